From an optimization exercise on the open Yosys and OpenROAD flow, aimed at small area and a short achievable clock period; shortcuts taken in it are not production practice. Where RTL was checked, it was by simulation tests only, not by an equivalence proof against the original. Order is by start time. A run may have started before the one above it ended, and the first run may already hold edits. Not every run is shown, and edits may drop behaviour that the tests do not exercise. Function not checked in runs 6, 7 and 15: the RTL went through the layout flow alone. Power is estimated from default activity; no workload was simulated.

--- design/flow/config.mk ---
export PLATFORM = sky130hd
export DESIGN_NAME = PRBS31_Seed_Checker
export DESIGN_NICKNAME = PRBS31_Seed_Checker
export VERILOG_FILES = /design/flow/design.v
export SDC_FILE = /design/flow/constraint.sdc
export NUM_CORES = 4
export LEC_CHECK = 0
export CAP_MARGIN = 20
export CORE_MARGIN = 2
export CORE_UTILIZATION = 40
export PLACE_DENSITY = 0.6
export SETUP_SLACK_MARGIN = 1.0
export SLEW_MARGIN = 20
--- design/flow/constraint.sdc ---
create_clock -name core_clock -period 25.0 [get_ports {clock}]
set_input_delay 5.0000 -clock core_clock [delete_from_list [all_inputs] [get_ports {clock}]]
set_output_delay 5.0000 -clock core_clock [all_outputs]
set_load 0.01 [all_outputs]
--- design/flow/design.v ---
`timescale 1ns / 1ps
module CRC32_8gen(
    input [7:0] data,
    input [31:0] crc32_init,
    output [31:0] crc32
    );
    wire [7:0]d;
    assign d=data;
    wire [31:0]c;
    assign c=crc32_init;
    reg [31:0] ct;
    always @(*)
    begin 
        ct[00]=c[30]^d[06]^c[24]^d[00];
        ct[01]=c[30]^d[06]^c[24]^d[00]^c[31]^d[07]^c[25]^d[01];
        ct[02]=c[30]^d[06]^c[24]^d[00]^c[31]^d[07]^c[25]^d[01]^c[26]^d[02];
        ct[03]=c[31]^d[07]^c[25]^d[01]^c[26]^d[02]^c[27]^d[03];
        ct[04]=c[30]^d[06]^c[24]^d[00]^c[26]^d[02]^c[27]^d[03]^c[28]^d[04];
        ct[05]=c[30]^d[06]^c[24]^d[00]^c[31]^d[07]^c[25]^d[01]^c[27]^d[03]^c[28]^d[04]^c[29]^d[05];
        ct[06]=c[31]^d[07]^c[25]^d[01]^c[26]^d[02]^c[28]^d[04]^c[29]^d[05]^c[30]^d[06];
        ct[07]=c[24]^d[00]^c[26]^d[02]^c[27]^d[03]^c[29]^d[05]^c[31]^d[07];
        ct[08]=c[24]^d[00]^c[25]^d[01]^c[27]^d[03]^c[28]^d[04]^c[00];
        ct[09]=c[25]^d[01]^c[26]^d[02]^c[28]^d[04]^c[29]^d[05]^c[01];
        ct[10]=c[30]^d[06]^c[24]^d[00]^c[26]^d[02]^c[27]^d[03]^c[29]^d[05]^c[30]^d[06]^c[02];
        ct[11]=c[30]^d[06]^c[24]^d[00]^c[31]^d[07]^c[25]^d[01]^c[27]^d[03]^c[28]^d[04]^c[30]^d[06]^c[31]^d[07]^c[03];
        ct[12]=c[30]^d[06]^c[24]^d[00]^c[31]^d[07]^c[25]^d[01]^c[26]^d[02]^c[28]^d[04]^c[29]^d[05]^c[31]^d[07]^c[04];
        ct[13]=c[31]^d[07]^c[25]^d[01]^c[26]^d[02]^c[27]^d[03]^c[29]^d[05]^c[30]^d[06]^c[05];
        ct[14]=c[26]^d[02]^c[27]^d[03]^c[28]^d[04]^c[30]^d[06]^c[31]^d[07]^c[06];	
        ct[15]=c[27]^d[03]^c[28]^d[04]^c[29]^d[05]^c[31]^d[07]^c[07];	
        ct[16]=c[30]^d[06]^c[24]^d[00]^c[28]^d[04]^c[29]^d[05]^c[30]^d[06]^c[08];
        ct[17]=c[31]^d[07]^c[25]^d[01]^c[29]^d[05]^c[30]^d[06]^c[31]^d[07]^c[09];	
        ct[18]=c[26]^d[02]^c[30]^d[06]^c[31]^d[07]^c[10];	
        ct[19]=c[27]^d[03]^c[31]^d[07]^c[11];	
        ct[20]=c[28]^d[04]^c[12];	
        ct[21]=c[29]^d[05]^c[13];	
        ct[22]=c[30]^d[06]^c[24]^d[00]^c[30]^d[06]^c[14];	
        ct[23]=c[30]^d[06]^c[24]^d[00]^c[31]^d[07]^c[25]^d[01]^c[31]^d[07]^c[15];	
        ct[24]=c[31]^d[07]^c[25]^d[01]^c[26]^d[02]^c[16];	
        ct[25]=c[26]^d[02]^c[27]^d[03]^c[17];	
        ct[26]=c[30]^d[06]^c[24]^d[00]^c[27]^d[03]^c[28]^d[04]^c[18];	
        ct[27]=c[31]^d[07]^c[25]^d[01]^c[28]^d[04]^c[29]^d[05]^c[19];	
        ct[28]=c[26]^d[02]^c[29]^d[05]^c[30]^d[06]^c[20];	
        ct[29]=c[27]^d[03]^c[30]^d[06]^c[31]^d[07]^c[21];	
        ct[30]=c[28]^d[04]^c[31]^d[07]^c[22];
        ct[31]=c[29]^d[05]^c[23];       
    end
    assign crc32=ct;
endmodule
`timescale 1ns / 1ps
module CRC32gen(
    input [223:0] data,
    output [31:0] crc32
  );
 wire [7:0]data8[27:0];
 wire [31:0] crc32_8[27:0];
 assign data8[0]=data[223:216];
 CRC32_8gen CRC32_8gen_inst(
 .data(data8[0]),
 .crc32_init(32'hffff_ffff),
 .crc32(crc32_8[0])
 );
 genvar i;
 generate
    for (i=1;i<28; i=i+1)
        begin
            assign data8[i]=data[224-8*i-1:216-8*i];
           CRC32_8gen CRC32_8gen_inst(
             .data(data8[i]), 
             .crc32_init(crc32_8[i-1]),
             .crc32(crc32_8[i])
            );   
        end
 endgenerate
 assign  crc32=crc32_8[27];
endmodule
`timescale 1ns / 1ps
module PRBS31_Seed_Checker(
    input clock,
    input reset,
    input pulse,
    input [3:0] channel,
    input [15:0] injectErrorCount,
    input [31:0] DataIn,
    output [17:0] shortErrorCount,
    output [127+128:0] dataOut
    );
reg [31:0] DataExpected;
 reg [31:0] DataOrigin;
 reg [47:0] TimeStamp;
 wire [63:0] Error_bit_Count;
reg [63:0] Data_reg;
always @(posedge clock)
begin
    if(reset)
        Data_reg<=64'b0;
    else
        Data_reg <= {DataIn[31:0], Data_reg[63:32]};
end
always @(posedge clock)
begin
    if(reset)
        TimeStamp <= 48'd0;
    else
        TimeStamp <= TimeStamp + 1;
end
reg [31:0] Bit_Error;
localparam idle=3'b001;
localparam check=3'b010;
localparam sync=3'b100;
localparam ifs1=3'b011;
localparam ifs2=3'b101;
reg [2:0] state;
reg [3:0] cnt;
reg [31:0] seeds;
reg [31:0] prbs7dataerr;
reg [15:0] INJECT_CNT_OLD;
reg RELINK;
always @(posedge clock)
begin
    if (reset) begin
        state<=idle;
        prbs7dataerr<=32'h0000;
        cnt<=4'b0;
        Bit_Error<=32'b0;
        seeds<=32'b0;
        INJECT_CNT_OLD<=16'h0000;
        RELINK<=1'b0;
    end
    else
    case(state)
    idle:begin
        prbs7dataerr<=32'h0000;
        cnt<=4'b0;
        Bit_Error<=32'b0;
        state<=check;
    end
    check:begin
        if(Data_reg[35:4]^Data_reg[32:1] == Data_reg[63:32])begin
            cnt<=cnt+1'b1;
            if (cnt==14)begin
                 state<=ifs2;
            end
            else state<=check;
        end
        else begin
            state<=check;
        end
    end
    ifs2:begin
       if (Data_reg[63:32]==32'h7009a0b2)begin   
           seeds[31:0]<=32'h1f044a52; 
           if (~RELINK) INJECT_CNT_OLD<=injectErrorCount+1; 
           else RELINK<=1'b0;
           state<=sync;
       end 
       else begin
            if(Data_reg[35:4]^Data_reg[32:1] == Data_reg[63:32])begin
                state<=ifs2;
            end
            else begin
                state<=check;
            end
       end
    end
    sync:begin
        state<=sync;
        seeds[31:0]<={ seeds[7]^seeds[1],
                      seeds[31:29]^seeds[6:4]^seeds[3:1],
                     seeds[31:4]^seeds[28:1]
                      };
       if (seeds[31]^Data_reg[63]) begin 
            prbs7dataerr<=prbs7dataerr+1'b1;
            Bit_Error[31]<=1'b1;
            end
            else Bit_Error[31]<=1'b0;
       if (seeds[30]^Data_reg[62]) begin
            prbs7dataerr<=prbs7dataerr+1'b1;
            Bit_Error[30]<=1'b1;
            end
            else Bit_Error[30]<=1'b0;
       if (seeds[29]^Data_reg[61]) begin
            prbs7dataerr<=prbs7dataerr+1'b1;
            Bit_Error[29]<=1'b1;
            end
            else Bit_Error[29]<=1'b0;
       if (seeds[28]^Data_reg[60]) begin
            prbs7dataerr<=prbs7dataerr+1'b1;
            Bit_Error[28]<=1'b1;
            end
            else Bit_Error[28]<=1'b0;
       if (seeds[27]^Data_reg[59]) begin 
            prbs7dataerr<=prbs7dataerr+1'b1;
            Bit_Error[27]<=1'b1;
            end
            else Bit_Error[27]<=1'b0;
       if (seeds[26]^Data_reg[58]) begin
            prbs7dataerr<=prbs7dataerr+1'b1;
            Bit_Error[26]<=1'b1;
            end
            else Bit_Error[26]<=1'b0;
       if (seeds[25]^Data_reg[57]) begin
            prbs7dataerr<=prbs7dataerr+1'b1;
            Bit_Error[25]<=1'b1;
            end
            else Bit_Error[25]<=1'b0;
       if (seeds[24]^Data_reg[56]) begin
            prbs7dataerr<=prbs7dataerr+1'b1;
            Bit_Error[24]<=1'b1;
            end
            else Bit_Error[24]<=1'b0;   
       if (seeds[23]^Data_reg[55]) begin 
            prbs7dataerr<=prbs7dataerr+1'b1;
            Bit_Error[23]<=1'b1;
            end
            else Bit_Error[23]<=1'b0;
       if (seeds[22]^Data_reg[54]) begin
            prbs7dataerr<=prbs7dataerr+1'b1;
            Bit_Error[22]<=1'b1;
            end
            else Bit_Error[22]<=1'b0;
       if (seeds[21]^Data_reg[53]) begin
            prbs7dataerr<=prbs7dataerr+1'b1;
            Bit_Error[21]<=1'b1;
            end
            else Bit_Error[21]<=1'b0;
       if (seeds[20]^Data_reg[52]) begin
            prbs7dataerr<=prbs7dataerr+1'b1;
            Bit_Error[20]<=1'b1;
            end
            else Bit_Error[20]<=1'b0;
       if (seeds[19]^Data_reg[51]) begin 
            prbs7dataerr<=prbs7dataerr+1'b1;
            Bit_Error[19]<=1'b1;
            end
            else Bit_Error[19]<=1'b0;
       if (seeds[18]^Data_reg[50]) begin
            prbs7dataerr<=prbs7dataerr+1'b1;
            Bit_Error[18]<=1'b1;
            end
            else Bit_Error[18]<=1'b0;
       if (seeds[17]^Data_reg[49]) begin
            prbs7dataerr<=prbs7dataerr+1'b1;
            Bit_Error[17]<=1'b1;
            end
            else Bit_Error[17]<=1'b0;
       if (seeds[16]^Data_reg[48]) begin
            prbs7dataerr<=prbs7dataerr+1'b1;
            Bit_Error[16]<=1'b1;
            end
            else Bit_Error[16]<=1'b0;       
      if (seeds[31-16]^Data_reg[63-16]) begin 
            prbs7dataerr<=prbs7dataerr+1'b1;
            Bit_Error[31-16]<=1'b1;
            end
            else Bit_Error[31-16]<=1'b0;
       if (seeds[30-16]^Data_reg[62-16]) begin
            prbs7dataerr<=prbs7dataerr+1'b1;
            Bit_Error[30-16]<=1'b1;
            end
            else Bit_Error[30-16]<=1'b0;
       if (seeds[29-16]^Data_reg[61-16]) begin
            prbs7dataerr<=prbs7dataerr+1'b1;
            Bit_Error[29-16]<=1'b1;
            end
            else Bit_Error[29-16]<=1'b0;
       if (seeds[28-16]^Data_reg[60-16]) begin
            prbs7dataerr<=prbs7dataerr+1'b1;
            Bit_Error[28-16]<=1'b1;
            end
            else Bit_Error[28-16]<=1'b0;
       if (seeds[27-16]^Data_reg[59-16]) begin 
            prbs7dataerr<=prbs7dataerr+1'b1;
            Bit_Error[27-16]<=1'b1;
            end
            else Bit_Error[27-16]<=1'b0;
       if (seeds[26-16]^Data_reg[58-16]) begin
            prbs7dataerr<=prbs7dataerr+1'b1;
            Bit_Error[26-16]<=1'b1;
            end
            else Bit_Error[26-16]<=1'b0;
       if (seeds[25-16]^Data_reg[57-16]) begin
            prbs7dataerr<=prbs7dataerr+1'b1;
            Bit_Error[25-16]<=1'b1;
            end
            else Bit_Error[25-16]<=1'b0;
       if (seeds[24-16]^Data_reg[56-16]) begin
            prbs7dataerr<=prbs7dataerr+1'b1;
            Bit_Error[24-16]<=1'b1;
            end
            else Bit_Error[24-16]<=1'b0;   
       if (seeds[23-16]^Data_reg[55-16]) begin 
            prbs7dataerr<=prbs7dataerr+1'b1;
            Bit_Error[23-16]<=1'b1;
            end
            else Bit_Error[23-16]<=1'b0;
       if (seeds[22-16]^Data_reg[54-16]) begin
            prbs7dataerr<=prbs7dataerr+1'b1;
            Bit_Error[22-16]<=1'b1;
            end
            else Bit_Error[22-16]<=1'b0;
       if (seeds[21-16]^Data_reg[53-16]) begin
            prbs7dataerr<=prbs7dataerr+1'b1;
            Bit_Error[21-16]<=1'b1;
            end
            else Bit_Error[21-16]<=1'b0;
       if (seeds[20-16]^Data_reg[52-16]) begin
            prbs7dataerr<=prbs7dataerr+1'b1;
            Bit_Error[20-16]<=1'b1;
            end
            else Bit_Error[20-16]<=1'b0;
       if (seeds[19-16]^Data_reg[51-16]) begin 
            prbs7dataerr<=prbs7dataerr+1'b1;
            Bit_Error[19-16]<=1'b1;
            end
            else Bit_Error[19-16]<=1'b0;
       if (seeds[18-16]^Data_reg[50-16]) begin
            prbs7dataerr<=prbs7dataerr+1'b1;
            Bit_Error[18-16]<=1'b1;
            end
            else Bit_Error[18-16]<=1'b0;
       if (seeds[17-16]^Data_reg[49-16]) begin
            prbs7dataerr<=prbs7dataerr+1'b1;
            Bit_Error[17-16]<=1'b1;
            end
            else Bit_Error[17-16]<=1'b0;
       if (seeds[16-16]^Data_reg[48-16]) begin
            prbs7dataerr<=prbs7dataerr+1'b1;
            Bit_Error[16-16]<=1'b1;
            end
            else Bit_Error[16-16]<=1'b0;         
       if ( reset )begin state<=idle; prbs7dataerr<=0;end
       if (prbs7dataerr-injectErrorCount==16'h3000) begin
            state<=idle;
            RELINK<=1'b1;
       end
    end
    default: state<=idle;
    endcase
end
wire [5:0] count;
assign count = Bit_Error[0] + Bit_Error[1] + Bit_Error[2] + Bit_Error[3] + 
               Bit_Error[4] + Bit_Error[5] + Bit_Error[6] + Bit_Error[7] +
               Bit_Error[8] + Bit_Error[9] + Bit_Error[10] + Bit_Error[11] +
               Bit_Error[12] + Bit_Error[13] + Bit_Error[14] + Bit_Error[15] +
               Bit_Error[16] + Bit_Error[17] + Bit_Error[18] + Bit_Error[19] +
               Bit_Error[20] + Bit_Error[21] + Bit_Error[22] + Bit_Error[23] +
               Bit_Error[24] + Bit_Error[25] + Bit_Error[26] + Bit_Error[27] +
               Bit_Error[28] + Bit_Error[29] + Bit_Error[30] + Bit_Error[31];
reg [63:0] Error_bit_Count_reg;
assign Error_bit_Count = Error_bit_Count_reg;
always @(posedge clock)
begin
    if(pulse)
        Error_bit_Count_reg <= 64'b0;
    else if(reset)
        Error_bit_Count_reg <= 64'b0;
    else
        Error_bit_Count_reg <= Error_bit_Count_reg + count;
end
assign shortErrorCount = Error_bit_Count[17:0];
wire errorFlag = |Bit_Error; 
always @(posedge clock)
begin
     DataOrigin<=Data_reg[63:32];
     DataExpected<=seeds;
end
wire [15:0] match_injectErrorCount;
assign match_injectErrorCount=injectErrorCount-INJECT_CNT_OLD;
wire [223:0]checked_data={errorFlag,channel,TimeStamp,match_injectErrorCount,DataExpected,DataOrigin,Bit_Error,Error_bit_Count[58:0]};
wire [31:0] CRC32;
CRC32gen CRC32gen_inst(
.data(checked_data),
.crc32(CRC32)
);
reg [127+128:0] dataOutReg;
always @(posedge clock)
begin
   dataOutReg <= {errorFlag,channel,TimeStamp,match_injectErrorCount,DataExpected,DataOrigin,Bit_Error,Error_bit_Count[58:0],CRC32}; 
end
assign dataOut = dataOutReg;
endmodule
--- design/flow/run.sh ---
#!/bin/bash
# synth_recipe.tcl (not shown) runs the flow's synth.tcl, then flattens the netlist and writes it again
# the make line also repeats each setting of config.mk as NAME=value (left out here)
make -C /OpenROAD-flow-scripts/flow DESIGN_CONFIG=/design/flow/config.mk WORK_HOME=/design/flow/orfs CLKGATE_MAP_FILE= SYNTH_SCRIPT=/design/flow/synth_recipe.tcl finish
==> metrics.md, run 1 <==
| Metric | Value |
|---|---|
| RR Startpoint | Bit_Error[0] |
| Most frequent cell after synthesis | xnor2_1 |
| Hold depth | 0 |
| DR WL/cell | 25.1 microns |
| CTS max path bufs | 3 |
| Die Wd | 361 microns |
| Row count | 130 |
| Endpoints failing hold | 0 |
| Number of CTS-inserted buffers | 73 |
| Synth warnings | 3 |
| Core footprint | 126,000 sq um |
| Slowest-stage cell, CP | clkdlybuf4s50_1 |
| Post-CTS resize count | 0 |
| Hold path endpoint | dataOutReg[140] |
| Max-cap violations | 0 |
| Die Y | 361 microns |
| FF+latch count, synth | 610 |
| Ports | 329 |
| Crit path capture type | flip-flop |
| Period Utilization, post-route | 93.9% |
| Largest net degree at the start of global routing | 93 |
| H-tree levels | 3 |
| Top-area cell type share of the netlist area | 26.2% |
| GRT Util Overall | between 20% and 30% |
| Critical R2R Capture | dataOutReg[28] |
| Area grow syn2layout | 17.4% |
| Postcts setup bufs | 0 |
| Slowest stage delay, CP | 830 ps |
| Startpoint types | input pin |
| Final ANT Viol Nets | 0 |
| Final setup viols | 0 |
| Final wirelength | around 150,000 microns |
| Slew HR | 33.9% |
| Drt pass-1 iters | 5 |
| Least-Margin Pin Slew | slightly below 1000 ps |
| Post-synthesis sequential area ratio | between 20% and 30% |
| Layout cells sized above 1 | 13.1% |
| First-pass GRT wire length | 223,000 microns |
| Initial Util | 40.4% |
| IO Port Bufs | 328 |
| Required @ worst endpoint | 25,570 ps |
| Synth Area per Inst | 12.8 sq um |
| Tmin final | around 23,000 ps |
| Status | finished clean |
| Worst-path maximum fanout | 9 |
| Largest register FFs | 256 |
| Arrival time at the worst endpoint | about 24,000 ps |
| Vias per cell | 5.01 |
| Distinct cells, synth | between 60 and 70 |
| Critical path type | in2reg |
| Number of DRC markers in iteration 0 | 2,531 |
| R2R depth | 43 |
| Clk slew on worst S/H paths | 60 ps |
| CTS tree | done |
| Gate Count Post-Synth | 3,971 |
| GPL Wtd Cong | 0.965 |
| Top cells by area, synth | xnor3_1 26%, dfxtp_1 24%, xnor2_1 14% |
| FILL cells | 11,200 |
| Slew Limit Fails | 0 |
| Skew final | 31.2 ps |
| Die footprint | 130,000 sq um |
| R2r setup slk | 5600 ps |
| Final core occ | between 40% and 50% |
| Synth Flop Type | dfxtp_1 |
| DRC violations left | 0 |
| Detailed placement HPWL | approximately 130,000 microns |
| Commonest cells in the netlist | 843 x xnor2_1, 610 x dfxtp_1, 592 x xnor3_1, 453 x xor2_1, 221 x nor2_1 |
| CTS Hold Bufs | 0 |
| Total grt overflow | 0 |
| Clk latency of the worst-skew pair | 700 ps |
| RSZ-0062 raised after global routing | no |
| Hold_sp | DataOrigin[17] |
| Clock net sink count | 610 |
| EDFF count, synth | 0 |
| Async SR Flop Fraction | 0% |
| Vias | 30,900 |
| Fin nets | 4,599 |
| HP Class | reg2reg |
| Root buf cell | clkbuf_16 |
| Setup TNS | 0 ps |
| Most frequent CP cell | xnor3_1 |
| Number of global-route vias before repair | around 32,000 |
| Post-Synthesis Cell Area | 51,000 sq um |
| Fmax | 0.0426 GHz |
| Antenna violations before repair | 5 |
| Area leader, netlist | xnor3_1 |
==> layout by cell type (no fill, tap or decap), types with 14 or more instances in the layout <==
master,count
a211oi_1,15
a21o_1,18
a21oi_1,59
a22oi_1,33
and3_1,37
buf_4,199
clkbuf_16,73
clkdlybuf4s50_1,326
dfxtp_1,610
fa_1,27
ha_1,53
inv_1,85
nand2_1,106
nand3_1,68
nand4_1,36
nor2_1,220
nor2b_1,74
nor3_1,14
nor4_1,30
o21ai_0,41
or3_1,24
xnor2_1,841
xnor2_2,87
xnor2_4,20
xnor3_1,585
xnor3_2,81
xor2_1,451
xor2_2,38
xor2_4,16
xor3_1,97
xor3_2,15
==> metal layers <==
metal / track usage [%] / share of wire, %
met5: 0 / 0
met4: 6.93 / 3.0
met1: 31.4 / 43
met3: 4.81 / 7.0
met2: 38.5 / 47
==> area by class of cell <==
class	count	area [sq um]	area share [%]
Clock buffer	94	2000	3.34
Inverter	86	323	0.540
Multi-Input combinational cell	3163	37900	63.3
Clock inverter	40	499	0.834
Tap cell	1650	2060	3.45
Timing Repair Buffer	530	4830	8.08
Sequential cell	610	12200	20.4
Antenna cell	4	10.0	0.0167
==> worst max-delay path by stage <==
stage / from / endpoint / slack (ps)
after detailed placement: channel[1] / dataOutReg[12] / 350
after global placement: channel[1] / dataOutReg[13] / 270
after CTS: channel[1] / dataOutReg[6] / 1020
after floorplan: channel[3] / dataOutReg[12] / 3420
after global routing: channel[2] / dataOutReg[13] / 1020
final: channel[0] / dataOutReg[28] / 1520
==> critical path, delay by kind of cell <==
kind / cells / cell delay, ps
xor gates and xnor gates: 39 / 17890
buffers and inverters: 2 / 1070
==> cell families after synthesis <==
kind of cell / Yosys count / share of synthesized area, %
AOI/OAI and AO/OA: 199 / 2.48
adders and majority gates: 80 / 2.36
muxes: 3 / 0.0589
xor gates and xnor gates: 2235 / 63.2
buffers and inverters: 198 / 1.78
DFF: 610 / 24.0
and+or+nand+nor: 646 / 6.19
==> metrics by stage <==
step	cells	instance area [sq um]	hold slack (ps)	worst slack, ps
finish	6177	59800	357	1520
global route	6174	59800	367	1020
CTS	6172	59800	363	1020
detailed placement	6038	57300	355	348
global placement	6038	57300	353	273
floorplan	3971	51000	326	3420
Power of run 1 is not shown: default switching activity piles up to over one toggle a cycle in this logic, so the estimate is an artifact.
==> inputs of run 2 (changes only) <==
==> design/flow/design.v (replaced) <==
`timescale 1ns / 1ps
module CRC32_8gen(
    input [7:0] data,
    input [31:0] crc32_init,
    output [31:0] crc32
    );
    wire [7:0]d;
    assign d=data;
    wire [31:0]c;
    assign c=crc32_init;
    reg [31:0] ct;
    always @(*)
    begin 
        ct[00]=c[30]^d[06]^c[24]^d[00];
        ct[01]=c[30]^d[06]^c[24]^d[00]^c[31]^d[07]^c[25]^d[01];
        ct[02]=c[30]^d[06]^c[24]^d[00]^c[31]^d[07]^c[25]^d[01]^c[26]^d[02];
        ct[03]=c[31]^d[07]^c[25]^d[01]^c[26]^d[02]^c[27]^d[03];
        ct[04]=c[30]^d[06]^c[24]^d[00]^c[26]^d[02]^c[27]^d[03]^c[28]^d[04];
        ct[05]=c[30]^d[06]^c[24]^d[00]^c[31]^d[07]^c[25]^d[01]^c[27]^d[03]^c[28]^d[04]^c[29]^d[05];
        ct[06]=c[31]^d[07]^c[25]^d[01]^c[26]^d[02]^c[28]^d[04]^c[29]^d[05]^c[30]^d[06];
        ct[07]=c[24]^d[00]^c[26]^d[02]^c[27]^d[03]^c[29]^d[05]^c[31]^d[07];
        ct[08]=c[24]^d[00]^c[25]^d[01]^c[27]^d[03]^c[28]^d[04]^c[00];
        ct[09]=c[25]^d[01]^c[26]^d[02]^c[28]^d[04]^c[29]^d[05]^c[01];
        ct[10]=c[30]^d[06]^c[24]^d[00]^c[26]^d[02]^c[27]^d[03]^c[29]^d[05]^c[30]^d[06]^c[02];
        ct[11]=c[30]^d[06]^c[24]^d[00]^c[31]^d[07]^c[25]^d[01]^c[27]^d[03]^c[28]^d[04]^c[30]^d[06]^c[31]^d[07]^c[03];
        ct[12]=c[30]^d[06]^c[24]^d[00]^c[31]^d[07]^c[25]^d[01]^c[26]^d[02]^c[28]^d[04]^c[29]^d[05]^c[31]^d[07]^c[04];
        ct[13]=c[31]^d[07]^c[25]^d[01]^c[26]^d[02]^c[27]^d[03]^c[29]^d[05]^c[30]^d[06]^c[05];
        ct[14]=c[26]^d[02]^c[27]^d[03]^c[28]^d[04]^c[30]^d[06]^c[31]^d[07]^c[06];	
        ct[15]=c[27]^d[03]^c[28]^d[04]^c[29]^d[05]^c[31]^d[07]^c[07];	
        ct[16]=c[30]^d[06]^c[24]^d[00]^c[28]^d[04]^c[29]^d[05]^c[30]^d[06]^c[08];
        ct[17]=c[31]^d[07]^c[25]^d[01]^c[29]^d[05]^c[30]^d[06]^c[31]^d[07]^c[09];	
        ct[18]=c[26]^d[02]^c[30]^d[06]^c[31]^d[07]^c[10];	
        ct[19]=c[27]^d[03]^c[31]^d[07]^c[11];	
        ct[20]=c[28]^d[04]^c[12];	
        ct[21]=c[29]^d[05]^c[13];	
        ct[22]=c[30]^d[06]^c[24]^d[00]^c[30]^d[06]^c[14];	
        ct[23]=c[30]^d[06]^c[24]^d[00]^c[31]^d[07]^c[25]^d[01]^c[31]^d[07]^c[15];	
        ct[24]=c[31]^d[07]^c[25]^d[01]^c[26]^d[02]^c[16];	
        ct[25]=c[26]^d[02]^c[27]^d[03]^c[17];	
        ct[26]=c[30]^d[06]^c[24]^d[00]^c[27]^d[03]^c[28]^d[04]^c[18];	
        ct[27]=c[31]^d[07]^c[25]^d[01]^c[28]^d[04]^c[29]^d[05]^c[19];	
        ct[28]=c[26]^d[02]^c[29]^d[05]^c[30]^d[06]^c[20];	
        ct[29]=c[27]^d[03]^c[30]^d[06]^c[31]^d[07]^c[21];	
        ct[30]=c[28]^d[04]^c[31]^d[07]^c[22];
        ct[31]=c[29]^d[05]^c[23];       
    end
    assign crc32=ct;
endmodule
module crc_rest(input [223:0] d, output [31:0] y);
  wire t0 = d[113] ^ d[187];
  wire t1 = d[121] ^ d[186];
  wire t2 = d[193] ^ d[197];
  wire t3 = d[98] ^ d[122];
  wire t4 = d[24] ^ d[94];
  wire t5 = d[119] ^ d[182];
  wire t6 = d[50] ^ d[120];
  wire t7 = d[52] ^ d[95];
  wire t8 = d[104] ^ d[183];
  wire t9 = d[105] ^ d[184];
  wire t10 = d[51] ^ d[83];
  wire t11 = d[60] ^ d[80];
  wire t12 = d[79] ^ t0;
  wire t13 = d[82] ^ d[207];
  wire t14 = d[123] ^ d[188];
  wire t15 = d[124] ^ d[189];
  wire t16 = d[143] ^ t1;
  wire t17 = d[29] ^ d[115];
  wire t18 = d[31] ^ d[117];
  wire t19 = d[47] ^ d[103];
  wire t20 = d[54] ^ d[97];
  wire t21 = d[111] ^ d[129];
  wire t22 = d[112] ^ d[130];
  wire t23 = d[116] ^ d[190];
  wire t24 = d[128] ^ t2;
  wire t25 = d[185] ^ d[202];
  wire t26 = d[55] ^ d[218];
  wire t27 = d[57] ^ t5;
  wire t28 = d[58] ^ d[171];
  wire t29 = d[59] ^ d[192];
  wire t30 = d[73] ^ d[216];
  wire t31 = d[74] ^ d[217];
  wire t32 = d[78] ^ d[223];
  wire t33 = d[81] ^ d[131];
  wire t34 = d[85] ^ d[210];
  wire t35 = d[86] ^ d[211];
  wire t36 = d[93] ^ t3;
  wire t37 = d[114] ^ t14;
  wire t38 = d[9] ^ d[27];
  wire t39 = d[25] ^ d[208];
  wire t40 = d[26] ^ d[132];
  wire t41 = d[28] ^ d[106];
  wire t42 = d[44] ^ d[100];
  wire t43 = d[53] ^ d[99];
  wire t44 = d[56] ^ d[71];
  wire t45 = d[84] ^ d[136];
  wire t46 = d[87] ^ d[88];
  wire t47 = d[89] ^ d[90];
  wire t48 = d[91] ^ d[92];
  wire t49 = d[101] ^ t6;
  wire t50 = d[110] ^ d[194];
  wire t51 = d[196] ^ t4;
  wire t52 = d[203] ^ t12;
  wire t53 = d[205] ^ t10;
  wire t54 = d[2] ^ d[75];
  wire t55 = d[3] ^ d[76];
  wire t56 = d[4] ^ d[77];
  wire t57 = d[7] ^ d[32];
  wire t58 = d[8] ^ d[33];
  wire t59 = d[19] ^ t21;
  wire t60 = d[20] ^ t22;
  wire t61 = d[21] ^ d[204];
  wire t62 = d[22] ^ t7;
  wire t63 = d[23] ^ d[206];
  wire t64 = d[48] ^ t8;
  wire t65 = d[49] ^ d[201];
  wire t66 = d[62] ^ d[195];
  wire t67 = d[68] ^ d[153];
  wire t68 = d[69] ^ d[154];
  wire t69 = d[70] ^ d[107];
  wire t70 = d[102] ^ d[133];
  wire t71 = d[108] ^ d[140];
  wire t72 = d[109] ^ d[135];
  wire t73 = d[125] ^ d[134];
  wire t74 = d[0] ^ d[149];
  wire t75 = d[1] ^ d[150];
  wire t76 = d[6] ^ d[137];
  wire t77 = d[18] ^ t24;
  wire t78 = d[30] ^ t23;
  wire t79 = d[34] ^ d[213];
  wire t80 = d[37] ^ d[214];
  wire t81 = d[38] ^ d[215];
  wire t82 = d[39] ^ d[138];
  wire t83 = d[40] ^ d[139];
  wire t84 = d[42] ^ d[126];
  wire t85 = d[43] ^ d[142];
  wire t86 = d[45] ^ d[65];
  wire t87 = d[96] ^ d[198];
  wire t88 = d[118] ^ d[127];
  wire t89 = d[141] ^ t9;
  wire t90 = d[148] ^ t11;
  wire t91 = d[191] ^ t18;
  wire t92 = t15 ^ t17;
  wire t93 = d[5] ^ d[13];
  wire t94 = d[14] ^ t26;
  wire t95 = d[16] ^ t19;
  wire t96 = d[17] ^ t46;
  wire t97 = d[35] ^ d[212];
  wire t98 = d[41] ^ d[61];
  wire t99 = d[46] ^ d[145];
  wire t100 = d[63] ^ d[151];
  wire t101 = d[64] ^ d[152];
  wire t102 = d[66] ^ d[209];
  wire t103 = d[176] ^ t16;
  wire t104 = d[181] ^ t13;
  wire t105 = d[199] ^ t20;
  wire t106 = d[10] ^ t43;
  wire t107 = d[11] ^ d[67];
  wire t108 = d[12] ^ t31;
  wire t109 = d[15] ^ t29;
  wire t110 = d[36] ^ d[174];
  wire t111 = d[144] ^ t39;
  wire t112 = d[146] ^ t25;
  wire t113 = d[147] ^ t33;
  wire t114 = d[172] ^ t28;
  wire t115 = d[173] ^ t47;
  wire t116 = d[175] ^ t44;
  wire t117 = d[178] ^ t37;
  wire t118 = d[180] ^ t38;
  wire t119 = d[200] ^ t32;
  wire t120 = t27 ^ t53;
  wire t121 = t30 ^ t86;
  wire t122 = t36 ^ t52;
  wire t123 = t42 ^ t66;
  wire t124 = t48 ^ t61;
  wire t125 = t50 ^ t54;
  wire t126 = d[177] ^ t56;
  wire t127 = d[179] ^ t71;
  wire t128 = t34 ^ t51;
  wire t129 = t35 ^ t41;
  wire t130 = t45 ^ t76;
  wire t131 = t49 ^ t69;
  wire t132 = t55 ^ t62;
  wire t133 = t59 ^ t82;
  wire t134 = t60 ^ t83;
  wire t135 = t65 ^ t70;
  wire t136 = t72 ^ t85;
  wire t137 = d[17] ^ t67;
  wire t138 = d[111] ^ t78;
  wire t139 = d[137] ^ t58;
  wire t140 = d[209] ^ t40;
  wire t141 = t57 ^ t75;
  wire t142 = t63 ^ t79;
  wire t143 = t68 ^ t89;
  wire t144 = t73 ^ t80;
  wire t145 = t81 ^ t103;
  wire t146 = t87 ^ t91;
  wire t147 = t92 ^ t97;
  wire t148 = t94 ^ t125;
  wire t149 = t111 ^ t121;
  wire t150 = d[5] ^ t2;
  wire t151 = d[6] ^ d[65];
  wire t152 = d[7] ^ d[72];
  wire t153 = d[28] ^ t73;
  wire t154 = d[32] ^ t102;
  wire t155 = d[36] ^ d[150];
  wire t156 = d[37] ^ t120;
  wire t157 = d[38] ^ d[120];
  wire t158 = d[47] ^ t98;
  wire t159 = d[50] ^ t105;
  wire t160 = d[52] ^ t114;
  wire t161 = d[56] ^ t88;
  wire t162 = d[57] ^ t119;
  wire t163 = d[59] ^ t101;
  wire t164 = d[66] ^ t25;
  wire t165 = d[75] ^ t84;
  wire t166 = d[80] ^ t106;
  wire t167 = d[82] ^ t96;
  wire t168 = d[89] ^ t16;
  wire t169 = d[99] ^ t64;
  wire t170 = d[100] ^ t113;
  wire t171 = d[107] ^ t123;
  wire t172 = d[108] ^ t128;
  wire t173 = d[114] ^ t107;
  wire t174 = d[119] ^ t7;
  wire t175 = d[127] ^ t93;
  wire t176 = d[135] ^ d[212];
  wire t177 = d[136] ^ t30;
  wire t178 = d[140] ^ t99;
  wire t179 = d[143] ^ t95;
  wire t180 = d[146] ^ d[185];
  wire t181 = d[147] ^ t57;
  wire t182 = d[151] ^ t116;
  wire t183 = d[152] ^ t27;
  wire t184 = d[198] ^ t77;
  wire t185 = d[200] ^ t11;
  wire t186 = d[201] ^ t40;
  wire t187 = d[204] ^ t74;
  wire t188 = d[211] ^ t13;
  wire t189 = t0 ^ t90;
  wire t190 = t36 ^ t132;
  wire t191 = t108 ^ t118;
  wire t192 = t109 ^ t135;
  wire t193 = t112 ^ t134;
  wire t194 = t127 ^ t142;
  wire t195 = d[0] ^ t75;
  wire t196 = d[1] ^ d[76];
  wire t197 = d[2] ^ d[195];
  wire t198 = d[3] ^ d[210];
  wire t199 = d[8] ^ d[79];
  wire t200 = d[9] ^ d[16];
  wire t201 = d[10] ^ t90;
  wire t202 = d[11] ^ d[138];
  wire t203 = d[12] ^ d[186];
  wire t204 = d[13] ^ d[69];
  wire t205 = d[14] ^ d[58];
  wire t206 = d[15] ^ d[40];
  wire t207 = d[18] ^ d[125];
  wire t208 = d[19] ^ t115;
  wire t209 = d[20] ^ t110;
  wire t210 = d[23] ^ t67;
  wire t211 = d[24] ^ d[88];
  wire t212 = d[25] ^ d[51];
  wire t213 = d[26] ^ d[179];
  wire t214 = d[27] ^ d[49];
  wire t215 = d[29] ^ d[41];
  wire t216 = d[31] ^ d[84];
  wire t217 = d[33] ^ d[197];
  wire t218 = d[35] ^ d[39];
  wire t219 = d[42] ^ t104;
  wire t220 = d[43] ^ t100;
  wire t221 = d[44] ^ d[67];
  wire t222 = d[45] ^ d[131];
  wire t223 = d[46] ^ t35;
  wire t224 = d[48] ^ d[70];
  wire t225 = d[53] ^ d[110];
  wire t226 = d[55] ^ t87;
  wire t227 = d[60] ^ d[72];
  wire t228 = d[61] ^ d[81];
  wire t229 = d[63] ^ d[97];
  wire t230 = d[64] ^ d[182];
  wire t231 = d[68] ^ d[95];
  wire t232 = d[73] ^ t26;
  wire t233 = d[77] ^ t129;
  wire t234 = d[79] ^ t100;
  wire t235 = d[83] ^ t19;
  wire t236 = d[87] ^ d[134];
  wire t237 = d[90] ^ d[91];
  wire t238 = d[92] ^ d[141];
  wire t239 = d[93] ^ d[122];
  wire t240 = d[94] ^ d[196];
  wire t241 = d[96] ^ t172;
  wire t242 = d[98] ^ t34;
  wire t243 = d[101] ^ t186;
  wire t244 = d[102] ^ d[216];
  wire t245 = d[106] ^ d[205];
  wire t246 = d[109] ^ d[183];
  wire t247 = d[112] ^ t93;
  wire t248 = d[113] ^ d[203];
  wire t249 = d[115] ^ t15;
  wire t250 = d[116] ^ d[132];
  wire t251 = d[118] ^ t112;
  wire t252 = d[121] ^ t177;
  wire t253 = d[123] ^ d[130];
  wire t254 = d[124] ^ t55;
  wire t255 = d[126] ^ t146;
  wire t256 = d[128] ^ t119;
  wire t257 = d[129] ^ d[149];
  wire t258 = d[133] ^ t182;
  wire t259 = d[139] ^ d[217];
  wire t260 = d[142] ^ d[175];
  wire t261 = d[144] ^ d[194];
  wire t262 = d[145] ^ t48;
  wire t263 = d[153] ^ d[208];
  wire t264 = d[154] ^ t104;
  wire t265 = d[174] ^ t51;
  wire t266 = d[176] ^ t136;
  wire t267 = d[177] ^ d[223];
  wire t268 = d[178] ^ t8;
  wire t269 = d[180] ^ t29;
  wire t270 = d[190] ^ t3;
  wire t271 = d[192] ^ t41;
  wire t272 = d[195] ^ t44;
  wire t273 = d[202] ^ t74;
  wire t274 = d[206] ^ t31;
  wire t275 = d[207] ^ t9;
  wire t276 = d[214] ^ t18;
  wire t277 = d[215] ^ t230;
  wire t278 = d[218] ^ t137;
  wire t279 = t1 ^ t117;
  wire t280 = t4 ^ t163;
  wire t281 = t17 ^ t175;
  wire t282 = t20 ^ t39;
  wire t283 = t32 ^ t214;
  wire t284 = t33 ^ t92;
  wire t285 = t42 ^ t45;
  wire t286 = t49 ^ t124;
  wire t287 = t52 ^ t68;
  wire t288 = t53 ^ t62;
  wire t289 = t56 ^ t138;
  wire t290 = t58 ^ t78;
  wire t291 = t63 ^ t65;
  wire t292 = t64 ^ t130;
  wire t293 = t71 ^ t174;
  wire t294 = t79 ^ t275;
  wire t295 = t84 ^ t288;
  wire t296 = t85 ^ t164;
  wire t297 = t114 ^ t273;
  wire t298 = t115 ^ t139;
  wire t299 = t122 ^ t126;
  wire t300 = t124 ^ t178;
  wire t301 = t133 ^ t197;
  wire t302 = t141 ^ t148;
  wire t303 = t144 ^ t179;
  wire t304 = t150 ^ t222;
  wire t305 = t153 ^ t264;
  wire t306 = t160 ^ t168;
  wire t307 = t165 ^ t232;
  wire t308 = d[0] ^ t147;
  wire t309 = d[1] ^ t192;
  wire t310 = d[4] ^ d[54];
  wire t311 = d[4] ^ d[103];
  wire t312 = d[5] ^ d[30];
  wire t313 = d[8] ^ d[21];
  wire t314 = d[9] ^ t242;
  wire t315 = d[12] ^ d[22];
  wire t316 = d[15] ^ d[191];
  wire t317 = d[16] ^ t102;
  wire t318 = d[26] ^ t103;
  wire t319 = d[27] ^ t228;
  wire t320 = d[28] ^ t132;
  wire t321 = d[30] ^ t77;
  wire t322 = d[31] ^ t180;
  wire t323 = d[33] ^ t268;
  wire t324 = d[34] ^ t4;
  wire t325 = d[41] ^ t131;
  wire t326 = d[44] ^ t296;
  wire t327 = d[46] ^ d[197];
  wire t328 = d[48] ^ d[108];
  wire t329 = d[51] ^ d[81];
  wire t330 = d[55] ^ t24;
  wire t331 = d[56] ^ t171;
  wire t332 = d[58] ^ t12;
  wire t333 = d[59] ^ d[103];
  wire t334 = d[60] ^ t158;
  wire t335 = d[61] ^ t43;
  wire t336 = d[62] ^ d[74];
  wire t337 = d[62] ^ t155;
  wire t338 = d[64] ^ d[149];
  wire t339 = d[67] ^ t91;
  wire t340 = d[68] ^ t94;
  wire t341 = d[69] ^ d[187];
  wire t342 = d[70] ^ t110;
  wire t343 = d[71] ^ d[78];
  wire t344 = d[71] ^ t88;
  wire t345 = d[72] ^ d[213];
  wire t346 = d[76] ^ d[105];
  wire t347 = d[77] ^ t159;
  wire t348 = d[80] ^ t70;
  wire t349 = d[83] ^ t154;
  wire t350 = d[84] ^ t59;
  wire t351 = d[85] ^ d[181];
  wire t352 = d[86] ^ t143;
  wire t353 = d[87] ^ t271;
  wire t354 = d[88] ^ t43;
  wire t355 = d[91] ^ d[193];
  wire t356 = d[92] ^ t95;
  wire t357 = d[94] ^ t72;
  wire t358 = d[97] ^ d[199];
  wire t359 = d[104] ^ d[150];
  wire t360 = d[105] ^ t136;
  wire t361 = d[106] ^ t157;
  wire t362 = d[107] ^ t147;
  wire t363 = d[109] ^ d[206];
  wire t364 = d[110] ^ t89;
  wire t365 = d[112] ^ t38;
  wire t366 = d[117] ^ t101;
  wire t367 = d[119] ^ t126;
  wire t368 = d[120] ^ t156;
  wire t369 = d[122] ^ t105;
  wire t370 = d[123] ^ t10;
  wire t371 = d[124] ^ t122;
  wire t372 = d[132] ^ t217;
  wire t373 = d[133] ^ d[205];
  wire t374 = d[134] ^ t28;
  wire t375 = d[135] ^ t98;
  wire t376 = d[136] ^ t188;
  wire t377 = d[138] ^ t244;
  wire t378 = d[139] ^ d[171];
  wire t379 = d[142] ^ t140;
  wire t380 = d[144] ^ t289;
  wire t381 = d[148] ^ t117;
  wire t382 = d[152] ^ t83;
  wire t383 = d[172] ^ d[187];
  wire t384 = d[172] ^ t294;
  wire t385 = d[173] ^ d[184];
  wire t386 = d[173] ^ t81;
  wire t387 = d[177] ^ t193;
  wire t388 = d[185] ^ d[215];
  wire t389 = d[186] ^ t185;
  wire t390 = d[188] ^ t76;
  wire t391 = d[189] ^ t6;
  wire t392 = d[190] ^ t58;
  wire t393 = d[191] ^ d[199];
  wire t394 = d[194] ^ t184;
  wire t395 = d[196] ^ t187;
  wire t396 = d[201] ^ t173;
  wire t397 = d[204] ^ t38;
  wire t398 = d[207] ^ t15;
  wire t399 = d[209] ^ t181;
  wire t400 = d[210] ^ t40;
  wire t401 = d[214] ^ t37;
  wire t402 = d[216] ^ t129;
  wire t403 = d[217] ^ t116;
  wire t404 = d[218] ^ t22;
  wire t405 = d[223] ^ t80;
  wire t406 = t5 ^ t109;
  wire t407 = t6 ^ t151;
  wire t408 = t8 ^ t61;
  wire t409 = t9 ^ t47;
  wire t410 = t13 ^ t50;
  wire t411 = t14 ^ t152;
  wire t412 = t16 ^ t265;
  wire t413 = t20 ^ t170;
  wire t414 = t21 ^ t23;
  wire t415 = t23 ^ t96;
  wire t416 = t24 ^ t312;
  wire t417 = t25 ^ t285;
  wire t418 = t28 ^ t32;
  wire t419 = t29 ^ t69;
  wire t420 = t31 ^ t190;
  wire t421 = t33 ^ t133;
  wire t422 = t34 ^ t143;
  wire t423 = t35 ^ t149;
  wire t424 = t37 ^ t255;
  wire t425 = t41 ^ t300;
  wire t426 = t46 ^ t247;
  wire t427 = t47 ^ t161;
  wire t428 = t50 ^ t118;
  wire t429 = t51 ^ t107;
  wire t430 = t54 ^ t145;
  wire t431 = t60 ^ t96;
  wire t432 = t63 ^ t305;
  wire t433 = t64 ^ t237;
  wire t434 = t66 ^ t89;
  wire t435 = t67 ^ t82;
  wire t436 = t68 ^ t106;
  wire t437 = t69 ^ t176;
  wire t438 = t70 ^ t338;
  wire t439 = t72 ^ t161;
  wire t440 = t74 ^ t241;
  wire t441 = t77 ^ t99;
  wire t442 = t80 ^ t194;
  wire t443 = t81 ^ t218;
  wire t444 = t86 ^ t393;
  wire t445 = t88 ^ t130;
  wire t446 = t90 ^ t204;
  wire t447 = t95 ^ t209;
  wire t448 = t97 ^ t201;
  wire t449 = t98 ^ t113;
  wire t450 = t100 ^ t187;
  wire t451 = t101 ^ t140;
  wire t452 = t104 ^ t169;
  wire t453 = t108 ^ t225;
  wire t454 = t110 ^ t200;
  wire t455 = t120 ^ t280;
  wire t456 = t123 ^ t128;
  wire t457 = t125 ^ t363;
  wire t458 = t131 ^ t167;
  wire t459 = t131 ^ t233;
  wire t460 = t134 ^ t231;
  wire t461 = t135 ^ t415;
  wire t462 = t141 ^ t246;
  wire t463 = t145 ^ t173;
  wire t464 = t146 ^ t403;
  wire t465 = t148 ^ t213;
  wire t466 = t149 ^ t248;
  wire t467 = t151 ^ t202;
  wire t468 = t152 ^ t369;
  wire t469 = t154 ^ t256;
  wire t470 = t155 ^ t169;
  wire t471 = t158 ^ t367;
  wire t472 = t162 ^ t189;
  wire t473 = t166 ^ t205;
  wire t474 = t167 ^ t274;
  wire t475 = t171 ^ t409;
  wire t476 = t176 ^ t292;
  wire t477 = t180 ^ t428;
  wire t478 = t181 ^ t199;
  wire t479 = t183 ^ t215;
  wire t480 = t183 ^ t262;
  wire t481 = t184 ^ t374;
  wire t482 = t185 ^ t196;
  wire t483 = t190 ^ t284;
  wire t484 = t191 ^ t254;
  wire t485 = t193 ^ t336;
  wire t486 = t194 ^ t226;
  wire t487 = t195 ^ t234;
  wire t488 = t198 ^ t263;
  wire t489 = t203 ^ t227;
  wire t490 = t206 ^ t270;
  wire t491 = t208 ^ t253;
  wire t492 = t210 ^ t251;
  wire t493 = t211 ^ t318;
  wire t494 = t212 ^ t267;
  wire t495 = t216 ^ t333;
  wire t496 = t219 ^ t279;
  wire t497 = t220 ^ t283;
  wire t498 = t221 ^ t419;
  wire t499 = t224 ^ t229;
  wire t500 = t235 ^ t290;
  wire t501 = t236 ^ t278;
  wire t502 = t238 ^ t243;
  wire t503 = t240 ^ t431;
  wire t504 = t249 ^ t331;
  wire t505 = t252 ^ t286;
  wire t506 = t257 ^ t342;
  wire t507 = t259 ^ t291;
  wire t508 = t266 ^ t420;
  wire t509 = t276 ^ t441;
  wire t510 = t277 ^ t282;
  wire t511 = t281 ^ t323;
  wire t512 = t287 ^ t460;
  wire t513 = t293 ^ t298;
  wire t514 = t297 ^ t353;
  wire t515 = t299 ^ t328;
  wire t516 = t301 ^ t423;
  wire t517 = t302 ^ t321;
  wire t518 = t304 ^ t316;
  wire t519 = t307 ^ t395;
  wire t520 = t317 ^ t456;
  wire t521 = t324 ^ t410;
  wire t522 = t330 ^ t489;
  wire t523 = t339 ^ t480;
  wire t524 = t346 ^ t427;
  wire t525 = t350 ^ t474;
  wire t526 = t355 ^ t439;
  wire t527 = t366 ^ t482;
  wire t528 = t383 ^ t397;
  wire t529 = t404 ^ t492;
  wire t530 = t408 ^ t518;
  assign y[0] = (((t521 ^ (((t5 ^ t88) ^ t106) ^ t138)) ^ t424) ^ ((((t159 ^ t243) ^ (t234 ^ ((d[29] ^ t221) ^ (t228 ^ t231)))) ^ ((t314 ^ t349) ^ t303)) ^ ((t466 ^ t476) ^ (t514 ^ t522))));
  assign y[1] = ~((((t450 ^ t453) ^ (t49 ^ (((d[129] ^ d[182]) ^ t204) ^ (t329 ^ t75)))) ^ (t303 ^ t461)) ^ (t504 ^ (((((t97 ^ t99) ^ t365) ^ (t372 ^ t386)) ^ ((t411 ^ t467) ^ t280)) ^ ((t294 ^ t332) ^ (t389 ^ t402)))));
  assign y[2] = ~(((t306 ^ (((t358 ^ ((d[13] ^ d[187]) ^ (d[203] ^ d[98]))) ^ (t398 ^ t443)) ^ (t445 ^ t451))) ^ t440) ^ (t517 ^ (((t454 ^ ((t199 ^ t253) ^ (t259 ^ t345))) ^ t156) ^ (t498 ^ ((t137 ^ t322) ^ (t348 ^ t354))))));
  assign y[3] = ~((t394 ^ t516) ^ (((((t34 ^ (d[36] ^ (d[188] ^ d[206]))) ^ t278) ^ (t389 ^ t436)) ^ ((t462 ^ t490) ^ t258)) ^ ((t413 ^ t513) ^ (t528 ^ (((t157 ^ t205) ^ t144) ^ (t254 ^ t495))))));
  assign y[4] = ~((((t479 ^ t500) ^ t463) ^ (t509 ^ t512)) ^ (t516 ^ ((((t108 ^ t109) ^ (t391 ^ t499)) ^ (t265 ^ t297)) ^ (t445 ^ ((((d[141] ^ d[148]) ^ t198) ^ (t237 ^ t245)) ^ ((t246 ^ t385) ^ (t42 ^ t56)))))));
  assign y[5] = ~(((t425 ^ t468) ^ t387) ^ (((((t144 ^ t274) ^ (t277 ^ t370)) ^ ((t375 ^ t407) ^ (t65 ^ (t250 ^ t260)))) ^ ((t166 ^ t281) ^ (t307 ^ t376))) ^ (((t487 ^ t498) ^ (t488 ^ ((t311 ^ t341) ^ (t343 ^ t385)))) ^ (t412 ^ t421))));
  assign y[6] = ~(((((t437 ^ ((d[50] ^ (d[11] ^ d[127])) ^ (t102 ^ t215))) ^ t258) ^ (t295 ^ t527)) ^ (t371 ^ t430)) ^ (t485 ^ (((((t238 ^ t250) ^ (t310 ^ t313)) ^ (t130 ^ t188)) ^ ((t268 ^ t411) ^ (t71 ^ ((d[154] ^ d[174]) ^ (d[43] ^ d[47]))))) ^ ((t149 ^ t170) ^ (t340 ^ t416)))));
  assign y[7] = ~(((((t364 ^ t478) ^ (t494 ^ ((t54 ^ t84) ^ t398))) ^ (t258 ^ t347)) ^ ((t442 ^ t479) ^ t530)) ^ ((t514 ^ (((t414 ^ t435) ^ (t99 ^ (d[24] ^ t341))) ^ (t179 ^ t201))) ^ t508));
  assign y[8] = ~((((t448 ^ t458) ^ (t487 ^ ((t121 ^ t126) ^ (t139 ^ t165)))) ^ (t469 ^ (((t327 ^ ((d[113] ^ d[116]) ^ (d[171] ^ d[178]))) ^ (t382 ^ t386)) ^ (t266 ^ t396)))) ^ (t529 ^ (((t495 ^ (((d[180] ^ d[34]) ^ t203) ^ t105)) ^ t156) ^ (t320 ^ t422))));
  assign y[9] = ((t527 ^ (((((d[151] ^ d[181]) ^ (d[18] ^ d[2])) ^ ((d[32] ^ d[35]) ^ t10)) ^ ((t211 ^ t244) ^ (t343 ^ t45))) ^ ((t113 ^ t223) ^ (t361 ^ t435)))) ^ ((((t314 ^ t396) ^ (t453 ^ t506)) ^ (t287 ^ t306)) ^ ((t326 ^ t471) ^ (t486 ^ t511))));
  assign y[10] = ((t511 ^ (((t382 ^ t418) ^ (t84 ^ (t2 ^ t200))) ^ (t143 ^ t189))) ^ ((((t252 ^ t349) ^ (t488 ^ ((t218 ^ t73) ^ t174))) ^ (t450 ^ ((t269 ^ t270) ^ (t337 ^ t357)))) ^ ((t459 ^ t464) ^ (t465 ^ t491))));
  assign y[11] = ((t484 ^ (((t137 ^ t186) ^ (t195 ^ t272)) ^ ((t276 ^ t418) ^ (t9 ^ ((d[102] ^ d[131]) ^ (d[211] ^ d[85])))))) ^ ((((t103 ^ t433) ^ (t447 ^ t490)) ^ ((t94 ^ ((t217 ^ t310) ^ t127)) ^ t305)) ^ ((t325 ^ t326) ^ (t455 ^ t466))));
  assign y[12] = ~(((((t219 ^ t457) ^ (t390 ^ (((d[52] ^ d[53]) ^ (d[57] ^ d[63])) ^ (t0 ^ t3)))) ^ (t309 ^ t352)) ^ ((t471 ^ t501) ^ t509)) ^ ((t505 ^ ((((t329 ^ t388) ^ t105) ^ (t116 ^ t175)) ^ (t138 ^ t191))) ^ t440));
  assign y[13] = ~(((((t436 ^ t510) ^ t302) ^ t481) ^ t508) ^ (t496 ^ (((((t224 ^ t227) ^ (t66 ^ t76)) ^ (t129 ^ t377)) ^ ((t391 ^ t53) ^ (t59 ^ t91))) ^ ((t162 ^ t251) ^ (t356 ^ t426)))));
  assign y[14] = ~((((t406 ^ t507) ^ t306) ^ (t465 ^ t503)) ^ (t299 ^ ((((((d[199] ^ d[208]) ^ t30) ^ (d[54] ^ (d[103] ^ d[118]))) ^ ((t55 ^ t87) ^ t220)) ^ ((t272 ^ t285) ^ (t335 ^ t370))) ^ (((t392 ^ t437) ^ (t467 ^ t59)) ^ ((t64 ^ t92) ^ t399)))));
  assign y[15] = ~((((t468 ^ t472) ^ (t484 ^ t513)) ^ (t380 ^ t520)) ^ (t530 ^ (((t60 ^ (((d[202] ^ d[49]) ^ t207) ^ (t26 ^ t378))) ^ t384) ^ (t117 ^ (((t44 ^ t45) ^ t163) ^ (t354 ^ t49))))));
  assign y[16] = ~((((t417 ^ (((t313 ^ t315) ^ (t35 ^ t358)) ^ (t178 ^ t247))) ^ (t452 ^ t469)) ^ ((t501 ^ t526) ^ t368)) ^ (t380 ^ (((t208 ^ t364) ^ (t377 ^ ((d[75] ^ (d[131] ^ d[151])) ^ (t19 ^ t213)))) ^ (t308 ^ t412))));
  assign y[17] = ((((t507 ^ t52) ^ t422) ^ (t476 ^ t477)) ^ (t523 ^ ((((((d[100] ^ d[101]) ^ (d[14] ^ d[213])) ^ ((d[45] ^ d[90]) ^ t1)) ^ ((t196 ^ t207) ^ (t21 ^ t260))) ^ (((t28 ^ t3) ^ t111) ^ (t209 ^ t235))) ^ (((t361 ^ t372) ^ (t62 ^ t78)) ^ (t256 ^ t426)))));
  assign y[18] = (((t424 ^ t493) ^ (t473 ^ ((((d[89] ^ t239) ^ (t260 ^ t351)) ^ (t12 ^ t405)) ^ (t192 ^ t292)))) ^ (t529 ^ (((t300 ^ t399) ^ t301) ^ (t384 ^ t459))));
  assign y[19] = (((t406 ^ (((t236 ^ t239) ^ (t245 ^ t57)) ^ (t111 ^ t283))) ^ t387) ^ ((((t159 ^ t170) ^ (t189 ^ t298)) ^ ((t344 ^ (((d[102] ^ d[193]) ^ (d[203] ^ d[22])) ^ ((d[3] ^ d[51]) ^ t202))) ^ (t356 ^ t401))) ^ ((t145 ^ t172) ^ (t352 ^ t362))));
  assign y[20] = ~(((t122 ^ t381) ^ (t449 ^ (((t378 ^ t388) ^ (t61 ^ t82)) ^ (t142 ^ t249)))) ^ ((t458 ^ t522) ^ ((((t357 ^ t454) ^ t290) ^ (t293 ^ t379)) ^ ((t402 ^ t433) ^ (t494 ^ (((d[125] ^ d[145]) ^ (d[149] ^ d[200])) ^ (t261 ^ t311)))))));
  assign y[21] = ((((t521 ^ t528) ^ t295) ^ (t362 ^ t381)) ^ ((t461 ^ t464) ^ ((((t127 ^ t177) ^ (t262 ^ t400)) ^ ((t93 ^ ((d[109] ^ d[120]) ^ (d[146] ^ d[61]))) ^ t166)) ^ ((t168 ^ t434) ^ (t405 ^ ((t207 ^ t257) ^ (t359 ^ t83)))))));
  assign y[22] = ((t520 ^ (((t340 ^ t360) ^ t122) ^ (t308 ^ t442))) ^ ((t502 ^ ((t191 ^ t334) ^ (t322 ^ (t121 ^ t27)))) ^ (((t376 ^ ((t46 ^ (d[147] ^ t373)) ^ t160)) ^ (t470 ^ t491)) ^ (t394 ^ t463))));
  assign y[23] = ((((t447 ^ (((t17 ^ t267) ^ (t351 ^ t5)) ^ (t115 ^ t118))) ^ t371) ^ (t526 ^ (((t223 ^ t407) ^ (t443 ^ t91)) ^ ((t79 ^ ((d[104] ^ d[128]) ^ (d[72] ^ d[96]))) ^ t379)))) ^ (t525 ^ (((t434 ^ t446) ^ t309) ^ (t413 ^ t519))));
  assign y[24] = (((t506 ^ ((((d[74] ^ d[86]) ^ t229) ^ t242) ^ (t250 ^ ((d[133] ^ d[175]) ^ (d[39] ^ d[40]))))) ^ t517) ^ (((((t271 ^ t319) ^ t117) ^ (t120 ^ t296)) ^ (t303 ^ t448)) ^ ((t452 ^ t503) ^ (t505 ^ t524))));
  assign y[25] = (((((t182 ^ t233) ^ t470) ^ t368) ^ (t430 ^ t481)) ^ ((t475 ^ (((((d[179] ^ d[208]) ^ (d[213] ^ d[21])) ^ (d[49] ^ (d[126] ^ d[130]))) ^ ((t107 ^ t18) ^ (t206 ^ t248))) ^ (((t261 ^ t48) ^ t139) ^ (t375 ^ t438)))) ^ (t483 ^ t525)));
  assign y[26] = (((((t334 ^ t77) ^ t320) ^ (t421 ^ t475)) ^ (t493 ^ t523)) ^ ((t519 ^ (((((d[10] ^ d[110]) ^ (d[210] ^ d[78])) ^ (t157 ^ t359)) ^ (t164 ^ t269)) ^ ((t282 ^ t291) ^ (t390 ^ t60)))) ^ t515));
  assign y[27] = ~(((((t462 ^ t497) ^ t524) ^ t485) ^ t515) ^ (t496 ^ (((((t245 ^ t261) ^ t140) ^ (t210 ^ t226)) ^ (t133 ^ t286)) ^ ((t304 ^ t429) ^ (t335 ^ (((d[189] ^ d[192]) ^ (d[211] ^ d[25])) ^ ((d[29] ^ d[58]) ^ t11)))))));
  assign y[28] = ((t504 ^ t512) ^ (((((t348 ^ t392) ^ (t39 ^ ((d[198] ^ d[212]) ^ (d[6] ^ d[90])))) ^ (t400 ^ ((d[99] ^ (d[179] ^ d[184])) ^ (t239 ^ t315)))) ^ ((t416 ^ t449) ^ (t457 ^ t497))) ^ ((t279 ^ t347) ^ (t425 ^ t455))));
  assign y[29] = ~((((t446 ^ t451) ^ t325) ^ (t477 ^ t486)) ^ (t483 ^ (((((d[7] ^ (d[141] ^ d[153])) ^ (t19 ^ t212)) ^ ((t216 ^ t240) ^ t123)) ^ ((t124 ^ t153) ^ (t188 ^ t37))) ^ (((t373 ^ ((d[183] ^ d[42]) ^ (d[63] ^ d[6]))) ^ (t414 ^ t444)) ^ (t162 ^ t332)))));
  assign y[30] = ~((((t478 ^ ((t136 ^ t269) ^ (t272 ^ t319))) ^ t241) ^ (t502 ^ (((t327 ^ ((d[104] ^ d[117]) ^ (d[184] ^ d[200]))) ^ (t438 ^ t444)) ^ (t147 ^ t401)))) ^ (t432 ^ (((t499 ^ (((d[66] ^ d[93]) ^ t1) ^ (t22 ^ t263))) ^ t289) ^ (t295 ^ t473))));
  assign y[31] = ((t500 ^ (((t344 ^ t36) ^ t192) ^ (t284 ^ t360))) ^ ((((t365 ^ ((d[65] ^ (d[143] ^ d[171])) ^ (t102 ^ t225))) ^ (t417 ^ t429)) ^ (t255 ^ t472)) ^ ((t510 ^ (((t345 ^ t7) ^ t150) ^ (t223 ^ t337))) ^ t432)));
endmodule
module crc_ch(input [3:0] ch, output [31:0] y);
  wire t0 = ch[0] ^ ch[2];
  wire t1 = ch[1] ^ ch[3];
  wire t2 = ch[3] ^ t0;
  wire t3 = t0 ^ t1;
  wire t4 = ch[0] ^ ch[1];
  wire t5 = ch[0] ^ t1;
  wire t6 = ch[1] ^ ch[2];
  wire t7 = ch[1] ^ t0;
  wire t8 = ch[2] ^ t1;
  assign y[0] = 1'b0;
  assign y[1] = 1'b0;
  assign y[2] = 1'b0;
  assign y[3] = ch[0];
  assign y[4] = t4;
  assign y[5] = t6;
  assign y[6] = t2;
  assign y[7] = t5;
  assign y[8] = t6;
  assign y[9] = t2;
  assign y[10] = t1;
  assign y[11] = t0;
  assign y[12] = t5;
  assign y[13] = t7;
  assign y[14] = t3;
  assign y[15] = t3;
  assign y[16] = t3;
  assign y[17] = t3;
  assign y[18] = t8;
  assign y[19] = t2;
  assign y[20] = t1;
  assign y[21] = ch[2];
  assign y[22] = ch[3];
  assign y[23] = ch[0];
  assign y[24] = t4;
  assign y[25] = t7;
  assign y[26] = t8;
  assign y[27] = t2;
  assign y[28] = t1;
  assign y[29] = ch[2];
  assign y[30] = ch[3];
  assign y[31] = 1'b0;
endmodule
module crc_match(input [15:0] m, output [31:0] y);
  wire t0 = m[1] ^ m[12];
  wire t1 = m[2] ^ m[13];
  wire t2 = m[3] ^ m[14];
  wire t3 = m[4] ^ m[9];
  wire t4 = m[5] ^ m[6];
  wire t5 = m[0] ^ m[11];
  wire t6 = m[15] ^ t0;
  wire t7 = m[7] ^ m[10];
  wire t8 = m[8] ^ t1;
  wire t9 = t2 ^ t6;
  wire t10 = t4 ^ t5;
  wire t11 = m[0] ^ m[2];
  wire t12 = m[7] ^ t3;
  wire t13 = t2 ^ t5;
  wire t14 = t7 ^ t8;
  wire t15 = m[1] ^ m[3];
  wire t16 = m[4] ^ m[15];
  wire t17 = m[5] ^ t6;
  wire t18 = m[6] ^ m[11];
  wire t19 = m[8] ^ m[13];
  wire t20 = t4 ^ t7;
  wire t21 = m[1] ^ m[10];
  wire t22 = m[3] ^ t14;
  wire t23 = m[4] ^ t11;
  wire t24 = m[6] ^ t13;
  wire t25 = m[9] ^ t10;
  wire t26 = m[10] ^ m[14];
  wire t27 = m[14] ^ t12;
  wire t28 = t0 ^ t12;
  wire t29 = t1 ^ t10;
  wire t30 = t3 ^ t4;
  assign y[0] = (((m[6] ^ m[7]) ^ t5) ^ t9);
  assign y[1] = ((m[4] ^ t8) ^ t24);
  assign y[2] = (t3 ^ t10);
  assign y[3] = (t0 ^ t20);
  assign y[4] = (t8 ^ t9);
  assign y[5] = ((t1 ^ t18) ^ t28);
  assign y[6] = (((m[12] ^ m[5]) ^ t2) ^ t14);
  assign y[7] = (t19 ^ t28);
  assign y[8] = ((t6 ^ t25) ^ t22);
  assign y[9] = (t24 ^ ((t0 ^ t3) ^ t14));
  assign y[10] = (t8 ^ (m[10] ^ t30));
  assign y[11] = ((m[10] ^ m[9]) ^ t17);
  assign y[12] = ((t1 ^ t7) ^ t9);
  assign y[13] = (t8 ^ (t16 ^ t13));
  assign y[14] = (((m[0] ^ m[5]) ^ t3) ^ t9);
  assign y[15] = ((t1 ^ t16) ^ (t21 ^ t4));
  assign y[16] = (t11 ^ t17);
  assign y[17] = (t15 ^ (m[6] ^ t1));
  assign y[18] = ((m[7] ^ t2) ^ t23);
  assign y[19] = (t16 ^ ((m[5] ^ m[8]) ^ t15));
  assign y[20] = (t11 ^ t30);
  assign y[21] = (t15 ^ t20);
  assign y[22] = ((m[8] ^ t23) ^ t9);
  assign y[23] = (t29 ^ (m[12] ^ t27));
  assign y[24] = ((t19 ^ t20) ^ t9);
  assign y[25] = (((m[15] ^ t18) ^ t8) ^ t27);
  assign y[26] = ((m[8] ^ t21) ^ t25);
  assign y[27] = (((m[2] ^ m[9]) ^ t0) ^ (t18 ^ t7));
  assign y[28] = ((m[11] ^ m[12]) ^ t22);
  assign y[29] = (t13 ^ (t3 ^ (m[12] ^ t19)));
  assign y[30] = ((t3 ^ (m[13] ^ t26)) ^ t17);
  assign y[31] = ((m[15] ^ t26) ^ t29);
endmodule
`timescale 1ns / 1ps
module PRBS31_Seed_Checker(
    input clock,
    input reset,
    input pulse,
    input [3:0] channel,
    input [15:0] injectErrorCount,
    input [31:0] DataIn,
    output [17:0] shortErrorCount,
    output [127+128:0] dataOut
    );
localparam [31:0] MAGIC = 32'h7009a0b2;
localparam [31:0] SEED  = 32'h1f044a52;
localparam [31:0] QINIT = 32'hffffd000;    
localparam [1:0] IDLE = 2'd0, CHECK = 2'd1, IFS2 = 2'd2, SYNC = 2'd3;
reg [31:0] Dh;           
reg [31:0] DO;           
reg [31:0] DE;           
reg        rd;           
reg        ld;           
reg        sv;           
reg [1:0]  state;
reg [3:0]  cnt;
reg [31:0] Q;            
reg [15:0] NOLD;         
reg        RELINK;
reg [17:0] ECL;          
reg        cy;           
reg        clr_d;        
reg [31:0] R;            
reg        oEF;
reg [3:0]  och;
reg [47:0] oTS;
reg [15:0] omatch;
reg [31:0] oDE, oDO, oBE;
reg [58:0] oEC;
wire [31:0] nxt = {DE[7]^DE[1], DE[31:29]^DE[6:4]^DE[3:1], DE[31:4]^DE[28:1]};
wire [31:0] seeds = rd ? 32'd0 : ld ? SEED : sv ? nxt : DE;
wire [31:0] BE = sv ? (DE ^ DO) : 32'd0;
wire        EF = |BE;
wire [47:0] TS = rd ? 48'd0 : oTS + 48'd1;
wire [40:0] ECH = clr_d ? 41'd0 : oEC[58:18] + {40'd0, cy};
wire [58:0] EC = {ECH, ECL};
wire [63:0] Data_reg = {Dh, DO};
wire        T = |(Data_reg[35:4]^Data_reg[32:1] == Data_reg[63:32]);
wire        magic = (Dh == MAGIC);
wire        anyerr = |(seeds ^ Dh);
wire        relink = (Q == {16'd0, injectErrorCount});
wire [5:0]  count = BE[0] + BE[1] + BE[2] + BE[3] + BE[4] + BE[5] + BE[6] + BE[7] + BE[8] + BE[9] + BE[10] + BE[11] + BE[12] + BE[13] + BE[14] + BE[15] + BE[16] + BE[17] + BE[18] + BE[19] + BE[20] + BE[21] + BE[22] + BE[23] + BE[24] + BE[25] + BE[26] + BE[27] + BE[28] + BE[29] + BE[30] + BE[31];
wire [18:0] ecsum = {1'b0, ECL} + {13'd0, count};
wire        clr = pulse | reset;
always @(posedge clock) begin
    Dh <= reset ? 32'd0 : DataIn;
    DO <= Dh;
    DE <= seeds;
    rd <= reset;
    ECL <= clr ? 18'd0 : ecsum[17:0];
    cy <= ~clr & ecsum[18];
    clr_d <= clr;
end
always @(posedge clock) begin
    ld <= 1'b0;
    sv <= 1'b0;
    if (reset) begin
        state <= IDLE;
        cnt <= 4'd0;
        Q <= QINIT;
        NOLD <= 16'd0;
        RELINK <= 1'b0;
    end else
    case (state)
    IDLE: begin
        cnt <= 4'd0;
        Q <= QINIT;
        state <= CHECK;
    end
    CHECK: begin
        if (T) begin
            cnt <= cnt + 4'd1;
            if (cnt == 4'd14) state <= IFS2;
        end
    end
    IFS2: begin
        if (magic) begin
            ld <= 1'b1;
            if (~RELINK) NOLD <= ~injectErrorCount;
            else RELINK <= 1'b0;
            state <= SYNC;
        end else if (!T)
            state <= CHECK;
    end
    SYNC: begin
        sv <= 1'b1;
        if (anyerr) Q <= Q + 32'd1;
        if (relink) begin
            state <= IDLE;
            RELINK <= 1'b1;
        end
    end
    endcase
end
wire [223:0] rec = {EF, channel, TS, 16'd0, DE, DO, BE, EC};
wire [31:0] crc_r;
crc_rest crc_rest_inst(.d(rec), .y(crc_r));
wire [31:0] crc_c;
crc_ch crc_ch_inst(.ch(channel), .y(crc_c));
always @(posedge clock) begin
    R <= crc_r ^ crc_c;
    oEF <= EF;
    och <= channel;
    oTS <= TS;
    omatch <= injectErrorCount + NOLD;
    oDE <= DE;
    oDO <= DO;
    oBE <= BE;
    oEC <= EC;
end
wire [31:0] crc_m;
crc_match crc_match_inst(.m(omatch), .y(crc_m));
assign dataOut = {oEF, och, oTS, omatch, oDE, oDO, oBE, oEC, R ^ crc_m};
assign shortErrorCount = ECL;
endmodule
==> metrics.md, run 2 <==
| Metric | Value |
|---|---|
| CTS max path bufs | 3 |
| Final core occ | 48.5% |
| Antenna violations before repair | 4 |
| Max VDD drop | 0.0455 mV |
| RR Startpoint | sv |
| Total grt overflow | 0 |
| Inst Count DP | 4,452 |
| Area of the multi-input gates | between 20,000 and 25,000 sq um |
| Cell Area, Placed | 34,500 sq um |
| Final ANT Viol Nets | 0 |
| CTS tree | done |
| GRT Util Overall | 34.0% |
| Tmin final | 8490 ps |
| Least-Margin Pin Slew | approximately 1300 ps |
| EDFF count, synth | 0 |
| Most frequent CP cell | xnor2_1 |
| Gate Count Post-Synth | 3,244 |
| Initial Util | 40.4% |
| Hold depth | 0 |
| R2r setup slk | 17,130 ps |
| HP Class | reg2reg |
| Most frequent cell after synthesis | xnor2_1 |
| Area leader, netlist | xnor2_1 |
| Required @ worst endpoint | around 20,000 ps |
| Largest net degree at the start of global routing | between 50 and 60 |
| Post-CTS resize count | 0 |
| IO Port Bufs | 328 |
| DR WL/cell | 30.0 microns |
| Max-cap violations | 0 |
| Detailed placement HPWL | 111,000 microns |
| Fmax | 0.118 GHz |
| Slew Limit Fails | 0 |
| Clk latency of the worst-skew pair | about 610 ps |
| Synth Area per Inst | 9.29 sq um |
| Drt pass-1 iters | 6 |
| Root buf cell | clkbuf_16 |
| Top-area cell type share of the netlist area | between 30% and 40% |
| Core footprint | 74,600 sq um |
| Die Wd | 278 microns |
| Arrival time at the worst endpoint | 3490 ps |
| Number of global-route vias before repair | 23,100 |
| Hold path endpoint | oEC[10] |
| WP buf/inv | 1 |
| Startpoint types | flip-flop |
| Crit path cell chain | xor2_1, xnor2_1, xnor2_1, xnor2_1, xnor2_1, clkdlybuf4s50_1 |
| Number of DRC markers in iteration 0 | 2,960 |
| CP top delay family | XOR/XNOR gates |
| Endpoints failing hold | 0 |
| First-pass GRT wire length | 184,000 microns |
| Synth warnings | 1 |
| CTS Hold Bufs | 0 |
| Leak | 13.4 nW |
| Top cells by area, synth | xnor2_1 33%, dfxtp_1 29%, xor2_1 12% |
| FF+latch count, synth | 430 |
| Hold_sp | ECL[10] |
| Post-synthesis sequential area ratio | approximately 29% |
| Postcts setup bufs | 0 |
| Slowest stage delay, CP | 580 ps |
| Non-filler cells, final | 4,540 |
| Clock net sink count | 430 |
| RSZ-0062 raised after global routing | no |
| Vias | 24,500 |
| Vias per cell | 5.40 |
| Distinct cells, synth | a little over 70 |
| Skew final | between 20 and 25 ps |
| Status | finished clean |
| Design Area, Final | around 36,000 sq um |
| Final wirelength | about 140,000 microns |
| Die Y | 278 microns |
| R2R depth | 22 |
| Largest register FFs | 59 |
| H-tree levels | 2 |
| FF/Latch Area | 8610 sq um |
| DRC violations left | 0 |
| Worst-path maximum fanout | 5 |
| Area grow syn2layout | 19.9% |
| Crit path capture type | primary output |
| Post-Synthesis Cell Area | 30,100 sq um |
| Slew HR | 15.6% |
| Number of CTS-inserted buffers | a little under 50 |
| FILL cells | ~7,100 |
| Critical path type | reg2out |
| Fin nets | 3,654 |
| Row count | 100 |
| Synth Flop Type | dfxtp_1 |
| Async SR Flop Fraction | 0% |
| Setup TNS | 0 ps |
| Ports | around 330 |
| Commonest cells after routing, fill and taps aside | 1,132 x xnor2_1, 428 x dfxtp_1, 414 x xor2_1, 327 x clkdlybuf4s50_1, 181 x nor2_1 |
| Commonest cells in the netlist | 1,132 x xnor2_1, 430 x dfxtp_1, 414 x xor2_1, 182 x nor2_1, 121 x clkbuf_1 |
| Die footprint | 77,500 sq um |
| Slowest-stage cell, CP | xnor2_1 |
| Most common cell after layout, fill and taps aside | xnor2_1 |
| Final setup viols | 0 |
| Clk slew on worst S/H paths | roughly 60 ps |
| PD cells | 62.4 nW/um^2 |
| GPL Wtd Cong | 1.09 |
| Largest register by flop count | oEC |
| Critical R2R Capture | ECL[16] |
| Period Utilization, post-route | roughly a third |
| Layout cells sized above 1 | 6.11% |
-- run 2: area by class of cell --
| class | count | share of cell area (%) |
|---|---|---|
| inverters | 106 | 1.10 |
| clock inverters | 20 | 0.696 |
| flip-flops and latches | 430 | 23.8 |
| clock buffers | 67 | 3.89 |
| multi-input cells | 2544 | 56.5 |
| well taps | 969 | 3.35 |
| diodes | 1 | 0.00692 |
| repair buffers | 403 | 10.6 |
-- run 2: logic make-up after synthesis --
family,after synthesis,share of synthesized area (%)
AO/OA/AOI/OAI,212,4.51
XOR/XNOR,1590,48.0
adder cells (fa/ha/maj),65,3.37
buffers and inverters,270,3.68
flip-flops,430,28.6
multiplexers,11,0.378
AND/OR/NAND/NOR,666,11.5
-- run 2: power breakdown --
group	internal, mW	switching, mW
sequential	0.728	0.0398
combinational	0.375	0.361
clock	0.444	0.306
total	1.55	0.706
-- run 2: worst reg2reg max path, delay by kind of cell (launching register included) --
family	cells	cell delay (ps)
adder cells (fa/ha/maj)	8	3800
AO/OA/AOI/OAI	5	1220
buffers and inverters	4	1180
flip-flops	1	910
AND/OR/NAND/NOR	4	490
XOR/XNOR	1	160
-- run 2: worst max-delay path by stage --
stage | startpoint | endpoint | cells past startpoint
2_1_floorplan | channel[2] | R[9] | 12
3_3_place_gp | channel[2] | R[9] | 13
3_5_place_dp | channel[2] | R[9] | 13
4_1_cts | omatch[1] | dataOut[14] | 6
5_1_grt | omatch[1] | dataOut[14] | 6
6_report | omatch[1] | dataOut[14] | 6
-- run 2: routing by layer --
| metal | share of wire [%] | wire length, microns | GRT usage [%] | up-vias |
|---|---|---|---|---|
| met5 | 0 | 0 | 0 | - |
| met3 | 10 | 14100 | 7.94 | 367 |
| met1 | 40 | 54700 | 44.4 | 11700 |
| met4 | 6.7 | 9120 | 19.6 | 0 |
| li1 | - | - | - | 10900 |
| met2 | 43 | 58100 | 51.5 | 1511 |
-- run 2: metrics by stage --
step                hold WS [ps]  worst slack [ps]  power, mW
floorplan                    329             17440       1.25
global placement             387             16370       1.51
detailed placement           388             16300       1.51
CTS                          397             16420       2.26
global route                 401             16300       2.33
finish                       400             16510       2.25
--- run 3: outline of the changes from run 2 ---
design/flow/design.v: 843 -> 1748 lines; modules unchanged: 1
  x2: new, 3 lines
  xn2: new, 3 lines
  crc_rest: edited, 565 -> 1362 lines, shown in part
  crc_late: new, 208 lines
  PRBS31_Seed_Checker: edited, 121 -> 123 lines
  removed: crc_ch, crc_match
==> module x2 as of run 3 <==
module x2(input a, input b, output y);
  assign y = a ^ b;
endmodule
==> module xn2 as of run 3 <==
module xn2(input a, input b, output y);
  assign y = ~(a ^ b);
endmodule
==> module crc_rest as of run 3, first 19 of 1362 lines <==
module crc_rest(input [223:0] d, output [31:0] y);
  wire t0, t1, t2, t3, t4, t5, t6, t7, t8, t9, t10, t11, t12, t13, t14, t15;
  wire t16, t17, t18, t19, t20, t21, t22, t23, t24, t25, t26, t27, t28, t29, t30, t31;
  wire t32, t33, t34, t35, t36, t37, t38, t39, t40, t41, t42, t43, t44, t45, t46, t47;
  wire t48, t49, t50, t51, t52, t53, t54, t55, t56, t57, t58, t59, t60, t61, t62, t63;
  wire t64, t65, t66, t67, t68, t69, t70, t71, t72, t73, t74, t75, t76, t77, t78, t79;
  wire t80, t81, t82, t83, t84, t85, t86, t87, t88, t89, t90, t91, t92, t93, t94, t95;
  wire t96, t97, t98, t99, t100, t101, t102, t103, t104, t105, t106, t107, t108, t109, t110, t111;
  wire t112, t113, t114, t115, t116, t117, t118, t119, t120, t121, t122, t123, t124, t125, t126, t127;
  wire t128, t129, t130, t131, t132, t133, t134, t135, t136, t137, t138, t139, t140, t141, t142, t143;
  wire t144, t145, t146, t147, t148, t149, t150, t151, t152, t153, t154, t155, t156, t157, t158, t159;
  wire t160, t161, t162, t163, t164, t165, t166, t167, t168, t169, t170, t171, t172, t173, t174, t175;
  wire t176, t177, t178, t179, t180, t181, t182, t183, t184, t185, t186, t187, t188, t189, t190, t191;
  wire t192, t193, t194, t195, t196, t197, t198, t199, t200, t201, t202, t203, t204, t205, t206, t207;
  wire t208, t209, t210, t211, t212, t213, t214, t215, t216, t217, t218, t219, t220, t221, t222, t223;
  wire t224, t225, t226, t227, t228, t229, t230, t231, t232, t233, t234, t235, t236, t237, t238, t239;
  wire t240, t241, t242, t243, t244, t245, t246, t247, t248, t249, t250, t251, t252, t253, t254, t255;
  wire t256, t257, t258, t259, t260, t261, t262, t263, t264, t265, t266, t267, t268, t269, t270, t271;
  wire t272, t273, t274, t275, t276, t277, t278, t279, t280, t281, t282, t283, t284, t285, t286, t287;
==> module crc_late as of run 3 <==
module crc_late(input [31:0] r, input [3:0] ch, input [15:0] m, output [31:0] y);
  wire t0, t1, t2, t3, t4, t5, t6, t7, t8, t9, t10, t11, t12, t13, t14, t15;
  wire t16, t17, t18, t19, t20, t21, t22, t23, t24, t25, t26, t27, t28, t29, t30, t31;
  wire t32, t33, t34, t35, t36, t37, t38, t39, t40, t41, t42, t43, t44, t45, t46, t47;
  wire t48, t49, t50, t51, t52, t53, t54, t55, t56, t57, t58, t59, t60, t61, t62, t63;
  wire t64, t65, t66, t67, t68, t69, t70, t71, t72, t73, t74, t75, t76, t77, t78, t79;
  wire t80, t81, t82, t83, t84, t85, t86, t87, t88, t89, t90, t91, t92, t93, t94, t95;
  wire t96, t97, t98, t99, t100, t101, t102, t103, t104, t105, t106, t107, t108, t109, t110, t111;
  wire t112, t113, t114, t115, t116, t117, t118, t119, t120, t121, t122, t123, t124, t125, t126, t127;
  wire t128, t129, t130, t131, t132, t133, t134, t135, t136, t137, t138, t139, t140, t141, t142, t143;
  wire t144, t145, t146, t147, t148, t149, t150, t151, t152, t153, t154, t155, t156, t157, t158, t159;
  wire t160, t161, t162;
  x2 u1(.a(m[1]), .b(m[12]), .y(t0));
  x2 u2(.a(m[2]), .b(m[13]), .y(t1));
  x2 u3(.a(m[3]), .b(m[14]), .y(t2));
  x2 u4(.a(ch[0]), .b(ch[2]), .y(t3));
  x2 u5(.a(ch[1]), .b(ch[3]), .y(t4));
  x2 u6(.a(m[4]), .b(m[9]), .y(t5));
  x2 u7(.a(m[5]), .b(m[6]), .y(t6));
  x2 u8(.a(m[0]), .b(m[11]), .y(t7));
  x2 u9(.a(m[15]), .b(t0), .y(t8));
  x2 u10(.a(m[7]), .b(m[10]), .y(t9));
  x2 u11(.a(m[8]), .b(t1), .y(t10));
  x2 u12(.a(t2), .b(t8), .y(t11));
  x2 u13(.a(m[5]), .b(t3), .y(t12));
  x2 u14(.a(t6), .b(t7), .y(t13));
  x2 u15(.a(ch[1]), .b(t10), .y(t14));
  x2 u16(.a(m[0]), .b(m[2]), .y(t15));
  x2 u17(.a(m[6]), .b(t3), .y(t16));
  x2 u18(.a(m[7]), .b(t5), .y(t17));
  x2 u19(.a(t2), .b(t7), .y(t18));
  x2 u20(.a(ch[0]), .b(t9), .y(t19));
  x2 u21(.a(ch[3]), .b(t9), .y(t20));
  x2 u22(.a(m[1]), .b(m[3]), .y(t21));
  x2 u23(.a(m[4]), .b(m[15]), .y(t22));
  x2 u24(.a(m[8]), .b(m[13]), .y(t23));
  x2 u25(.a(m[10]), .b(t4), .y(t24));
  x2 u26(.a(t4), .b(t15), .y(t25));
  x2 u27(.a(ch[0]), .b(t17), .y(t26));
  x2 u28(.a(ch[2]), .b(m[9]), .y(t27));
  x2 u29(.a(ch[3]), .b(m[8]), .y(t28));
  x2 u30(.a(m[1]), .b(t24), .y(t29));
  x2 u31(.a(m[3]), .b(t9), .y(t30));
  x2 u32(.a(m[10]), .b(m[14]), .y(t31));
  x2 u33(.a(m[11]), .b(t0), .y(t32));
  x2 u34(.a(m[12]), .b(t10), .y(t33));
  x2 u35(.a(t1), .b(t4), .y(t34));
  x2 u36(.a(t1), .b(t13), .y(t35));
  x2 u37(.a(t3), .b(t22), .y(t36));
  x2 u38(.a(t5), .b(t6), .y(t37));
  x2 u39(.a(t5), .b(t18), .y(t38));
  x2 u40(.a(t6), .b(t19), .y(t39));
  x2 u41(.a(t8), .b(t12), .y(t40));
  x2 u42(.a(t13), .b(t27), .y(t41));
  x2 u43(.a(t16), .b(t20), .y(t42));
  x2 u44(.a(r[0]), .b(m[6]), .y(t43));
  x2 u45(.a(m[7]), .b(t43), .y(t44));
  x2 u46(.a(t7), .b(t44), .y(t45));
  x2 u47(.a(t11), .b(t45), .y(t46));
  x2 u48(.a(r[1]), .b(m[4]), .y(t47));
  x2 u49(.a(m[6]), .b(t47), .y(t48));
  x2 u50(.a(t10), .b(t18), .y(t49));
  x2 u51(.a(t48), .b(t49), .y(t50));
  x2 u52(.a(r[2]), .b(t5), .y(t51));
  x2 u53(.a(t13), .b(t51), .y(t52));
  x2 u54(.a(r[3]), .b(t0), .y(t53));
  x2 u55(.a(t53), .b(t39), .y(t54));
  x2 u56(.a(r[4]), .b(ch[0]), .y(t55));
  x2 u57(.a(t55), .b(t11), .y(t56));
  x2 u58(.a(t14), .b(t56), .y(t57));
  x2 u59(.a(r[5]), .b(ch[1]), .y(t58));
  x2 u60(.a(ch[2]), .b(t58), .y(t59));
  x2 u61(.a(t59), .b(m[6]), .y(t60));
  x2 u62(.a(t1), .b(t60), .y(t61));
  x2 u63(.a(t17), .b(t32), .y(t62));
  x2 u64(.a(t61), .b(t62), .y(t63));
  x2 u65(.a(r[6]), .b(t12), .y(t64));
  x2 u66(.a(t2), .b(t20), .y(t65));
  x2 u67(.a(t64), .b(t33), .y(t66));
  x2 u68(.a(t65), .b(t66), .y(t67));
  x2 u69(.a(r[7]), .b(t4), .y(t68));
  x2 u70(.a(t68), .b(t0), .y(t69));
  x2 u71(.a(t23), .b(t69), .y(t70));
  x2 u72(.a(t26), .b(t70), .y(t71));
  x2 u73(.a(r[8]), .b(t30), .y(t72));
  x2 u74(.a(t8), .b(t14), .y(t73));
  x2 u75(.a(t41), .b(t72), .y(t74));
  x2 u76(.a(t73), .b(t74), .y(t75));
  x2 u77(.a(r[9]), .b(t0), .y(t76));
  x2 u78(.a(t10), .b(t76), .y(t77));
  x2 u79(.a(t38), .b(t42), .y(t78));
  x2 u80(.a(t77), .b(t78), .y(t79));
  x2 u81(.a(r[10]), .b(t24), .y(t80));
  x2 u82(.a(t10), .b(t37), .y(t81));
  x2 u83(.a(t80), .b(t81), .y(t82));
  x2 u84(.a(r[11]), .b(m[10]), .y(t83));
  x2 u85(.a(m[9]), .b(t83), .y(t84));
  x2 u86(.a(t84), .b(t40), .y(t85));
  x2 u87(.a(r[12]), .b(t19), .y(t86));
  x2 u88(.a(t34), .b(t11), .y(t87));
  x2 u89(.a(t86), .b(t87), .y(t88));
  x2 u90(.a(r[13]), .b(t18), .y(t89));
  x2 u91(.a(t36), .b(t14), .y(t90));
  x2 u92(.a(t89), .b(t90), .y(t91));
  x2 u93(.a(r[14]), .b(t4), .y(t92));
  x2 u94(.a(t92), .b(m[0]), .y(t93));
  x2 u95(.a(t12), .b(t5), .y(t94));
  x2 u96(.a(t93), .b(t94), .y(t95));
  x2 u97(.a(t11), .b(t95), .y(t96));
  x2 u98(.a(r[15]), .b(t1), .y(t97));
  x2 u99(.a(t6), .b(t29), .y(t98));
  x2 u100(.a(t36), .b(t97), .y(t99));
  x2 u101(.a(t98), .b(t99), .y(t100));
  x2 u102(.a(r[16]), .b(t25), .y(t101));
  x2 u103(.a(t101), .b(t40), .y(t102));
  x2 u104(.a(r[17]), .b(t16), .y(t103));
  x2 u105(.a(t21), .b(t103), .y(t104));
  x2 u106(.a(t34), .b(t104), .y(t105));
  x2 u107(.a(r[18]), .b(ch[2]), .y(t106));
  x2 u108(.a(t106), .b(m[4]), .y(t107));
  x2 u109(.a(m[7]), .b(t107), .y(t108));
  x2 u110(.a(t2), .b(t108), .y(t109));
  x2 u111(.a(t25), .b(t109), .y(t110));
  x2 u112(.a(r[19]), .b(t12), .y(t111));
  x2 u113(.a(t21), .b(t22), .y(t112));
  x2 u114(.a(t28), .b(t111), .y(t113));
  x2 u115(.a(t112), .b(t113), .y(t114));
  x2 u116(.a(r[20]), .b(t25), .y(t115));
  x2 u117(.a(t37), .b(t115), .y(t116));
  x2 u118(.a(r[21]), .b(ch[2]), .y(t117));
  x2 u119(.a(t117), .b(t21), .y(t118));
  x2 u120(.a(t6), .b(t9), .y(t119));
  x2 u121(.a(t118), .b(t119), .y(t120));
  x2 u122(.a(r[22]), .b(m[4]), .y(t121));
  x2 u123(.a(t121), .b(t15), .y(t122));
  x2 u124(.a(t28), .b(t122), .y(t123));
  x2 u125(.a(t11), .b(t123), .y(t124));
  x2 u126(.a(r[23]), .b(m[12]), .y(t125));
  x2 u127(.a(m[14]), .b(t125), .y(t126));
  x2 u128(.a(t126), .b(t26), .y(t127));
  x2 u129(.a(t35), .b(t127), .y(t128));
  x2 u130(.a(r[24]), .b(ch[1]), .y(t129));
  x2 u131(.a(t129), .b(t23), .y(t130));
  x2 u132(.a(t130), .b(t11), .y(t131));
  x2 u133(.a(t39), .b(t131), .y(t132));
  x2 u134(.a(r[25]), .b(m[11]), .y(t133));
  x2 u135(.a(m[14]), .b(m[15]), .y(t134));
  x2 u136(.a(t133), .b(t134), .y(t135));
  x2 u137(.a(t16), .b(t135), .y(t136));
  x2 u138(.a(t17), .b(t136), .y(t137));
  x2 u139(.a(t14), .b(t137), .y(t138));
  x2 u140(.a(r[26]), .b(m[8]), .y(t139));
  x2 u141(.a(t139), .b(t29), .y(t140));
  x2 u142(.a(t140), .b(t41), .y(t141));
  x2 u143(.a(r[27]), .b(m[2]), .y(t142));
  x2 u144(.a(m[9]), .b(t142), .y(t143));
  x2 u145(.a(t143), .b(t32), .y(t144));
  x2 u146(.a(t144), .b(t42), .y(t145));
  x2 u147(.a(r[28]), .b(t4), .y(t146));
  x2 u148(.a(t146), .b(m[11]), .y(t147));
  x2 u149(.a(t147), .b(t30), .y(t148));
  x2 u150(.a(t148), .b(t33), .y(t149));
  x2 u151(.a(r[29]), .b(ch[2]), .y(t150));
  x2 u152(.a(t150), .b(m[12]), .y(t151));
  x2 u153(.a(t151), .b(t23), .y(t152));
  x2 u154(.a(t152), .b(t38), .y(t153));
  x2 u155(.a(r[30]), .b(ch[3]), .y(t154));
  x2 u156(.a(t154), .b(m[13]), .y(t155));
  x2 u157(.a(m[5]), .b(t155), .y(t156));
  x2 u158(.a(t31), .b(t5), .y(t157));
  x2 u159(.a(t156), .b(t157), .y(t158));
  x2 u160(.a(t8), .b(t158), .y(t159));
  x2 u161(.a(r[31]), .b(m[15]), .y(t160));
  x2 u162(.a(t160), .b(t31), .y(t161));
  x2 u163(.a(t161), .b(t35), .y(t162));
  assign y[0] = t46;
  assign y[1] = t50;
  assign y[2] = t52;
  assign y[3] = t54;
  assign y[4] = t57;
  assign y[5] = t63;
  assign y[6] = t67;
  assign y[7] = t71;
  assign y[8] = t75;
  assign y[9] = t79;
  assign y[10] = t82;
  assign y[11] = t85;
  assign y[12] = t88;
  assign y[13] = t91;
  assign y[14] = t96;
  assign y[15] = t100;
  assign y[16] = t102;
  assign y[17] = t105;
  assign y[18] = t110;
  assign y[19] = t114;
  assign y[20] = t116;
  assign y[21] = t120;
  assign y[22] = t124;
  assign y[23] = t128;
  assign y[24] = t132;
  assign y[25] = t138;
  assign y[26] = t141;
  assign y[27] = t145;
  assign y[28] = t149;
  assign y[29] = t153;
  assign y[30] = t159;
  assign y[31] = t162;
endmodule
==> module PRBS31_Seed_Checker as of run 3 <==
module PRBS31_Seed_Checker(
    input clock,
    input reset,
    input pulse,
    input [3:0] channel,
    input [15:0] injectErrorCount,
    input [31:0] DataIn,
    output [17:0] shortErrorCount,
    output [127+128:0] dataOut
    );
localparam [31:0] MAGIC = 32'h7009a0b2;
localparam [31:0] SEED  = 32'h1f044a52;
localparam [31:0] QINIT = 32'hffffd000;    
localparam [1:0] IDLE = 2'd0, CHECK = 2'd1, IFS2 = 2'd2, SYNC = 2'd3;
reg [31:0] Dh;           
reg [31:0] DO;           
reg [31:0] DE;           
reg        rd;           
reg        ld;           
reg        sv;           
reg [1:0]  state;
reg [3:0]  cnt;
reg [31:0] Q;            
reg [15:0] NOLD;         
reg        RELINK;
reg [17:0] ECL;          
reg        cy;           
reg        clr_d;        
reg [31:0] R;            
reg [5:0]  popR;         
reg        errR;         
reg        oEF;
reg [3:0]  och;
reg [47:0] oTS;
reg [15:0] omatch;
reg [31:0] oDE, oDO, oBE;
reg [58:0] oEC;
wire [31:0] nxt = {DE[7]^DE[1], DE[31:29]^DE[6:4]^DE[3:1], DE[31:4]^DE[28:1]};
wire [31:0] seeds = rd ? 32'd0 : ld ? SEED : sv ? nxt : DE;
wire [31:0] BE = sv ? (DE ^ DO) : 32'd0;
wire        EF = sv & errR;
wire [47:0] TS = rd ? 48'd0 : oTS + 48'd1;
wire [40:0] ECH = clr_d ? 41'd0 : oEC[58:18] + {40'd0, cy};
wire [58:0] EC = {ECH, ECL};
wire [63:0] Data_reg = {Dh, DO};    
wire        T = |(Data_reg[35:4]^Data_reg[32:1] == Data_reg[63:32]);
wire        magic = (Dh == MAGIC);
wire        anyerr = |diff;
wire        relink = (Q == {16'd0, injectErrorCount});
wire [31:0] diff = seeds ^ Dh;
wire [5:0]  pop = diff[0] + diff[1] + diff[2] + diff[3] + diff[4] + diff[5] + diff[6] + diff[7] + diff[8] + diff[9] + diff[10] + diff[11] + diff[12] + diff[13] + diff[14] + diff[15] + diff[16] + diff[17] + diff[18] + diff[19] + diff[20] + diff[21] + diff[22] + diff[23] + diff[24] + diff[25] + diff[26] + diff[27] + diff[28] + diff[29] + diff[30] + diff[31];
wire [5:0]  count = sv ? popR : 6'd0;
wire [18:0] ecsum = {1'b0, ECL} + {13'd0, count};
wire        clr = pulse | reset;
always @(posedge clock) begin
    Dh <= DataIn;
    DO <= rd ? 32'd0 : Dh;
    popR <= pop;
    errR <= anyerr;
    DE <= seeds;
    rd <= reset;
    ECL <= clr ? 18'd0 : ecsum[17:0];
    cy <= ~clr & ecsum[18];
    clr_d <= clr;
end
always @(posedge clock) begin
    ld <= 1'b0;
    sv <= 1'b0;
    if (reset) begin
        state <= IDLE;
        NOLD <= 16'd0;
        RELINK <= 1'b0;
    end else
    case (state)
    IDLE: begin
        cnt <= 4'd0;
        Q <= QINIT;
        state <= CHECK;
    end
    CHECK: begin
        if (T) begin
            cnt <= cnt + 4'd1;
            if (cnt == 4'd14) state <= IFS2;
        end
    end
    IFS2: begin
        if (magic) begin
            ld <= 1'b1;
            if (~RELINK) NOLD <= ~injectErrorCount;
            else RELINK <= 1'b0;
            state <= SYNC;
        end else if (!T)
            state <= CHECK;
    end
    SYNC: begin
        sv <= 1'b1;
        if (anyerr) Q <= Q + 32'd1;
        if (relink) begin
            state <= IDLE;
            RELINK <= 1'b1;
        end
    end
    endcase
end
wire [223:0] rec = {EF, 4'd0, TS, 16'd0, DE, DO, BE, EC};
wire [15:0] match = injectErrorCount + NOLD;
wire [31:0] crc_r, crc;
crc_rest crc_rest_inst(.d(rec), .y(crc_r));
crc_late crc_late_inst(.r(crc_r), .ch(channel), .m(match), .y(crc));
always @(posedge clock) begin
    R <= crc;
    oEF <= EF;
    och <= channel;
    oTS <= TS;
    omatch <= match;
    oDE <= DE;
    oDO <= DO;
    oBE <= BE;
    oEC <= EC;
end
assign dataOut = {oEF, och, oTS, omatch, oDE, oDO, oBE, oEC, R};
assign shortErrorCount = ECL;
endmodule
--- a/design/flow/config.mk
+++ b/design/flow/config.mk
@@ -11,3 +11,5 @@
 export PLACE_DENSITY = 0.6
 export SETUP_SLACK_MARGIN = 1.0
 export SLEW_MARGIN = 20
+export SYNTH_HIERARCHICAL = 1
+export SYNTH_MINIMUM_KEEP_SIZE = 0
==> metrics.md, run 3 <==
| Metric | Value |
|---|---|
| Critical R2R Capture | R[25] |
| Core footprint | 74,100 sq um |
| Clk latency of the worst-skew pair | approximately 600 ps |
| GRT Util Overall | a little over a third |
| Die footprint | 76,800 sq um |
| DR WL/cell | 32.1 microns |
| R2R depth | 22 |
| Commonest cells after routing, fill and taps aside | 1,567 x xor2_1, 399 x dfxtp_1, 328 x clkdlybuf4s50_1, 169 x nor2_1, 119 x buf_4 |
| Vias per cell | 5.28 |
| Largest register FFs | 59 |
| CP Capture Point | R[4] |
| Synth Area per Inst | 9.58 sq um |
| Antenna violations before repair | 5 |
| RSZ-0062 raised after global routing | no |
| Endpoints failing hold | 0 |
| CTS Hold Bufs | 0 |
| Post-Synthesis Cell Area | between 20,000 and 30,000 sq um |
| Area grow syn2layout | 20.8% |
| Leak | 18.8 nW |
| Postcts setup bufs | 0 |
| Synth warnings | 7 |
| Fin nets | about 3,600 |
| Ports | 329 |
| Most common cell after layout, fill and taps aside | xor2_1 |
| Row count | 100 |
| H-tree levels | 2 |
| Startpoint types | input pin |
| Drt pass-1 iters | 5 |
| IO Port Bufs | 328 |
| Largest register by flop count | oEC |
| Tmin final | between 9000 and 10,000 ps |
| Number of CTS-inserted buffers | 47 |
| Arrival time at the worst endpoint | 9940 ps |
| Required @ worst endpoint | 25,470 ps |
| Worst-path maximum fanout | 6 |
| PD cells | approximately 66 nW/um^2 |
| CTS tree | done |
| Skew final | 23.9 ps |
| WHS | 359 ps |
| RR Startpoint | cy |
| Clock net sink count | 437 |
| Total grt overflow | 0 |
| Max-cap violations | 0 |
| Largest net degree at the start of global routing | slightly below 90 |
| Vias | 23,700 |
| Max VDD drop | 0.0675 mV |
| Crit path capture type | flip-flop |
| Slew Limit Fails | 0 |
| Setup TNS | 0 ps |
| Die Wd | roughly 280 microns |
| Number of global-route vias before repair | 22,900 |
| CTS max path bufs | 3 |
| HP Class | reg2reg |
| Final wirelength | 144,000 microns |
| Post-CTS resize count | 0 |
| R2r setup slk | 17,630 ps |
| Final setup viols | 0 |
| Critical path type | in2reg |
| Layout cells sized above 1 | just under 6% |
| Final ANT Viol Nets | 0 |
| Fmax | 0.106 GHz |
| Status | finished clean |
| Number of DRC markers in iteration 0 | 2,834 |
| First-pass GRT wire length | 193,000 microns |
| Initial Util | 40.3% |
| Slew HR | 18.4% |
| Root buf cell | clkbuf_16 |
| Total Power | 2.40 mW |
| Least-Margin Pin Slew | 1220 ps |
| Detailed placement HPWL | 120,000 microns |
| DRC violations left | 0 |
| Die Y | between 200 and 300 microns |
| GPL Wtd Cong | 1.11 |
| Period Utilization, post-route | 37.9% |
| Gate Count Post-Synth | roughly 3,100 |
| Clk slew on worst S/H paths | 60 ps |
| Critical path origin | injectErrorCount[0] |
## run 3: worst min path at each step
stage / to / slack, ps / cells after the start / start
finish: oDO[22] / 360 / 0 / DO[22]
global route: oDO[22] / 370 / 0 / DO[22]
CTS: oDO[22] / 360 / 0 / DO[22]
detailed placement: oDO[22] / 350 / 0 / DO[22]
global placement: oDO[22] / 360 / 0 / DO[22]
floorplan: oDE[5] / 410 / 0 / DE[5]
## run 3: layer usage
metal	share of wire (%)	GRT usage (%)
met5	0.012	0
met4	6.1	18.9
met3	8.8	7.70
met2	43	55.5
met1	42	48.9
## run 3: metrics by stage
stage / cell area [sq um] / util, % / worst slack [ps] / instances
global placement: 34400 / 46.5 / 14900 / 4400
finish: 36000 / 48.7 / 15530 / 4489
floorplan: 29800 / - / 16320 / 3113
CTS: 36000 / 48.6 / 15480 / 4487
global route: 36000 / 48.7 / 15130 / 4487
detailed placement: 34400 / 46.5 / 14860 / 4400
## run 3: worst max-delay path: stages
cell and delay (ps):
clkdlybuf4s50_1 530, ha_1 210, inv_1 60, fa_1 410, nor2b_1 120, o21ai_0 90, a21boi_0 250, o21ai_0 160
a31oi_1 420, or4_1 180, nand3_1 260, xor2_1 650, xor2_1 550, xor2_1 690, xor2_1 170, xor2_1 190
## run 3: final cells by class
type / count / area (sq um)
multi-input cells: 2487 / 19700
inverters: 60 / 225
clock inverters: 18 / 196
repair buffers: 447 / 4180
fillers: 7058 / 38000
flip-flops and latches: 437 / 9110
well taps: 969 / 1210
diodes: 2 / 5.00
clock buffers: 69 / 1400
## run 3: where the power goes
group          internal, mW  total, mW  switching [mW]  leakage [nW]
combinational         0.361      0.878           0.517          14.5
sequential            0.762      0.796          0.0341          3.57
clock                 0.413      0.721           0.308         0.772
==> inputs of run 4 (changes only) <==
==> design/flow/flow/run.sh (new file) <==
#!/bin/bash
# Layout flow: the standard synthesis unchanged, then the standard layout
# with timing repair aimed at a tighter setup margin (the SDC is unchanged).
set -euo pipefail
bash standard.sh synth > synth.log 2>&1
bash standard.sh SETUP_SLACK_MARGIN=19 finish > layout.log 2>&1
==> design/flow/standard.sh (new file) <==
#!/bin/bash
# synth_recipe.tcl (not shown) runs the flow's synth.tcl, then flattens the netlist and writes it again
# the make line also repeats each setting of config.mk as NAME=value (left out here)
make -C /OpenROAD-flow-scripts/flow DESIGN_CONFIG=/design/flow/config.mk WORK_HOME=/design/flow/orfs CLKGATE_MAP_FILE= SYNTH_SCRIPT=/design/flow/synth_recipe.tcl "${@:-finish}"
removed: design/flow/run.sh
==> metrics.md, run 4 <==
| Metric | Value |
|---|---|
| Layout cells sized above 1 | around 29% |
| Row count | 100 |
| Number of DRC markers in iteration 0 | 2,471 |
| Hold path endpoint | oDO[15] |
| H-tree levels | 2 |
| Tmin final | 7450 ps |
| GPL Wtd Cong | 1.11 |
| Clock net sink count | roughly 440 |
| GRT Util Overall | 37.8% |
| Period Utilization, post-route | 29.8% |
| FILL cells | roughly 6,700 |
| Endpoints failing hold | 0 |
| R2r setup slk | 17,880 ps |
| Met1 usage | about half |
| RSZ-0062 raised after global routing | yes |
| Met3 Use GR | 8.18% |
| Commonest cells after routing, fill and taps aside | 1,511 x xor2_1, 271 x buf_6, 246 x buf_4, 179 x dfxtp_2, 167 x nor2_1 |
| Slowest-stage cell, CP | fa_2 |
| Final ANT Viol Nets | 0 |
| Core footprint | 74,100 sq um |
| Root buf cell | clkbuf_16 |
| Vias per cell | 5.32 |
| Fin nets | approximately 3,800 |
| Most frequent CP cell | xor2_1 |
| Slew Limit Fails | 0 |
| Initial Util | 40.3% |
| Clk latency of the worst-skew pair | 630 ps |
| Number of CTS-inserted buffers | 48 |
| Least-Margin Pin Slew | 1350 ps |
| RR Startpoint | cy |
| Die Wd | 277 microns |
| Startpoint types | input pin |
| Leak | between 20 and 25 nW |
| DR WL/cell | 32.1 microns |
| IO Port Bufs | 328 |
| GRT Max-Usage Layer | met2 |
| PD cells | ~63 nW/um^2 |
| Critical R2R Capture | R[25] |
| Largest register by flop count | oEC |
| Max VDD drop | around 0.14 mV |
| Die footprint | about 77,000 sq um |
| Max-cap violations | 0 |
| Largest register FFs | around 60 |
| Fmax | 0.134 GHz |
| WP buf/inv | 3 |
| Area grow syn2layout | 33.1% |
| R2R depth | 22 |
| HP Class | reg2reg |
| Hold depth | 0 |
| Met2 usage | between 50 and 60% |
| Slew HR | 9.86% |
| Required @ worst endpoint | 25,530 ps |
| Total grt overflow | 0 |
| Synth warnings | 7 |
| Post-Synthesis Cell Area | 29,800 sq um |
| Setup TNS | 0 ps |
| Worst-path maximum fanout | 5 |
| Clk slew on worst S/H paths | approximately 70 ps |
| Arrival time at the worst endpoint | 7970 ps |
| Gate Count Post-Synth | 3,113 |
| CTS max path bufs | 3 |
| Skew final | 34.7 ps |
| Final setup viols | 0 |
| First-pass GRT wire length | 199,000 microns |
| Critical path type | in2reg |
| Largest net degree at the start of global routing | 53 |
| Crit path capture type | flip-flop |
| Vias | 24,800 |
| Ports | 329 |
| CP top delay family | XOR/XNOR gates |
| Most common cell after layout, fill and taps aside | xor2_1 |
| Drt pass-1 iters | 7 |
| Cell Area, Placed | 34,700 sq um |
| Hold_sp | DO[15] |
| Design Area, Final | a little under 40,000 sq um |
| CTS tree | done |
| Detailed placement HPWL | 119,000 microns |
| Slowest stage delay, CP | 390 ps |
| Die Y | 277 microns |
| Status | finished clean |
| Synth Area per Inst | ~9.6 sq um |
| Number of global-route vias before repair | approximately 24,000 |
| DRC violations left | 0 |
| Final wirelength | between 150,000 and 200,000 microns |
| Antenna violations before repair | 2 |
| Crit path cell chain | buf_8, ha_4, inv_4, fa_2, nor2b_2, o21ai_2, a21boi_2, o21ai_2, a31oi_4, nor4_1, or3_4, buf_6, xor2_2, xor2_1, xor2_1, xor2_1, xor2_1 |
==> run 4: cell type report <==
cell class / instances / area, sq um / share of cell area [%]
well taps: 969 / 1210 / 3.05
clock inverters: 17 / 236 / 0.596
repair buffers: 625 / 5900 / 14.9
multi-input cells: 2492 / 21000 / 53.0
diodes: 1 / 2.50 / 0.00630
flip-flops and latches: 437 / 9620 / 24.2
inverters: 60 / 230 / 0.580
clock buffers: 73 / 1480 / 3.72
==> run 4: worst max-delay path by stage <==
| stage | startpoint | cells after the start | end | slack [ps] |
|---|---|---|---|---|
| 4_1_cts | injectErrorCount[0] | 16 | R[12] | 17560 |
| 6_report | injectErrorCount[0] | 17 | R[25] | 17550 |
| 5_1_grt | injectErrorCount[0] | 17 | R[25] | 17400 |
| 3_3_place_gp | injectErrorCount[1] | 14 | R[13] | 16040 |
| 3_5_place_dp | injectErrorCount[0] | 15 | R[13] | 16050 |
| 2_1_floorplan | injectErrorCount[0] | 16 | R[4] | 17000 |
==> run 4: where the power goes <==
group | switching (mW) | total [mW] | internal (mW)
clock network | 0.315 | 0.760 | 0.445
registers | 0.0361 | 0.795 | 0.759
logic | 0.553 | 0.947 | 0.394
total | 0.905 | 2.50 | 1.60
==> run 4: repair_timing <==
item | CTS | global route
setup endpoints to repair | 382 | 370
buffers inserted | 137 | 49
hold buffers | 0 | 0
gates resized for setup | 1745 | 173
pin swaps | 65 | 42
cloned | 5 | 2
==> run 4: through the flow <==
| stage | hold WS [ps] | power (mW) | worst slack [ps] | instances | util (%) |
|---|---|---|---|---|---|
| finish | 386 | 2.50 | 17550 | 4674 | 53.6 |
| global route | 381 | 2.61 | 17400 | 4673 | 53.6 |
| CTS | 378 | 2.47 | 17560 | 4622 | 52.1 |
| detailed placement | 371 | 1.69 | 16050 | 4390 | 46.9 |
| global placement | 366 | 1.69 | 16040 | 4390 | 46.9 |
| floorplan | 405 | 1.59 | 17000 | 3113 | - |
==> run 4: metal layers <==
layer	vias up	routed length (microns)	part of all wire, %
met5	-	99	0.066
met4	2	9680	6.4
met3	363	13400	8.9
met2	1367	65400	44
met1	12100	61700	41
li1	11000	-	-
==> inputs of run 5 (changes only) <==
==> design/flow/flow/run.sh (replaced) <==
#!/bin/bash
# Layout flow: the standard synthesis unchanged, then the standard layout
# with timing repair aimed at a tighter setup margin (the SDC is unchanged).
set -euo pipefail
bash standard.sh synth > synth.log 2>&1
bash standard.sh SETUP_SLACK_MARGIN=17 finish > layout.log 2>&1
==> metrics.md, run 5 <==
| Metric | Value |
|---|---|
| Inst Count DP | 4,394 |
| Die footprint | 76,800 sq um |
| Antenna cells | 0 |
| R2R depth | 23 |
| Fmax | about 0.13 GHz |
| Synth warnings | 7 |
| Startpoint types | input pin |
| Largest net degree at the start of global routing | 93 |
| Ports | roughly 330 |
| Least-Margin Pin Slew | 1300 ps |
| Crit path capture type | flip-flop |
| Worst-path maximum fanout | 4 |
| Initial Util | 40.3% |
| Number of DRC markers in iteration 0 | 2,720 |
| Number of CTS-inserted buffers | 48 |
| Leak | around 19 nW |
| Number of global-route vias before repair | 23,100 |
| Period Utilization, post-route | 31.5% |
| Gate Count Post-Synth | 3,113 |
| First-pass GRT wire length | 198,000 microns |
| FILL cells | between 7,000 and 8,000 |
| Fin nets | 3,617 |
| Post-Synthesis Cell Area | 29,800 sq um |
| R2r setup slk | 17,580 ps |
| Largest register FFs | between 50 and 60 |
| Hold_sp | DO[18] |
| Status | finished clean |
| Endpoints failing hold | 0 |
| CTS max path bufs | 3 |
| Tmin final | about 8000 ps |
| Slew HR | around an eighth |
| Synth Area per Inst | between 9 and 10 sq um |
| Skew final | 29.8 ps |
| Detailed placement HPWL | between 100,000 and 150,000 microns |
| Max VDD drop | 0.112 mV |
| Area of the multi-input gates | 20,200 sq um |
| Layout cells sized above 1 | 7.69% |
| Clk latency of the worst-skew pair | 630 ps |
| H-tree levels | 2 |
| Slew Limit Fails | 0 |
| Final wirelength | 149,000 microns |
| Vias per cell | between 5 and 6 |
| IO Port Bufs | ~330 |
| Hold depth | 0 |
| CTS tree | done |
| Critical path origin | injectErrorCount[4] |
| Drt pass-1 iters | 5 |
| Setup TNS | 0 ps |
| DRC violations left | 0 |
| Required @ worst endpoint | 25,530 ps |
| Antenna violations before repair | 4 |
| Critical R2R Capture | R[18] |
| Most common cell after layout, fill and taps aside | xor2_1 |
| Max-cap violations | 0 |
| Root buf cell | clkbuf_16 |
| GPL Wtd Cong | 1.09 |
| RSZ-0062 raised after global routing | no |
| Arrival time at the worst endpoint | 8400 ps |
| Area grow syn2layout | 23.2% |
| Largest register by flop count | oEC |
| FF/Latch Area | approximately 9100 sq um |
| Non-filler cells, final | 4,506 |
| HP Class | reg2reg |
| PD cells | between 60 and 70 nW/um^2 |
| Row count | 100 |
| Clock net sink count | 437 |
| Commonest cells after routing, fill and taps aside | 1,546 x xor2_1, 399 x dfxtp_1, 324 x clkdlybuf4s50_1, 167 x nor2_1, 138 x buf_4 |
| Core footprint | 74,100 sq um |
| Final ANT Viol Nets | 0 |
| Vias | roughly 24,000 |
| Clk slew on worst S/H paths | 60 ps |
| Die Y | 277 microns |
| Final setup viols | 0 |
| Die Wd | 277 microns |
| DR WL/cell | 33.0 microns |
| Hold path endpoint | oDO[18] |
| GRT Util Overall | 37.8% |
| Critical path type | in2reg |
| RR Startpoint | cy |
| Total grt overflow | 0 |
run 5: worst max-delay path: stages:
cell and delay [ps]:
clkdlybuf4s50_1 470, ha_1 280, nor3_1 190, o211ai_1 160
a31oi_2 280, o21ai_0 110, and2_2 250, o21ai_1 230
xnor2_2 230, xor2_4 280, xor2_4 310, xor2_4 240
xor2_1 200, xor2_1 160
run 5: metal layers:
layer  share of wire [%]  wire [microns]  global-route usage, %  up-vias
li1                    -               -                      -    10700
met1                  44           65400                   51.2    11700
met2                  42           63000                   56.7     1177
met3                 7.8           11600                   8.61      325
met4                 5.8            8640                   18.4        2
met5              0.0087              13                      0        -
run 5: metrics by stage:
stage	setup WS, ps	util [%]	instance area, sq um	power [mW]	hold WS [ps]
5_1_grt	17020	49.6	36700	2.58	393
2_1_floorplan	17000	-	30000	1.59	405
4_1_cts	16950	49.3	36500	2.46	378
6_report	17130	49.6	36700	2.46	368
3_3_place_gp	16000	46.6	34600	1.70	366
3_5_place_dp	15950	46.7	34600	1.70	370
run 5: worst max path at each step:
stage	end	slack, ps	cells after the start
after global routing	R[25]	17020	14
after CTS	R[8]	16950	14
after detailed placement	R[8]	15950	14
after global placement	R[8]	16000	14
after floorplan	R[9]	17000	16
final	R[8]	17130	14
run 5: area by class of cell:
cell class                 instances  share of cell area (%)
multi-input combinational       2487                    54.9
inverter                          60                   0.613
tap                              969                    3.30
clock inverter                    23                   0.943
clock buffer                      63                    3.56
timing repair buffer             467                    11.8
sequential                       437                    24.8
run 5: power by group:
part | switching, mW | leakage, nW | internal (mW)
combinational | 0.537 | 14.8 | 0.372
sequential | 0.0345 | 3.57 | 0.762
clock | 0.312 | 0.808 | 0.444
total | 0.883 | 19.1 | 1.58
run 5: what timing repair did:
item	4_1_cts	5_1_grt
pin swaps	6	15
hold buffers	0	0
resized for setup	23	20
setup buffers	13	13
endpoints found under the setup margin	25	25
cloned	0	0
==> inputs of run 6 (changes only) <==
--- a/design/flow/design.v
+++ b/design/flow/design.v
@@ -52,6 +52,215 @@
 module xn2(input a, input b, output y);
   assign y = ~(a ^ b);
 endmodule
+module an2(input a, input b, output y);
+  assign y = a & b;
+endmodule
+module ao21(input a, input b, input c, output y);
+  assign y = (a & b) | c;
+endmodule
+module add16(input [15:0] a, input [15:0] b, output [15:0] s);
+  wire [15:0] p0, g0;
+  x2 up0(.a(a[0]), .b(b[0]), .y(p0[0]));
+  an2 ug0(.a(a[0]), .b(b[0]), .y(g0[0]));
+  x2 up1(.a(a[1]), .b(b[1]), .y(p0[1]));
+  an2 ug1(.a(a[1]), .b(b[1]), .y(g0[1]));
+  x2 up2(.a(a[2]), .b(b[2]), .y(p0[2]));
+  an2 ug2(.a(a[2]), .b(b[2]), .y(g0[2]));
+  x2 up3(.a(a[3]), .b(b[3]), .y(p0[3]));
+  an2 ug3(.a(a[3]), .b(b[3]), .y(g0[3]));
+  x2 up4(.a(a[4]), .b(b[4]), .y(p0[4]));
+  an2 ug4(.a(a[4]), .b(b[4]), .y(g0[4]));
+  x2 up5(.a(a[5]), .b(b[5]), .y(p0[5]));
+  an2 ug5(.a(a[5]), .b(b[5]), .y(g0[5]));
+  x2 up6(.a(a[6]), .b(b[6]), .y(p0[6]));
+  an2 ug6(.a(a[6]), .b(b[6]), .y(g0[6]));
+  x2 up7(.a(a[7]), .b(b[7]), .y(p0[7]));
+  an2 ug7(.a(a[7]), .b(b[7]), .y(g0[7]));
+  x2 up8(.a(a[8]), .b(b[8]), .y(p0[8]));
+  an2 ug8(.a(a[8]), .b(b[8]), .y(g0[8]));
+  x2 up9(.a(a[9]), .b(b[9]), .y(p0[9]));
+  an2 ug9(.a(a[9]), .b(b[9]), .y(g0[9]));
+  x2 up10(.a(a[10]), .b(b[10]), .y(p0[10]));
+  an2 ug10(.a(a[10]), .b(b[10]), .y(g0[10]));
+  x2 up11(.a(a[11]), .b(b[11]), .y(p0[11]));
+  an2 ug11(.a(a[11]), .b(b[11]), .y(g0[11]));
+  x2 up12(.a(a[12]), .b(b[12]), .y(p0[12]));
+  an2 ug12(.a(a[12]), .b(b[12]), .y(g0[12]));
+  x2 up13(.a(a[13]), .b(b[13]), .y(p0[13]));
+  an2 ug13(.a(a[13]), .b(b[13]), .y(g0[13]));
+  x2 up14(.a(a[14]), .b(b[14]), .y(p0[14]));
+  an2 ug14(.a(a[14]), .b(b[14]), .y(g0[14]));
+  x2 up15(.a(a[15]), .b(b[15]), .y(p0[15]));
+  an2 ug15(.a(a[15]), .b(b[15]), .y(g0[15]));
+  wire G1_1;
+  ao21 ug1_1(.a(p0[1]), .b(g0[0]), .c(g0[1]), .y(G1_1));
+  wire G1_2;
+  ao21 ug1_2(.a(p0[2]), .b(g0[1]), .c(g0[2]), .y(G1_2));
+  wire P1_2;
+  an2 up1_2(.a(p0[2]), .b(p0[1]), .y(P1_2));
+  wire G1_3;
+  ao21 ug1_3(.a(p0[3]), .b(g0[2]), .c(g0[3]), .y(G1_3));
+  wire P1_3;
+  an2 up1_3(.a(p0[3]), .b(p0[2]), .y(P1_3));
+  wire G1_4;
+  ao21 ug1_4(.a(p0[4]), .b(g0[3]), .c(g0[4]), .y(G1_4));
+  wire P1_4;
+  an2 up1_4(.a(p0[4]), .b(p0[3]), .y(P1_4));
+  wire G1_5;
+  ao21 ug1_5(.a(p0[5]), .b(g0[4]), .c(g0[5]), .y(G1_5));
+  wire P1_5;
+  an2 up1_5(.a(p0[5]), .b(p0[4]), .y(P1_5));
+  wire G1_6;
+  ao21 ug1_6(.a(p0[6]), .b(g0[5]), .c(g0[6]), .y(G1_6));
+  wire P1_6;
+  an2 up1_6(.a(p0[6]), .b(p0[5]), .y(P1_6));
+  wire G1_7;
+  ao21 ug1_7(.a(p0[7]), .b(g0[6]), .c(g0[7]), .y(G1_7));
+  wire P1_7;
+  an2 up1_7(.a(p0[7]), .b(p0[6]), .y(P1_7));
+  wire G1_8;
+  ao21 ug1_8(.a(p0[8]), .b(g0[7]), .c(g0[8]), .y(G1_8));
+  wire P1_8;
+  an2 up1_8(.a(p0[8]), .b(p0[7]), .y(P1_8));
+  wire G1_9;
+  ao21 ug1_9(.a(p0[9]), .b(g0[8]), .c(g0[9]), .y(G1_9));
+  wire P1_9;
+  an2 up1_9(.a(p0[9]), .b(p0[8]), .y(P1_9));
+  wire G1_10;
+  ao21 ug1_10(.a(p0[10]), .b(g0[9]), .c(g0[10]), .y(G1_10));
+  wire P1_10;
+  an2 up1_10(.a(p0[10]), .b(p0[9]), .y(P1_10));
+  wire G1_11;
+  ao21 ug1_11(.a(p0[11]), .b(g0[10]), .c(g0[11]), .y(G1_11));
+  wire P1_11;
+  an2 up1_11(.a(p0[11]), .b(p0[10]), .y(P1_11));
+  wire G1_12;
+  ao21 ug1_12(.a(p0[12]), .b(g0[11]), .c(g0[12]), .y(G1_12));
+  wire P1_12;
+  an2 up1_12(.a(p0[12]), .b(p0[11]), .y(P1_12));
+  wire G1_13;
+  ao21 ug1_13(.a(p0[13]), .b(g0[12]), .c(g0[13]), .y(G1_13));
+  wire P1_13;
+  an2 up1_13(.a(p0[13]), .b(p0[12]), .y(P1_13));
+  wire G1_14;
+  ao21 ug1_14(.a(p0[14]), .b(g0[13]), .c(g0[14]), .y(G1_14));
+  wire P1_14;
+  an2 up1_14(.a(p0[14]), .b(p0[13]), .y(P1_14));
+  wire G2_2;
+  ao21 ug2_2(.a(P1_2), .b(g0[0]), .c(G1_2), .y(G2_2));
+  wire G2_3;
+  ao21 ug2_3(.a(P1_3), .b(G1_1), .c(G1_3), .y(G2_3));
+  wire G2_4;
+  ao21 ug2_4(.a(P1_4), .b(G1_2), .c(G1_4), .y(G2_4));
+  wire P2_4;
+  an2 up2_4(.a(P1_4), .b(P1_2), .y(P2_4));
+  wire G2_5;
+  ao21 ug2_5(.a(P1_5), .b(G1_3), .c(G1_5), .y(G2_5));
+  wire P2_5;
+  an2 up2_5(.a(P1_5), .b(P1_3), .y(P2_5));
+  wire G2_6;
+  ao21 ug2_6(.a(P1_6), .b(G1_4), .c(G1_6), .y(G2_6));
+  wire P2_6;
+  an2 up2_6(.a(P1_6), .b(P1_4), .y(P2_6));
+  wire G2_7;
+  ao21 ug2_7(.a(P1_7), .b(G1_5), .c(G1_7), .y(G2_7));
+  wire P2_7;
+  an2 up2_7(.a(P1_7), .b(P1_5), .y(P2_7));
+  wire G2_8;
+  ao21 ug2_8(.a(P1_8), .b(G1_6), .c(G1_8), .y(G2_8));
+  wire P2_8;
+  an2 up2_8(.a(P1_8), .b(P1_6), .y(P2_8));
+  wire G2_9;
+  ao21 ug2_9(.a(P1_9), .b(G1_7), .c(G1_9), .y(G2_9));
+  wire P2_9;
+  an2 up2_9(.a(P1_9), .b(P1_7), .y(P2_9));
+  wire G2_10;
+  ao21 ug2_10(.a(P1_10), .b(G1_8), .c(G1_10), .y(G2_10));
+  wire P2_10;
+  an2 up2_10(.a(P1_10), .b(P1_8), .y(P2_10));
+  wire G2_11;
+  ao21 ug2_11(.a(P1_11), .b(G1_9), .c(G1_11), .y(G2_11));
+  wire P2_11;
+  an2 up2_11(.a(P1_11), .b(P1_9), .y(P2_11));
+  wire G2_12;
+  ao21 ug2_12(.a(P1_12), .b(G1_10), .c(G1_12), .y(G2_12));
+  wire P2_12;
+  an2 up2_12(.a(P1_12), .b(P1_10), .y(P2_12));
+  wire G2_13;
+  ao21 ug2_13(.a(P1_13), .b(G1_11), .c(G1_13), .y(G2_13));
+  wire P2_13;
+  an2 up2_13(.a(P1_13), .b(P1_11), .y(P2_13));
+  wire G2_14;
+  ao21 ug2_14(.a(P1_14), .b(G1_12), .c(G1_14), .y(G2_14));
+  wire P2_14;
+  an2 up2_14(.a(P1_14), .b(P1_12), .y(P2_14));
+  wire G3_4;
+  ao21 ug3_4(.a(P2_4), .b(g0[0]), .c(G2_4), .y(G3_4));
+  wire G3_5;
+  ao21 ug3_5(.a(P2_5), .b(G1_1), .c(G2_5), .y(G3_5));
+  wire G3_6;
+  ao21 ug3_6(.a(P2_6), .b(G2_2), .c(G2_6), .y(G3_6));
+  wire G3_7;
+  ao21 ug3_7(.a(P2_7), .b(G2_3), .c(G2_7), .y(G3_7));
+  wire G3_8;
+  ao21 ug3_8(.a(P2_8), .b(G2_4), .c(G2_8), .y(G3_8));
+  wire P3_8;
+  an2 up3_8(.a(P2_8), .b(P2_4), .y(P3_8));
+  wire G3_9;
+  ao21 ug3_9(.a(P2_9), .b(G2_5), .c(G2_9), .y(G3_9));
+  wire P3_9;
+  an2 up3_9(.a(P2_9), .b(P2_5), .y(P3_9));
+  wire G3_10;
+  ao21 ug3_10(.a(P2_10), .b(G2_6), .c(G2_10), .y(G3_10));
+  wire P3_10;
+  an2 up3_10(.a(P2_10), .b(P2_6), .y(P3_10));
+  wire G3_11;
+  ao21 ug3_11(.a(P2_11), .b(G2_7), .c(G2_11), .y(G3_11));
+  wire P3_11;
+  an2 up3_11(.a(P2_11), .b(P2_7), .y(P3_11));
+  wire G3_12;
+  ao21 ug3_12(.a(P2_12), .b(G2_8), .c(G2_12), .y(G3_12));
+  wire P3_12;
+  an2 up3_12(.a(P2_12), .b(P2_8), .y(P3_12));
+  wire G3_13;
+  ao21 ug3_13(.a(P2_13), .b(G2_9), .c(G2_13), .y(G3_13));
+  wire P3_13;
+  an2 up3_13(.a(P2_13), .b(P2_9), .y(P3_13));
+  wire G3_14;
+  ao21 ug3_14(.a(P2_14), .b(G2_10), .c(G2_14), .y(G3_14));
+  wire P3_14;
+  an2 up3_14(.a(P2_14), .b(P2_10), .y(P3_14));
+  wire G4_8;
+  ao21 ug4_8(.a(P3_8), .b(g0[0]), .c(G3_8), .y(G4_8));
+  wire G4_9;
+  ao21 ug4_9(.a(P3_9), .b(G1_1), .c(G3_9), .y(G4_9));
+  wire G4_10;
+  ao21 ug4_10(.a(P3_10), .b(G2_2), .c(G3_10), .y(G4_10));
+  wire G4_11;
+  ao21 ug4_11(.a(P3_11), .b(G2_3), .c(G3_11), .y(G4_11));
+  wire G4_12;
+  ao21 ug4_12(.a(P3_12), .b(G3_4), .c(G3_12), .y(G4_12));
+  wire G4_13;
+  ao21 ug4_13(.a(P3_13), .b(G3_5), .c(G3_13), .y(G4_13));
+  wire G4_14;
+  ao21 ug4_14(.a(P3_14), .b(G3_6), .c(G3_14), .y(G4_14));
+  assign s[0] = p0[0];
+  x2 us1(.a(p0[1]), .b(g0[0]), .y(s[1]));
+  x2 us2(.a(p0[2]), .b(G1_1), .y(s[2]));
+  x2 us3(.a(p0[3]), .b(G2_2), .y(s[3]));
+  x2 us4(.a(p0[4]), .b(G2_3), .y(s[4]));
+  x2 us5(.a(p0[5]), .b(G3_4), .y(s[5]));
+  x2 us6(.a(p0[6]), .b(G3_5), .y(s[6]));
+  x2 us7(.a(p0[7]), .b(G3_6), .y(s[7]));
+  x2 us8(.a(p0[8]), .b(G3_7), .y(s[8]));
+  x2 us9(.a(p0[9]), .b(G4_8), .y(s[9]));
+  x2 us10(.a(p0[10]), .b(G4_9), .y(s[10]));
+  x2 us11(.a(p0[11]), .b(G4_10), .y(s[11]));
+  x2 us12(.a(p0[12]), .b(G4_11), .y(s[12]));
+  x2 us13(.a(p0[13]), .b(G4_12), .y(s[13]));
+  x2 us14(.a(p0[14]), .b(G4_13), .y(s[14]));
+  x2 us15(.a(p0[15]), .b(G4_14), .y(s[15]));
+endmodule
 module crc_rest(input [223:0] d, output [31:0] y);
   wire t0, t1, t2, t3, t4, t5, t6, t7, t8, t9, t10, t11, t12, t13, t14, t15;
   wire t16, t17, t18, t19, t20, t21, t22, t23, t24, t25, t26, t27, t28, t29, t30, t31;
@@ -1471,12 +1680,12 @@
   x2 u43(.a(t16), .b(t20), .y(t42));
   x2 u44(.a(r[0]), .b(m[6]), .y(t43));
   x2 u45(.a(m[7]), .b(t43), .y(t44));
-  x2 u46(.a(t7), .b(t44), .y(t45));
-  x2 u47(.a(t11), .b(t45), .y(t46));
+  x2 u46(.a(t44), .b(t7), .y(t45));
+  x2 u47(.a(t45), .b(t11), .y(t46));
   x2 u48(.a(r[1]), .b(m[4]), .y(t47));
   x2 u49(.a(m[6]), .b(t47), .y(t48));
-  x2 u50(.a(t10), .b(t18), .y(t49));
-  x2 u51(.a(t48), .b(t49), .y(t50));
+  x2 u50(.a(t48), .b(t10), .y(t49));
+  x2 u51(.a(t18), .b(t49), .y(t50));
   x2 u52(.a(r[2]), .b(t5), .y(t51));
   x2 u53(.a(t13), .b(t51), .y(t52));
   x2 u54(.a(r[3]), .b(t0), .y(t53));
@@ -1487,13 +1696,13 @@
   x2 u59(.a(r[5]), .b(ch[1]), .y(t58));
   x2 u60(.a(ch[2]), .b(t58), .y(t59));
   x2 u61(.a(t59), .b(m[6]), .y(t60));
-  x2 u62(.a(t1), .b(t60), .y(t61));
+  x2 u62(.a(t60), .b(t1), .y(t61));
   x2 u63(.a(t17), .b(t32), .y(t62));
   x2 u64(.a(t61), .b(t62), .y(t63));
   x2 u65(.a(r[6]), .b(t12), .y(t64));
-  x2 u66(.a(t2), .b(t20), .y(t65));
-  x2 u67(.a(t64), .b(t33), .y(t66));
-  x2 u68(.a(t65), .b(t66), .y(t67));
+  x2 u66(.a(t2), .b(t64), .y(t65));
+  x2 u67(.a(t20), .b(t65), .y(t66));
+  x2 u68(.a(t33), .b(t66), .y(t67));
   x2 u69(.a(r[7]), .b(t4), .y(t68));
   x2 u70(.a(t68), .b(t0), .y(t69));
   x2 u71(.a(t23), .b(t69), .y(t70));
@@ -1518,39 +1727,39 @@
   x2 u90(.a(r[13]), .b(t18), .y(t89));
   x2 u91(.a(t36), .b(t14), .y(t90));
   x2 u92(.a(t89), .b(t90), .y(t91));
-  x2 u93(.a(r[14]), .b(t4), .y(t92));
-  x2 u94(.a(t92), .b(m[0]), .y(t93));
-  x2 u95(.a(t12), .b(t5), .y(t94));
-  x2 u96(.a(t93), .b(t94), .y(t95));
-  x2 u97(.a(t11), .b(t95), .y(t96));
-  x2 u98(.a(r[15]), .b(t1), .y(t97));
-  x2 u99(.a(t6), .b(t29), .y(t98));
-  x2 u100(.a(t36), .b(t97), .y(t99));
+  x2 u93(.a(r[14]), .b(m[0]), .y(t92));
+  x2 u94(.a(t4), .b(t92), .y(t93));
+  x2 u95(.a(t93), .b(t12), .y(t94));
+  x2 u96(.a(t5), .b(t94), .y(t95));
+  x2 u97(.a(t95), .b(t11), .y(t96));
+  x2 u98(.a(r[15]), .b(t6), .y(t97));
+  x2 u99(.a(t1), .b(t97), .y(t98));
+  x2 u100(.a(t29), .b(t36), .y(t99));
   x2 u101(.a(t98), .b(t99), .y(t100));
   x2 u102(.a(r[16]), .b(t25), .y(t101));
   x2 u103(.a(t101), .b(t40), .y(t102));
-  x2 u104(.a(r[17]), .b(t16), .y(t103));
-  x2 u105(.a(t21), .b(t103), .y(t104));
-  x2 u106(.a(t34), .b(t104), .y(t105));
+  x2 u104(.a(r[17]), .b(t21), .y(t103));
+  x2 u105(.a(t103), .b(t16), .y(t104));
+  x2 u106(.a(t104), .b(t34), .y(t105));
   x2 u107(.a(r[18]), .b(ch[2]), .y(t106));
   x2 u108(.a(t106), .b(m[4]), .y(t107));
   x2 u109(.a(m[7]), .b(t107), .y(t108));
-  x2 u110(.a(t2), .b(t108), .y(t109));
-  x2 u111(.a(t25), .b(t109), .y(t110));
-  x2 u112(.a(r[19]), .b(t12), .y(t111));
-  x2 u113(.a(t21), .b(t22), .y(t112));
-  x2 u114(.a(t28), .b(t111), .y(t113));
-  x2 u115(.a(t112), .b(t113), .y(t114));
+  x2 u110(.a(t25), .b(t108), .y(t109));
+  x2 u111(.a(t109), .b(t2), .y(t110));
+  x2 u112(.a(r[19]), .b(t21), .y(t111));
+  x2 u113(.a(t111), .b(t12), .y(t112));
+  x2 u114(.a(t28), .b(t112), .y(t113));
+  x2 u115(.a(t22), .b(t113), .y(t114));
   x2 u116(.a(r[20]), .b(t25), .y(t115));
-  x2 u117(.a(t37), .b(t115), .y(t116));
+  x2 u117(.a(t115), .b(t37), .y(t116));
   x2 u118(.a(r[21]), .b(ch[2]), .y(t117));
   x2 u119(.a(t117), .b(t21), .y(t118));
-  x2 u120(.a(t6), .b(t9), .y(t119));
-  x2 u121(.a(t118), .b(t119), .y(t120));
+  x2 u120(.a(t118), .b(t6), .y(t119));
+  x2 u121(.a(t119), .b(t9), .y(t120));
   x2 u122(.a(r[22]), .b(m[4]), .y(t121));
-  x2 u123(.a(t121), .b(t15), .y(t122));
-  x2 u124(.a(t28), .b(t122), .y(t123));
-  x2 u125(.a(t11), .b(t123), .y(t124));
+  x2 u123(.a(t15), .b(t121), .y(t122));
+  x2 u124(.a(t122), .b(t28), .y(t123));
+  x2 u125(.a(t123), .b(t11), .y(t124));
   x2 u126(.a(r[23]), .b(m[12]), .y(t125));
   x2 u127(.a(m[14]), .b(t125), .y(t126));
   x2 u128(.a(t126), .b(t26), .y(t127));
@@ -1561,15 +1770,15 @@
   x2 u133(.a(t39), .b(t131), .y(t132));
   x2 u134(.a(r[25]), .b(m[11]), .y(t133));
   x2 u135(.a(m[14]), .b(m[15]), .y(t134));
-  x2 u136(.a(t133), .b(t134), .y(t135));
-  x2 u137(.a(t16), .b(t135), .y(t136));
+  x2 u136(.a(t16), .b(t133), .y(t135));
+  x2 u137(.a(t134), .b(t135), .y(t136));
   x2 u138(.a(t17), .b(t136), .y(t137));
   x2 u139(.a(t14), .b(t137), .y(t138));
   x2 u140(.a(r[26]), .b(m[8]), .y(t139));
   x2 u141(.a(t139), .b(t29), .y(t140));
   x2 u142(.a(t140), .b(t41), .y(t141));
   x2 u143(.a(r[27]), .b(m[2]), .y(t142));
-  x2 u144(.a(m[9]), .b(t142), .y(t143));
+  x2 u144(.a(t142), .b(m[9]), .y(t143));
   x2 u145(.a(t143), .b(t32), .y(t144));
   x2 u146(.a(t144), .b(t42), .y(t145));
   x2 u147(.a(r[28]), .b(t4), .y(t146));
@@ -1581,10 +1790,10 @@
   x2 u153(.a(t151), .b(t23), .y(t152));
   x2 u154(.a(t152), .b(t38), .y(t153));
   x2 u155(.a(r[30]), .b(ch[3]), .y(t154));
-  x2 u156(.a(t154), .b(m[13]), .y(t155));
-  x2 u157(.a(m[5]), .b(t155), .y(t156));
-  x2 u158(.a(t31), .b(t5), .y(t157));
-  x2 u159(.a(t156), .b(t157), .y(t158));
+  x2 u156(.a(t154), .b(m[5]), .y(t155));
+  x2 u157(.a(m[13]), .b(t155), .y(t156));
+  x2 u158(.a(t156), .b(t31), .y(t157));
+  x2 u159(.a(t5), .b(t157), .y(t158));
   x2 u160(.a(t8), .b(t158), .y(t159));
   x2 u161(.a(r[31]), .b(m[15]), .y(t160));
   x2 u162(.a(t160), .b(t31), .y(t161));
@@ -1728,7 +1937,8 @@
     endcase
 end
 wire [223:0] rec = {EF, 4'd0, TS, 16'd0, DE, DO, BE, EC};
-wire [15:0] match = injectErrorCount + NOLD;
+wire [15:0] match;
+add16 add16_inst(.a(injectErrorCount), .b(NOLD), .s(match));
 wire [31:0] crc_r, crc;
 crc_rest crc_rest_inst(.d(rec), .y(crc_r));
 crc_late crc_late_inst(.r(crc_r), .ch(channel), .m(match), .y(crc));
==> metrics.md, run 6 <==
| Metric | Value |
|---|---|
| Clk slew on worst S/H paths | about 60 ps |
| Max-cap violations | 0 |
| Slew Limit Fails | 0 |
| Largest register FFs | 59 |
| CTS Hold Bufs | 0 |
| Final wirelength | around 150,000 microns |
| Crit path cell chain | clkdlybuf4s50_1, xor2_2, and2_1, and2_1, and2_1, a21o_1, xor2_2, xor2_2, xor2_1, xor2_1, xor2_1, xor2_1 |
| Synth warnings | 7 |
| Vias | 24,200 |
| Area of the multi-input gates | a little over 20,000 sq um |
| Number of global-route vias before repair | approximately 23,000 |
| Detailed placement HPWL | approximately 120,000 microns |
| Skew final | 34.2 ps |
| Leak | 19.4 nW |
| Vias per cell | between 5 and 6 |
| WP buf/inv | 1 |
| Startpoint types | input pin |
| DRC violations left | 0 |
| Largest net degree at the start of global routing | 90 |
| Max VDD drop | 0.0582 mV |
| H-tree levels | 2 |
| Least-Margin Pin Slew | ~1200 ps |
| Setup WS post-layout | 17,150 ps |
| Layout cells sized above 1 | 6.66% |
| Slew HR | 19.8% |
| Arrival time at the worst endpoint | 8360 ps |
| Required @ worst endpoint | 25,510 ps |
| Clock net sink count | 437 |
| Core footprint | 75,700 sq um |
| FILL cells | ~7,200 |
| Crit path capture type | flip-flop |
| Die Wd | 280 microns |
| Slowest-stage cell, CP | clkdlybuf4s50_1 |
| Period Utilization, post-route | 31.4% |
| Die Y | 280 microns |
| Most common cell after layout, fill and taps aside | xor2_1 |
| Pre-CTS WS | about 16,000 ps |
| Drt pass-1 iters | 5 |
| Synth Area per Inst | 9.51 sq um |
| Fin nets | 3,655 |
| First-pass GRT wire length | 198,000 microns |
| Area grow syn2layout | 21.0% |
| Worst-path maximum fanout | 5 |
| CTS max path bufs | 3 |
| CTS tree | done |
| Antenna violations before repair | 4 |
| Status | finished clean |
| Gate Count Post-Synth | 3,202 |
| Endpoints failing hold | 0 |
| Largest register by flop count | oEC |
| Initial Util | 40.2% |
| Ports | 329 |
| GPL Wtd Cong | 1.12 |
| RSZ-0062 raised after global routing | yes |
| Commonest cells after routing, fill and taps aside | 1,555 x xor2_1, 399 x dfxtp_1, 328 x clkdlybuf4s50_1, 177 x nor2_1, 116 x buf_4 |
| Number of DRC markers in iteration 0 | 2,610 |
| GRT Util Overall | 37.1% |
| DR WL/cell | between 30 and 40 microns |
| Tmin final | 7850 ps |
| Slowest stage delay, CP | just over 600 ps |
| Total grt overflow | 0 |
| Row count | 101 |
| Die footprint | 78,400 sq um |
| Number of CTS-inserted buffers | 48 |
| R2r setup slk | 17,930 ps |
| FF/Latch Area | 9120 sq um |
| Setup TNS | 0 ps |
| Final setup viols | 0 |
| CP top delay family | XOR/XNOR gates |
| Critical path type | in2reg |
| Final ANT Viol Nets | 0 |
| PD cells | 66.0 nW/um^2 |
| Most frequent CP cell | xor2_1 |
| Fmax | 0.127 GHz |
| IO Port Bufs | 328 |
| Root buf cell | clkbuf_16 |
| Post-Synthesis Cell Area | just over 30,000 sq um |
| Clk latency of the worst-skew pair | roughly 620 ps |
| HP Class | reg2reg |
-- run 6: what timing repair did --
action                                  4_1_cts  5_1_grt
hold endpoints to repair                      0        0
endpoints found under the setup margin       19       12
resized for setup                            16       19
buffers inserted                              1        0
pin swaps                                     1        2
-- run 6: per-stage QoR --
stage | power (mW) | cell area [sq um] | hold WS [ps] | instances | util [%]
floorplan | 1.63 | 30500 | 405 | 3202 | -
global placement | 1.72 | 35000 | 405 | 4481 | 46.2
detailed placement | 1.73 | 35000 | 403 | 4482 | 46.2
CTS | 2.44 | 36700 | 406 | 4569 | 48.5
global route | 2.55 | 36900 | 403 | 4569 | 48.7
finish | 2.43 | 36900 | 405 | 4570 | 48.7
-- run 6: worst paths after layout --
path	startpoint	endpoint	cells past startpoint
max reg2reg	oTS[17]	R[30]	19
min reg2reg	DO[29]	oDO[29]	0
min	DO[29]	oDO[29]	0
max	injectErrorCount[9]	R[9]	12
-- run 6: metal layers --
layer | global-route usage [%] | routed length (microns) | up-vias
met5 | 0 | 20 | -
met4 | 19.6 | 9540 | 2
met3 | 8.35 | 12400 | 346
met2 | 54.8 | 61800 | 1276
met1 | 50.4 | 64400 | 11700
li1 | - | - | 10900
-- run 6: area by class of cell --
class | count | area share, %
well taps | 978 | 3.32
repair buffers | 444 | 11.3
clock buffers | 62 | 3.60
multi-input cells | 2569 | 55.9
flip-flops and latches | 437 | 24.7
clock inverters | 24 | 0.614
diodes | 1 | 0.00679
inverters | 55 | 0.560
-- run 6: power breakdown --
group,leakage [nW],internal (mW),switching (mW)
logic,15.1,0.384,0.544
registers,3.57,0.763,0.0371
clock network,0.765,0.398,0.307
total,19.4,1.55,0.888
==> inputs of run 7 (changes only) <==
==> design/flow/flow/run.sh (replaced) <==
#!/bin/bash
# Layout flow: the standard synthesis unchanged, then the standard layout
# with timing repair aimed at a tighter setup margin (the SDC is unchanged).
set -euo pipefail
bash standard.sh synth > synth.log 2>&1
bash standard.sh SETUP_SLACK_MARGIN=19 finish > layout.log 2>&1
==> metrics.md, run 7 <==
| Metric | Value |
|---|---|
| Status | finished clean |
| Final wirelength | ~150,000 microns |
| Period Utilization, post-route | 27.8% |
| DRC violations left | 0 |
| GPL Wtd Cong | 1.11 |
| Vias per cell | 5.32 |
| Die footprint | 78,400 sq um |
| Number of CTS-inserted buffers | 48 |
| Core footprint | 75,700 sq um |
| Layout cells sized above 1 | 27.8% |
| GRT Max-Usage Layer | met2 |
| Startpoint types | input pin |
| Antenna violations before repair | 3 |
| PD cells | 64.1 nW/um^2 |
| DR WL/cell | 32.3 microns |
| Critical path type | in2reg |
| Tmin final | 6960 ps |
| Total grt overflow | 0 |
| Die Wd | 280 microns |
| Row count | 101 |
| Initial Util | 40.2% |
| Detailed placement HPWL | 124,000 microns |
| Largest net degree at the start of global routing | 76 |
| Most common cell after layout, fill and taps aside | xor2_1 |
| Met3 Use GR | 9.67% |
| Vias | 25,300 |
| Skew final | approximately 34 ps |
| Setup TNS | 0 ps |
| Number of global-route vias before repair | 24,600 |
| Arrival time at the worst endpoint | 7480 ps |
| CTS tree | done |
| Worst-path maximum fanout | 4 |
| Inst Count DP | 4,484 |
| Largest register FFs | 59 |
| Setup WS post-layout | 18,040 ps |
| GRT Util Overall | 38.1% |
| RSZ-0062 raised after global routing | yes |
| Endpoints failing hold | 0 |
| H-tree levels | 2 |
| Synth warnings | 7 |
| Met2 usage | 57.6% |
| Clock net sink count | 437 |
| Root buf cell | clkbuf_16 |
| Commonest cells after routing, fill and taps aside | 1,489 x xor2_1, 270 x buf_6, 251 x buf_4, 187 x dfxtp_2, 176 x nor2_1 |
| Fmax | 0.144 GHz |
| Slew Limit Fails | 0 |
| Number of DRC markers in iteration 0 | 2,593 |
| Pre-CTS WS | 16,290 ps |
| Synth Area per Inst | 9.51 sq um |
| Die Y | 280 microns |
| IO Port Bufs | 328 |
| HP Class | reg2reg |
| Required @ worst endpoint | between 20,000 and 30,000 ps |
| Drt pass-1 iters | 5 |
| Max VDD drop | 0.0529 mV |
| Final ANT Viol Nets | 0 |
| Slew HR | 13.0% |
| CTS Hold Bufs | 0 |
| Final core occ | 53.2% |
| First-pass GRT wire length | 203,000 microns |
| Leak | 21.4 nW |
| Area grow syn2layout | 32.1% |
| Fin nets | 3,829 |
| Clk latency of the worst-skew pair | 630 ps |
| Largest register by flop count | oEC |
| Met1 usage | 50.5% |
| Post-Synthesis Cell Area | 30,500 sq um |
| Clk slew on worst S/H paths | 60 ps |
| CTS max path bufs | 3 |
| Least-Margin Pin Slew | 1300 ps |
| Gate Count Post-Synth | approximately 3,200 |
| Non-filler cells, final | 4,747 |
| Max-cap violations | 0 |
| Crit path capture type | flip-flop |
| Ports | 329 |
| Final setup viols | 0 |
run 7: final cells by class:
class,count,area (sq um)
Fill cell,6838,35400
Multi-Input combinational cell,2569,21700
Sequential cell,437,9580
Timing Repair Buffer,618,5860
Clock buffer,58,1320
Tap cell,978,1220
Clock inverter,29,363
Inverter,55,210
Antenna cell,3,7.51
run 7: worst paths after layout:
kind                                           from  endpoint  slack [ps]  depth (start not counted)
worst max-delay path            injectErrorCount[3]     R[12]       18040                         12
worst min-delay path                         ECL[7]    oEC[7]         410                          0
worst max register to register               oTS[5]     R[30]       18200                         20
worst min register to register               ECL[7]    oEC[7]         410                          0
run 7: metal layers:
metal	up-vias	wire length, microns
met5	-	0
met4	0	9000
met3	357	14400
met2	1346	65800
met1	12300	64200
li1	11200	-
run 7: per-stage QoR:
stage / area (sq um) / total power [mW] / hold slack (ps)
6_report: 40300 / 2.58 / 410
5_1_grt: 40200 / 2.69 / 419
4_1_cts: 39200 / 2.54 / 417
3_5_place_dp: 35400 / 1.75 / 483
3_3_place_gp: 35400 / 1.74 / 480
2_1_floorplan: 30900 / 1.63 / 405
run 7: repair_timing:
item	CTS	global route
hold endpoints to repair	0	0
pin swaps	57	47
buffers inserted	129	42
gates cloned	0	2
setup endpoints to repair	375	354
gates resized for setup	1811	147
run 7: where the power goes:
part	total [mW]	internal, mW	switching (mW)
logic	1.01	0.424	0.589
registers	0.806	0.763	0.0436
clock network	0.760	0.435	0.325
total	2.58	1.62	0.958
run 7: worst max-delay path, stage by stage:
cell,delay (ps)
buf_12,110
xor2_4,150
a21o_1,230
buf_4,140
a21o_4,200
a21o_4,220
xor2_4,240
xor2_4,260
xor2_4,270
xor2_4,270
xor2_1,190
xor2_1,170
==> inputs of run 8 (changes only) <==
--- a/design/flow/design.v
+++ b/design/flow/design.v
@@ -1877,7 +1877,9 @@
 wire [40:0] ECH = clr_d ? 41'd0 : oEC[58:18] + {40'd0, cy};
 wire [58:0] EC = {ECH, ECL};
 wire [63:0] Data_reg = {Dh, DO};    
-wire        T = |(Data_reg[35:4]^Data_reg[32:1] == Data_reg[63:32]);
+wire        z35_5 = ~|Data_reg[35:5];
+wire        eqz   = ~|Data_reg[63:36] & ~|Data_reg[4:1];
+wire        T = ~(z35_5 & (Data_reg[4] == eqz));
 wire        magic = (Dh == MAGIC);
 wire        anyerr = |diff;
 wire        relink = (Q == {16'd0, injectErrorCount});
==> design/flow/flow/run.sh (replaced) <==
#!/bin/bash
# Layout flow: the standard synthesis unchanged, then the standard layout
# with smaller port buffers and clock buffers, synthesis buffers removed, and
# timing repair aimed at a tighter setup margin (the SDC is unchanged).
set -euo pipefail
bash standard.sh synth > synth.log 2>&1
bash standard.sh SETUP_SLACK_MARGIN=19 REMOVE_ABC_BUFFERS=1 \
  "BUFFER_PORTS_ARGS=-buffer_cell sky130_fd_sc_hd__buf_1" \
  CTS_BUF_LIST=sky130_fd_sc_hd__clkbuf_8 finish > layout.log 2>&1
==> metrics.md, run 8 <==
| Metric | Value |
|---|---|
| Required @ worst endpoint | roughly 26,000 ps |
| HP Class | reg2reg |
| Fmax | 0.144 GHz |
| CTS tree | done |
| Area grow syn2layout | 31.9% |
| Die footprint | between 70,000 and 80,000 sq um |
| Largest net degree at the start of global routing | 73 |
| Total Power | 2.51 mW |
| Tmin final | 6930 ps |
| Leak | around 21 nW |
| Critical path origin | cy |
| Crit path capture type | flip-flop |
| First-pass GRT wire length | 203,000 microns |
| Number of CTS-inserted buffers | between 70 and 80 |
| Number of global-route vias before repair | between 20,000 and 25,000 |
| Synth warnings | 7 |
| RSZ-0062 raised after global routing | yes |
| Endpoints failing hold | 0 |
| Worst-path maximum fanout | 5 |
| IO Port Bufs | 328 |
| Fin nets | 3,765 |
| Die Y | 276 microns |
| Period Utilization, post-route | 27.7% |
| Largest register by flop count | oEC |
| Arrival time at the worst endpoint | 7530 ps |
| PD cells | between 60 and 70 nW/um^2 |
| Setup TNS | 0 ps |
| Largest register FFs | between 50 and 60 |
| DR WL/cell | 32.6 microns |
| CTS max path bufs | 3 |
| Drt pass-1 iters | 5 |
| Final wirelength | 153,000 microns |
| Least-Margin Pin Slew | 1250 ps |
| DRC violations left | 0 |
| Ports | 329 |
| Synth Area per Inst | 9.60 sq um |
| Antenna violations before repair | 5 |
| Skew final | 35.5 ps |
| Startpoint types | flip-flop |
| Total grt overflow | 0 |
| Slowest stage delay, CP | roughly 900 ps |
| Detailed placement HPWL | 123,000 microns |
| Post-Synthesis Cell Area | about 30,000 sq um |
| Commonest cells after routing, fill and taps aside | 1,455 x xor2_1, 269 x buf_4, 239 x buf_6, 210 x nor2_1, 176 x dfxtp_2 |
| Hold_sp | DO[30] |
| Clock net sink count | 437 |
| Layout cells sized above 1 | 29.1% |
| Vias | roughly 24,000 |
| Max-cap violations | 0 |
| Row count | 99 |
| Slew Limit Fails | 0 |
| Die Wd | 276 microns |
| Most common cell after layout, fill and taps aside | xor2_1 |
| Slew HR | 16.4% |
| Clk slew on worst S/H paths | 70 ps |
| Max VDD drop | 0.0631 mV |
| Number of DRC markers in iteration 0 | 2,332 |
| Gate Count Post-Synth | 3,089 |
| Initial Util | 40.5% |
| Critical path type | reg2reg |
| Final ANT Viol Nets | 0 |
| Root buf cell | clkbuf_8 |
| Vias per cell | 5.22 |
| Final core occ | 53.4% |
| H-tree levels | 3 |
| Final setup viols | 0 |
| RR Startpoint | cy |
| Clk latency of the worst-skew pair | 710 ps |
| Slowest-stage cell, CP | xor2_1 |
| Status | finished clean |
| Most frequent CP cell | xor2_1 |
| Core footprint | 73,200 sq um |
| GPL Wtd Cong | roughly 1.1 |
| Crit path cell chain | ha_1, ha_1, and4_1, nand2_1, nor3_1, and2_1, nand2_1, xor2_1, nor2_1, xor2_1, xor2_1, xor2_1, xor2_1, xor2_1, xor2_1, xnor2_1, xor2_1, xor2_1, xor2_1, xor2_1 |
| GRT Util Overall | 39.0% |
| CTS Hold Bufs | 0 |
[run 8: area by class of cell]
class / count / area, sq um
inverter: 45 / 173
multi-input combinational: 2479 / 20900
fill: 6604 / 34100
clock buffer: 92 / 1270
sequential: 437 / 9560
tap: 959 / 1200
clock inverter: 43 / 472
timing repair buffer: 627 / 5560
antenna: 5 / 12.5
[run 8: final timing paths]
| kind | endpoint | slack (ps) | cells past startpoint |
|---|---|---|---|
| worst max-delay path | R[1] | 18070 | 20 |
| worst min-delay path | oDO[30] | 490 | 0 |
| worst max register to register | R[1] | 18070 | 20 |
| worst min register to register | oDO[30] | 490 | 0 |
[run 8: power breakdown]
part           switching [mW]  total, mW  internal [mW]
logic                   0.567      0.958          0.391
clock network           0.329      0.761          0.432
registers              0.0348      0.795          0.760
[run 8: worst max-delay path, delay by kind of cell, from the launching register on]
kind	cells	cell delay, ps
adder cells (fa/ha/maj)	2	490
AND/OR/NAND/NOR	6	1620
XOR/XNOR	12	4200
flip-flops	1	520
[run 8: layer usage]
| metal | up-vias | routed length, microns | track usage, % |
|---|---|---|---|
| li1 | 10900 | - | - |
| met1 | 12000 | 64100 | 50.8 |
| met2 | 1186 | 66900 | 59.9 |
| met3 | 357 | 11700 | 7.99 |
| met4 | 4 | 10200 | 22.5 |
| met5 | - | 27 | 0 |
[run 8: what timing repair did]
action                     CTS  global route
gates resized for setup    892           163
hold endpoints to repair     0             0
cloned                       0             1
setup buffers              135            34
pin swaps                   58            29
setup endpoints to repair  348           320
[run 8: through the flow]
stage | instance area (sq um) | hold slack [ps] | instances | setup slack [ps]
2_1_floorplan | 28800 | 403 | 2961 | 17000
3_3_place_gp | 32300 | 489 | 4376 | 16080
3_5_place_dp | 32300 | 472 | 4377 | 16110
4_1_cts | 38100 | 503 | 4647 | 18190
5_1_grt | 39100 | 509 | 4683 | 17990
6_report | 39100 | 488 | 4687 | 18070
==> inputs of run 9 (changes only) <==
--- a/design/flow/flow/run.sh
+++ b/design/flow/flow/run.sh
@@ -4,6 +4,6 @@
 # timing repair aimed at a tighter setup margin (the SDC is unchanged).
 set -euo pipefail
 bash standard.sh synth > synth.log 2>&1
-bash standard.sh SETUP_SLACK_MARGIN=19 REMOVE_ABC_BUFFERS=1 \
+bash standard.sh SETUP_SLACK_MARGIN=18 REMOVE_ABC_BUFFERS=1 \
   "BUFFER_PORTS_ARGS=-buffer_cell sky130_fd_sc_hd__buf_1" \
   CTS_BUF_LIST=sky130_fd_sc_hd__clkbuf_8 finish > layout.log 2>&1
==> metrics.md, run 9 <==
| Metric | Value |
|---|---|
| Most common cell after layout, fill and taps aside | xor2_1 |
| Number of DRC markers in iteration 0 | 2,180 |
| Vias | 23,600 |
| Commonest cells after routing, fill and taps aside | 1,489 x xor2_1, 399 x dfxtp_1, 315 x buf_1, 213 x nor2_1, 159 x buf_4 |
| Period Utilization, post-route | 27.7% |
| Synth Area per Inst | 9.60 sq um |
| Endpoints failing hold | 0 |
| Status | finished clean |
| Least-Margin Pin Slew | 1290 ps |
| CTS Hold Bufs | 0 |
| Arrival time at the worst endpoint | 7520 ps |
| Number of global-route vias before repair | 22,900 |
| RSZ-0062 raised after global routing | yes |
| Slew Limit Fails | 0 |
| Drt pass-1 iters | 8 |
| Max VDD drop | approximately 0.063 mV |
| Total grt overflow | 0 |
| CTS max path bufs | 3 |
| Row count | 99 |
| CTS tree | done |
| First-pass GRT wire length | 196,000 microns |
| HP Class | reg2reg |
| FILL cells | 7,096 |
| Crit path capture type | flip-flop |
| Final setup viols | 0 |
| Area grow syn2layout | 18.6% |
| Clk latency of the worst-skew pair | 710 ps |
| Total Power | 2.44 mW |
| DR WL/cell | between 30 and 40 microns |
| Worst-path maximum fanout | 4 |
| Final wirelength | 147,000 microns |
| Fin nets | 3,630 |
| Gate Count Post-Synth | 3,089 |
| Die Wd | 276 microns |
| Tmin final | a little under 7000 ps |
| Ports | 329 |
| DRC violations left | 0 |
| Detailed placement HPWL | 123,000 microns |
| Required @ worst endpoint | 25,600 ps |
| Vias per cell | 5.18 |
| Core footprint | 73,200 sq um |
| Max-cap violations | 0 |
| Initial Util | 40.5% |
| Skew final | 38.6 ps |
| GPL Wtd Cong | 1.06 |
| Slew HR | 13.8% |
| Fmax | 0.145 GHz |
| Number of CTS-inserted buffers | 75 |
| Synth warnings | 7 |
| Largest register by flop count | oEC |
| Layout cells sized above 1 | 10.7% |
| Root buf cell | clkbuf_8 |
| Startpoint types | input pin |
| H-tree levels | 3 |
| Clk slew on worst S/H paths | 60 ps |
| Die Y | 276 microns |
| Setup TNS | 0 ps |
| Clock net sink count | 437 |
| Largest register FFs | 59 |
| Largest net degree at the start of global routing | 73 |
| GRT Util Overall | 37.7% |
| IO Port Bufs | 328 |
| PD cells | 69.3 nW/um^2 |
| Die footprint | 76,300 sq um |
| Critical path type | in2reg |
| Antenna violations before repair | 2 |
| Leak | 18.8 nW |
| Post-Synthesis Cell Area | 29,600 sq um |
| Final ANT Viol Nets | 0 |
-- run 9: timing repair --
action | CTS | global route
endpoints found under the setup margin | 29 | 24
gates resized for setup | 61 | 76
pin swaps | 12 | 33
buffers inserted | 16 | 19
-- run 9: path summary, 6_finish.rpt --
kind,slack [ps],start,to,cells after the start
setup / recovery,18080,injectErrorCount[9],R[8],14
hold / removal,500,Dh[3],DO[3],1
setup reg to reg,18110,oTS[0],R[1],20
hold reg to reg,500,Dh[3],DO[3],1
-- run 9: routing by layer --
| metal | vias up | share of wire [%] | global-route usage [%] |
|---|---|---|---|
| li1 | 10700 | - | - |
| met1 | 11400 | 43 | 49.8 |
| met2 | 1156 | 43 | 57.1 |
| met3 | 311 | 7.7 | 8.34 |
| met4 | 2 | 6.2 | 20.4 |
| met5 | - | 0.012 | 0 |
-- run 9: area by class of cell --
type	count	area [sq um]	area share, %
repair buffers	492	2590	7.37
well taps	959	1200	3.41
flip-flops and latches	437	9110	25.9
clock inverters	43	472	1.34
diodes	2	5.00	0.0142
inverters	45	169	0.480
multi-input cells	2479	20300	57.9
clock buffers	92	1270	3.60
-- run 9: stage by stage --
stage / hold WS [ps] / utilization (%) / cell area, sq um / setup slack, ps / instances
2_1_floorplan: 403 / - / 28800 / 17000 / 2961
3_3_place_gp: 489 / 44.1 / 32300 / 16080 / 4376
6_report: 504 / 48.0 / 35200 / 18080 / 4549
4_1_cts: 498 / 47.3 / 34700 / 18000 / 4528
5_1_grt: 514 / 48.0 / 35200 / 17950 / 4548
3_5_place_dp: 472 / 44.1 / 32300 / 16110 / 4377
-- run 9: critical path: stages --
cell and delay, ps:
clkbuf_4 160, and2_4 170, a21o_1 190, a21o_1 180, a21o_1 150, a21o_1 160, xor2_1 190, buf_4 210
xor2_4 220, buf_12 150, xor2_4 200, xor2_2 210, xor2_1 180, xor2_1 140
-- run 9: report_power, final --
| group | switching, mW | total (mW) | internal, mW |
|---|---|---|---|
| clock | 0.328 | 0.760 | 0.432 |
| sequential | 0.0307 | 0.793 | 0.762 |
| combinational | 0.545 | 0.885 | 0.340 |
| total | 0.903 | 2.44 | 1.53 |
==> inputs of run 10 (changes only) <==
--- a/design/flow/config.mk
+++ b/design/flow/config.mk
@@ -7,8 +7,8 @@
 export LEC_CHECK = 0
 export CAP_MARGIN = 20
 export CORE_MARGIN = 2
-export CORE_UTILIZATION = 40
-export PLACE_DENSITY = 0.6
+export CORE_UTILIZATION = 65
+export PLACE_DENSITY = 0.8
 export SETUP_SLACK_MARGIN = 1.0
 export SLEW_MARGIN = 20
 export SYNTH_HIERARCHICAL = 1
==> metrics.md, run 10 <==
| Metric | Value |
|---|---|
| Status | finished clean |
| Number of global-route vias before repair | 25,000 |
| Setup TNS | 0 ps |
| CTS max path bufs | 3 |
| Tmin final | 7260 ps |
| DR WL/cell | 32.8 microns |
| Drt pass-1 iters | 10 |
| Least-Margin Pin Slew | 1310 ps |
| Critical path type | in2reg |
| Total grt overflow | 0 |
| Endpoints failing hold | 0 |
| CTS tree | done |
| Largest net degree at the start of global routing | 73 |
| Commonest cells after routing, fill and taps aside | 1,478 x xor2_1, 399 x dfxtp_1, 313 x buf_1, 213 x nor2_1, 125 x buf_4 |
| Initial Util | 65.6% |
| Period Utilization, post-route | 29.0% |
| Final setup viols | 0 |
| Clk slew on worst S/H paths | 70 ps |
| Clock net sink count | 437 |
| IO Port Bufs | approximately 330 |
| Leak | 18.5 nW |
| First-pass GRT wire length | approximately 180,000 microns |
| Gate Count Post-Synth | about 3,000 |
| Antenna violations before repair | 4 |
| GPL Wtd Cong | roughly 1.3 |
| Slew Limit Fails | 0 |
| Largest register by flop count | oEC |
| Die Y | 218 microns |
| Root buf cell | clkbuf_8 |
| H-tree levels | 3 |
| GRT Util Overall | 54.7% |
| Startpoint types | input pin |
| Final wirelength | 136,000 microns |
| Ports | 329 |
| Row count | 78 |
| Core footprint | 45,200 sq um |
| Largest register FFs | 59 |
| PD cells | 70.1 nW/um^2 |
| RSZ-0062 raised after global routing | yes |
| DRC violations left | 0 |
| Vias | between 20,000 and 30,000 |
| Most common cell after layout, fill and taps aside | xor2_1 |
| Post-Synthesis Cell Area | just under 30,000 sq um |
| Die footprint | 47,300 sq um |
| Vias per cell | 6.40 |
| Detailed placement HPWL | approximately 100,000 microns |
| Crit path capture type | flip-flop |
| Layout cells sized above 1 | 10.2% |
| Skew final | 43.3 ps |
| Fmax | 0.138 GHz |
| CTS Hold Bufs | 0 |
| Max VDD drop | 0.152 mV |
| Synth warnings | 7 |
| Final ANT Viol Nets | 0 |
| Slew HR | 12.6% |
| Non-filler cells, final | 4,147 |
| Fin nets | approximately 3,600 |
| Inst Count DP | between 3,000 and 4,000 |
| HP Class | reg2reg |
| Max-cap violations | 0 |
| Worst-path maximum fanout | 4 |
| Required @ worst endpoint | 25,600 ps |
| Area grow syn2layout | 16.5% |
| Number of CTS-inserted buffers | 70 |
| Clk latency of the worst-skew pair | 720 ps |
| Arrival time at the worst endpoint | 7860 ps |
| Synth Area per Inst | 9.60 sq um |
| Number of DRC markers in iteration 0 | just over 4,000 |
| Die Wd | 218 microns |
run 10: changes by cell type in the layout (fill, tap and decap cells not counted), sizes merged:
| cell | previous run | this run |
|---|---|---|
| clkbuf | 97 | 89 |
| bufinv | 9 | 7 |
| buf | 487 | 452 |
| clkinvlp | 1 | 2 |
| clkinv | 11 | 16 |
| diode | 2 | 4 |
| inv | 67 | 61 |
run 10: report_power, final:
group / total [mW] / internal, mW / switching, mW / leakage (nW)
Sequential: 0.798 / 0.762 / 0.0361 / 3.57
Combinational: 0.918 / 0.346 / 0.572 / 14.1
Clock: 0.707 / 0.386 / 0.321 / 0.871
run 10: worst paths after layout:
check,from,cells past startpoint,slack (ps),end
max,injectErrorCount[2],12,17740,R[6]
min,DO[31],0,500,oDO[31]
max reg2reg,cy,22,17740,R[5]
min reg2reg,DO[31],0,500,oDO[31]
run 10: layer usage:
layer	vias up	part of all wire, %	global-route usage (%)
met5	-	0.21	2.71
met4	10	10	42.0
met3	826	15	28.5
met2	2527	39	75.7
met1	12600	35	63.2
li1	10600	-	-
run 10: metrics by stage:
step	util (%)	power (mW)	instance area [sq um]	hold WS [ps]	setup WS [ps]
6_report	76.5	2.42	34600	497	17740
5_1_grt	76.4	2.49	34500	505	17480
4_1_cts	74.9	2.33	33800	480	17980
3_5_place_dp	69.6	1.62	31400	471	16020
3_3_place_gp	69.5	1.58	31400	456	16150
2_1_floorplan	-	1.39	28800	403	17000
run 10: worst max-delay path, stage by stage:
cell and delay (ps):
buf_4 150, xor2_4 170, a21o_1 190, a21o_1 220, a21o_4 190, buf_4 150, xor2_4 580, xor2_4 330
xor2_1 240, xor2_1 220, xor2_1 200, xor2_1 200
run 10: what timing repair did:
action / CTS / global route
pin swaps: 22 / 51
resized for setup: 72 / 105
endpoints found under the setup margin: 30 / 29
gates cloned: 0 / 0
buffers inserted: 27 / 19
run 10: layout make-up:
| cell class | instances | area (sq um) |
|---|---|---|
| Multi-Input combinational cell | 2479 | 20600 |
| Fill cell | 3042 | 10600 |
| Sequential cell | 437 | 9110 |
| Timing Repair Buffer | 456 | 2340 |
| Clock buffer | 85 | 1170 |
| Tap cell | 600 | 751 |
| Clock inverter | 41 | 418 |
| Inverter | 45 | 169 |
| Antenna cell | 4 | 10.0 |
==> inputs of run 11 (changes only) <==
--- a/design/flow/flow/run.sh
+++ b/design/flow/flow/run.sh
@@ -4,6 +4,6 @@
 # timing repair aimed at a tighter setup margin (the SDC is unchanged).
 set -euo pipefail
 bash standard.sh synth > synth.log 2>&1
-bash standard.sh SETUP_SLACK_MARGIN=18 REMOVE_ABC_BUFFERS=1 \
+bash standard.sh SETUP_SLACK_MARGIN=18.5 REMOVE_ABC_BUFFERS=1 \
   "BUFFER_PORTS_ARGS=-buffer_cell sky130_fd_sc_hd__buf_1" \
   CTS_BUF_LIST=sky130_fd_sc_hd__clkbuf_8 finish > layout.log 2>&1
--- a/design/flow/config.mk
+++ b/design/flow/config.mk
@@ -7,8 +7,8 @@
 export LEC_CHECK = 0
 export CAP_MARGIN = 20
 export CORE_MARGIN = 2
-export CORE_UTILIZATION = 65
-export PLACE_DENSITY = 0.8
+export CORE_UTILIZATION = 40
+export PLACE_DENSITY = 0.6
 export SETUP_SLACK_MARGIN = 1.0
 export SLEW_MARGIN = 20
 export SYNTH_HIERARCHICAL = 1
==> metrics.md, run 11 <==
| Metric | Value |
|---|---|
| Total grt overflow | 0 |
| Setup TNS | 0 ps |
| Tmin final | ~7000 ps |
| Leak | 19.0 nW |
| Number of DRC markers in iteration 0 | 2,215 |
| Antenna violations before repair | 3 |
| Number of CTS-inserted buffers | 75 |
| Startpoint types | flip-flop |
| Synth warnings | 7 |
| Slew Limit Fails | 0 |
| R2R depth | 20 |
| Die Y | 276 microns |
| Synth Area per Inst | 9.60 sq um |
| Final core occ | 49.3% |
| Worst-path maximum fanout | 5 |
| Detailed placement HPWL | around 120,000 microns |
| DRC violations left | 0 |
| Initial Util | between 40% and 50% |
| H-tree levels | 3 |
| Arrival time at the worst endpoint | ~7500 ps |
| Max-cap violations | 0 |
| Final ANT Viol Nets | 0 |
| CTS Hold Bufs | 0 |
| Slew HR | 14.6% |
| Number of global-route vias before repair | 23,200 |
| RSZ-0062 raised after global routing | yes |
| Gate Count Post-Synth | 3,089 |
| Inst Count DP | between 4,000 and 5,000 |
| Clk slew on worst S/H paths | 60 ps |
| IO Port Bufs | 328 |
| Vias | 23,800 |
| Vias per cell | 5.19 |
| Endpoints failing hold | 0 |
| Most common cell after layout, fill and taps aside | xor2_1 |
| Area grow syn2layout | 21.7% |
| HP Class | reg2reg |
| Largest register FFs | 59 |
| Row count | 99 |
| Layout cells sized above 1 | 13.0% |
| CTS tree | done |
| Crit path capture type | flip-flop |
| Pre-CTS WS | 16,110 ps |
| Fin nets | 3,660 |
| Least-Margin Pin Slew | 1280 ps |
| Setup WS post-layout | 18,060 ps |
| First-pass GRT wire length | 197,000 microns |
| Required @ worst endpoint | between 20,000 and 30,000 ps |
| Core footprint | 73,200 sq um |
| Clock net sink count | 437 |
| Post-Synthesis Cell Area | 29,600 sq um |
| Hold depth | 0 |
| Root buf cell | clkbuf_8 |
| Period Utilization, post-route | approximately 28% |
| Fmax | approximately 0.14 GHz |
| Die footprint | 76,300 sq um |
| Largest net degree at the start of global routing | 73 |
| DR WL/cell | 32.4 microns |
| PD cells | 68.6 nW/um^2 |
| Skew final | 31.7 ps |
| Drt pass-1 iters | 6 |
| Max VDD drop | 0.0631 mV |
| Final wirelength | between 100,000 and 150,000 microns |
| CTS max path bufs | 3 |
| Status | finished clean |
| Die Wd | 276 microns |
| Final setup viols | 0 |
| Clk latency of the worst-skew pair | around 700 ps |
| Ports | 329 |
| Critical path type | reg2reg |
| Commonest cells after routing, fill and taps aside | 1,448 x xor2_1, 392 x dfxtp_1, 315 x buf_1, 211 x nor2_1, 169 x buf_4 |
| GPL Wtd Cong | 1.06 |
| Largest register by flop count | oEC |
| Non-filler cells, final | 4,580 |
| GRT Util Overall | between 30 and 40% |
run 11: final cells by class:
type | count | area, sq um
inverters | 45 | 169
clock buffers | 92 | 1270
diodes | 3 | 7.51
flip-flops and latches | 437 | 9130
multi-input cells | 2479 | 20900
well taps | 959 | 1200
repair buffers | 522 | 2970
fillers | 6978 | 37100
clock inverters | 43 | 472
run 11: final timing paths:
check | start | to | slack (ps)
setup / recovery | cy | R[1] | 18060
hold / removal | ECL[10] | oEC[10] | 460
setup reg to reg | cy | R[1] | 18060
hold reg to reg | ECL[10] | oEC[10] | 460
run 11: report_power, final:
group,leakage (nW),internal (mW),switching (mW)
registers,3.57,0.762,0.0310
clock network,0.957,0.432,0.328
logic,14.5,0.359,0.565
total,19.0,1.55,0.924
run 11: worst max-delay path, cell delays in order, from the launching register on:
cell and delay, ps:
dfxtp_1 520, ha_1 270, ha_1 230, and4_1 370
nand2_1 110, nor3_1 360, and2_1 330, nand2_1 100
xor2_1 150, nor2_1 360, xor2_1 830, xor2_1 730
xor2_1 220, xor2_1 180, xor2_1 690, xor2_1 170
xnor2_1 340, xor2_1 210, xor2_1 290, xor2_2 180
xor2_1 170
run 11: per-stage QoR:
stage               hold slack (ps)  cell area [sq um]  power, mW
global route                    469              36100       2.58
floorplan                       403              28800       1.39
finish                          460              36100       2.48
global placement                489              32300       1.65
detailed placement              472              32300       1.65
CTS                             456              35500       2.44
run 11: layer usage:
metal / vias up / GRT usage, % / wire [microns]
met3: 332 / 7.67 / 11200
met4: 2 / 20.4 / 9430
met2: 1114 / 58.0 / 64000
li1: 10700 / - / -
met1: 11600 / 50.5 / 63900
met5: - / 0 / 12
run 11: repair_timing:
item                       in CTS  in global routing
pin swaps                      55                 26
resized for setup             171                 63
setup buffers                  49                 15
setup endpoints to repair      41                 34
==> inputs of run 12 (changes only) <==
==> design/flow/flow/run.sh (replaced) <==
#!/bin/bash
# Layout flow: the standard synthesis unchanged, then the standard layout
# with smaller port buffers and clock buffers, synthesis buffers removed,
# free gate sizing, and timing repair aimed at a tighter setup margin (the
# SDC is unchanged).
set -euo pipefail
bash standard.sh synth > synth.log 2>&1
bash standard.sh SETUP_SLACK_MARGIN=18 REMOVE_ABC_BUFFERS=1 MATCH_CELL_FOOTPRINT=0 \
  "BUFFER_PORTS_ARGS=-buffer_cell sky130_fd_sc_hd__buf_1" \
  CTS_BUF_LIST=sky130_fd_sc_hd__clkbuf_8 finish > layout.log 2>&1
==> metrics.md, run 12 <==
| Metric | Value |
|---|---|
| Core footprint | about 73,000 sq um |
| Startpoint types | input pin |
| Final setup viols | 0 |
| Antenna violations before repair | 2 |
| Die footprint | 76,300 sq um |
| Synth Area per Inst | 9.60 sq um |
| Root buf cell | clkbuf_8 |
| Clk slew on worst S/H paths | ~60 ps |
| Die Y | 276 microns |
| Max-cap violations | 0 |
| Least-Margin Pin Slew | approximately 1300 ps |
| Initial Util | 40.5% |
| Setup TNS | 0 ps |
| Worst-path maximum fanout | 4 |
| Critical path type | in2reg |
| Leak | approximately 19 nW |
| Final core occ | 48.0% |
| First-pass GRT wire length | between 150,000 and 200,000 microns |
| Final ANT Viol Nets | 0 |
| Hold depth | 0 |
| Area grow syn2layout | 18.4% |
| Fin nets | 3,624 |
| Clk latency of the worst-skew pair | 710 ps |
| Ports | 329 |
| Max VDD drop | between 0.06 and 0.07 mV |
| Number of DRC markers in iteration 0 | 2,099 |
| Largest net degree at the start of global routing | 73 |
| WHS | 503 ps |
| Row count | 99 |
| Number of global-route vias before repair | 22,900 |
| Required @ worst endpoint | 25,640 ps |
| Largest register by flop count | oEC |
| Number of CTS-inserted buffers | 75 |
| Skew final | 33.5 ps |
| Most common cell after layout, fill and taps aside | xor2_1 |
| Hold path endpoint | oDO[30] |
| DRC violations left | 0 |
| PD cells | roughly 69 nW/um^2 |
| GRT Util Overall | between 30 and 40% |
| Tmin final | 6970 ps |
| GPL Wtd Cong | 1.06 |
| Status | finished clean |
| Detailed placement HPWL | 123,000 microns |
| Vias per cell | 5.18 |
| Commonest cells after routing, fill and taps aside | 1,487 x xor2_1, 399 x dfxtp_1, 315 x buf_1, 213 x nor2_1, 154 x buf_4 |
| Die Wd | between 200 and 300 microns |
| Endpoints failing hold | 0 |
| Hold_sp | DO[30] |
| DR WL/cell | 32.4 microns |
| Layout cells sized above 1 | between 10% and 20% |
| RR Startpoint | oTS[0] |
| CTS Hold Bufs | 0 |
| Non-filler cells, final | 4,544 |
| Drt pass-1 iters | 7 |
| Inst Count DP | 4,377 |
| Arrival time at the worst endpoint | 7610 ps |
| Period Utilization, post-route | 27.9% |
| Synth warnings | 7 |
| RSZ-0062 raised after global routing | yes |
| H-tree levels | 3 |
| Gate Count Post-Synth | 3,089 |
| Pre-CTS WS | 16,110 ps |
| Fmax | 0.143 GHz |
| CTS max path bufs | 3 |
| Slew HR | 14.5% |
| HP Class | reg2reg |
| CTS tree | done |
| Vias | 23,500 |
| Setup WS post-layout | ~18,000 ps |
| Largest register FFs | just under 60 |
| Post-Synthesis Cell Area | ~30,000 sq um |
| Crit path capture type | flip-flop |
| Cell Area, Placed | 32,300 sq um |
| Design Area, Final | 35,100 sq um |
| Slew Limit Fails | 0 |
| R2R depth | 20 |
| R2r setup slk | 18,050 ps |
| IO Port Bufs | 328 |
| Clock net sink count | 437 |
| Critical R2R Capture | R[1] |
| Total grt overflow | 0 |
| Total Power | 2.43 mW |
| Final wirelength | 147,000 microns |
-- run 12: how the worst max path moves through the flow --
stage                               from   end  slack [ps]  cells past startpoint
floorplan            injectErrorCount[7]  R[4]       17000                     11
CTS                 injectErrorCount[13]  R[9]       18000                     13
global route        injectErrorCount[13]  R[9]       17950                     13
detailed placement   injectErrorCount[6]  R[4]       16110                     13
global placement     injectErrorCount[6]  R[4]       16080                     13
finish               injectErrorCount[2]  R[6]       18030                     11
-- run 12: worst max-delay path, stage by stage --
cell	delay, ps
clkbuf_2	150
xor2_2	210
a21o_1	200
a21o_1	170
a21o_1	190
xor2_2	460
xor2_2	410
xor2_1	210
xor2_1	240
xor2_1	210
xor2_1	160
-- run 12: per-layer routing --
layer  GRT usage [%]  vias up  routed length (microns)
met3            8.34      325                    11400
met5               0        -                       17
met1            49.8    11400                    63500
met4            20.4        2                     9150
li1                -    10600                        -
met2            57.1     1162                    63200
-- run 12: report_power, final --
group | leakage, nW | internal, mW | switching [mW]
clock | 0.957 | 0.432 | 0.326
sequential | 3.57 | 0.762 | 0.0307
combinational | 14.2 | 0.339 | 0.545
total | 18.7 | 1.53 | 0.902
-- run 12: final cells by class --
cell class | count | area (sq um)
fill | 7095 | 38100
multi-input combinational | 2479 | 20400
sequential | 437 | 9110
timing repair buffer | 486 | 2530
clock buffer | 92 | 1270
tap | 959 | 1200
clock inverter | 43 | 472
inverter | 45 | 169
antenna | 3 | 7.51
-- run 12: timing repair --
item,4_1_cts,5_1_grt
pin swaps,12,34
setup endpoints to repair,29,24
setup buffers,17,12
resized for setup,61,82
==> inputs of run 13 (changes only) <==
--- a/design/flow/flow/run.sh
+++ b/design/flow/flow/run.sh
@@ -5,6 +5,6 @@
 # SDC is unchanged).
 set -euo pipefail
 bash standard.sh synth > synth.log 2>&1
-bash standard.sh SETUP_SLACK_MARGIN=18 REMOVE_ABC_BUFFERS=1 MATCH_CELL_FOOTPRINT=0 \
+bash standard.sh SETUP_SLACK_MARGIN=19 REMOVE_ABC_BUFFERS=1 MATCH_CELL_FOOTPRINT=0 \
   "BUFFER_PORTS_ARGS=-buffer_cell sky130_fd_sc_hd__buf_1" \
   CTS_BUF_LIST=sky130_fd_sc_hd__clkbuf_8 finish > layout.log 2>&1
==> metrics.md, run 13 <==
| Metric | Value |
|---|---|
| Die Wd | 276 microns |
| Antenna violations before repair | 4 |
| CTS tree | done |
| Slew HR | ~18% |
| Least-Margin Pin Slew | 1230 ps |
| Design Area, Final | 39,100 sq um |
| Hold depth | 0 |
| Max VDD drop | 0.0631 mV |
| Cell Area, Placed | 32,300 sq um |
| Slowest stage delay, CP | 300 ps |
| Gate Count Post-Synth | between 3,000 and 4,000 |
| Leak | ~21 nW |
| Slowest-stage cell, CP | xor2_4 |
| Area grow syn2layout | 32.0% |
| GRT Util Overall | 38.9% |
| Status | finished clean |
| Number of global-route vias before repair | 24,000 |
| GPL Wtd Cong | between 1 and 1.5 |
| Crit path cell chain | buf_12, and2_4, a21o_1, a21o_1, a21o_1, a21o_1, xor2_4, xor2_4, xor2_4, xor2_4, xor2_1, xor2_1 |
| DRC violations left | 0 |
| Critical R2R Capture | R[1] |
| Commonest cells after routing, fill and taps aside | 1,448 x xor2_1, 268 x buf_4, 240 x buf_6, 209 x nor2_1, 176 x dfxtp_2 |
| Root buf cell | clkbuf_8 |
| Die footprint | approximately 76,000 sq um |
| Crit path capture type | flip-flop |
| HP Class | reg2reg |
| Max-cap violations | 0 |
| Total Power | 2.52 mW |
| IO Port Bufs | 328 |
| Initial Util | 40.5% |
| Endpoints failing hold | 0 |
| Critical path type | in2reg |
| Arrival time at the worst endpoint | around 7500 ps |
| Final core occ | 53.5% |
| RR Startpoint | cy |
| Hold_sp | DO[30] |
| DR WL/cell | 32.8 microns |
| Clk latency of the worst-skew pair | 710 ps |
| Number of CTS-inserted buffers | 75 |
| Final ANT Viol Nets | 0 |
| Drt pass-1 iters | 8 |
| Final setup viols | 0 |
| Fmax | approximately 0.14 GHz |
| CTS max path bufs | 3 |
| RSZ-0062 raised after global routing | yes |
| First-pass GRT wire length | 202,000 microns |
| Hold path endpoint | oDO[30] |
| Required @ worst endpoint | between 20,000 and 30,000 ps |
| H-tree levels | 3 |
| PD cells | 64.4 nW/um^2 |
| Row count | 99 |
| Core footprint | roughly 73,000 sq um |
| Largest register by flop count | oEC |
| Tmin final | 6930 ps |
| Slew Limit Fails | 0 |
| Largest register FFs | 59 |
| Post-Synthesis Cell Area | 29,600 sq um |
| Ports | 329 |
| Total grt overflow | 0 |
| Non-filler cells, final | approximately 4,700 |
| Detailed placement HPWL | approximately 120,000 microns |
| Synth Area per Inst | 9.60 sq um |
| Synth warnings | 7 |
| Period Utilization, post-route | 27.7% |
| Vias | 24,500 |
| Number of DRC markers in iteration 0 | 2,163 |
| Inst Count DP | 4,377 |
| Setup TNS | 0 ps |
| Final wirelength | 154,000 microns |
| Vias per cell | around 5.2 |
| R2R depth | 20 |
| Clock net sink count | 437 |
| Die Y | 276 microns |
| Startpoint types | input pin |
| R2r setup slk | ~18,000 ps |
| Worst-path maximum fanout | 4 |
| Clk slew on worst S/H paths | 70 ps |
| FILL cells | between 6,000 and 7,000 |
| Skew final | 32.2 ps |
| Largest net degree at the start of global routing | between 70 and 80 |
| Most common cell after layout, fill and taps aside | xor2_1 |
| Fin nets | 3,764 |
| Layout cells sized above 1 | 29.2% |
[run 13: routing by layer]
layer	GRT usage, %	vias up	share of wire, %	wire length (microns)
met5	0	-	0	0
met4	21.6	0	6.8	10400
met3	7.66	373	7.5	11500
met2	60.1	1231	44	67100
met1	50.9	12000	42	64500
li1	-	10900	-	-
[run 13: area by class of cell]
| cell class | count | area [sq um] | area share [%] |
|---|---|---|---|
| Timing Repair Buffer | 626 | 5530 | 14.1 |
| Tap cell | 959 | 1200 | 3.07 |
| Multi-Input combinational cell | 2479 | 20900 | 53.5 |
| Clock buffer | 92 | 1270 | 3.24 |
| Sequential cell | 437 | 9560 | 24.4 |
| Inverter | 45 | 173 | 0.441 |
| Antenna cell | 3 | 7.51 | 0.0192 |
| Clock inverter | 43 | 472 | 1.21 |
[run 13: worst max-delay path by stage]
stage,startpoint,to,slack [ps]
global route,injectErrorCount[5],R[4],17970
floorplan,injectErrorCount[7],R[4],17000
CTS,injectErrorCount[5],R[12],18180
global placement,injectErrorCount[6],R[4],16080
detailed placement,injectErrorCount[6],R[4],16110
finish,injectErrorCount[1],R[13],18070
[run 13: worst max-delay path: cells and delay by family]
family                 cells  cell delay [ps]
AO/OA/AOI/OAI              4              800
XOR/XNOR                   6             1460
buffers and inverters      1              110
AND/OR/NAND/NOR            1              160
[run 13: per-stage QoR]
stage               hold WS [ps]  worst slack, ps
detailed placement           472            16110
global route                 511            17970
finish                       495            18070
floorplan                    403            17000
CTS                          503            18180
global placement             489            16080
[run 13: where the power goes]
group	total, mW	switching, mW	internal (mW)
sequential	0.795	0.0351	0.760
clock	0.763	0.331	0.432
combinational	0.961	0.571	0.391
[run 13: repair_timing]
action                                  in CTS  in global routing
cloned                                       0                  1
setup buffers                              126                 42
resized for setup                         1158                192
pin swaps                                   55                 36
hold buffers                                 0                  0
endpoints found under the setup margin     348                319
==> inputs of run 14 (changes only) <==
==> design/flow/flow/run.sh (replaced) <==
#!/bin/bash
# Layout flow: the standard synthesis unchanged, then the standard layout
# with smaller port buffers and clock buffers, synthesis buffers removed, and
# timing repair aimed at a tighter setup margin (the SDC is unchanged).
set -euo pipefail
bash standard.sh synth > synth.log 2>&1
bash standard.sh SETUP_SLACK_MARGIN=18 REMOVE_ABC_BUFFERS=1 \
  "BUFFER_PORTS_ARGS=-buffer_cell sky130_fd_sc_hd__buf_1" \
  CTS_BUF_LIST=sky130_fd_sc_hd__clkbuf_8 finish > layout.log 2>&1
--- a/design/flow/config.mk
+++ b/design/flow/config.mk
@@ -7,8 +7,8 @@
 export LEC_CHECK = 0
 export CAP_MARGIN = 20
 export CORE_MARGIN = 2
-export CORE_UTILIZATION = 40
-export PLACE_DENSITY = 0.6
+export CORE_UTILIZATION = 50
+export PLACE_DENSITY = 0.7
 export SETUP_SLACK_MARGIN = 1.0
 export SLEW_MARGIN = 20
 export SYNTH_HIERARCHICAL = 1
==> metrics.md, run 14 <==
| Metric | Value |
|---|---|
| Status | finished clean |
| Most frequent CP cell | xor2_4 |
| Area grow syn2layout | 16.7% |
| Leak | 18.6 nW |
| Largest register FFs | 59 |
| Least-Margin Pin Slew | between 1000 and 1500 ps |
| Crit path capture type | flip-flop |
| Number of global-route vias before repair | 22,900 |
| Antenna violations before repair | 5 |
| Die Y | roughly 250 microns |
| Die Wd | 248 microns |
| DR WL/cell | 32.2 microns |
| Startpoint types | input pin |
| GPL Wtd Cong | approximately 1.1 |
| CTS max path bufs | 3 |
| IO Port Bufs | between 300 and 400 |
| Setup WS post-layout | 18,040 ps |
| First-pass GRT wire length | 186,000 microns |
| Hold depth | 0 |
| RR Startpoint | oTS[0] |
| Clock net sink count | ~440 |
| Vias | 24,100 |
| Arrival time at the worst endpoint | between 7000 and 8000 ps |
| Detailed placement HPWL | 115,000 microns |
| Max VDD drop | 0.0888 mV |
| Slew Limit Fails | 0 |
| Met2 usage | between 60% and 70% |
| Critical path type | in2reg |
| Vias per cell | roughly 5.5 |
| Critical R2R Capture | R[25] |
| Most common cell after layout, fill and taps aside | xor2_1 |
| Tmin final | 6960 ps |
| Synth Area per Inst | 9.60 sq um |
| Layout cells sized above 1 | 10.2% |
| Skew final | roughly 44 ps |
| Post-Synthesis Cell Area | 29,600 sq um |
| Final wirelength | 140,000 microns |
| Inst Count DP | 4,186 |
| Final ANT Viol Nets | 0 |
| Largest register by flop count | oEC |
| Max-cap violations | 0 |
| Hold_sp | ECL[15] |
| Worst-path maximum fanout | 4 |
| Core footprint | 58,800 sq um |
| Crit path cell chain | clkbuf_4, xor2_4, a21o_1, a21o_1, a21o_4, a21o_1, xor2_4, xor2_1, buf_4, xor2_4, xor2_4, xor2_1, xor2_1 |
| Met1 usage | between 50% and 60% |
| Period Utilization, post-route | 27.8% |
| Die footprint | 61,300 sq um |
| Row count | 89 |
| Final core occ | a little under 60% |
| Commonest cells after routing, fill and taps aside | 1,487 x xor2_1, 399 x dfxtp_1, 314 x buf_1, 215 x nor2_1, 150 x buf_4 |
| Final setup viols | 0 |
| Slew HR | around 15% |
| Drt pass-1 iters | 6 |
| CP top delay family | XOR/XNOR gates |
| Pre-CTS WS | 16,040 ps |
| Gate Count Post-Synth | 3,089 |
| Fmax | 0.144 GHz |
| R2R depth | 21 |
| GRT Max-Usage Layer | met2 |
| WP buf/inv | 2 |
| Root buf cell | clkbuf_8 |
| Number of DRC markers in iteration 0 | 2,809 |
| Clk latency of the worst-skew pair | approximately 700 ps |
| PD cells | 67.4 nW/um^2 |
| Required @ worst endpoint | 25,590 ps |
| Number of CTS-inserted buffers | 74 |
| Total grt overflow | 0 |
| Setup TNS | 0 ps |
| Fin nets | 3,619 |
| HP Class | reg2reg |
| DRC violations left | 0 |
| CTS tree | done |
| Clk slew on worst S/H paths | ~60 ps |
| Met3 Use GR | 11.1% |
| H-tree levels | 3 |
| RSZ-0062 raised after global routing | yes |
| Initial Util | 50.4% |
| R2r setup slk | 18,140 ps |
| Synth warnings | 7 |
| Hold path endpoint | oEC[15] |
| Non-filler cells, final | ~4,400 |
| GRT Util Overall | 45.1% |
| Largest net degree at the start of global routing | 73 |
| Slowest-stage cell, CP | xor2_4 |
| Slowest stage delay, CP | 250 ps |
| Endpoints failing hold | 0 |
| Ports | 329 |
run 14: final cells by class:
cell class	instances	area, sq um
Antenna cell	5	12.5
Clock buffer	87	1200
Clock inverter	46	329
Fill cell	5190	24200
Inverter	45	169
Multi-Input combinational cell	2479	20400
Sequential cell	437	9110
Tap cell	773	967
Timing Repair Buffer	482	2450
run 14: how the worst max path moves through the flow:
| stage | start | to | slack, ps | depth (start not counted) |
|---|---|---|---|---|
| after floorplan | injectErrorCount[7] | R[4] | 17000 | 11 |
| after global placement | injectErrorCount[9] | R[4] | 16080 | 12 |
| after detailed placement | injectErrorCount[11] | R[4] | 16040 | 12 |
| after CTS | injectErrorCount[0] | R[24] | 17980 | 10 |
| after global routing | injectErrorCount[2] | R[9] | 17930 | 11 |
| final | injectErrorCount[4] | R[13] | 18040 | 13 |
run 14: per-layer routing:
| metal | vias to the layer above | share of wire (%) |
|---|---|---|
| met5 | - | 0.0093 |
| met3 | 379 | 9.7 |
| li1 | 10600 | - |
| met4 | 2 | 7.6 |
| met1 | 11700 | 41 |
| met2 | 1463 | 42 |
run 14: power by group:
group	switching [mW]	leakage, nW	total, mW	internal [mW]
Sequential	0.0317	3.57	0.794	0.762
Clock	0.313	0.862	0.667	0.353
Combinational	0.535	14.2	0.872	0.337
Total	0.880	18.6	2.33	1.45
run 14: stage by stage:
| stage | area [sq um] | hold WS (ps) | power, mW |
|---|---|---|---|
| floorplan | 28800 | 403 | 1.39 |
| global placement | 32000 | 336 | 1.63 |
| detailed placement | 32000 | 353 | 1.64 |
| CTS | 34200 | 368 | 2.31 |
| global route | 34600 | 375 | 2.43 |
| finish | 34600 | 367 | 2.33 |
run 14: repair_timing:
item | 4_1_cts | 5_1_grt
setup endpoints to repair | 29 | 24
setup buffers | 21 | 8
pin swaps | 21 | 19
endpoints found under the hold margin | 0 | 0
gates resized for setup | 71 | 40
hold buffers | 0 | 0
==> inputs of run 15 (changes only) <==
--- a/design/flow/design.v
+++ b/design/flow/design.v
@@ -1861,13 +1861,13 @@
 reg        cy;           
 reg        clr_d;        
 reg [31:0] R;            
-reg [5:0]  popR;         
 reg        errR;         
 reg        oEF;
 reg [3:0]  och;
 reg [47:0] oTS;
 reg [15:0] omatch;
-reg [31:0] oDE, oDO, oBE;
+reg [31:0] oDE, oDO;
+reg        osv;          
 reg [58:0] oEC;
 wire [31:0] nxt = {DE[7]^DE[1], DE[31:29]^DE[6:4]^DE[3:1], DE[31:4]^DE[28:1]};
 wire [31:0] seeds = rd ? 32'd0 : ld ? SEED : sv ? nxt : DE;
@@ -1881,17 +1881,15 @@
 wire        eqz   = ~|Data_reg[63:36] & ~|Data_reg[4:1];
 wire        T = ~(z35_5 & (Data_reg[4] == eqz));
 wire        magic = (Dh == MAGIC);
+wire [31:0] diff = seeds ^ Dh;
 wire        anyerr = |diff;
 wire        relink = (Q == {16'd0, injectErrorCount});
-wire [31:0] diff = seeds ^ Dh;
-wire [5:0]  pop = diff[0] + diff[1] + diff[2] + diff[3] + diff[4] + diff[5] + diff[6] + diff[7] + diff[8] + diff[9] + diff[10] + diff[11] + diff[12] + diff[13] + diff[14] + diff[15] + diff[16] + diff[17] + diff[18] + diff[19] + diff[20] + diff[21] + diff[22] + diff[23] + diff[24] + diff[25] + diff[26] + diff[27] + diff[28] + diff[29] + diff[30] + diff[31];
-wire [5:0]  count = sv ? popR : 6'd0;
+wire [5:0]  count = BE[0] + BE[1] + BE[2] + BE[3] + BE[4] + BE[5] + BE[6] + BE[7] + BE[8] + BE[9] + BE[10] + BE[11] + BE[12] + BE[13] + BE[14] + BE[15] + BE[16] + BE[17] + BE[18] + BE[19] + BE[20] + BE[21] + BE[22] + BE[23] + BE[24] + BE[25] + BE[26] + BE[27] + BE[28] + BE[29] + BE[30] + BE[31];
 wire [18:0] ecsum = {1'b0, ECL} + {13'd0, count};
 wire        clr = pulse | reset;
 always @(posedge clock) begin
     Dh <= DataIn;
     DO <= rd ? 32'd0 : Dh;
-    popR <= pop;
     errR <= anyerr;
     DE <= seeds;
     rd <= reset;
@@ -1952,9 +1950,10 @@
     omatch <= match;
     oDE <= DE;
     oDO <= DO;
-    oBE <= BE;
+    osv <= sv;
     oEC <= EC;
 end
+wire [31:0] oBE = osv ? (oDE ^ oDO) : 32'd0;
 assign dataOut = {oEF, och, oTS, omatch, oDE, oDO, oBE, oEC, R};
 assign shortErrorCount = ECL;
 endmodule
--- a/design/flow/config.mk
+++ b/design/flow/config.mk
@@ -7,8 +7,8 @@
 export LEC_CHECK = 0
 export CAP_MARGIN = 20
 export CORE_MARGIN = 2
-export CORE_UTILIZATION = 50
-export PLACE_DENSITY = 0.7
+export CORE_UTILIZATION = 40
+export PLACE_DENSITY = 0.6
 export SETUP_SLACK_MARGIN = 1.0
 export SLEW_MARGIN = 20
 export SYNTH_HIERARCHICAL = 1
==> metrics.md, run 15 <==
| Metric | Value |
|---|---|
| GPL Wtd Cong | 1.09 |
| Clk latency of the worst-skew pair | just over 700 ps |
| Fmax | 0.144 GHz |
| Worst-path maximum fanout | 4 |
| Leak | 19.2 nW |
| DR WL/cell | 33.7 microns |
| Die Wd | 278 microns |
| RR Startpoint | oTS[0] |
| Initial Util | around two fifths |
| PD cells | 59.2 nW/um^2 |
| Period Utilization, post-route | 27.8% |
| Required @ worst endpoint | roughly 26,000 ps |
| Vias | between 20,000 and 25,000 |
| Tmin final | 6940 ps |
| Final setup viols | 0 |
| CTS max path bufs | 3 |
| R2R depth | 21 |
| R2r setup slk | approximately 18,000 ps |
| CTS Hold Bufs | 0 |
| Startpoint types | input pin |
| Slew HR | 12.2% |
| Root buf cell | clkbuf_8 |
| Number of CTS-inserted buffers | between 70 and 80 |
| Max VDD drop | between 0.04 and 0.05 mV |
| Critical R2R Capture | R[25] |
| Max-cap violations | 0 |
| Setup WS post-layout | 18,060 ps |
| Commonest cells after routing, fill and taps aside | 1,511 x xor2_1, 361 x dfxtp_1, 315 x buf_1, 222 x nor2_1, 198 x buf_4 |
| Final core occ | 47.8% |
| Most common cell after layout, fill and taps aside | xor2_1 |
| Die footprint | a little under 80,000 sq um |
| Layout cells sized above 1 | 11.1% |
| Pre-CTS WS | 16,070 ps |
| DRC violations left | 0 |
| IO Port Bufs | 328 |
| Gate Count Post-Synth | 3,250 |
| Fin nets | 3,791 |
| Final ANT Viol Nets | 0 |
| Total Power | 2.11 mW |
| Drt pass-1 iters | 6 |
| Post-Synthesis Cell Area | 30,100 sq um |
| Arrival time at the worst endpoint | 7550 ps |
| Synth warnings | 7 |
| H-tree levels | 3 |
| Hold_sp | DO[30] |
| Largest register by flop count | oEC |
| Least-Margin Pin Slew | 1310 ps |
| Core footprint | 74,400 sq um |
| Hold path endpoint | oDO[30] |
| RSZ-0062 raised after global routing | yes |
| Number of DRC markers in iteration 0 | between 2,000 and 2,500 |
| Largest register FFs | 59 |
| Antenna violations before repair | 1 |
| Detailed placement HPWL | 132,000 microns |
| Die Y | approximately 280 microns |
| Area grow syn2layout | 18.3% |
| Row count | 100 |
| Hold depth | 0 |
| Clock net sink count | 400 |
| Setup TNS | 0 ps |
| First-pass GRT wire length | 210,000 microns |
| Slew Limit Fails | 0 |
| CTS tree | done |
| HP Class | reg2reg |
| Total grt overflow | 0 |
| Clk slew on worst S/H paths | 70 ps |
| GRT Util Overall | 40.1% |
| Skew final | 79.5 ps |
| Final wirelength | 159,000 microns |
| Vias per cell | between 5 and 6 |
| Ports | 329 |
| Largest net degree at the start of global routing | 73 |
| Crit path capture type | flip-flop |
| Number of global-route vias before repair | 24,500 |
| Status | finished clean |
| Endpoints failing hold | 0 |
| Critical path type | in2reg |
| Critical path origin | injectErrorCount[1] |
| Synth Area per Inst | 9.25 sq um |
==> run 15: cell types whose count changed in the layout (fill, tap and decap cells not counted), moves of 12 or more <==
cell | before | now
a211oi_1 | 36 | 48
o22ai_1 | 0 | 14
clkinv_2 | 20 | 6
dfxtp_1 | 399 | 361
and2_1 | 54 | 72
xor2_1 | 1487 | 1511
nand2_1 | 70 | 85
buf_4 | 150 | 198
and2_4 | 2 | 17
inv_1 | 59 | 81
==> run 15: report_power, final <==
| part | switching, mW | internal, mW | leakage [nW] |
|---|---|---|---|
| clock | 0.300 | 0.340 | 0.817 |
| combinational | 0.474 | 0.270 | 15.1 |
| sequential | 0.0281 | 0.695 | 3.27 |
==> run 15: layer usage <==
layer	track usage [%]	vias to the layer above	share of wire [%]
met5	0	-	0
met4	30.5	0	9.0
met3	5.80	445	5.7
met2	65.6	1138	46
met1	47.7	11900	39
li1	-	11200	-
==> run 15: worst max path at each step <==
stage	cells after the start	endpoint	slack [ps]
final	13	R[9]	18060
after global routing	12	R[4]	17950
after CTS	13	R[4]	18000
after detailed placement	12	R[13]	16070
after global placement	12	R[4]	16120
after floorplan	11	R[4]	17000
==> run 15: critical path, stage by stage <==
cell and delay [ps]:
buf_8 110, and2_4 150, a21o_1 190, a21o_1 200, a21o_4 210, a21o_1 230
xor2_4 240, xor2_4 270, xor2_4 320, buf_4 180, buf_4 100, xor2_1 190
xor2_1 160
==> run 15: layout make-up <==
type,count,area (sq um)
repair buffers,532,2900
fillers,7246,38900
diodes,2,5.00
clock buffers,85,1170
multi-input cells,2621,21400
inverters,63,239
flip-flops and latches,400,8370
well taps,969,1210
clock inverters,38,264
==> run 15: timing repair <==
action                                  4_1_cts  5_1_grt
buffers inserted                             19       30
cloned                                        0        0
pin swaps                                    18       34
endpoints found under the setup margin       72       36
gates resized for setup                      71       99
==> run 15: through the flow <==
step | hold slack (ps) | instance area [sq um] | cells
2_1_floorplan | 402 | 29100 | 3084
3_3_place_gp | 457 | 32700 | 4536
3_5_place_dp | 458 | 32700 | 4536
5_1_grt | 443 | 35600 | 4709
4_1_cts | 426 | 34900 | 4678
6_report | 437 | 35600 | 4710
==> inputs of run 16 (changes only) <==
--- a/design/flow/design.v
+++ b/design/flow/design.v
@@ -1861,13 +1861,13 @@
 reg        cy;           
 reg        clr_d;        
 reg [31:0] R;            
+reg [5:0]  popR;         
 reg        errR;         
 reg        oEF;
 reg [3:0]  och;
 reg [47:0] oTS;
 reg [15:0] omatch;
-reg [31:0] oDE, oDO;
-reg        osv;          
+reg [31:0] oDE, oDO, oBE;
 reg [58:0] oEC;
 wire [31:0] nxt = {DE[7]^DE[1], DE[31:29]^DE[6:4]^DE[3:1], DE[31:4]^DE[28:1]};
 wire [31:0] seeds = rd ? 32'd0 : ld ? SEED : sv ? nxt : DE;
@@ -1881,15 +1881,17 @@
 wire        eqz   = ~|Data_reg[63:36] & ~|Data_reg[4:1];
 wire        T = ~(z35_5 & (Data_reg[4] == eqz));
 wire        magic = (Dh == MAGIC);
-wire [31:0] diff = seeds ^ Dh;
 wire        anyerr = |diff;
 wire        relink = (Q == {16'd0, injectErrorCount});
-wire [5:0]  count = BE[0] + BE[1] + BE[2] + BE[3] + BE[4] + BE[5] + BE[6] + BE[7] + BE[8] + BE[9] + BE[10] + BE[11] + BE[12] + BE[13] + BE[14] + BE[15] + BE[16] + BE[17] + BE[18] + BE[19] + BE[20] + BE[21] + BE[22] + BE[23] + BE[24] + BE[25] + BE[26] + BE[27] + BE[28] + BE[29] + BE[30] + BE[31];
+wire [31:0] diff = seeds ^ Dh;
+wire [5:0]  pop = diff[0] + diff[1] + diff[2] + diff[3] + diff[4] + diff[5] + diff[6] + diff[7] + diff[8] + diff[9] + diff[10] + diff[11] + diff[12] + diff[13] + diff[14] + diff[15] + diff[16] + diff[17] + diff[18] + diff[19] + diff[20] + diff[21] + diff[22] + diff[23] + diff[24] + diff[25] + diff[26] + diff[27] + diff[28] + diff[29] + diff[30] + diff[31];
+wire [5:0]  count = sv ? popR : 6'd0;
 wire [18:0] ecsum = {1'b0, ECL} + {13'd0, count};
 wire        clr = pulse | reset;
 always @(posedge clock) begin
     Dh <= DataIn;
     DO <= rd ? 32'd0 : Dh;
+    popR <= pop;
     errR <= anyerr;
     DE <= seeds;
     rd <= reset;
@@ -1950,10 +1952,9 @@
     omatch <= match;
     oDE <= DE;
     oDO <= DO;
-    osv <= sv;
+    oBE <= BE;
     oEC <= EC;
 end
-wire [31:0] oBE = osv ? (oDE ^ oDO) : 32'd0;
 assign dataOut = {oEF, och, oTS, omatch, oDE, oDO, oBE, oEC, R};
 assign shortErrorCount = ECL;
 endmodule
==> design/flow/flow/run.sh (replaced) <==
#!/bin/bash
# Layout flow: the standard synthesis unchanged, then the standard layout
# with smaller port buffers, synthesis buffers removed, and timing repair
# aimed at a tighter setup margin (the SDC is unchanged).
set -euo pipefail
bash standard.sh synth > synth.log 2>&1
bash standard.sh SETUP_SLACK_MARGIN=18 REMOVE_ABC_BUFFERS=1 \
  "BUFFER_PORTS_ARGS=-buffer_cell sky130_fd_sc_hd__buf_1" finish > layout.log 2>&1
--- a/design/flow/config.mk
+++ b/design/flow/config.mk
@@ -8,6 +8,8 @@
 export CAP_MARGIN = 20
 export CORE_MARGIN = 2
 export CORE_UTILIZATION = 40
+export CTS_CLUSTER_DIAMETER = 60
+export CTS_CLUSTER_SIZE = 20
 export PLACE_DENSITY = 0.6
 export SETUP_SLACK_MARGIN = 1.0
 export SLEW_MARGIN = 20
==> metrics.md, run 16 <==
| Metric | Value |
|---|---|
| Number of global-route vias before repair | 22,500 |
| Endpoints failing hold | 0 |
| Final ANT Viol Nets | 0 |
| Layout cells sized above 1 | roughly a tenth |
| DR WL/cell | 32.7 microns |
| Root buf cell | clkbuf_16 |
| Largest register FFs | 59 |
| Gate Count Post-Synth | 3,089 |
| CTS Hold Bufs | 0 |
| Fmax | 0.143 GHz |
| DRC violations left | 0 |
| Row count | 99 |
| Synth Area per Inst | about 9.6 sq um |
| Period Utilization, post-route | 28.0% |
| Worst-path maximum fanout | 4 |
| CTS max path bufs | 3 |
| FILL cells | 7,075 |
| Final setup viols | 0 |
| WP buf/inv | 2 |
| CP top delay family | XOR/XNOR gates |
| Die Y | 276 microns |
| Die Wd | 276 microns |
| Final core occ | between 40% and 50% |
| H-tree levels | 2 |
| Number of DRC markers in iteration 0 | 2,187 |
| Most common cell after layout, fill and taps aside | xor2_1 |
| Clk latency of the worst-skew pair | 600 ps |
| Largest net degree at the start of global routing | 73 |
| Startpoint types | input pin |
| Vias per cell | 5.19 |
| Status | finished clean |
| IO Port Bufs | approximately 330 |
| Core footprint | 73,200 sq um |
| Leak | 18.6 nW |
| Least-Margin Pin Slew | approximately 1300 ps |
| Synth warnings | 7 |
| Total grt overflow | 0 |
| Total Power | 2.36 mW |
| Detailed placement HPWL | around 120,000 microns |
| Post-Synthesis Cell Area | 29,600 sq um |
| GRT Util Overall | 37.4% |
| Number of CTS-inserted buffers | 39 |
| GPL Wtd Cong | 1.06 |
| Max VDD drop | 0.0772 mV |
| Ports | 329 |
| Clk slew on worst S/H paths | ~80 ps |
| CTS tree | done |
| Initial Util | 40.5% |
| Inst Count DP | ~4,400 |
| Slew Limit Fails | 0 |
| Crit path cell chain | buf_12, xor2_4, a21o_1, a21o_1, a21o_1, a21o_1, xor2_1, buf_4, xor2_4, xor2_4, xor2_4, xor2_2, xor2_1 |
| Final wirelength | 147,000 microns |
| Crit path capture type | flip-flop |
| FF/Latch Area | 9110 sq um |
| Largest register by flop count | oEC |
| Max-cap violations | 0 |
| Skew final | 32.5 ps |
| Slew HR | 14.7% |
| Required @ worst endpoint | about 26,000 ps |
| First-pass GRT wire length | 195,000 microns |
| Vias | 23,300 |
| RSZ-0062 raised after global routing | yes |
| Setup TNS | 0 ps |
| Clock net sink count | 437 |
| PD cells | 67.3 nW/um^2 |
| Commonest cells after routing, fill and taps aside | 1,481 x xor2_1, 399 x dfxtp_1, 315 x buf_1, 213 x nor2_1, 164 x buf_4 |
| Slowest stage delay, CP | approximately 330 ps |
| Arrival time at the worst endpoint | 7500 ps |
| Tmin final | 7000 ps |
| Critical path type | in2reg |
| Slowest-stage cell, CP | xor2_4 |
| Fin nets | around 3,600 |
| Non-filler cells, final | about 4,500 |
| Die footprint | roughly 76,000 sq um |
| Antenna violations before repair | 2 |
| HP Class | reg2reg |
| Drt pass-1 iters | 6 |
| Area of the multi-input gates | between 20,000 and 25,000 sq um |
| Area grow syn2layout | 18.0% |
==> run 16: stage by stage <==
step / hold WS (ps) / setup slack [ps] / instance area, sq um
2_1_floorplan: 403 / 17000 / 28800
3_3_place_gp: 489 / 16080 / 32300
3_5_place_dp: 472 / 16110 / 32300
4_1_cts: 478 / 18000 / 34500
5_1_grt: 508 / 17920 / 35000
6_report: 481 / 18000 / 35000
==> run 16: final timing paths <==
| path | start | endpoint | slack (ps) | cells past startpoint |
|---|---|---|---|---|
| max reg2reg | oTS[0] | R[1] | 18020 | 20 |
| max | injectErrorCount[5] | R[12] | 18000 | 13 |
| min | ECL[10] | oEC[10] | 480 | 0 |
| min reg2reg | ECL[10] | oEC[10] | 480 | 0 |
==> run 16: power breakdown <==
part           total [mW]  switching (mW)  internal [mW]
clock               0.665           0.315          0.351
sequential          0.791          0.0306          0.761
combinational       0.899           0.554          0.345
==> run 16: layout make-up <==
type	count	area share [%]
inverter	45	0.483
sequential	437	26.0
antenna	3	0.0215
timing repair buffer	498	7.59
multi-input combinational	2479	58.4
clock buffer	45	3.00
clock inverter	24	1.03
tap	959	3.43
==> run 16: metal layers <==
layer / track usage (%) / vias up / wire length (microns)
li1: - / 10600 / -
met1: 50.1 / 11300 / 62900
met2: 57.6 / 1112 / 63900
met4: 18.5 / 6 / 8500
met5: 0 / - / 44
met3: 7.01 / 292 / 11300
==> run 16: worst register-to-register path, cell delays in order (launching register included) <==
cell	delay, ps
dfxtp_1	420
ha_1	240
and4_1	270
and4_4	320
nand2_4	80
nor3_4	360
nand2_2	140
or3_1	380
a21oi_2	130
buf_4	270
xor2_1	840
xor2_1	850
xor2_1	630
xor2_1	260
xor2_1	190
xor2_1	360
xnor2_1	250
xor2_1	210
xor2_1	280
xor2_2	190
xor2_1	200
==> run 16: timing repair <==
action                                  CTS  global route
endpoints found under the setup margin   31            29
gates resized for setup                  78            86
buffers inserted                         24            17
pin swaps                                16            29
cloned                                    0             0
==> inputs of run 17 (changes only) <==
==> design/flow/flow/run.sh (replaced) <==
#!/bin/bash
# Layout flow: the standard synthesis unchanged, then the standard layout
# with smaller port buffers and clock buffers, synthesis buffers removed, and
# timing repair aimed at a tighter setup margin (the SDC is unchanged).
set -euo pipefail
bash standard.sh synth > synth.log 2>&1
bash standard.sh SETUP_SLACK_MARGIN=18 REMOVE_ABC_BUFFERS=1 \
  "BUFFER_PORTS_ARGS=-buffer_cell sky130_fd_sc_hd__buf_1" \
  CTS_BUF_LIST=sky130_fd_sc_hd__clkbuf_8 finish > layout.log 2>&1
--- a/design/flow/config.mk
+++ b/design/flow/config.mk
@@ -8,8 +8,7 @@
 export CAP_MARGIN = 20
 export CORE_MARGIN = 2
 export CORE_UTILIZATION = 40
-export CTS_CLUSTER_DIAMETER = 60
-export CTS_CLUSTER_SIZE = 20
+export GPL_TIMING_DRIVEN = 0
 export PLACE_DENSITY = 0.6
 export SETUP_SLACK_MARGIN = 1.0
 export SLEW_MARGIN = 20
==> metrics.md, run 17 <==
| Metric | Value |
|---|---|
| Die footprint | 76,300 sq um |
| CTS Hold Bufs | 0 |
| Max-cap violations | 0 |
| RR Startpoint | oTS[0] |
| Final ANT Viol Nets | 0 |
| PD cells | 70.0 nW/um^2 |
| Slowest stage delay, CP | 840 ps |
| Slew Limit Fails | 0 |
| Clock net sink count | 437 |
| Ports | 329 |
| Die Y | between 200 and 300 microns |
| Total grt overflow | 0 |
| Post-Synthesis Cell Area | 29,600 sq um |
| FILL cells | 7,015 |
| HP Class | reg2reg |
| Gate Count Post-Synth | 3,089 |
| Largest net degree at the start of global routing | 73 |
| Crit path capture type | flip-flop |
| Die Wd | 276 microns |
| Number of CTS-inserted buffers | 76 |
| WP buf/inv | 0 |
| Clk latency of the worst-skew pair | 690 ps |
| Initial Util | 40.5% |
| R2r setup slk | about 18,000 ps |
| Final core occ | around 47% |
| Max VDD drop | 0.0508 mV |
| Hold_sp | Dh[10] |
| CTS tree | done |
| Slowest-stage cell, CP | nor2_1 |
| GRT Util Overall | 36.2% |
| Area grow syn2layout | 16.9% |
| Arrival time at the worst endpoint | 7600 ps |
| FF/Latch Area | 9120 sq um |
| Vias | 23,200 |
| Least-Margin Pin Slew | 1300 ps |
| Layout cells sized above 1 | approximately 8.7% |
| Synth Area per Inst | between 9 and 10 sq um |
| Number of DRC markers in iteration 0 | 2,406 |
| GPL Wtd Cong | 1.12 |
| Most frequent CP cell | xor2_1 |
| Synth warnings | 7 |
| Final setup viols | 0 |
| Critical path origin | oTS[0] |
| Core footprint | 73,200 sq um |
| Largest register FFs | 59 |
| Status | finished clean |
| Startpoint types | flip-flop |
| CP top delay family | XOR/XNOR gates |
| Fin nets | roughly 3,500 |
| Most common cell after layout, fill and taps aside | xor2_1 |
| Antenna violations before repair | 5 |
| Leak | 18.2 nW |
| Endpoints failing hold | 0 |
| DRC violations left | 0 |
| DR WL/cell | 32.0 microns |
| First-pass GRT wire length | 189,000 microns |
| CTS max path bufs | 3 |
| Detailed placement HPWL | about 120,000 microns |
| Vias per cell | 5.23 |
| Largest register by flop count | oEC |
| Row count | 99 |
| Crit path cell chain | ha_1, and4_1, and4_4, nand3_1, xor2_1, nor2_1, xor2_1, xor2_1, xor2_2, xor2_1, xor2_1, xor2_1, xor2_1, xor2_1, xor2_1, xor2_1, xor2_1, xor2_1 |
| Drt pass-1 iters | 5 |
| Fmax | 0.143 GHz |
| Slew HR | 12.3% |
| Critical path type | reg2reg |
| H-tree levels | 3 |
| Final wirelength | 142,000 microns |
| Number of global-route vias before repair | 22,500 |
| Required @ worst endpoint | 25,580 ps |
| Area of the multi-input gates | 20,700 sq um |
| Skew final | 43.7 ps |
| Worst-path maximum fanout | 5 |
| Root buf cell | clkbuf_8 |
| Setup TNS | 0 ps |
| Clk slew on worst S/H paths | 60 ps |
| Commonest cells after routing, fill and taps aside | 1,472 x xor2_1, 397 x dfxtp_1, 313 x buf_1, 203 x nor2_1, 122 x xnor2_1 |
| Period Utilization, post-route | 28.0% |
| IO Port Bufs | 328 |
| RSZ-0062 raised after global routing | yes |
| Tmin final | 7010 ps |
run 17: layer usage:
metal  global-route usage (%)  vias to the layer above  share of wire, %
met3                     6.70                      373               7.4
li1                         -                    10400                 -
met4                     21.6                        2               7.1
met5                        0                        -            0.0078
met2                     55.1                     1228                43
met1                     47.9                    11200                43
run 17: final timing paths:
path | end | depth (start not counted)
max | R[23] | 18
min | DO[10] | 1
max reg2reg | R[23] | 18
min reg2reg | DO[10] | 1
run 17: worst register-to-register path, cell delays in order (launching register included):
cell	delay, ps
dfxtp_1	430
ha_1	240
and4_1	290
and4_4	330
nand3_1	110
xor2_1	150
nor2_1	840
xor2_1	560
xor2_1	700
xor2_2	610
xor2_1	790
xor2_1	370
xor2_1	230
xor2_1	190
xor2_1	210
xor2_1	270
xor2_1	230
xor2_1	220
xor2_1	180
run 17: through the flow:
step                power [mW]  worst slack [ps]  hold WS (ps)  cells  cell area [sq um]
floorplan                 1.39             17000           403   2961              28800
global placement          1.64             14500           489   4248              31300
detailed placement        1.64             15650           489   4253              31500
CTS                       2.41             18000           498   4415              34100
global route              2.54             17920           533   4433              34600
finish                    2.43             17990           499   4436              34700
run 17: area by class of cell:
class,count,share of cell area [%]
diodes,4,0.0289
flip-flops and latches,437,26.3
repair buffers,374,5.02
clock inverters,46,1.43
clock buffers,92,3.65
inverters,45,0.491
well taps,959,3.46
multi-input cells,2479,59.6
run 17: repair_timing:
item,4_1_cts,5_1_grt
resized for setup,90,61
pin swaps,24,20
buffers inserted,24,17
endpoints found under the hold margin,0,0
endpoints found under the setup margin,32,26
run 17: power breakdown:
part	total (mW)	leakage [nW]	internal [mW]	switching [mW]
Combinational	0.873	13.7	0.339	0.534
Sequential	0.796	3.57	0.762	0.0344
Clock	0.757	0.955	0.434	0.323
Total	2.43	18.2	1.53	0.892
==> inputs of run 18 (changes only) <==
==> design/flow/flow/run.sh (replaced) <==
#!/bin/bash
# Layout flow: the standard synthesis unchanged, then the standard layout
# with smaller port buffers and clock buffers, no clock-tree dummy loads,
# synthesis buffers removed, and timing repair aimed at a tighter setup
# margin (the SDC is unchanged).
set -euo pipefail
bash standard.sh synth > synth.log 2>&1
bash standard.sh SETUP_SLACK_MARGIN=18 REMOVE_ABC_BUFFERS=1 \
  "BUFFER_PORTS_ARGS=-buffer_cell sky130_fd_sc_hd__buf_1" \
  "CTS_ARGS=-sink_clustering_enable -repair_clock_nets -dont_use_dummy_load -buf_list sky130_fd_sc_hd__clkbuf_8" \
  finish > layout.log 2>&1
--- a/design/flow/config.mk
+++ b/design/flow/config.mk
@@ -8,7 +8,6 @@
 export CAP_MARGIN = 20
 export CORE_MARGIN = 2
 export CORE_UTILIZATION = 40
-export GPL_TIMING_DRIVEN = 0
 export PLACE_DENSITY = 0.6
 export SETUP_SLACK_MARGIN = 1.0
 export SLEW_MARGIN = 20
==> metrics.md, run 18 <==
| Metric | Value |
|---|---|
| Status | finished clean |
| Die Y | 276 microns |
| Clk slew on worst S/H paths | 50 ps |
| Design Area, Final | 34,600 sq um |
| Most common cell after layout, fill and taps aside | xor2_1 |
| Hold depth | 1 |
| Cell Area, Placed | 32,300 sq um |
| Skew final | 94.6 ps |
| Non-filler cells, final | 4,496 |
| Fin nets | 3,637 |
| Synth Area per Inst | 9.60 sq um |
| Core footprint | 73,200 sq um |
| Endpoints failing hold | 0 |
| Initial Util | 40.5% |
| Largest register FFs | 59 |
| Setup TNS | 0 ps |
| Final ANT Viol Nets | 0 |
| Drt pass-1 iters | 5 |
| Least-Margin Pin Slew | 1280 ps |
| Arrival time at the worst endpoint | around 7600 ps |
| Largest register by flop count | oEC |
| Inst Count DP | 4,377 |
| CTS tree | done |
| Die Wd | 276 microns |
| Pre-CTS WS | 16,110 ps |
| Commonest cells after routing, fill and taps aside | 1,485 x xor2_1, 399 x dfxtp_1, 315 x buf_1, 213 x nor2_1, 167 x buf_4 |
| CTS max path bufs | 3 |
| HP Class | reg2reg |
| Period Utilization, post-route | 28.0% |
| Leak | 18.4 nW |
| Gate Count Post-Synth | 3,089 |
| GRT Util Overall | between 30% and 40% |
| DR WL/cell | between 30 and 40 microns |
| DRC violations left | 0 |
| Critical path type | in2reg |
| Fmax | 0.143 GHz |
| Max VDD drop | roughly 0.063 mV |
| Clk latency of the worst-skew pair | 700 ps |
| H-tree levels | 3 |
| Number of CTS-inserted buffers | 75 |
| Total grt overflow | 0 |
| Number of global-route vias before repair | 22,700 |
| Synth warnings | 7 |
| FILL cells | 7,138 |
| WHS | between 500 and 600 ps |
| Layout cells sized above 1 | about a tenth |
| CTS Hold Bufs | 0 |
| Worst-path maximum fanout | 5 |
| Max-cap violations | 0 |
| Ports | ~330 |
| PD cells | between 60 and 70 nW/um^2 |
| Vias | ~24,000 |
| Number of DRC markers in iteration 0 | 2,199 |
| Largest net degree at the start of global routing | 73 |
| Row count | 99 |
| GPL Wtd Cong | 1.06 |
| Antenna violations before repair | 2 |
| Vias per cell | 5.23 |
| Slew HR | 14.1% |
| Post-Synthesis Cell Area | around 30,000 sq um |
| R2R depth | 20 |
| Root buf cell | clkbuf_8 |
| Final wirelength | 147,000 microns |
| IO Port Bufs | 328 |
| Final core occ | 47.3% |
| Detailed placement HPWL | ~120,000 microns |
| Area grow syn2layout | 16.8% |
| Clock net sink count | 437 |
| Total Power | 2.22 mW |
| Startpoint types | input pin |
| First-pass GRT wire length | 195,000 microns |
| Die footprint | 76,300 sq um |
| Slew Limit Fails | 0 |
| Crit path capture type | flip-flop |
| Required @ worst endpoint | around 26,000 ps |
| RSZ-0062 raised after global routing | yes |
| Final setup viols | 0 |
| Tmin final | 7000 ps |
| Setup WS post-layout | about 18,000 ps |
## run 18: area by class of cell
cell class	count	area (sq um)	share of cell area, %
timing repair buffer	499	2690	7.76
clock buffer	75	1030	2.98
inverter	45	169	0.488
sequential	437	9110	26.3
antenna	2	5.00	0.0144
tap	959	1200	3.46
multi-input combinational	2479	20400	59.0
## run 18: power breakdown
group	switching (mW)	leakage (nW)	internal (mW)
Combinational	0.547	14.3	0.345
Clock	0.274	0.539	0.264
Sequential	0.0305	3.57	0.762
## run 18: final timing paths
| check | start | end | slack [ps] |
|---|---|---|---|
| worst max-delay path | injectErrorCount[3] | R[12] | 18000 |
| worst min-delay path | Dh[3] | DO[3] | 500 |
| worst max register to register | cy | R[1] | 18070 |
| worst min register to register | Dh[3] | DO[3] | 500 |
## run 18: worst max-delay path, cell delays in order
cell and delay (ps):
buf_8 110, xor2_4 160, a21o_1 230, a21o_1 180, a21o_1 190, a21o_1 170, xor2_1 150, buf_4 200
xor2_4 290, buf_6 170, xor2_4 290, xor2_2 190, xor2_1 200
## run 18: layer usage
layer,track usage [%],routed length [microns]
met1,50.1,63300
met2,57.2,63300
met3,7.93,11200
met4,19.9,9110
met5,0,30
## run 18: timing repair
action,CTS,global route
gates cloned,0,0
resized for setup,67,102
buffers inserted,18,24
hold endpoints to repair,0,0
pin swaps,15,40
setup endpoints to repair,30,28
==> inputs of run 19 (changes only) <==
--- a/design/flow/config.mk
+++ b/design/flow/config.mk
@@ -7,8 +7,8 @@
 export LEC_CHECK = 0
 export CAP_MARGIN = 20
 export CORE_MARGIN = 2
-export CORE_UTILIZATION = 40
-export PLACE_DENSITY = 0.6
+export CORE_UTILIZATION = 50
+export PLACE_DENSITY = 0.7
 export SETUP_SLACK_MARGIN = 1.0
 export SLEW_MARGIN = 20
 export SYNTH_HIERARCHICAL = 1
==> metrics.md, run 19 <==
| Metric | Value |
|---|---|
| Status | finished clean |
| Endpoints failing hold | 0 |
| Vias | 24,200 |
| RR Startpoint | oTS[0] |
| Startpoint types | input pin |
| HP Class | reg2reg |
| Area of the multi-input gates | 20,300 sq um |
| Number of CTS-inserted buffers | 74 |
| Final core occ | around three fifths |
| Synth warnings | 7 |
| Fmax | 0.143 GHz |
| Area grow syn2layout | 15.4% |
| Vias per cell | 5.63 |
| First-pass GRT wire length | 186,000 microns |
| GPL Wtd Cong | 1.08 |
| CTS tree | done |
| Antenna violations before repair | 5 |
| Clk latency of the worst-skew pair | roughly 700 ps |
| Row count | 89 |
| Die Wd | approximately 250 microns |
| Post-Synthesis Cell Area | 29,600 sq um |
| PD cells | 64.3 nW/um^2 |
| IO Port Bufs | ~330 |
| Final ANT Viol Nets | 0 |
| Largest register by flop count | oEC |
| Worst-path maximum fanout | 4 |
| Largest net degree at the start of global routing | 73 |
| Die Y | 248 microns |
| Leak | between 15 and 20 nW |
| Skew final | 76.8 ps |
| Largest register FFs | 59 |
| Flop pwr share | 36.1% |
| Setup TNS | 0 ps |
| Die footprint | 61,300 sq um |
| Hold_sp | ECL[15] |
| Max-cap violations | 0 |
| Total net switching power | approximately 0.84 mW |
| Final setup viols | 0 |
| Combinational share of power | 40.1% |
| Crit path capture type | flip-flop |
| Pint | approximately 1.4 mW |
| CTS max path bufs | 3 |
| H-tree levels | 3 |
| Fin nets | 3,633 |
| Sw frac | between 30% and 40% |
| Total grt overflow | 0 |
| RSZ-0062 raised after global routing | yes |
| DR WL/cell | around 33 microns |
| Initial Util | 50.4% |
| Clk slew on worst S/H paths | 50 ps |
| GRT Util Overall | 45.1% |
| Critical path type | in2reg |
| Layout cells sized above 1 | 9.52% |
| Period Utilization, post-route | between 20% and 30% |
| Number of global-route vias before repair | 22,800 |
| Critical path origin | injectErrorCount[6] |
| DRC violations left | 0 |
| Slew HR | between 10% and 20% |
| Detailed placement HPWL | 115,000 microns |
| Ports | between 300 and 400 |
| Slew Limit Fails | 0 |
| Drt pass-1 iters | 5 |
| Clock power frac | 23.8% |
| Clock net sink count | 437 |
| FF/Latch Area | 9110 sq um |
| Synth Area per Inst | around 9.6 sq um |
| Tmin final | between 6000 and 7000 ps |
| Final wirelength | 140,000 microns |
| Core footprint | 58,800 sq um |
| Arrival time at the worst endpoint | 7570 ps |
| Required @ worst endpoint | about 26,000 ps |
| Root buf cell | clkbuf_8 |
| Number of DRC markers in iteration 0 | ~2,700 |
| Most common cell after layout, fill and taps aside | xor2_1 |
| Commonest cells after routing, fill and taps aside | 1,488 x xor2_1, 399 x dfxtp_1, 315 x buf_1, 215 x nor2_1, 163 x buf_4 |
| FILL cells | 5,239 |
| Least-Margin Pin Slew | roughly 1300 ps |
| Max VDD drop | 0.0880 mV |
| Gate Count Post-Synth | 3,089 |
run 19: cell type report:
class | instances | share of cell area, %
Timing Repair Buffer | 496 | 7.55
Tap cell | 773 | 2.83
Multi-Input combinational cell | 2479 | 59.5
Clock buffer | 74 | 2.98
Sequential cell | 437 | 26.6
Inverter | 45 | 0.494
Antenna cell | 3 | 0.0219
run 19: stage by stage:
| stage | instance area [sq um] | power, mW | setup WS, ps | std cells | hold WS (ps) |
|---|---|---|---|---|---|
| 6_report | 34200 | 2.20 | 18010 | 4307 | 370 |
| 5_1_grt | 34200 | 2.30 | 17940 | 4305 | 377 |
| 4_1_cts | 33700 | 2.17 | 17840 | 4284 | 370 |
| 3_5_place_dp | 32000 | 1.64 | 16040 | 4186 | 353 |
| 3_3_place_gp | 32000 | 1.63 | 16080 | 4186 | 336 |
| 2_1_floorplan | 28800 | 1.39 | 17000 | 2961 | 403 |
run 19: final timing paths:
path	endpoint	slack (ps)	depth (start not counted)
setup / recovery	R[25]	18010	13
hold / removal	oEC[15]	370	0
setup reg to reg	R[25]	18080	21
hold reg to reg	oEC[15]	370	0
run 19: worst max-delay path, cell delays in order:
cell and delay [ps]:
clkbuf_2 130, xor2_2 180, a21o_1 210, a21o_1 200
a21o_1 190, a21o_1 210, xor2_4 220, buf_4 190
xor2_1 210, xor2_1 200, xor2_1 190, xor2_1 260
xor2_1 160
run 19: timing repair:
action | 4_1_cts | 5_1_grt
gates resized for setup | 68 | 46
buffers inserted | 24 | 19
endpoints found under the setup margin | 29 | 26
hold buffers | 0 | 0
pin swaps | 19 | 27
run 19: routing by layer:
layer | track usage (%) | vias to the layer above | share of wire (%)
met5 | 0 | - | 0.0085
met4 | 31.0 | 2 | 8.3
met3 | 11.2 | 431 | 9.9
met2 | 64.4 | 1471 | 41
met1 | 59.8 | 11700 | 41
li1 | - | 10600 | -
run 19: power groups by stage:
stage / registers, mW / logic (mW) / clock network (mW)
5_1_grt: 0.797 / 0.945 / 0.555
2_1_floorplan: 0.815 / 0.576 / 0
3_5_place_dp: 0.809 / 0.829 / 0
6_report: 0.795 / 0.883 / 0.524
4_1_cts: 0.794 / 0.846 / 0.530
3_3_place_gp: 0.809 / 0.818 / 0

==> static timing again, ports no longer ideal <==
The flow's constraints put no driver on any port. The routed layouts listed below were extracted and timed again, unchanged, in two steps.
Step 1 assumes that a clkbuf_16 drives the clock port and a buf_2 every other input.
Step 2 moves the port delays by t, midway between the first and last clock arrival at a register: inputs arrive t later, outputs are due t later. That takes back most of the time a late clock gives input paths.
Three values: no drivers, after step 1, after step 2; two values: the first two.
| run | t (ns) | setup slack, ns | slew at the worst register clock pin (ns) | worst data-port slew with drivers (ns) |
|---|---|---|---|---|
| run 1 | 0.756 | 1.518 / 1.563 / 0.807 | 0.08 / 0.08 | 0.10 |
| run 2 | 0.669 | 16.510 / 16.437 / 16.265 | 0.07 / 0.07 | 0.06 |
| run 3 | 0.663 | 15.532 / 15.573 / 14.910 | 0.07 / 0.07 | 0.05 |
| run 4 | 0.685 | 17.553 / 17.575 / 16.890 | 0.07 / 0.07 | 0.05 |
| run 5 | 0.679 | 17.135 / 17.177 / 16.498 | 0.08 / 0.08 | 0.05 |
| run 6 | 0.667 | 17.149 / 17.190 / 16.523 | 0.07 / 0.07 | 0.06 |
| run 7 | 0.683 | 18.043 / 18.062 / 17.379 | 0.07 / 0.07 | 0.08 |
| run 8 | 0.759 | 18.065 / 18.065 / 17.329 | 0.08 / 0.08 | 0.08 |
| run 9 | 0.748 | 18.081 / 18.105 / 17.373 | 0.08 / 0.08 | 0.06 |
| run 10 | 0.752 | 17.742 / 17.743 / 17.030 | 0.08 / 0.08 | 0.06 |
| run 11 | 0.747 | 18.061 / 18.061 / 17.331 | 0.07 / 0.07 | 0.09 |
| run 12 | 0.751 | 18.031 / 18.052 / 17.320 | 0.07 / 0.07 | 0.06 |
| run 13 | 0.765 | 18.073 / 18.089 / 17.324 | 0.08 / 0.08 | 0.08 |
| run 14 | 0.738 | 18.040 / 18.084 / 17.345 | 0.08 / 0.08 | 0.05 |
| run 15 | 0.748 | 18.055 / 18.055 / 17.307 | 0.08 / 0.08 | 0.09 |
| run 16 | 0.646 | 18.005 / 18.008 / 17.362 | 0.08 / 0.08 | 0.08 |
| run 17 | 0.742 | 17.989 / 17.989 / 17.322 | 0.07 / 0.07 | 0.07 |
| run 18 | 0.719 | 18.001 / 18.018 / 17.300 | 0.07 / 0.07 | 0.08 |
| run 19 | 0.726 | 18.010 / 18.052 / 17.325 | 0.06 / 0.06 | 0.05 |
After both steps every run listed still meets setup and hold. For run 13, which loses most, drivers alone change the setup slack by +0.016 ns; drivers and shift together by -0.749 ns.
